Context: an optimization exercise on an open-source flow, tuned for small area and a short achievable clock period. The choices shown serve that exercise and are no tape-out recipe. RTL that was checked went through simulation tests only; none was proved equivalent to the original. Runs are listed by start time; runs that overlapped did not see each other's results, and the first one shown may already differ from the original design. Not every run is shown, and edits may drop behaviour that the tests do not exercise. Function not checked in runs 2 to 4 and 7 to 10: the RTL went through the layout flow alone. No activity file was given, so power comes from the tool's default toggle rates.

==> design.v <==
module sign_extend( immed_in, ext_immed_out );
	input[15:0] immed_in;
	output[31:0] ext_immed_out;
	assign ext_immed_out = { {16{immed_in[15]}}, immed_in };
endmodule
module unsign_extend( immed_in, ext_immed_out );
	input[15:0] immed_in;
	output[31:0] ext_immed_out;
	assign ext_immed_out = { 16'd0, immed_in };
endmodule
module mux2( sel, a, b, y );
    parameter bitwidth=32;
    input sel;
    input  [bitwidth-1:0] a, b;
    output [bitwidth-1:0] y;
    assign y = sel ? b : a;
endmodule
module MUX3x1( output_data, signal, alu, hi, lo );
  input [1:0]signal;
  input [31:0]alu, hi, lo;
  output [31:0]output_data;
  assign output_data = ( signal == 2'b00 )?hi:( ( signal == 2'b01 )?lo:alu );
endmodule
module TwoToOneMux(out, sel, in1, in0);
output out;
input sel, in1, in0;
assign out = sel ? in1 : in0 ;
endmodule
module Shifter(out, B, A);
input [0:31]A, B;
output [0:31]out;
wire [0:31]w1, w2, w3, w4;
TwoToOneMux TTOM10(w1[0], B[31], A[1], A[0]);
TwoToOneMux TTOM11(w1[1], B[31], A[2], A[1]);
TwoToOneMux TTOM12(w1[2], B[31], A[3], A[2]);
TwoToOneMux TTOM13(w1[3], B[31], A[4], A[3]);
TwoToOneMux TTOM14(w1[4], B[31], A[5], A[4]);
TwoToOneMux TTOM15(w1[5], B[31], A[6], A[5]);
TwoToOneMux TTOM16(w1[6], B[31], A[7], A[6]);
TwoToOneMux TTOM17(w1[7], B[31], A[8], A[7]);
TwoToOneMux TTOM18(w1[8], B[31], A[9], A[8]);
TwoToOneMux TTOM19(w1[9], B[31], A[10], A[9]);
TwoToOneMux TTOM110(w1[10], B[31], A[11], A[10]);
TwoToOneMux TTOM111(w1[11], B[31], A[12], A[11]);
TwoToOneMux TTOM112(w1[12], B[31], A[13], A[12]);
TwoToOneMux TTOM113(w1[13], B[31], A[14], A[13]);
TwoToOneMux TTOM114(w1[14], B[31], A[15], A[14]);
TwoToOneMux TTOM115(w1[15], B[31], A[16], A[15]);
TwoToOneMux TTOM116(w1[16], B[31], A[17], A[16]);
TwoToOneMux TTOM117(w1[17], B[31], A[18], A[17]);
TwoToOneMux TTOM118(w1[18], B[31], A[19], A[18]);
TwoToOneMux TTOM119(w1[19], B[31], A[20], A[19]);
TwoToOneMux TTOM120(w1[20], B[31], A[21], A[20]);
TwoToOneMux TTOM121(w1[21], B[31], A[22], A[21]);
TwoToOneMux TTOM122(w1[22], B[31], A[23], A[22]);
TwoToOneMux TTOM123(w1[23], B[31], A[24], A[23]);
TwoToOneMux TTOM124(w1[24], B[31], A[25], A[24]);
TwoToOneMux TTOM125(w1[25], B[31], A[26], A[25]);
TwoToOneMux TTOM126(w1[26], B[31], A[27], A[26]);
TwoToOneMux TTOM127(w1[27], B[31], A[28], A[27]);
TwoToOneMux TTOM128(w1[28], B[31], A[29], A[28]);
TwoToOneMux TTOM129(w1[29], B[31], A[30], A[29]);
TwoToOneMux TTOM130(w1[30], B[31], A[31], A[30]);
TwoToOneMux TTOM131(w1[31], B[31], 1'b0, A[31]);
TwoToOneMux TTOM20(w2[0], B[30], w1[2], w1[0]);
TwoToOneMux TTOM21(w2[1], B[30], w1[3], w1[1]);
TwoToOneMux TTOM22(w2[2], B[30], w1[4], w1[2]);
TwoToOneMux TTOM23(w2[3], B[30], w1[5], w1[3]);
TwoToOneMux TTOM24(w2[4], B[30], w1[6], w1[4]);
TwoToOneMux TTOM25(w2[5], B[30], w1[7], w1[5]);
TwoToOneMux TTOM26(w2[6], B[30], w1[8], w1[6]);
TwoToOneMux TTOM27(w2[7], B[30], w1[9], w1[7]);
TwoToOneMux TTOM28(w2[8], B[30], w1[10], w1[8]);
TwoToOneMux TTOM29(w2[9], B[30], w1[11], w1[9]);
TwoToOneMux TTOM210(w2[10], B[30], w1[12], w1[10]);
TwoToOneMux TTOM211(w2[11], B[30], w1[13], w1[11]);
TwoToOneMux TTOM212(w2[12], B[30], w1[14], w1[12]);
TwoToOneMux TTOM213(w2[13], B[30], w1[15], w1[13]);
TwoToOneMux TTOM214(w2[14], B[30], w1[16], w1[14]);
TwoToOneMux TTOM215(w2[15], B[30], w1[17], w1[15]);
TwoToOneMux TTOM216(w2[16], B[30], w1[18], w1[16]);
TwoToOneMux TTOM217(w2[17], B[30], w1[19], w1[17]);
TwoToOneMux TTOM218(w2[18], B[30], w1[20], w1[18]);
TwoToOneMux TTOM219(w2[19], B[30], w1[21], w1[19]);
TwoToOneMux TTOM220(w2[20], B[30], w1[22], w1[20]);
TwoToOneMux TTOM221(w2[21], B[30], w1[23], w1[21]);
TwoToOneMux TTOM222(w2[22], B[30], w1[24], w1[22]);
TwoToOneMux TTOM223(w2[23], B[30], w1[25], w1[23]);
TwoToOneMux TTOM224(w2[24], B[30], w1[26], w1[24]);
TwoToOneMux TTOM225(w2[25], B[30], w1[27], w1[25]);
TwoToOneMux TTOM226(w2[26], B[30], w1[28], w1[26]);
TwoToOneMux TTOM227(w2[27], B[30], w1[29], w1[27]);
TwoToOneMux TTOM228(w2[28], B[30], w1[30], w1[28]);
TwoToOneMux TTOM229(w2[29], B[30], w1[31], w1[29]);
TwoToOneMux TTOM230(w2[30], B[30], 1'b0, w1[30]);
TwoToOneMux TTOM231(w2[31], B[30], 1'b0, w1[31]);
TwoToOneMux TTOM30(w3[0], B[29], w2[4], w2[0]);
TwoToOneMux TTOM31(w3[1], B[29], w2[5], w2[1]);
TwoToOneMux TTOM32(w3[2], B[29], w2[6], w2[2]);
TwoToOneMux TTOM33(w3[3], B[29], w2[7], w2[3]);
TwoToOneMux TTOM34(w3[4], B[29], w2[8], w2[4]);
TwoToOneMux TTOM35(w3[5], B[29], w2[9], w2[5]);
TwoToOneMux TTOM36(w3[6], B[29], w2[10], w2[6]);
TwoToOneMux TTOM37(w3[7], B[29], w2[11], w2[7]);
TwoToOneMux TTOM38(w3[8], B[29], w2[12], w2[8]);
TwoToOneMux TTOM39(w3[9], B[29], w2[13], w2[9]);
TwoToOneMux TTOM310(w3[10], B[29], w2[14], w2[10]);
TwoToOneMux TTOM311(w3[11], B[29], w2[15], w2[11]);
TwoToOneMux TTOM312(w3[12], B[29], w2[16], w2[12]);
TwoToOneMux TTOM313(w3[13], B[29], w2[17], w2[13]);
TwoToOneMux TTOM314(w3[14], B[29], w2[18], w2[14]);
TwoToOneMux TTOM315(w3[15], B[29], w2[19], w2[15]);
TwoToOneMux TTOM316(w3[16], B[29], w2[20], w2[16]);
TwoToOneMux TTOM317(w3[17], B[29], w2[21], w2[17]);
TwoToOneMux TTOM318(w3[18], B[29], w2[22], w2[18]);
TwoToOneMux TTOM319(w3[19], B[29], w2[23], w2[19]);
TwoToOneMux TTOM320(w3[20], B[29], w2[24], w2[20]);
TwoToOneMux TTOM321(w3[21], B[29], w2[25], w2[21]);
TwoToOneMux TTOM322(w3[22], B[29], w2[26], w2[22]);
TwoToOneMux TTOM323(w3[23], B[29], w2[27], w2[23]);
TwoToOneMux TTOM324(w3[24], B[29], w2[28], w2[24]);
TwoToOneMux TTOM325(w3[25], B[29], w2[29], w2[25]);
TwoToOneMux TTOM326(w3[26], B[29], w2[30], w2[26]);
TwoToOneMux TTOM327(w3[27], B[29], w2[31], w2[27]);
TwoToOneMux TTOM328(w3[28], B[29], 1'b0, w2[28]);
TwoToOneMux TTOM329(w3[29], B[29], 1'b0, w2[29]);
TwoToOneMux TTOM330(w3[30], B[29], 1'b0, w2[30]);
TwoToOneMux TTOM331(w3[31], B[29], 1'b0, w2[31]);
TwoToOneMux TTOM40(w4[0], B[28], w3[8], w3[0]);
TwoToOneMux TTOM41(w4[1], B[28], w3[9], w3[1]);
TwoToOneMux TTOM42(w4[2], B[28], w3[10], w3[2]);
TwoToOneMux TTOM43(w4[3], B[28], w3[11], w3[3]);
TwoToOneMux TTOM44(w4[4], B[28], w3[12], w3[4]);
TwoToOneMux TTOM45(w4[5], B[28], w3[13], w3[5]);
TwoToOneMux TTOM46(w4[6], B[28], w3[14], w3[6]);
TwoToOneMux TTOM47(w4[7], B[28], w3[15], w3[7]);
TwoToOneMux TTOM48(w4[8], B[28], w3[16], w3[8]);
TwoToOneMux TTOM49(w4[9], B[28], w3[17], w3[9]);
TwoToOneMux TTOM410(w4[10], B[28], w3[18], w3[10]);
TwoToOneMux TTOM411(w4[11], B[28], w3[19], w3[11]);
TwoToOneMux TTOM412(w4[12], B[28], w3[20], w3[12]);
TwoToOneMux TTOM413(w4[13], B[28], w3[21], w3[13]);
TwoToOneMux TTOM414(w4[14], B[28], w3[22], w3[14]);
TwoToOneMux TTOM415(w4[15], B[28], w3[23], w3[15]);
TwoToOneMux TTOM416(w4[16], B[28], w3[24], w3[16]);
TwoToOneMux TTOM417(w4[17], B[28], w3[25], w3[17]);
TwoToOneMux TTOM418(w4[18], B[28], w3[26], w3[18]);
TwoToOneMux TTOM419(w4[19], B[28], w3[27], w3[19]);
TwoToOneMux TTOM420(w4[20], B[28], w3[28], w3[20]);
TwoToOneMux TTOM421(w4[21], B[28], w3[29], w3[21]);
TwoToOneMux TTOM422(w4[22], B[28], w3[30], w3[22]);
TwoToOneMux TTOM423(w4[23], B[28], w3[31], w3[23]);
TwoToOneMux TTOM424(w4[24], B[28], 1'b0, w3[24]);
TwoToOneMux TTOM425(w4[25], B[28], 1'b0, w3[25]);
TwoToOneMux TTOM426(w4[26], B[28], 1'b0, w3[26]);
TwoToOneMux TTOM427(w4[27], B[28], 1'b0, w3[27]);
TwoToOneMux TTOM428(w4[28], B[28], 1'b0, w3[28]);
TwoToOneMux TTOM429(w4[29], B[28], 1'b0, w3[29]);
TwoToOneMux TTOM430(w4[30], B[28], 1'b0, w3[30]);
TwoToOneMux TTOM431(w4[31], B[28], 1'b0, w3[31]);
TwoToOneMux TTOM50(out[0], B[27], w4[16], w4[0]);
TwoToOneMux TTOM51(out[1], B[27], w4[17], w4[1]);
TwoToOneMux TTOM52(out[2], B[27], w4[18], w4[2]);
TwoToOneMux TTOM53(out[3], B[27], w4[19], w4[3]);
TwoToOneMux TTOM54(out[4], B[27], w4[20], w4[4]);
TwoToOneMux TTOM55(out[5], B[27], w4[21], w4[5]);
TwoToOneMux TTOM56(out[6], B[27], w4[22], w4[6]);
TwoToOneMux TTOM57(out[7], B[27], w4[23], w4[7]);
TwoToOneMux TTOM58(out[8], B[27], w4[24], w4[8]);
TwoToOneMux TTOM59(out[9], B[27], w4[25], w4[9]);
TwoToOneMux TTOM510(out[10], B[27], w4[26], w4[10]);
TwoToOneMux TTOM511(out[11], B[27], w4[27], w4[11]);
TwoToOneMux TTOM512(out[12], B[27], w4[28], w4[12]);
TwoToOneMux TTOM513(out[13], B[27], w4[29], w4[13]);
TwoToOneMux TTOM514(out[14], B[27], w4[30], w4[14]);
TwoToOneMux TTOM515(out[15], B[27], w4[31], w4[15]);
TwoToOneMux TTOM516(out[16], B[27], 1'b0, w4[16]);
TwoToOneMux TTOM517(out[17], B[27], 1'b0, w4[17]);
TwoToOneMux TTOM518(out[18], B[27], 1'b0, w4[18]);
TwoToOneMux TTOM519(out[19], B[27], 1'b0, w4[19]);
TwoToOneMux TTOM520(out[20], B[27], 1'b0, w4[20]);
TwoToOneMux TTOM521(out[21], B[27], 1'b0, w4[21]);
TwoToOneMux TTOM522(out[22], B[27], 1'b0, w4[22]);
TwoToOneMux TTOM523(out[23], B[27], 1'b0, w4[23]);
TwoToOneMux TTOM524(out[24], B[27], 1'b0, w4[24]);
TwoToOneMux TTOM525(out[25], B[27], 1'b0, w4[25]);
TwoToOneMux TTOM526(out[26], B[27], 1'b0, w4[26]);
TwoToOneMux TTOM527(out[27], B[27], 1'b0, w4[27]);
TwoToOneMux TTOM528(out[28], B[27], 1'b0, w4[28]);
TwoToOneMux TTOM529(out[29], B[27], 1'b0, w4[29]);
TwoToOneMux TTOM530(out[30], B[27], 1'b0, w4[30]);
TwoToOneMux TTOM531(out[31], B[27], 1'b0, w4[31]);
endmodule
module	bitFullAdder( Sum, Cout, A, B, Cin );
input A, B, Cin;
output Sum, Cout;
wire Sum, Cout, w1, w2, w3;
xor xor_ABCin( Sum, A, B, Cin );
or or_AB( w1, A, B );
and and_w1Cin( w2, w1, Cin );
and and_AB( w3, A, B );
or or_w2w3( Cout, w2, w3 );
endmodule
module bMUX4x1( output_data, sel, And, Or, Fa, Slt );
  input [2:0]sel;
  input And, Or, Fa, Slt;
  output output_data;
  assign output_data = sel[2]?Slt:( sel[1]?Fa:( sel[0]?Or:And ));
endmodule
module bALU( S, Cout, Set, A, B, Cin, Binv, ctrl, less, MSB );
  input A, B, Cin;
  input [2:0]ctrl;
  input Binv, less, MSB;
  output S, Cout, Set;
  wire Set, Cout, S;
  wire B2FA, andAB_output, orAB_output, FA_output;
  and and_AB( andAB_output, A, B );
  or or_AB( orAB_output, A, B ) ;
  xor xor_BinvB( B2FA, B, Binv );
  bitFullAdder bFA( FA_output, Cout, A, B2FA, Cin );
  and and_MSB( Set, FA_output, MSB );
  bMUX4x1 mux4x1( S, ctrl, andAB_output, orAB_output, FA_output, less );
endmodule
module ALU32( result, zero, dataA, dataB, signal );
	input [31:0]dataA;
	input [31:0]dataB;
	input [2:0]signal;
	output [31:0]result;
	output zero;
	wire Binv, set;
	wire [30:0]tmp;
	wire [31:0]cout;
	assign Binv = ( signal == 3'b011 )? 1'b1 :( signal == 3'b100 )? 1'b1 : 1'b0;
	assign zero = ( result == 32'd0 )? 1'b1 : 1'b0;
	bALU alu0( .S(result[0]), .Cout(cout[0]), .Set(tmp[0]), .A(dataA[0]), .B(dataB[0]), .Cin(Binv), .Binv(Binv), .ctrl(signal), .less(set), .MSB(1'b0));
	bALU alu1( .S(result[1]), .Cout(cout[1]), .Set(tmp[1]), .A(dataA[1]), .B(dataB[1]), .Cin(cout[0]), .Binv(Binv), .ctrl(signal), .less(1'b0), .MSB(1'b0));
	bALU alu2( .S(result[2]), .Cout(cout[2]), .Set(tmp[2]), .A(dataA[2]), .B(dataB[2]), .Cin(cout[1]), .Binv(Binv), .ctrl(signal), .less(1'b0), .MSB(1'b0));
	bALU alu3( .S(result[3]), .Cout(cout[3]), .Set(tmp[3]), .A(dataA[3]), .B(dataB[3]), .Cin(cout[2]), .Binv(Binv), .ctrl(signal), .less(1'b0), .MSB(1'b0));
	bALU alu4( .S(result[4]), .Cout(cout[4]), .Set(tmp[4]), .A(dataA[4]), .B(dataB[4]), .Cin(cout[3]), .Binv(Binv), .ctrl(signal), .less(1'b0), .MSB(1'b0));
	bALU alu5( .S(result[5]), .Cout(cout[5]), .Set(tmp[5]), .A(dataA[5]), .B(dataB[5]), .Cin(cout[4]), .Binv(Binv), .ctrl(signal), .less(1'b0), .MSB(1'b0));
	bALU alu6( .S(result[6]), .Cout(cout[6]), .Set(tmp[6]), .A(dataA[6]), .B(dataB[6]), .Cin(cout[5]), .Binv(Binv), .ctrl(signal), .less(1'b0), .MSB(1'b0));
	bALU alu7( .S(result[7]), .Cout(cout[7]), .Set(tmp[7]), .A(dataA[7]), .B(dataB[7]), .Cin(cout[6]), .Binv(Binv), .ctrl(signal), .less(1'b0), .MSB(1'b0));
	bALU alu8( .S(result[8]), .Cout(cout[8]), .Set(tmp[8]), .A(dataA[8]), .B(dataB[8]), .Cin(cout[7]), .Binv(Binv), .ctrl(signal), .less(1'b0), .MSB(1'b0));
	bALU alu9( .S(result[9]), .Cout(cout[9]), .Set(tmp[9]), .A(dataA[9]), .B(dataB[9]), .Cin(cout[8]), .Binv(Binv), .ctrl(signal), .less(1'b0), .MSB(1'b0));
	bALU alu10( .S(result[10]), .Cout(cout[10]), .Set(tmp[10]), .A(dataA[10]), .B(dataB[10]), .Cin(cout[9]), .Binv(Binv), .ctrl(signal), .less(1'b0), .MSB(1'b0));
	bALU alu11( .S(result[11]), .Cout(cout[11]), .Set(tmp[11]), .A(dataA[11]), .B(dataB[11]), .Cin(cout[10]), .Binv(Binv), .ctrl(signal), .less(1'b0), .MSB(1'b0));
	bALU alu12( .S(result[12]), .Cout(cout[12]), .Set(tmp[12]), .A(dataA[12]), .B(dataB[12]), .Cin(cout[11]), .Binv(Binv), .ctrl(signal), .less(1'b0), .MSB(1'b0));
	bALU alu13( .S(result[13]), .Cout(cout[13]), .Set(tmp[13]), .A(dataA[13]), .B(dataB[13]), .Cin(cout[12]), .Binv(Binv), .ctrl(signal), .less(1'b0), .MSB(1'b0));
	bALU alu14( .S(result[14]), .Cout(cout[14]), .Set(tmp[14]), .A(dataA[14]), .B(dataB[14]), .Cin(cout[13]), .Binv(Binv), .ctrl(signal), .less(1'b0), .MSB(1'b0));
	bALU alu15( .S(result[15]), .Cout(cout[15]), .Set(tmp[15]), .A(dataA[15]), .B(dataB[15]), .Cin(cout[14]), .Binv(Binv), .ctrl(signal), .less(1'b0), .MSB(1'b0));
	bALU alu16( .S(result[16]), .Cout(cout[16]), .Set(tmp[16]), .A(dataA[16]), .B(dataB[16]), .Cin(cout[15]), .Binv(Binv), .ctrl(signal), .less(1'b0), .MSB(1'b0));
	bALU alu17( .S(result[17]), .Cout(cout[17]), .Set(tmp[17]), .A(dataA[17]), .B(dataB[17]), .Cin(cout[16]), .Binv(Binv), .ctrl(signal), .less(1'b0), .MSB(1'b0));
	bALU alu18( .S(result[18]), .Cout(cout[18]), .Set(tmp[18]), .A(dataA[18]), .B(dataB[18]), .Cin(cout[17]), .Binv(Binv), .ctrl(signal), .less(1'b0), .MSB(1'b0));
	bALU alu19( .S(result[19]), .Cout(cout[19]), .Set(tmp[19]), .A(dataA[19]), .B(dataB[19]), .Cin(cout[18]), .Binv(Binv), .ctrl(signal), .less(1'b0), .MSB(1'b0));
	bALU alu20( .S(result[20]), .Cout(cout[20]), .Set(tmp[20]), .A(dataA[20]), .B(dataB[20]), .Cin(cout[19]), .Binv(Binv), .ctrl(signal), .less(1'b0), .MSB(1'b0));
	bALU alu21( .S(result[21]), .Cout(cout[21]), .Set(tmp[21]), .A(dataA[21]), .B(dataB[21]), .Cin(cout[20]), .Binv(Binv), .ctrl(signal), .less(1'b0), .MSB(1'b0));
	bALU alu22( .S(result[22]), .Cout(cout[22]), .Set(tmp[22]), .A(dataA[22]), .B(dataB[22]), .Cin(cout[21]), .Binv(Binv), .ctrl(signal), .less(1'b0), .MSB(1'b0));
	bALU alu23( .S(result[23]), .Cout(cout[23]), .Set(tmp[23]), .A(dataA[23]), .B(dataB[23]), .Cin(cout[22]), .Binv(Binv), .ctrl(signal), .less(1'b0), .MSB(1'b0));
	bALU alu24( .S(result[24]), .Cout(cout[24]), .Set(tmp[24]), .A(dataA[24]), .B(dataB[24]), .Cin(cout[23]), .Binv(Binv), .ctrl(signal), .less(1'b0), .MSB(1'b0));
	bALU alu25( .S(result[25]), .Cout(cout[25]), .Set(tmp[25]), .A(dataA[25]), .B(dataB[25]), .Cin(cout[24]), .Binv(Binv), .ctrl(signal), .less(1'b0), .MSB(1'b0));
	bALU alu26( .S(result[26]), .Cout(cout[26]), .Set(tmp[26]), .A(dataA[26]), .B(dataB[26]), .Cin(cout[25]), .Binv(Binv), .ctrl(signal), .less(1'b0), .MSB(1'b0));
	bALU alu27( .S(result[27]), .Cout(cout[27]), .Set(tmp[27]), .A(dataA[27]), .B(dataB[27]), .Cin(cout[26]), .Binv(Binv), .ctrl(signal), .less(1'b0), .MSB(1'b0));
	bALU alu28( .S(result[28]), .Cout(cout[28]), .Set(tmp[28]), .A(dataA[28]), .B(dataB[28]), .Cin(cout[27]), .Binv(Binv), .ctrl(signal), .less(1'b0), .MSB(1'b0));
	bALU alu29( .S(result[29]), .Cout(cout[29]), .Set(tmp[29]), .A(dataA[29]), .B(dataB[29]), .Cin(cout[28]), .Binv(Binv), .ctrl(signal), .less(1'b0), .MSB(1'b0));
	bALU alu30( .S(result[30]), .Cout(cout[30]), .Set(tmp[30]), .A(dataA[30]), .B(dataB[30]), .Cin(cout[29]), .Binv(Binv), .ctrl(signal), .less(1'b0), .MSB(1'b0));
	bALU alu31( .S(result[31]), .Cout(cout[31]), .Set(set), .A(dataA[31]), .B(dataB[31]), .Cin(cout[30]), .Binv(Binv), .ctrl(signal), .less(1'b0), .MSB(1'b1));
endmodule
module TotalALU( Output, dataA, dataB, signal, Zero, shamt );
	input [31:0] dataA ;
	input [31:0] dataB ;
	input [2:0] signal ;
	input [4:0] shamt ;
	output [31:0] Output ;
	output Zero;
	wire [31:0] ALUOut, ShifterOut, Ex_shamt ;
	assign Ex_shamt = { 27'd0, shamt };
	ALU32 ALU32( .result(ALUOut), .dataA(dataA), .dataB(dataB), .signal(signal), .zero(Zero) );
	Shifter Shifter( .out(ShifterOut), .B(Ex_shamt), .A(dataB) );
	assign Output = ( signal == 3'b101 )? ShifterOut : ALUOut;
endmodule
module add32(a, b, result);
  input [31:0] a, b;
  output [31:0] result;
  assign result = a + b;
endmodule
module reg32 ( clk, rst, en_reg, d_in, d_out );
    input clk, rst, en_reg;
    input[31:0]	d_in;
    output[31:0] d_out;
    reg [31:0] d_out;
    always @( posedge clk ) begin
        if ( rst )
			d_out <= 32'b0;
        else if ( en_reg && d_in != 32'd0 )
			d_out <= d_in;
    end
endmodule
module reg_file( clk, RegWrite, RN1, RN2, WN, WD, RD1, RD2 );
	input clk;
	input RegWrite;
	input[4:0] RN1, RN2, WN;
	input[31:0] WD;
	output[31:0] RD1, RD2;
	reg[31:0] file_array[31:1];
	assign RD1 = ( RN1 == 0 ) ? 32'd0 : file_array[RN1];
	assign RD2 = ( RN2 == 0 ) ? 32'd0 : file_array[RN2];
	always @( posedge clk ) begin
		if ( RegWrite && (WN != 0) )
			file_array[WN] <= WD;
	end
endmodule
module ifid( PCout, InstructionOut, clk, rst, PCin, InstructionIn );
	output reg [31:0] PCout, InstructionOut;
	input[31:0] PCin, InstructionIn;
	input clk, rst;
	always@(posedge clk) begin
		if ( rst ) begin
			PCout <= 32'd0;
			InstructionOut <= 32'd0;
		end
		else begin
			PCout <= PCin;
			InstructionOut <= InstructionIn;
		end
	end
endmodule
module idex(RegWriteO, MemtoRegO, MemReadO, MemWriteO, BranchO, ALUOpO, RegDstO, ALUSrcO, PCO, RD1O, RD2O, EXTNDEDImmO, rtO, rdO, functO, shamtO,
	    RegWriteI, MemtoRegI, MemReadI, MemWriteI, BranchI, ALUOpI, RegDstI, ALUSrcI, PCI, RD1I, RD2I, EXTNDEDImmI, rtI, rdI, functI, shamtI, clk, rst);
	output reg RegWriteO, MemtoRegO, MemReadO, MemWriteO, BranchO, RegDstO, ALUSrcO;
	input RegWriteI, MemtoRegI, MemReadI, MemWriteI, BranchI, RegDstI, ALUSrcI, clk, rst;
	output reg [1:0] ALUOpO;
	input [1:0] ALUOpI;
	output reg [31:0] PCO, RD1O, RD2O, EXTNDEDImmO;
	input [31:0] PCI, RD1I, RD2I, EXTNDEDImmI;
	output reg [4:0] rtO, rdO;
	input [4:0] rtI, rdI;
	output reg [5:0]functO;
	input [5:0]functI;
	output reg [4:0]shamtO;
	input [4:0]shamtI;
	always@(posedge clk) begin
		if ( rst ) begin
			RegWriteO <= 1'b0;
			MemtoRegO <= 1'b0;
			MemReadO <= 1'b0;
			MemWriteO <= 1'b0;
			BranchO <= 1'b0;
			RegDstO <= 1'b0;
			ALUSrcO <= 1'b0;
			ALUOpO <= 2'b0;
			PCO <= 32'd0;
			RD1O <= 32'd0;
			RD2O <= 32'd0;
			EXTNDEDImmO <= 32'd0;
			rtO <= 5'd0;
			rdO <= 5'd0;
			functO <= 6'd0;
			shamtO <= 5'd0;
		end
		else begin
			RegWriteO <= RegWriteI;
			MemtoRegO <= MemtoRegI;
			MemReadO <= MemReadI;
			MemWriteO <= MemWriteI;
			BranchO <= BranchI;
			RegDstO <= RegDstI;
			ALUSrcO <= ALUSrcI;
			ALUOpO <= ALUOpI;
			PCO <= PCI;
			RD1O <= RD1I;
			RD2O <= RD2I;
			EXTNDEDImmO <= EXTNDEDImmI;
			rtO <= rtI;
			rdO <= rdI;
			functO <= functI;
			shamtO <= shamtI;
		end
	end
endmodule
module exmem( RegWriteO, MemtoRegO, MemReadO, MemWriteO, BranchO, PCO, zeroO, ALUtoDataMemAddrO, RD2toDataMemWDO, WNO, jrO, 
	      RegWriteI, MemtoRegI, MemReadI, MemWriteI, BranchI, PCI, zeroI, ALUtoDataMemAddrI, RD2toDataMemWDI, WNI, jrI, clk, rst );
	output reg RegWriteO, MemtoRegO, MemReadO, MemWriteO, BranchO, zeroO;
	input RegWriteI, MemtoRegI, MemReadI, MemWriteI, BranchI, zeroI, clk, rst;
	output reg [31:0] PCO, ALUtoDataMemAddrO, RD2toDataMemWDO;
	input [31:0] PCI, ALUtoDataMemAddrI, RD2toDataMemWDI;
	output reg [4:0] WNO;
	input [4:0] WNI;
	output reg jrO;
	input jrI;
	always@( posedge clk ) begin
		if ( rst ) begin
			RegWriteO <= 1'b0;
			MemtoRegO <= 1'b0;
			MemReadO <= 1'b0;
			MemWriteO <= 1'b0;
			BranchO <= 1'b0;
			zeroO <= 1'b0;
			PCO <= 32'd0;
			ALUtoDataMemAddrO <= 32'd0;
			RD2toDataMemWDO <= 32'd0;
			WNO <= 5'd0;
			jrO <= 1'b0;
		end
		else begin
			RegWriteO <= RegWriteI;
			MemtoRegO <= MemtoRegI;
			MemReadO <= MemReadI;
			MemWriteO <= MemWriteI;
			BranchO <= BranchI;
			zeroO <= zeroI;
			PCO <= PCI;
			ALUtoDataMemAddrO <= ALUtoDataMemAddrI;
			RD2toDataMemWDO <= RD2toDataMemWDI;
			WNO <= WNI;
			jrO <= jrI;
		end
	end
endmodule
module memwb( RegWriteO, MemtoRegO, DataMemRDO, ALUResultO, WNO,
	      RegWriteI, MemtoRegI, DataMemRDI, ALUResultI, WNI, clk, rst );
	output reg RegWriteO, MemtoRegO;
	input RegWriteI, MemtoRegI, clk, rst;
	output reg [31:0] DataMemRDO, ALUResultO;
	input [31:0] DataMemRDI, ALUResultI;
	output reg [4:0] WNO;
	input [4:0] WNI;
	always@(posedge clk) begin
		if ( rst ) begin
			RegWriteO <= 1'b0;
			MemtoRegO <= 1'b0;
			DataMemRDO <= 32'd0;
			ALUResultO <= 32'd0;
			WNO <= 5'd0;
		end
		else begin
			RegWriteO <= RegWriteI;
			MemtoRegO <= MemtoRegI;
			DataMemRDO <= DataMemRDI;
			ALUResultO <= ALUResultI;
			WNO <= WNI;
		end
	end
endmodule
module control_single( RegDst, ALUOP, ALUSrc, Branch, MemRead, MemWrite, Regwrite, MemToReg, Jump, opcode, Sign ) ;
    input [5:0]opcode ;
    output reg RegDst, ALUSrc, Branch, MemRead, MemWrite, Regwrite, MemToReg, Jump, Sign ;
	output reg [1:0]ALUOP ;
    parameter R_FORMAT = 6'd0 ;
    parameter LW = 6'd35 ;
    parameter SW = 6'd43 ;
    parameter BEQ = 6'd4 ;
	parameter J = 6'd2 ;
	parameter ANDI = 6'd12;
    always @( opcode ) begin
        case ( opcode )
          R_FORMAT : 
          begin
              RegDst = 1'b1 ; ALUOP = 2'b10 ; ALUSrc = 1'b0; Branch = 1'b0 ; Sign = 1'b1;
              MemRead = 1'b0 ; MemWrite = 1'b0 ; Regwrite = 1'b1 ; MemToReg = 1'b0 ; Jump = 1'b0 ;
          end
          LW :
          begin
              RegDst = 1'b0 ; ALUOP = 2'b00 ; ALUSrc = 1'b1 ; Branch = 1'b0 ; Sign = 1'b1;
              MemRead = 1'b1 ; MemWrite = 1'b0 ; Regwrite = 1'b1 ; MemToReg = 1'b1 ; Jump = 1'b0 ;
          end
          SW :
          begin
              RegDst = 1'b0 ; ALUOP = 2'b00 ; ALUSrc = 1'b1 ; Branch = 1'b0 ; Sign = 1'b1;
              MemRead = 1'b0 ; MemWrite = 1'b1 ; Regwrite = 1'b0 ; MemToReg = 1'b0 ; Jump = 1'b0 ;
          end
          BEQ :
          begin
              RegDst = 1'b0 ; ALUOP = 2'b01 ; ALUSrc = 1'b0 ; Branch = 1'b1 ; Sign = 1'b1;
              MemRead = 1'b0 ; MemWrite = 1'b0 ; Regwrite = 1'b0 ; MemToReg = 1'b0 ; Jump = 1'b0 ;
          end
          J :
          begin
              RegDst = 1'b0 ; ALUOP = 2'b00 ; ALUSrc = 1'b0 ; Branch = 1'b0 ; Sign = 1'b1;
              MemRead = 1'b0 ; MemWrite = 1'b0 ; Regwrite = 1'b0 ; MemToReg = 1'b0 ; Jump = 1'b1 ;
          end
          ANDI :
          begin
              RegDst = 1'b0 ; ALUOP = 2'b11 ; ALUSrc = 1'b1 ; Branch = 1'b0 ; Sign = 1'b0;
              MemRead = 1'b0 ; MemWrite = 1'b0 ; Regwrite = 1'b1 ; MemToReg = 1'b0 ; Jump = 1'b0 ;
          end
          default
          begin
              RegDst = 1'b0 ; ALUOP = 2'b00 ; ALUSrc = 1'b0 ; Branch = 1'b0 ; Sign = 1'b1;
              MemRead = 1'b0 ; MemWrite = 1'b0 ; Regwrite = 1'b0 ; MemToReg = 1'b0 ; Jump = 1'b0 ;
          end
        endcase
    end
endmodule
module alu_ctl(ALUOp, Funct, ALUOperation, JumpReg, DIVOperation, HILOOperation);
    input [1:0] ALUOp;
    input [5:0] Funct;
    output [2:0] ALUOperation;
	output [1:0] HILOOperation;
	output DIVOperation;
	output JumpReg;
	reg		DIVOperation;
	reg	   [1:0]HILOOperation;
	reg		JumpReg;
    reg    [2:0] ALUOperation;
	parameter F_sll = 6'd0;
	parameter F_jr = 6'd8;
    parameter F_add = 6'd32;
    parameter F_sub = 6'd34;
    parameter F_and = 6'd36;
    parameter F_or  = 6'd37;
    parameter F_slt = 6'd42;
	parameter F_divu = 6'd27;
	parameter F_mfhi = 6'd16;
	parameter F_mflo = 6'd18;
    parameter ALU_and = 3'b000;
    parameter ALU_or  = 3'b001;
	parameter ALU_add = 3'b010;
    parameter ALU_sub = 3'b011;
    parameter ALU_slt = 3'b100;
	parameter ALU_sll = 3'b101;
    always @(ALUOp or Funct)
    begin
        case (ALUOp) 
            2'b00 : ALUOperation = ALU_add;
            2'b01 : ALUOperation = ALU_sub;
			2'b11 : ALUOperation = ALU_and;  
            2'b10 : case (Funct) 
                        F_add : ALUOperation = ALU_add;
                        F_sub : ALUOperation = ALU_sub;
                        F_and : ALUOperation = ALU_and;
                        F_or  : ALUOperation = ALU_or;
                        F_slt : ALUOperation = ALU_slt;
						F_sll : ALUOperation = ALU_sll;
						F_jr : ALUOperation = ALU_add;
                        default ALUOperation = ALU_and;
                    endcase
            default ALUOperation = ALU_and;
        endcase
		if( ALUOp == 2'b10 && Funct == F_divu )
			DIVOperation = 1'b1;
		else
			DIVOperation = 1'b0;
		if( ALUOp == 2'b10 && Funct == F_mfhi )
			HILOOperation = 2'b00;
		else if( ALUOp == 2'b10 && Funct == F_mflo )
			HILOOperation = 2'b01;
		else
			HILOOperation = 2'b10;
		if( ALUOp == 2'b10 && Funct == F_jr ) 
			JumpReg = 1'b1;
		else
			JumpReg = 1'b0;
    end
endmodule
module divider( Divout, Done, Diviend, Divsor, Signal, reset, clk ) ;
input [31:0]Diviend ;
input [31:0]Divsor ;
input Signal ;
input reset ;
input clk ;
output [63:0]Divout ;
output Done ;
reg [63:0]DIVR ;
reg [63:0]REM ;
reg [31:0]QUOT ;
reg [5:0]counter ;
reg busy ;
wire [63:0] divr_cur = Signal ? { Divsor, 32'b0 } : DIVR ;
wire [63:0] rem_cur  = Signal ? { 32'b0, Diviend } : REM ;
wire [31:0] quot_cur = Signal ? 32'b0 : QUOT ;
wire [5:0]  cnt_cur  = Signal ? 6'd0 : counter ;
wire [64:0] diff = { 1'b0, rem_cur } - { 1'b0, divr_cur } ;
wire ge = ~diff[64] ;
wire [63:0] rem_nxt = ge ? diff[63:0] : rem_cur ;
wire [31:0] quot_nxt = { quot_cur[30:0], ge } ;
wire active = Signal | busy ;
assign Done = active && ( cnt_cur == 6'd32 ) ;
assign Divout = { rem_nxt[31:0], quot_nxt } ;
always@( posedge clk )
 begin
  if ( reset )
  begin
    DIVR <= 64'b0 ;
    REM <= 64'b0 ;
    QUOT <= 32'b0 ;
	counter <= 6'b000000 ;
    busy <= 1'b0 ;
  end
  else if ( active )
  begin
    DIVR <= divr_cur >> 1 ;
    REM <= rem_nxt ;
    QUOT <= quot_nxt ;
    counter <= cnt_cur + 6'd1 ;
    busy <= ( cnt_cur != 6'd32 ) ;
  end
end
endmodule
module hilo( HI, LO, Divans, load, reset, clk ) ;
input [63:0]Divans ;
input load ;
input reset ;
input clk ;
reg [63:0]HILO ;
output [31:0]HI ;
output [31:0]LO ;
always@( posedge clk )
begin
  if ( reset )
    HILO <= 64'b0 ;
  else if ( load )
    HILO <= Divans ;
end
assign HI = HILO[63:32] ;
assign LO = HILO[31:0] ;
endmodule
module mips_pipeline( clk, rst, imem_addr, imem_rdata, dmem_addr, dmem_wdata, dmem_we, dmem_re, dmem_rdata, wb_we, wb_wn, wb_wd );
	input clk, rst;
	output [31:0] imem_addr;
	input  [31:0] imem_rdata;
	output [31:0] dmem_addr, dmem_wdata;
	output dmem_we, dmem_re;
	input  [31:0] dmem_rdata;
	output wb_we;
	output [4:0] wb_wn;
	output [31:0] wb_wd;
	wire[31:0] IF_instr, ID_instr;
	wire [5:0] ID_opcode, ID_funct, EX_funct;
    wire [4:0] ID_rs, ID_rt, ID_rd, ID_shamt, EX_shamt,  EX_rt, EX_rd;
    wire [15:0] ID_immed;
    wire [31:0] sign_ext_imm, unsign_ext_imm, ID_extend_immed, EX_extend_immed, b_offset;
    wire [25:0] jumpoffset;
    wire [4:0] EX_rfile_wn, MEM_rfile_wn, WB_rfile_wn;
    wire [31:0] ID_rfile_rd1, EX_rfile_rd1, ID_rfile_rd2, EX_rfile_rd2, MEM_rfile_rd2, WB_rfile_wd, EX_alu_b, EX_alu_out, MEM_alu_out, WB_alu_out, pc_next,
                pc, MEM_dmem_rdata, WB_dmem_rdata,  jump_addr, branch_addr;
	wire [31:0] IF_pc_incr, jr_pc_incr, ID_pc_incr, EX_pc_incr, EX_b_tgt, MEM_b_tgt;
	wire [31:0] HI_MUX, LO_MUX, ALU_MUX;
    wire ID_RegWrite, EX_RegWrite, MEM_RegWrite, WB_RegWrite, ID_Branch, EX_Branch, MEM_Branch,  PCSrc, ID_RegDst, EX_RegDst, ID_MemtoReg, EX_MemtoReg, MEM_MemtoReg, WB_MemtoReg;
	wire ID_MemRead, EX_MemRead, MEM_MemRead, ID_MemWrite, EX_MemWrite, MEM_MemWrite, ID_ALUSrc, EX_ALUSrc, EX_Zero, MEM_Zero, Jump, ID_sign, EX_jr, MEM_jr;
    wire [1:0] ID_ALUOp, EX_ALUOp;
    wire [2:0] Operation;
	wire DIVOp, DivDone;
	wire [1:0]HILOOp;
	wire [63:0] DivAns ;
    assign ID_opcode = ID_instr[31:26];
    assign ID_rs = ID_instr[25:21];
    assign ID_rt = ID_instr[20:16];
    assign ID_rd = ID_instr[15:11];
    assign ID_shamt = ID_instr[10:6];
    assign ID_funct = ID_instr[5:0];
    assign ID_immed = ID_instr[15:0];
    assign jumpoffset = ID_instr[25:0];
    assign b_offset = ( EX_extend_immed + 32'd3 ) << 2;
	assign jump_addr = { IF_pc_incr[31:28], jumpoffset << 2 };
	assign imem_addr = pc;
	assign IF_instr = imem_rdata;
	assign dmem_addr = MEM_alu_out;
	assign dmem_wdata = MEM_rfile_rd2;
	assign dmem_we = MEM_MemWrite;
	assign dmem_re = MEM_MemRead;
	assign MEM_dmem_rdata = dmem_rdata;
	assign wb_we = WB_RegWrite && ( WB_rfile_wn != 5'd0 );
	assign wb_wn = WB_rfile_wn;
	assign wb_wd = WB_rfile_wd;
	reg32 PC( .clk(clk), .rst(rst), .en_reg(1'b1), .d_in(pc_next), .d_out(pc) );
	ifid IFID( .PCout(ID_pc_incr), .InstructionOut(ID_instr), .clk(clk), .rst(rst), .PCin(IF_pc_incr), .InstructionIn(IF_instr) );
	idex IDEX( 	.RegWriteO(EX_RegWrite), .MemtoRegO(EX_MemtoReg), .MemReadO(EX_MemRead), .MemWriteO(EX_MemWrite), .BranchO(EX_Branch), .ALUOpO(EX_ALUOp), .RegDstO(EX_RegDst), .ALUSrcO(EX_ALUSrc),
				.PCO(EX_pc_incr), .RD1O(EX_rfile_rd1), .RD2O(EX_rfile_rd2), .EXTNDEDImmO(EX_extend_immed), .rtO(EX_rt), .rdO(EX_rd), .functO(EX_funct), .shamtO(EX_shamt), 
				.RegWriteI(ID_RegWrite), .MemtoRegI(ID_MemtoReg), .MemReadI(ID_MemRead), .MemWriteI(ID_MemWrite), .BranchI(ID_Branch), .ALUOpI(ID_ALUOp), .RegDstI(ID_RegDst), .ALUSrcI(ID_ALUSrc), 
				.PCI(ID_pc_incr), .RD1I(ID_rfile_rd1), .RD2I(ID_rfile_rd2), .EXTNDEDImmI(ID_extend_immed), .rtI(ID_rt), .rdI(ID_rd), .functI(ID_funct), .shamtI(ID_shamt), .clk(clk), .rst(rst) );
	exmem EXMEM( 	.RegWriteO(MEM_RegWrite), .MemtoRegO(MEM_MemtoReg), .MemReadO(MEM_MemRead), .MemWriteO(MEM_MemWrite), .BranchO(MEM_Branch), .PCO(MEM_b_tgt), .jrO(MEM_jr),  
					.zeroO(MEM_Zero), .ALUtoDataMemAddrO(MEM_alu_out), .RD2toDataMemWDO(MEM_rfile_rd2), .WNO(MEM_rfile_wn), 
					.RegWriteI(EX_RegWrite), .MemtoRegI(EX_MemtoReg), .MemReadI(EX_MemRead), .MemWriteI(EX_MemWrite), .BranchI(EX_Branch), .PCI(EX_b_tgt), .jrI(EX_jr), 
					.zeroI(EX_Zero), .ALUtoDataMemAddrI(EX_alu_out), .RD2toDataMemWDI(EX_rfile_rd2), .WNI(EX_rfile_wn), .clk(clk), .rst(rst) );
	memwb MEMWB( 	.RegWriteO(WB_RegWrite), .MemtoRegO(WB_MemtoReg), .DataMemRDO(WB_dmem_rdata), .ALUResultO(WB_alu_out), .WNO(WB_rfile_wn),
					.RegWriteI(MEM_RegWrite), .MemtoRegI(MEM_MemtoReg), .DataMemRDI(MEM_dmem_rdata), .ALUResultI(MEM_alu_out), .WNI(MEM_rfile_wn), .clk(clk), .rst(rst) );
	sign_extend SignExt( .immed_in(ID_immed), .ext_immed_out(sign_ext_imm) );
	unsign_extend UnSignExt( .immed_in(ID_immed), .ext_immed_out(unsign_ext_imm) );
	add32 PCADD( .a(pc), .b(32'd4), .result(IF_pc_incr) );
    add32 BRADD( .a(EX_pc_incr), .b(b_offset), .result(EX_b_tgt) );
    TotalALU ALU( .signal(Operation), .dataA(EX_rfile_rd1), .dataB(EX_alu_b), .Output(ALU_MUX), .Zero(EX_Zero), .shamt(EX_shamt) );
    divider DIVIDER( .Divout(DivAns), .Done(DivDone), .Diviend(EX_rfile_rd1), .Divsor(EX_alu_b), .Signal(DIVOp), .reset(rst), .clk(clk) );
    hilo HILO( .HI(HI_MUX), .LO(LO_MUX), .Divans(DivAns), .load(DivDone), .reset(rst), .clk(clk) );
	MUX3x1 ALU_HI_LO_MUX( .output_data(EX_alu_out), .signal(HILOOp), .alu(ALU_MUX), .hi(HI_MUX), .lo(LO_MUX) );
    and BR_AND(PCSrc, MEM_Branch, MEM_Zero);
    mux2 #(5) RFMUX( .sel(EX_RegDst), .a(EX_rt), .b(EX_rd), .y(EX_rfile_wn) );
	mux2 #(32) EXTMUX( .sel(ID_sign), .a(unsign_ext_imm), .b(sign_ext_imm), .y(ID_extend_immed) ) ;
    mux2 #(32) PCMUX( .sel(PCSrc), .a(jr_pc_incr), .b(MEM_b_tgt), .y(branch_addr) );
	mux2 #(32) JRMUX( .sel(MEM_jr), .a(IF_pc_incr), .b(MEM_alu_out), .y(jr_pc_incr) ); 
	mux2 #(32) JMUX( .sel(Jump), .a(branch_addr), .b(jump_addr), .y(pc_next) );
    mux2 #(32) ALUMUX( .sel(EX_ALUSrc), .a(EX_rfile_rd2), .b(EX_extend_immed), .y(EX_alu_b) );
    mux2 #(32) WRMUX( .sel(WB_MemtoReg), .a(WB_alu_out), .b(WB_dmem_rdata), .y(WB_rfile_wd) );
    control_single CTL(.opcode(ID_opcode), .RegDst(ID_RegDst), .ALUSrc(ID_ALUSrc), .MemToReg(ID_MemtoReg), 
                       .Regwrite(ID_RegWrite), .MemRead(ID_MemRead), .MemWrite(ID_MemWrite), .Branch(ID_Branch), 
                       .Jump(Jump), .ALUOP(ID_ALUOp), .Sign(ID_sign));
    alu_ctl ALUCTL( .ALUOp(EX_ALUOp), .Funct(EX_funct), .ALUOperation(Operation), .JumpReg(EX_jr), .DIVOperation(DIVOp), .HILOOperation(HILOOp) );
	reg_file RegFile( .clk(clk), .RegWrite(WB_RegWrite), .RN1(ID_rs), .RN2(ID_rt), .WN(WB_rfile_wn), 
					  .WD(WB_rfile_wd), .RD1(ID_rfile_rd1), .RD2(ID_rfile_rd2) );
endmodule
==> constraint.sdc <==
create_clock -name core_clock -period 14.5 [get_ports {clk}]
set_input_delay 2.9000 -clock core_clock [delete_from_list [all_inputs] [get_ports {clk}]]
set_output_delay 2.9000 -clock core_clock [all_outputs]
set_load 0.01 [all_outputs]
==> run.sh <==
#!/bin/bash
# synth_recipe.tcl (not shown) runs the flow's synth.tcl, then flattens the netlist and writes it again
# the make line also repeats each setting of config.mk as NAME=value (left out here)
make -C /OpenROAD-flow-scripts/flow DESIGN_CONFIG=/design/flow/config.mk WORK_HOME=/design/flow/orfs CLKGATE_MAP_FILE= SYNTH_SCRIPT=/design/flow/synth_recipe.tcl finish
==> config.mk <==
export PLATFORM = sky130hd
export DESIGN_NAME = mips_pipeline
export DESIGN_NICKNAME = mips_pipeline
export VERILOG_FILES = /design/flow/design.v
export SDC_FILE = /design/flow/constraint.sdc
export NUM_CORES = 4
export LEC_CHECK = 0
export CAP_MARGIN = 20
export CORE_MARGIN = 2
export CORE_UTILIZATION = 40
export SLEW_MARGIN = 20
==> reports/qor.yml, run 1 <==
status: "complete, no violations"
cts_num_sinks: 1621
critical_path_class: "reg -> reg"
synth-async-reset-ratio: 0
max-cap-violations: 0
dr_wl_met3_microns: 20800
post_drt_wl_per_cell_microns: 29.9
p_sw_frac: 0.257
leakage_nw: 30.3
slew_headroom: 0.243
h-tree-depth: 4
cts.clk_slew.worst_paths_ps: 60
period_needed_ps: 14060
dp_cells: 8620
cp-start-kind: "flip-flop"
synth_area_sq_um: 78100
cts_buffers: 175
highest_layer: "met5"
critPathArrivalTime_ps: 14750
max-clock-path-buffers: 3
synth.ff_latch_count: 1621
setup_ws_ps: 441
antenna_found_initial: 17
max_slew.worst_pin.slew_ps: 1120
die_h_microns: 446
powerDensity_nw_per_um2: 121
place_ws_ps: -371
max-vdd-ir-drop_mv: 0.146
r2r-end: "EXMEM.ALUtoDataMemAddrO[0]"
pwr-share-comb: 0.107
clock.fmax_ghz: 0.0711
synth_nets: 6369
routed-via-count: 54100
holdPathEnd: "IDEX.PCO[18]"
dieArea_sq_um: 199000
slew_violations: 0
synthCells: 6169
synth_edf_count: 992
post-route-period-util: 0.970
drtIter0Drc: 5651
grt_pass1_wl_microns: 382000
die_w_microns: 446
areaGrowthSynthToFinish_pct: 13.7
start_util: 0.402
clkPwrFrac: 0.414
postCtsHoldBufs: 0
dr_wl_met2_microns: 126000
port_buffers: 201
internal-power_mw: 7.99
io_pins: 202
drc: 0
core_sq_um: 194000
rows: 162
stdcell_count: 8948
grt_pass1_vias: 52800
p_sw_mw: 2.77
cts_root_buf: "clkbuf_16"
hp-start: "IFID.PCout[18]"
wl_met1_microns: 106000
ys_seq_area_frac: 0.543
synth_warnings: 10
critPathLaunch: "IDEX.functO[1]"
min_path_type: "reg -> reg"
via_per_inst: 6.05
fin_nets: 6456
p_seq_frac: 0.479
insertion_delay_ps: 840
grt_max_degree: 103
grt-ovfl-total: 0
cp_common_cell: "fa_2"
place_congestion: 0.944
cts_tree: "yes"
fin_area_sq_um: 88800
worst_setup_path_end_kind: "flip-flop"
hpwl_microns: 172000
hold_viol_final: 0
synth_ff_type: "edfxtp_1"
dpl_cell_area_sq_um: 83100
fin_worst_skew_ps: 43.7
wirelength_microns: 267000
cp.required_ps: 15190
dr.pass1.iters: 8
yosysUniqueCellTypes: 92
fin_util: 0.457
drive_gt1_frac: 0.168
setup_violations: 0
reg2reg_depth: 50
hold_depth: 1
grtUsageTotal: 0.266
rrSetupSlack_ps: 440
ant_nets: 0
synth.avg_cell_area_sq_um: 12.7
worst_path_largest_cell_delay_ps: 430
crit_fanout: 6
rr_startpoint: "IDEX.functO[1]"
cpMaxStageDelayCell: "fa_2"
worst max path at each step:
stage / end / slack (ps) / depth (start not counted)
after global routing: EXMEM.ALUtoDataMemAddrO[0] / -2 / 50
after CTS: EXMEM.ALUtoDataMemAddrO[0] / 2 / 50
after detailed placement: EXMEM.ALUtoDataMemAddrO[0] / -370 / 50
after floorplan: EXMEM.ALUtoDataMemAddrO[0] / 30 / 52
final: EXMEM.ALUtoDataMemAddrO[0] / 440 / 50
after global placement: EXMEM.ALUtoDataMemAddrO[0] / -330 / 50
timing repair:
| action | CTS | global route |
|---|---|---|
| gates resized for setup | 9 | 11 |
| pin swaps | 0 | 10 |
| setup buffers | 0 | 1 |
| endpoints found under the setup margin | 2 | 2 |
area by class of cell:
cell class,instances,area [sq um]
antenna,8,20.0
clock buffer,249,4910
clock inverter,70,767
fill,17300,106000
inverter,66,248
multi-input combinational,4028,34000
sequential,1621,42400
tap,2542,3180
timing repair buffer,364,3270
per-stage QoR:
step                setup TNS, ps  power, mW  hold WS (ps)
finish                          0       10.8           424
global route                -2.26       11.1           441
CTS                             0       10.8           429
detailed placement           -693       6.38           421
global placement             -649       6.37           418
floorplan                       0       5.82           410
power groups by stage:
stage,sequential [mW],combinational (mW),clock [mW]
finish,5.15,1.15,4.46
global route,5.16,1.21,4.69
CTS,5.15,1.14,4.52
detailed placement,5.25,1.13,0
global placement,5.25,1.12,0
floorplan,5.16,0.658,0
worst max-delay path, delay by kind of cell, from the launching register on:
kind	cells	cell delay (ps)
AND/OR/NAND/NOR	3	210
multiplexers	2	470
flip-flops	1	340
adder cells (fa/ha/maj)	31	11000
buffers and inverters	6	470
AO/OA/AOI/OAI	4	840
XOR/XNOR	4	570
synth_stat cells, drive strengths merged (19+ instances only):
cell type	n	area [sq um]
edfxtp	992	29800
dfxtp	629	12600
nor2	611	2300
mux4	463	10400
nand2	447	1680
mux2i	429	4290
a21oi	396	1990
clkbuf	318	1190
o21ai	231	1160
nor2b	203	1270
buf	136	648
nand3	109	546
o211ai	103	773
ha	102	1280
xnor2	94	823
and2	64	400
inv	64	240
mux2	63	717
a211oi	58	435
xor2	54	473
nor3	47	235
nand4	46	294
a221oi	43	377
a22oi	40	300
a21o	38	285
fa	32	641
o21a	30	225
o221ai	28	263
a2bb2oi	22	193
a31oi	19	119
registers in the layout, indices dropped and copies added (netlist names), 6 cells and up:
name and count:
RegFile.file_array 992, DIVIDER.REM 64, HILO.HILO 64, DIVIDER.DIVR 63
EXMEM.ALUtoDataMemAddrO 32, EXMEM.PCO 32, EXMEM.RD2toDataMemWDO 32, IDEX.PCO 32
IDEX.RD1O 32, IDEX.RD2O 32, IFID.InstructionOut 32, IFID.PCout 32
MEMWB.ALUResultO 32, MEMWB.DataMemRDO 32, PC.d_out 32, DIVIDER.QUOT 31
DIVIDER.counter 6
cell families after synthesis:
logic type | count (synthesis) | share of synthesized area
xor+xnor | 148 | 0.0166
mux | 955 | 0.198
compound gates | 1160 | 0.0956
simple gates | 1629 | 0.0956
buf+inv | 520 | 0.0268
flops | 1621 | 0.543
fa+ha+maj | 136 | 0.0248
routing by layer:
layer / track usage / vias up
met3: 0.0444 / 516
met5: 0 / -
met1: 0.350 / 27600
li1: - / 23600
met4: 0.135 / 4
met2: 0.424 / 2420
cells in the final DEF, fill, tap and decap left out, types with 29 or more instances in the layout:
cell and instances:
inv_1 59, mux4_2 463, nand4_1 45, and2_1 62
dfxtp_1 613, xnor2_1 94, xor2_1 54, buf_4 161
clkdlybuf4s50_1 200, mux2_2 61, o21ai_0 220, a21oi_1 394
a211oi_1 58, a221oi_1 42, clkbuf_16 179, a21o_1 38
mux2i_1 428, nor3_1 47, o211ai_1 103, clkbuf_1 53
nor2b_1 202, ha_1 100, nor2_4 33, nor2_1 576
nand3_1 108, a22oi_1 40, edfxtp_1 992, o21a_1 29
nand2_1 446
==> run 2, diff against run 1 <==
==> design.v (replaced) <==
module mips_pipeline( clk, rst, imem_addr, imem_rdata, dmem_addr, dmem_wdata, dmem_we, dmem_re, dmem_rdata, wb_we, wb_wn, wb_wd );
	input clk, rst;
	output [31:0] imem_addr;
	input  [31:0] imem_rdata;
	output [31:0] dmem_addr, dmem_wdata;
	output dmem_we, dmem_re;
	input  [31:0] dmem_rdata;
	output wb_we;
	output [4:0] wb_wn;
	output [31:0] wb_wd;
	reg [31:0] pc;
	reg [31:0] id_pc;
	reg [31:0] id_ir;
	reg [31:0] ex_a, ex_b, ex_x;
	reg [4:0]  ex_wn;
	reg        ex_we, ex_mrd, ex_mwr, ex_br, ex_jr, ex_div;
	reg        ex_sub, ex_sum, ex_and, ex_or, ex_slt, ex_sll, ex_hi, ex_lo, ex_tgt;
	reg [31:0] mem_out, mem_sd;
	reg [4:0]  mem_wn;
	reg        mem_we, mem_mrd, mem_mwr, mem_redir;
	reg [31:0] wb_d;
	reg [4:0]  wb_n;
	reg        wb_e;
	reg [31:0] rf [1:31];
	reg [31:0] dv_r, dv_q, dv_d;
	reg [4:0]  dv_cnt;
	reg        dv_busy;
	reg [31:0] hi, lo;
	assign imem_addr  = pc;
	assign dmem_addr  = mem_out;
	assign dmem_wdata = mem_sd;
	assign dmem_we    = mem_mwr;
	assign dmem_re    = mem_mrd;
	assign wb_we      = wb_e;
	assign wb_wn      = wb_n;
	assign wb_wd      = wb_d;
	wire [5:0]  op  = id_ir[31:26];
	wire [4:0]  rs  = id_ir[25:21];
	wire [4:0]  rt  = id_ir[20:16];
	wire [4:0]  rd  = id_ir[15:11];
	wire [5:0]  fn  = id_ir[5:0];
	wire [15:0] imm = id_ir[15:0];
	wire is_r    = ( op == 6'd0 );
	wire is_lw   = ( op == 6'd35 );
	wire is_sw   = ( op == 6'd43 );
	wire is_beq  = ( op == 6'd4 );
	wire is_j    = ( op == 6'd2 );
	wire is_andi = ( op == 6'd12 );
	wire f_add  = ( fn == 6'd32 ) | ( fn == 6'd8 );
	wire f_sub  = ( fn == 6'd34 );
	wire f_or   = ( fn == 6'd37 );
	wire f_slt  = ( fn == 6'd42 );
	wire f_sll  = ( fn == 6'd0 );
	wire f_hi   = ( fn == 6'd16 );
	wire f_lo   = ( fn == 6'd18 );
	wire f_and  = ~( f_add | f_sub | f_or | f_slt | f_sll | f_hi | f_lo );
	wire [4:0] id_wn = is_r ? rd : rt;
	wire id_we = ( is_r | is_lw | is_andi ) & ( id_wn != 5'd0 );
	wire [31:0] rs_v = ( rs == 5'd0 ) ? 32'd0 : rf[rs];
	wire [31:0] rt_v = ( rt == 5'd0 ) ? 32'd0 : rf[rt];
	wire use_imm = is_lw | is_sw | is_andi;
	wire [31:0] ext_imm = { {16{imm[15] & ~is_andi}}, imm };
	wire [31:0] id_tgt = id_pc + { {14{imm[15]}}, imm, 2'b00 } + 32'd16;
	wire [31:0] sum = ex_a + ( ex_b ^ {32{ex_sub}} ) + { 31'd0, ex_sub };
	wire [31:0] shl = ex_b << ex_x[4:0];
	wire        eq  = ( ex_a == ex_b );
	wire [31:0] ex_out = ( {32{ex_sum}} & sum )
	                   | ( {32{ex_and}} & ( ex_a & ex_b ) )
	                   | ( {32{ex_or}}  & ( ex_a | ex_b ) )
	                   | ( {32{ex_slt}} & { 31'd0, sum[31] } )
	                   | ( {32{ex_sll}} & shl )
	                   | ( {32{ex_hi}}  & hi )
	                   | ( {32{ex_lo}}  & lo )
	                   | ( {32{ex_tgt}} & ex_x );
	wire [32:0] dv_t  = { dv_r, dv_q[31] } - { 1'b0, dv_d };
	wire        dv_ge = ~dv_t[32];
	wire [31:0] dv_rn = dv_ge ? dv_t[31:0] : { dv_r[30:0], dv_q[31] };
	wire [31:0] dv_qn = { dv_q[30:0], dv_ge };
	wire        dv_last = dv_busy & ( dv_cnt == 5'd31 );
	wire [31:0] pc4   = pc + 32'd4;
	wire [31:0] jaddr = { 2'b00, pc4[31:28], id_ir[23:0], 2'b00 };
	wire [31:0] pc_nx = is_j ? jaddr : ( mem_redir ? mem_out : pc4 );
	always @( posedge clk ) begin
		if ( rst )
			pc <= 32'd0;
		else if ( pc_nx != 32'd0 )
			pc <= pc_nx;
	end
	always @( posedge clk ) begin
		id_pc <= pc;
		id_ir[25:0] <= imem_rdata[25:0];
		if ( rst )
			id_ir[31:26] <= 6'h3f;	 
		else
			id_ir[31:26] <= imem_rdata[31:26];
	end
	always @( posedge clk ) begin
		ex_a  <= rs_v;
		ex_b  <= use_imm ? ext_imm : rt_v;
		ex_x  <= is_sw ? rt_v : ( is_beq ? id_tgt : { 27'd0, id_ir[10:6] } );
		ex_wn <= id_wn;
		ex_sub <= is_r & ( f_sub | f_slt );
		ex_sum <= is_lw | is_sw | ( is_r & ( f_add | f_sub ) );
		ex_and <= is_andi | ( is_r & f_and );
		ex_or  <= is_r & f_or;
		ex_slt <= is_r & f_slt;
		ex_sll <= is_r & f_sll;
		ex_hi  <= is_r & f_hi;
		ex_lo  <= is_r & f_lo;
		ex_tgt <= is_beq;
		if ( rst ) begin
			ex_we  <= 1'b0;
			ex_mrd <= 1'b0;
			ex_mwr <= 1'b0;
			ex_br  <= 1'b0;
			ex_jr  <= 1'b0;
			ex_div <= 1'b0;
		end
		else begin
			ex_we  <= id_we;
			ex_mrd <= is_lw;
			ex_mwr <= is_sw;
			ex_br  <= is_beq;
			ex_jr  <= is_r & ( fn == 6'd8 );
			ex_div <= is_r & ( fn == 6'd27 );
		end
	end
	always @( posedge clk ) begin
		mem_out <= ex_out;
		mem_sd  <= ex_x;
		mem_wn  <= ex_wn;
		if ( rst ) begin
			mem_we    <= 1'b0;
			mem_mrd   <= 1'b0;
			mem_mwr   <= 1'b0;
			mem_redir <= 1'b0;
		end
		else begin
			mem_we    <= ex_we;
			mem_mrd   <= ex_mrd;
			mem_mwr   <= ex_mwr;
			mem_redir <= ( ex_br & eq ) | ex_jr;
		end
	end
	always @( posedge clk ) begin
		wb_d <= mem_mrd ? dmem_rdata : mem_out;
		wb_n <= mem_wn;
		if ( rst )
			wb_e <= 1'b0;
		else
			wb_e <= mem_we;
	end
	always @( posedge clk ) begin
		if ( wb_e )
			rf[wb_n] <= wb_d;
	end
	always @( posedge clk ) begin
		if ( rst )
			dv_busy <= 1'b0;
		else if ( ex_div )
			dv_busy <= 1'b1;
		else if ( dv_last )
			dv_busy <= 1'b0;
		if ( ex_div ) begin
			dv_r   <= 32'd0;
			dv_q   <= ex_a;
			dv_d   <= ex_b;
			dv_cnt <= 5'd0;
		end
		else if ( dv_busy ) begin
			dv_r   <= dv_rn;
			dv_q   <= dv_qn;
			dv_cnt <= dv_cnt + 5'd1;
		end
	end
	always @( posedge clk ) begin
		if ( rst ) begin
			hi <= 32'd0;
			lo <= 32'd0;
		end
		else if ( dv_last & ~ex_div ) begin
			hi <= dv_rn;
			lo <= dv_qn;
		end
	end
endmodule
==> run 2 against run 1 <==
Sequential cell count down 140. Clock power shrank 4%. Final cell count shrank 13%. Wire length down 7.6%. Clock skew decreased by 8.0 ps.
==> reports/qor.yml, run 2 <==
min_path_type: "reg -> reg"
max-clock-path-buffers: 3  # unchanged
synth.avg_cell_area_sq_um: 13.8  # +8.9%
synth_area_sq_um: 70600  # -9.5%
synth.ff_latch_count: 1481  # -8.6%
cts_tree: "yes"
highest_layer: "met5"
grt_max_degree: 106  # +2.9%
leakage_nw: 29.5  # -2.8%
cts_num_sinks: 1481  # -8.6%
max_slew.worst_pin.slew_ps: 1160  # +31.8 ps
synthMuxAreaShare: 0.190  # -0.00740
grt_pass1_wl_microns: 349000  # -8.6%
crit_path_cell_trace: "clkdlybuf4s50_1"
status: "complete, no violations"
slew_headroom: 0.229  # -0.0133
dp_cells: 7451  # -14%
port_buffers: 201  # unchanged
insertion_delay_ps: 830  # about the same
core_sq_um: 176000  # -9.6%
dr.pass1.iters: 6  # -2
cp.required_ps: 11600  # -3590 ps
max-vdd-ir-drop_mv: 0.136  # -6.5%
post-route-period-util: 0.384  # -0.586
synthCells: 5124  # -17%
crit_buf_inv: 1  # -5
cts.clk_slew.worst_paths_ps: 60  # about the same
grt-ovfl-total: 0  # unchanged
synth_edf_count: 1056  # +6.5%
io_pins: 202  # unchanged
synth.most_common_cell: "edfxtp_1"
final_cell_mix: "1056 x edfxtp_1, 408 x dfxtp_1, 398 x mux4_2"
place_congestion: 0.965  # +2.2%
setup_violations: 0  # unchanged
rsz0062_at_grt: "no"
routed-via-count: 48500  # -10%
via_per_inst: 6.25  # +3.5%
power_mw: 9.79  # -9.1%
slew_violations: 0  # unchanged
crit_fanout: 32  # +26
die_h_microns: 424  # -4.9%
antenna_found_initial: 11  # -6
synth_nets: 5386  # -15%
wl_met1_microns: 93900  # -11%
period_needed_ps: 5560  # -8490 ps
drc: 0  # unchanged
fin_worst_skew_ps: 35.7  # -7.98 ps
finalSetupTns_ps: 0  # unchanged
cts_root_buf: "clkbuf_16"
fin_nets: 5538  # -14%
synth_top_family_by_area: "multiplexers"
path_delay_family: "flip-flops"
critical_path_class: "reg -> out"
drtIter0Drc: 6150  # +8.8%
synth-async-reset-ratio: 0  # unchanged
ant_nets: 0  # unchanged
synth_ff_type: "edfxtp_1"
synth_compound_area_frac: 0.107  # +0.0119
ys_top_cells_by_area: "edfxtp_1 45%, mux4_2 13%, dfxtp_1 12%, mux2i_1 4.6%, ha_1 3.4%"
grt_pass1_vias: 47200  # -11%
wirelength_microns: 247000  # -7.6%
areaGrowthSynthToFinish_pct: 14.7
powerDensity_nw_per_um2: 121  # -0.32%
synth_xor_xnor_area_share: 0.0164  # -0.000214
dr_wl_met2_microns: 116000  # -8.1%
synth-adder-area-share: 0.0350  # +0.0102
layout_commonest_cell: "edfxtp_1"
synth_top_area_frac: 0.449  # +0.0675
yosysUniqueCellTypes: 90  # -2.2%
postCtsHoldBufs: 0  # unchanged
start_util: 0.402  # about the same
critPathArrivalTime_ps: 2660  # -12090 ps
post_drt_wl_per_cell_microns: 31.9  # +6.6%
cpMaxStageDelayCell: "dfxtp_1"
dr_wl_met3_microns: 20600  # -0.76%
largest_reg_flops: 992  # unchanged
stdcell_count: 7758  # -13%
hpwl_microns: 156000  # -9.2%
yosysTopAreaCell: "edfxtp_1"
rows: 154  # -4.9%
ys_seq_area_frac: 0.570  # +0.0267
clock.fmax_ghz: 0.180  # +150%
h-tree-depth: 4  # unchanged
cp-start-kind: "flip-flop"
die_w_microns: 424  # -4.9%
cts_setup_buffers: 0  # unchanged
drive_gt1_frac: 0.181  # +0.0125
hold_viol_final: 0  # unchanged
yosys.area_share.simple: 0.0547  # -0.0409
cts_buffers: 162  # -7.4%
synth_warnings: 1  # -9
dieArea_sq_um: 180000  # -9.5%
top_register: "rf"
worst_path_largest_cell_delay_ps: 980  # +550 ps
max-cap-violations: 0  # unchanged
ys_top_cells_by_count: "1056 x edfxtp_1, 425 x dfxtp_1, 398 x mux4_2"
postCtsResizedCells: 0  # -9
grtUsageTotal: 0.270  # +0.00444
worst_setup_path_end_kind: "output port"
## run 2: cell count changes after synthesis, moves of 69 or more
| cell | previous run | this run |
|---|---|---|
| a211oi_1 | 58 | 139 |
| o211ai_1 | 103 | 27 |
| clkbuf_1 | 317 | 239 |
| nor2b_1 | 203 | 21 |
| mux2i_1 | 429 | 327 |
| dfxtp_1 | 629 | 425 |
| nand2_1 | 447 | 231 |
| inv_1 | 62 | 131 |
| o22ai_1 | 12 | 94 |
| ha_1 | 102 | 193 |
| nor2_1 | 609 | 272 |
## run 2: final cells by class
cell class | count | area, sq um
fill | 15500 | 94700
sequential | 1481 | 40300
multi-input combinational | 3166 | 28800
clock buffer | 199 | 4380
timing repair buffer | 328 | 3020
tap | 2340 | 2930
clock inverter | 103 | 1100
inverter | 137 | 514
antenna | 4 | 10.0
## run 2: logic make-up (layout without fill, tap and decap cells)
| kind of cell | Yosys count | in the layout |
|---|---|---|
| DFF | 1481 | 1481 |
| AOI/OAI and AO/OA | 1184 | 1184 |
| muxes | 832 | 832 |
| and+or+nand+nor | 824 | 824 |
| buffers and inverters | 477 | 767 |
| adders and majority gates | 196 | 196 |
| xor gates and xnor gates | 130 | 130 |
| other | 0 | 4 |
## run 2: worst paths after layout
kind,startpoint,to,slack (ps),depth (start not counted)
max,wb_d[19],wb_wd[19],8940,1
min reg2reg,mem_wn[2],wb_n[2],330,0
max reg2reg,id_ir[16],ex_x[13],9440,7
min,mem_wn[2],wb_n[2],330,0
## run 2: report_power, final
part / internal (mW) / leakage [nW] / switching (mW) / total (mW)
Combinational: 0.348 / 12.9 / 0.497 / 0.845
Sequential: 4.54 / 13.9 / 0.128 / 4.67
Clock: 2.50 / 2.69 / 1.78 / 4.27
Total: 7.38 / 29.5 / 2.40 / 9.79
## run 2: per-layer routing
layer	up-vias	GRT usage
li1	20600	-
met1	24700	0.341
met2	2586	0.435
met3	622	0.0508
met4	10	0.160
met5	-	0
## run 2: through the flow
step	hold WS, ps	util	worst slack [ps]	cell area, sq um
after floorplan	310	-	10520	70600
after global placement	314	0.430	9440	75500
after detailed placement	317	0.430	9360	75500
after CTS	330	0.461	8870	81000
after global routing	333	0.461	8750	81000
final	328	0.461	8940	81000
==> run 3, diff against run 2 <==
--- a/design.v
+++ b/design.v
@@ -80,10 +80,12 @@
 	wire [31:0] pc4   = pc + 32'd4;
 	wire [31:0] jaddr = { 2'b00, pc4[31:28], id_ir[23:0], 2'b00 };
 	wire [31:0] pc_nx = is_j ? jaddr : ( mem_redir ? mem_out : pc4 );
+	wire pc_hold = is_j ? ( ( pc[31:28] == { 4{&pc[27:2]} } ) & ( id_ir[23:0] == 24'd0 ) )
+	                    : ( mem_redir ? ( mem_out == 32'd0 ) : ( pc == 32'hfffffffc ) );
 	always @( posedge clk ) begin
 		if ( rst )
 			pc <= 32'd0;
-		else if ( pc_nx != 32'd0 )
+		else if ( ~pc_hold )
 			pc <= pc_nx;
 	end
 	always @( posedge clk ) begin
@@ -161,17 +163,11 @@
 			dv_busy <= 1'b1;
 		else if ( dv_last )
 			dv_busy <= 1'b0;
-		if ( ex_div ) begin
-			dv_r   <= 32'd0;
-			dv_q   <= ex_a;
-			dv_d   <= ex_b;
-			dv_cnt <= 5'd0;
-		end
-		else if ( dv_busy ) begin
-			dv_r   <= dv_rn;
-			dv_q   <= dv_qn;
-			dv_cnt <= dv_cnt + 5'd1;
-		end
+		dv_r   <= ex_div ? 32'd0 : dv_rn;
+		dv_q   <= ex_div ? ex_a : dv_qn;
+		dv_cnt <= ex_div ? 5'd0 : dv_cnt + 5'd1;
+		if ( ex_div )
+			dv_d <= ex_b;
 	end
 	always @( posedge clk ) begin
 		if ( rst ) begin
==> flow/run.sh (new file) <==
#!/bin/bash
# Standard ORFS layout (standard.sh) with a setup margin for timing repair.
bash standard.sh SETUP_SLACK_MARGIN=10.5 finish > standard.log 2>&1
==> standard.sh (new file) <==
#!/bin/bash
# synth_recipe.tcl (not shown) runs the flow's synth.tcl, then flattens the netlist and writes it again
# the make line also repeats each setting of config.mk as NAME=value (left out here)
make -C /OpenROAD-flow-scripts/flow DESIGN_CONFIG=/design/flow/config.mk WORK_HOME=/design/flow/orfs CLKGATE_MAP_FILE= SYNTH_SCRIPT=/design/flow/synth_recipe.tcl "${@:-finish}"
removed: run.sh
==> run 3 against run 2 <==
Still clean on timing, DRC and antenna. Cell area rose by 3.0%. Largest cell class unchanged. Critical path depth grew 1. Critical endpoint is now wb_wd[2]. Via count increased by 0.70%. Setup slack better by 1200 ps. First-iteration DRC count increased by 4.4%. Clock skew is 16 ps higher. Synthesized area shrank 0.46%. Sequential cell count stayed put. Sequential share of layout area is 1.3 points lower.
==> reports/qor.yml, run 3 <==
fin_nets: 5651  # +2.0%
hold_viol_final: 0  # unchanged
place_ws_ps: 9730  # +367 ps
antenna_found_initial: 10  # -1
core_sq_um: 174000  # -0.87%
h-tree-depth: 4  # unchanged
synth_warnings: 1  # unchanged
wirelength_microns: 257000  # +3.9%
cts_tree: "yes"
stdcell_count: 7860  # +1.3%
synth.avg_cell_area_sq_um: 13.9  # +0.74%
insertion_delay_ps: 840  # about the same
slew_violations: 0  # unchanged
critPathLaunch: "wb_d[2]"
dr_wl_met2_microns: 119000  # +2.8%
grt_max_degree: 152  # +43%
port_buffers: 201  # unchanged
synth_top_area_frac: 0.437  # -0.0116
post_drt_wl_per_cell_microns: 32.7  # +2.5%
layout_commonest_cell: "edfxtp_1"
dieArea_sq_um: 179000  # -0.45%
yosysTopAreaCell: "edfxtp_1"
rr_startpoint: "id_ir[18]"
leakage_nw: 30.9  # +4.8%
rsz0062_at_grt: "yes"
rows: 153  # -0.65%
ys_top_cells_by_area: "edfxtp_1 44%, mux4_2 14%, dfxtp_1 13%, mux2i_1 4.5%, ha_1 3.4%"
ant_nets: 0  # unchanged
drc: 0  # unchanged
highest_layer: "met5"
fin_worst_skew_ps: 51.3  # +15.6 ps
grt_pass1_vias: 47700  # +0.96%
period_needed_ps: 4350  # -1220 ps
setup_violations: 0  # unchanged
synthCells: 5063  # -1.2%
drive_gt1_frac: 0.263  # +0.0822
synth_area_sq_um: 70300  # -0.46%
start_util: 0.404  # +0.00166
crit_fanout: 2  # -94%
cts.clk_slew.worst_paths_ps: 60  # about the same
place_congestion: 0.932  # -3.5%
via_per_inst: 6.22  # -0.60%
dr_wl_met3_microns: 25000  # +21%
die_h_microns: 423  # -0.23%
areaGrowthSynthToFinish_pct: 18.7
setup_ws_ps: 10150  # +1220 ps
clock.fmax_ghz: 0.230  # +28%
r2r-end: "ex_x[27]"
reg2reg_depth: 9  # +2
synth_edf_count: 1024  # -3.0%
worst_setup_path_end_kind: "output port"
routed-via-count: 48900  # +0.70%
min_path_type: "reg -> reg"
cts_buffers: 160  # -1.2%
synth-async-reset-ratio: 0  # unchanged
max_slew.worst_pin.slew_ps: 1130  # -24.8 ps
nFillCells: 15100  # -2.7%
cp-start-kind: "flip-flop"
hpwl_microns: 151000  # -3.4%
hp-start: "ex_wn[4]"
max-vdd-ir-drop_mv: 0.0978  # -28%
max-clock-path-buffers: 3  # unchanged
fin_util: 0.479  # +0.0179
slew_headroom: 0.239  # +0.00961
synth.ff_latch_count: 1481  # unchanged
grt_pass1_wl_microns: 359000  # +3.0%
cts_num_sinks: 1481  # unchanged
ys_seq_area_frac: 0.568  # -0.00193
final_cell_mix: "1024 x edfxtp_1, 435 x mux4_2, 319 x a21oi_1"
top_register: "rf"
critPathArrivalTime_ps: 1450  # -1210 ps
die_w_microns: 423  # -0.23%
cp.required_ps: 11600  # about the same
synth_ff_type: "edfxtp_1"
post-route-period-util: 0.300  # -0.0841
powerDensity_nw_per_um2: 129  # +6.4%
ys_top_cells_by_count: "1024 x edfxtp_1, 457 x dfxtp_1, 435 x mux4_2"
io_pins: 202  # unchanged
largest_reg_flops: 992  # unchanged
synth.most_common_cell: "edfxtp_1"
dr.pass1.iters: 6  # unchanged
grtUsageTotal: 0.281  # +0.0110
yosysUniqueCellTypes: 86  # -4.4%
critical_path_class: "reg -> out"
max-cap-violations: 0  # unchanged
drtIter0Drc: 6423  # +4.4%
dp_cells: 7381  # -0.94%
wl_met1_microns: 96600  # +2.9%
rrSetupSlack_ps: 10570  # +1130 ps
finalSetupTns_ps: 0  # unchanged
grt-ovfl-total: 0  # unchanged
cts_root_buf: "clkbuf_16"
cp-endpoint: "wb_wd[2]"
synth_nets: 5325  # -1.1%
status: "complete, no violations"
## run 3: power by group
group	internal (mW)	switching (mW)
registers	4.62	0.165
clock network	2.43	1.80
logic	0.737	0.973
## run 3: what timing repair did
item | CTS | global route
pin swaps | 1 | 0
endpoints found under the setup margin | 279 | 201
hold buffers | 0 | 0
buffers inserted | 144 | 10
gates resized for setup | 996 | 41
cloned | 17 | 0
## run 3: area by class of cell
cell class | instances | area [sq um] | area share
Inverter | 137 | 514 | 0.00616
Sequential cell | 1481 | 40300 | 0.483
Multi-Input combinational cell | 3110 | 28900 | 0.346
Timing Repair Buffer | 499 | 5300 | 0.0635
Clock inverter | 81 | 1010 | 0.0121
Clock buffer | 220 | 4450 | 0.0533
Antenna cell | 7 | 17.5 | 0.000210
Tap cell | 2325 | 2910 | 0.0349
## run 3: critical path, cell delays in order (launching register included)
cell and delay (ps):
dfxtp_4 360, buf_12 130, buf_8 120
## run 3: cells by family after synthesis
logic type	Yosys count	synth area share
DFF	1481	0.568
xor gates and xnor gates	134	0.0170
muxes	865	0.203
AOI/OAI and AO/OA	1063	0.0951
adders and majority gates	196	0.0352
and+or+nand+nor	852	0.0563
buffers and inverters	472	0.0263
## run 3: worst min path at each step
| stage | to | slack [ps] | cells past startpoint |
|---|---|---|---|
| 4_1_cts | mem_wn[4] | 310 | 0 |
| 5_1_grt | wb_n[1] | 330 | 0 |
| 2_1_floorplan | mem_wn[0] | 310 | 0 |
| 3_3_place_gp | wb_n[2] | 310 | 0 |
| 6_report | mem_wn[4] | 320 | 0 |
| 3_5_place_dp | wb_n[2] | 320 | 0 |
## run 3: per-layer routing
layer,up-vias,GRT usage
met5,-,0
li1,20600,-
met3,614,0.0612
met2,2822,0.446
met1,24900,0.361
met4,2,0.149
## run 3: through the flow
step,hold WS (ps),power [mW],cell area [sq um]
floorplan,310,6.01,70300
global route,328,11.1,83400
CTS,313,10.7,83200
finish,320,10.7,83400
global placement,312,6.50,75200
detailed placement,316,6.51,75300
==> run 4, diff against run 3 <==
==> flow/run.sh (replaced) <==
#!/bin/bash
# Standard ORFS layout (standard.sh), with plain buffers on the ports
# and a setup margin for timing repair.
export BUFFER_PORTS_ARGS="-buffer_cell sky130_fd_sc_hd__buf_4"
bash standard.sh SETUP_SLACK_MARGIN=10.5 finish > standard.log 2>&1
==> run 4 against run 3 <==
Synthesized area did not move. Via count grew 0.26%. Largest power group unchanged. Die area stayed put. Synthesized cell count is the same. Critical path depth unchanged. Cell area fell by 0.31%. Clock skew decreased by 7.6 ps. Utilization is 0.15 points lower. Clock power hardly changed. Clock-buffer cell count decreased by 1. Wire length rose by 0.77%. Still clean on timing, DRC and antenna.
==> reports/qor.yml, run 4 <==
drtIter0Drc: 6404  # -0.30%
antenna_found_initial: 15  # +5
worst_path_largest_cell_delay_ps: 350  # about the same
drc: 0  # unchanged
grt_pass1_wl_microns: 362000  # +0.70%
synth_area_sq_um: 70300  # unchanged
rows: 153  # unchanged
ys_seq_area_frac: 0.568  # unchanged
synth_top_area_frac: 0.437  # unchanged
post_drt_wl_per_cell_microns: 33.0  # +0.99%
ant_nets: 0  # unchanged
h-tree-depth: 4  # unchanged
layout_commonest_cell: "edfxtp_1"
fin_util: 0.477  # -0.00149
cp.required_ps: 11600  # about the same
grt_pass1_vias: 47900  # +0.56%
synth-async-reset-ratio: 0  # unchanged
final_cell_mix: "1024 x edfxtp_1, 435 x mux4_2, 318 x a21oi_1"
stdcell_count: 7843  # -0.22%
grt-ovfl-total: 0  # unchanged
cp-start-kind: "flip-flop"
max-clock-path-buffers: 3  # unchanged
top_register: "rf"
max-cap-violations: 0  # unchanged
wirelength_microns: 259000  # +0.77%
synth_nets: 5325  # unchanged
yosysUniqueCellTypes: 86  # unchanged
place_congestion: 0.917  # -1.6%
setup_violations: 0  # unchanged
synth.ff_latch_count: 1481  # unchanged
crit_fanout: 2  # unchanged
worst_setup_path_end_kind: "output port"
slew_headroom: 0.254  # +0.0153
ys_top_cells_by_count: "1024 x edfxtp_1, 457 x dfxtp_1, 435 x mux4_2"
slew_violations: 0  # unchanged
fin_worst_skew_ps: 43.8  # -7.55 ps
start_util: 0.404  # unchanged
die_h_microns: 423  # unchanged
yosysTopAreaCell: "edfxtp_1"
synth.most_common_cell: "edfxtp_1"
cts.clk_slew.worst_paths_ps: 60  # about the same
routed-via-count: 49000  # +0.26%
drive_gt1_frac: 0.275  # +0.0124
crit_buf_inv: 2  # unchanged
max_slew.worst_pin.slew_ps: 1120  # -12.5 ps
critical_path_class: "reg -> out"
synthCells: 5063  # unchanged
cts_buffers: 162  # +1.3%
largest_reg_flops: 992  # unchanged
hold_ws_ps: 331  # +10.9 ps
grt_max_degree: 138  # -9.2%
finalSetupTns_ps: 0  # unchanged
synth_edf_count: 1024  # unchanged
max-vdd-ir-drop_mv: 0.150  # +53%
critPathArrivalTime_ps: 1460  # about the same
cts_root_buf: "clkbuf_16"
min_path_type: "reg -> reg"
areaGrowthSynthToFinish_pct: 18.3
ys_top_cells_by_area: "edfxtp_1 44%, mux4_2 14%, dfxtp_1 13%, mux2i_1 4.5%, ha_1 3.4%"
insertion_delay_ps: 840  # about the same
cpMaxStageDelayCell: "dfxtp_4"
crit_path_cell_trace: "buf_12 > buf_6"
synth_warnings: 1  # unchanged
dieArea_sq_um: 179000  # unchanged
fin_nets: 5638  # -0.23%
rsz0062_at_grt: "yes"
die_w_microns: 423  # unchanged
cts_tree: "yes"
synth_ff_type: "edfxtp_1"
core_sq_um: 174000  # unchanged
postCtsHoldBufs: 0  # unchanged
hold_viol_final: 0  # unchanged
io_pins: 202  # unchanged
synth.avg_cell_area_sq_um: 13.9  # unchanged
place_ws_ps: 9570  # -166 ps
setup_ws_ps: 10140  # -15.6 ps
via_per_inst: 6.25  # +0.47%
dr.pass1.iters: 8  # +2
dp_cells: 7367  # -0.19%
status: "complete, no violations"
hpwl_microns: 152000  # +0.69%
clock.fmax_ghz: 0.229  # -0.36%
cts_num_sinks: 1481  # unchanged
leakage_nw: 30.8  # -0.24%
powerDensity_nw_per_um2: 129  # +0.36%
grtUsageTotal: 0.284  # +0.00282
path_delay_family: "flip-flops"
post-route-period-util: 0.301  # +0.00108
port_buffers: 201  # unchanged
period_needed_ps: 4360  # +15.6 ps
-- run 4: cell counts after synthesis --
No cell type changed its count.
-- run 4: final cells by class --
cell class                      instances  area (sq um)
Clock inverter                         81           945
Inverter                              137           514
Antenna cell                            6          15.0
Fill cell                           15200         91000
Multi-Input combinational cell       3111         28900
Timing Repair Buffer                  483          5000
Clock buffer                          219          4480
Sequential cell                      1481         40400
Tap cell                             2325          2910
-- run 4: stage by stage --
stage / power, mW / instance area, sq um
floorplan: 6.01 / 70300
global placement: 6.51 / 74600
detailed placement: 6.51 / 74600
CTS: 10.7 / 83000
global route: 11.1 / 83200
finish: 10.7 / 83200
-- run 4: timing repair --
action / 4_1_cts / 5_1_grt
gates cloned: 17 / 0
resized for setup: 445 / 27
setup buffers: 146 / 6
pin swaps: 0 / 0
setup endpoints to repair: 294 / 215
-- run 4: cells by family after synthesis --
logic type | share of synthesized area
mux | 0.203
xor+xnor | 0.0170
flops | 0.568
buf+inv | 0.0263
simple gates | 0.0563
fa+ha+maj | 0.0352
compound gates | 0.0951
-- run 4: final timing paths --
| path | start | endpoint | slack [ps] | cells after the start |
|---|---|---|---|---|
| worst max-delay path | wb_d[4] | wb_wd[4] | 10140 | 2 |
| worst min-delay path | ex_wn[0] | mem_wn[0] | 330 | 0 |
| worst max register to register | id_ir[19] | ex_b[0] | 10510 | 7 |
| worst min register to register | ex_wn[0] | mem_wn[0] | 330 | 0 |
-- run 4: layer usage --
| metal | vias up | part of all wire | global-route usage |
|---|---|---|---|
| met4 | 2 | 0.061 | 0.156 |
| met2 | 2855 | 0.46 | 0.445 |
| li1 | 20500 | - | - |
| met1 | 25000 | 0.38 | 0.372 |
| met3 | 616 | 0.095 | 0.0556 |
| met5 | - | 0.000042 | 0 |
-- run 4: power breakdown --
part           internal, mW  switching, mW  total (mW)  leakage, nW
combinational         0.733          0.970        1.70         14.2
clock                  2.41           1.81        4.22         2.63
sequential             4.62          0.188        4.81         14.0
==> run 5, diff against run 4 <==
--- a/design.v
+++ b/design.v
@@ -26,6 +26,7 @@
 	reg [4:0]  dv_cnt;
 	reg        dv_busy;
 	reg [31:0] hi, lo;
+	reg        dv_pend, hilo_z;	 
 	assign imem_addr  = pc;
 	assign dmem_addr  = mem_out;
 	assign dmem_wdata = mem_sd;
@@ -69,14 +70,19 @@
 	                   | ( {32{ex_or}}  & ( ex_a | ex_b ) )
 	                   | ( {32{ex_slt}} & { 31'd0, sum[31] } )
 	                   | ( {32{ex_sll}} & shl )
-	                   | ( {32{ex_hi}}  & hi )
-	                   | ( {32{ex_lo}}  & lo )
+	                   | ( {32{ex_hi}}  & hi_v )
+	                   | ( {32{ex_lo}}  & lo_v )
 	                   | ( {32{ex_tgt}} & ex_x );
 	wire [32:0] dv_t  = { dv_r, dv_q[31] } - { 1'b0, dv_d };
 	wire        dv_ge = ~dv_t[32];
 	wire [31:0] dv_rn = dv_ge ? dv_t[31:0] : { dv_r[30:0], dv_q[31] };
 	wire [31:0] dv_qn = { dv_q[30:0], dv_ge };
-	wire        dv_last = dv_busy & ( dv_cnt == 5'd31 );
+	wire        dv_b0 = ( ex_b[31:1] == 31'd0 );
+	wire        dv_ge1 = dv_b0 & ( ~ex_b[0] | ex_a[31] );	 
+	wire        dv_r1  = ex_a[31] & ~( dv_b0 & ex_b[0] );	 
+	wire        dv_end = dv_busy & ( dv_cnt == 5'd30 );
+	wire [31:0] hi_v = hilo_z ? 32'd0 : hi;
+	wire [31:0] lo_v = hilo_z ? 32'd0 : lo;
 	wire [31:0] pc4   = pc + 32'd4;
 	wire [31:0] jaddr = { 2'b00, pc4[31:28], id_ir[23:0], 2'b00 };
 	wire [31:0] pc_nx = is_j ? jaddr : ( mem_redir ? mem_out : pc4 );
@@ -157,26 +163,29 @@
 			rf[wb_n] <= wb_d;
 	end
 	always @( posedge clk ) begin
-		if ( rst )
+		if ( rst ) begin
 			dv_busy <= 1'b0;
-		else if ( ex_div )
-			dv_busy <= 1'b1;
-		else if ( dv_last )
-			dv_busy <= 1'b0;
-		dv_r   <= ex_div ? 32'd0 : dv_rn;
-		dv_q   <= ex_div ? ex_a : dv_qn;
+			dv_pend <= 1'b0;
+		end
+		else begin
+			dv_busy <= ex_div | ( dv_busy & ~dv_end );
+			dv_pend <= ~ex_div & dv_end;
+		end
+		dv_r   <= ex_div ? { 31'd0, dv_r1 } : dv_rn;
+		dv_q   <= ex_div ? { ex_a[30:0], dv_ge1 } : dv_qn;
 		dv_cnt <= ex_div ? 5'd0 : dv_cnt + 5'd1;
 		if ( ex_div )
 			dv_d <= ex_b;
 	end
+	wire hilo_ld = dv_pend & ~ex_div & ~rst;
 	always @( posedge clk ) begin
-		if ( rst ) begin
-			hi <= 32'd0;
-			lo <= 32'd0;
-		end
-		else if ( dv_last & ~ex_div ) begin
-			hi <= dv_rn;
-			lo <= dv_qn;
+		if ( rst )
+			hilo_z <= 1'b1;
+		else if ( hilo_ld )
+			hilo_z <= 1'b0;
+		if ( hilo_ld ) begin
+			hi <= dv_r;
+			lo <= dv_q;
 		end
 	end
 endmodule
==> flow/run.sh (replaced) <==
#!/bin/bash
# Standard ORFS layout (standard.sh) with a setup margin for timing repair.
bash standard.sh SETUP_SLACK_MARGIN=10.5 finish > standard.log 2>&1
--- a/config.mk
+++ b/config.mk
@@ -7,5 +7,7 @@
 export LEC_CHECK = 0
 export CAP_MARGIN = 20
 export CORE_MARGIN = 2
-export CORE_UTILIZATION = 40
+export CORE_UTILIZATION = 65
+export CTS_CLUSTER_DIAMETER = 60
+export CTS_CLUSTER_SIZE = 25
 export SLEW_MARGIN = 20
==> run 5 against run 4 <==
Still clean. Combinational power barely moved. First-iteration DRC count rose by 23%. Sequential share of layout area rose by 2.3 points.
==> reports/qor.yml, run 5 <==
worst_setup_path_end_kind: "output port"
grt-ovfl-total: 0  # unchanged
post-route-period-util: 0.296  # -0.00469
finalSetupTns_ps: 0  # unchanged
largest_reg_flops: 992  # unchanged
fin_nets: 5504  # -2.4%
ys_top_cells_by_area: "edfxtp_1 46%, mux4_2 13%, dfxtp_1 11%, mux2i_1 5.0%, ha_1 3.4%"
port_buffers: 201  # unchanged
die_w_microns: 333  # -21%
yosysTopAreaCell: "edfxtp_1"
layout_commonest_cell: "edfxtp_1"
path_delay_family: "flip-flops"
crit_buf_inv: 2  # unchanged
final_cell_mix: "1088 x edfxtp_1, 415 x mux4_2, 349 x mux2i_1"
insertion_delay_ps: 760  # -80 ps
cp-start-kind: "flip-flop"
rows: 120  # -22%
routed-via-count: 49900  # +1.9%
slew_headroom: 0.158  # -0.0957
hpwl_microns: 146000  # -4.1%
grtUsageTotal: 0.447  # +0.163
slew_violations: 0  # unchanged
critical_path_class: "reg -> out"
leakage_nw: 30.1  # -2.5%
max-vdd-ir-drop_mv: 0.138  # -7.8%
rsz0062_at_grt: "yes"
cpMaxStageDelayCell: "dfxtp_4"
fin_util: 0.753  # +0.275
hold_viol_final: 0  # unchanged
via_per_inst: 7.40  # +18%
grt_max_degree: 164  # +19%
place_congestion: 1.06  # +15%
dp_cells: 6357  # -14%
synth.most_common_cell: "edfxtp_1"
cp.required_ps: 11600  # about the same
cts.clk_slew.worst_paths_ps: 90  # +30 ps
hp-start: "mem_wn[1]"
powerDensity_nw_per_um2: 123  # -4.8%
rrSetupSlack_ps: 10410  # -100 ps
synth_ff_type: "edfxtp_1"
yosysUniqueCellTypes: 84  # -2.3%
die_h_microns: 333  # -21%
synth-async-reset-ratio: 0  # unchanged
fin_area_sq_um: 80700  # -3.0%
dieArea_sq_um: 111000  # -38%
min_path_type: "reg -> reg"
synth_warnings: 1  # unchanged
top_register: "rf"
dpl_cell_area_sq_um: 74000  # -0.76%
cts_root_buf: "clkbuf_16"
cts_buffers: 112  # -31%
areaGrowthSynthToFinish_pct: 14.8
place_ws_ps: 9740  # +171 ps
start_util: 0.656  # +0.253
setup_violations: 0  # unchanged
synth_nets: 5213  # -2.1%
grt_pass1_vias: 47700  # -0.39%
drc: 0  # unchanged
r2r-end: "ex_b[22]"
synthCells: 4951  # -2.2%
drive_gt1_frac: 0.258  # -0.0172
max-clock-path-buffers: 3  # unchanged
rr_startpoint: "id_ir[18]"
synth.avg_cell_area_sq_um: 14.2  # +2.3%
fin_worst_skew_ps: 53.8  # +10.1 ps
crit_path_cell_trace: "buf_12 > buf_6"
ys_top_cells_by_count: "1088 x edfxtp_1, 415 x mux4_2, 395 x dfxtp_1"
synth_top_area_frac: 0.465  # +0.0271
h-tree-depth: 3  # -1
ant_nets: 0  # unchanged
drtIter0Drc: 7874  # +23%
stdcell_count: 6751  # -14%
grt_pass1_wl_microns: 348000  # -3.7%
critPathArrivalTime_ps: 1390  # -70 ps
cts_num_sinks: 1483  # +0.14%
io_pins: 202  # unchanged
wirelength_microns: 250000  # -3.3%
clock.fmax_ghz: 0.233  # +1.6%
max_slew.worst_pin.slew_ps: 1250  # +130 ps
synth_edf_count: 1088  # +6.3%
holdPathEnd: "wb_n[1]"
synth.ff_latch_count: 1483  # +0.14%
setup_ws_ps: 10210  # +68.0 ps
crit_fanout: 2  # unchanged
worst_path_largest_cell_delay_ps: 370  # +20 ps
ys_seq_area_frac: 0.577  # +0.00941
antenna_found_initial: 17  # +2
cts_tree: "yes"
max-cap-violations: 0  # unchanged
reg2reg_depth: 9  # +2
nFillCells: 6561  # -57%
period_needed_ps: 4290  # -68.0 ps
hold_depth: 0  # unchanged
postCtsHoldBufs: 0  # unchanged
post_drt_wl_per_cell_microns: 37.1  # +12%
synth_area_sq_um: 70300  # about the same
core_sq_um: 107000  # -38%
dr.pass1.iters: 6  # -2
status: "complete, no violations"
run 5: cell count changes after synthesis, moves of 26 or more:
cell and delta:
o21ai_0 -33, buf_1 -28, a21oi_1 -45, nand2_1 -90, nor3b_1 -27, dfxtp_1 -62, mux2i_1 +30, nor3_1 +26
edfxtp_1 +64, clkbuf_1 -27
run 5: final cells by class:
cell class	count	area, sq um	share of cell area
timing repair buffer	488	5120	0.0634
clock buffer	125	2900	0.0359
tap	1403	1760	0.0217
sequential	1483	41000	0.508
inverter	134	503	0.00623
antenna	7	17.5	0.000217
multi-input combinational	3023	28300	0.350
clock inverter	88	1100	0.0137
run 5: cells by family after synthesis:
| logic type | synth area share |
|---|---|
| AOI/OAI and AO/OA | 0.0923 |
| DFF | 0.577 |
| adders and majority gates | 0.0352 |
| and+or+nand+nor | 0.0521 |
| xor gates and xnor gates | 0.0166 |
| buffers and inverters | 0.0259 |
| muxes | 0.201 |
run 5: stage by stage:
step	hold WS [ps]	total power [mW]
after global placement	313	6.53
after detailed placement	314	6.55
after global routing	337	10.2
after floorplan	310	6.04
final	332	9.91
after CTS	321	9.86
run 5: repair_timing:
item | in CTS | in global routing
gates resized for setup | 978 | 41
pin swaps | 1 | 1
cloned | 16 | 3
setup endpoints to repair | 235 | 189
setup buffers | 142 | 12
run 5: worst max path at each step:
stage | to | cells after the start | from
floorplan | hi[0] | 2 | rst
global placement | hi[10] | 4 | rst
detailed placement | lo[10] | 4 | rst
CTS | wb_wd[14] | 2 | wb_d[14]
global route | wb_wd[10] | 2 | wb_d[10]
finish | wb_wd[10] | 2 | wb_d[10]
run 5: metal layers:
metal	track usage	vias to the layer above	part of all wire
li1	-	20200	-
met1	0.573	24600	0.33
met3	0.130	926	0.14
met5	0	-	0.00044
met4	0.298	16	0.082
met2	0.665	4199	0.44
run 5: power by group:
| part | leakage, nW | internal, mW | total [mW] | switching (mW) |
|---|---|---|---|---|
| sequential | 14.1 | 4.67 | 4.88 | 0.206 |
| combinational | 14.1 | 0.725 | 1.69 | 0.961 |
| clock | 1.93 | 1.60 | 3.34 | 1.75 |
==> run 6, diff against run 5 <==
--- a/config.mk
+++ b/config.mk
@@ -8,6 +8,7 @@
 export CAP_MARGIN = 20
 export CORE_MARGIN = 2
 export CORE_UTILIZATION = 65
-export CTS_CLUSTER_DIAMETER = 60
-export CTS_CLUSTER_SIZE = 25
+export CTS_BUF_LIST = sky130_fd_sc_hd__clkbuf_16
+export CTS_CLUSTER_DIAMETER = 100
+export CTS_CLUSTER_SIZE = 30
 export SLEW_MARGIN = 20
==> run 6 against run 5 <==
Still clean. Clock skew down 20 ps. Register-to-register slack barely moved. Fmax about the same. Utilization fell by 2.3 points. Setup slack worse by 0.80 ps. Highest routed layer unchanged.
==> reports/qor.yml, run 6 <==
worst_setup_path_end_kind: "output port"
status: "complete, no violations"
drtIter0Drc: 8103  # +2.9%
critPathArrivalTime_ps: 1390  # about the same
max-vdd-ir-drop_mv: 0.137  # -0.97%
cts_buffers: 56  # -50%
critPathLaunch: "wb_d[25]"
synth.avg_cell_area_sq_um: 14.2  # unchanged
postCtsHoldBufs: 0  # unchanged
drive_gt1_frac: 0.236  # -0.0218
yosysUniqueCellTypes: 84  # unchanged
grt-ovfl-total: 0  # unchanged
fin_nets: 5439  # -1.2%
synth_top_area_frac: 0.465  # unchanged
rsz0062_at_grt: "yes"
internal-power_mw: 6.12  # -13%
powerDensity_nw_per_um2: 110  # -11%
setup_violations: 0  # unchanged
cts.clk_slew.worst_paths_ps: 120  # +30 ps
synth_ff_type: "edfxtp_1"
dr.pass1.iters: 6  # unchanged
dr_wl_met3_microns: 32900  # -6.0%
final_cell_mix: "1088 x edfxtp_1, 415 x mux4_2, 349 x mux2i_1"
via_per_inst: 7.42  # +0.28%
ant_nets: 0  # unchanged
dp_cells: 6357  # unchanged
core_sq_um: 107000  # unchanged
hold_viol_final: 0  # unchanged
rr_startpoint: "id_ir[18]"
nFillCells: 6866  # +4.6%
grt_max_degree: 164  # unchanged
leakage_nw: 29.0  # -3.4%
cp-endpoint: "wb_wd[25]"
yosysTopAreaCell: "edfxtp_1"
period_needed_ps: 4290  # +0.800 ps
rrSetupSlack_ps: 10410  # about the same
max-clock-path-buffers: 3  # unchanged
die_w_microns: 333  # unchanged
rows: 120  # unchanged
cts_num_sinks: 1483  # unchanged
port_buffers: 201  # unchanged
fin_util: 0.730  # -0.0227
largest_reg_flops: 992  # unchanged
top_register: "rf"
routed-via-count: 49200  # -1.6%
dr_wl_met2_microns: 111000  # +0.16%
io_pins: 202  # unchanged
synth_nets: 5213  # unchanged
r2r-end: "ex_b[1]"
ys_top_cells_by_count: "1088 x edfxtp_1, 415 x mux4_2, 395 x dfxtp_1"
synth-async-reset-ratio: 0  # unchanged
clkPwrFrac: 0.236  # -0.101
antenna_found_initial: 13  # -4
synth_warnings: 1  # unchanged
hold_ws_ps: 332  # +0.0660 ps
synth_area_sq_um: 70300  # unchanged
highest_layer: "met5"
synthCells: 4951  # unchanged
hpwl_microns: 146000  # unchanged
stdcell_count: 6627  # -1.8%
wirelength_microns: 247000  # -1.2%
die_h_microns: 333  # unchanged
layout_commonest_cell: "edfxtp_1"
grt_pass1_vias: 46900  # -1.8%
pwr-share-comb: 0.196  # +0.026
power_mw: 8.58  # -13%
critical_path_class: "reg -> out"
synth_edf_count: 1088  # unchanged
min_path_type: "reg -> reg"
cts_root_buf: "clkbuf_16"
h-tree-depth: 2  # -1
areaGrowthSynthToFinish_pct: 11.3
drc: 0  # unchanged
cp-start-kind: "flip-flop"
grtUsageTotal: 0.441  # -0.00610
start_util: 0.656  # unchanged
p_sw_mw: 2.46  # -16%
clock.fmax_ghz: 0.233  # about the same
dieArea_sq_um: 111000  # unchanged
synth.ff_latch_count: 1483  # unchanged
p_sw_frac: 0.287  # -0.00724
slew_violations: 0  # unchanged
finalSetupTns_ps: 0  # unchanged
fin_worst_skew_ps: 33.9  # -19.9 ps
p_seq_frac: 0.568  # +0.076
cts_tree: "yes"
ys_top_cells_by_area: "edfxtp_1 46%, mux4_2 13%, dfxtp_1 11%, mux2i_1 5.0%, ha_1 3.4%"
synth.most_common_cell: "edfxtp_1"
max-cap-violations: 0  # unchanged
wl_met1_microns: 83300  # -0.12%
ys_seq_area_frac: 0.577  # unchanged
place_congestion: 1.06  # unchanged
reg2reg_depth: 8  # -1
max_slew.worst_pin.slew_ps: 1180  # -71.5 ps
insertion_delay_ps: 750  # about the same
slew_headroom: 0.193  # +0.0340
cp.required_ps: 11600  # about the same
post-route-period-util: 0.296  # about the same
post_drt_wl_per_cell_microns: 37.3  # +0.64%
grt_pass1_wl_microns: 344000  # -1.4%
crit_fanout: 2  # unchanged
## run 6: cell counts after synthesis
No cell type changed its count.
## run 6: how the worst min path moves through the flow
stage,from,to,slack [ps],cells past startpoint
floorplan,ex_wn[0],mem_wn[0],310,0
global placement,ex_wn[2],mem_wn[2],310,0
detailed placement,mem_wn[4],wb_n[4],310,0
CTS,mem_wn[3],wb_n[3],330,0
global route,mem_wn[3],wb_n[3],330,0
finish,mem_wn[3],wb_n[3],330,0
## run 6: area by class of cell
cell class	instances	area, sq um	share of cell area
Sequential cell	1483	41000	0.524
Multi-Input combinational cell	3023	28300	0.362
Timing Repair Buffer	479	5050	0.0646
Tap cell	1403	1760	0.0224
Clock buffer	56	1400	0.0179
Inverter	134	503	0.00643
Clock inverter	46	228	0.00291
Antenna cell	3	7.51	0.0000959
## run 6: critical path, stage by stage (launching register included)
cell     delay [ps]
dfxtp_4         370
buf_12          140
buf_6           120
## run 6: metal layers
layer	vias up	GRT usage
met4	14	0.281
met3	868	0.117
met5	-	0
met2	3994	0.669
li1	19900	-
met1	24400	0.567
## run 6: cell families after synthesis
logic type,Yosys count,synth area share
mux,879,0.201
flops,1483,0.577
fa+ha+maj,196,0.0352
compound gates,1024,0.0923
xor+xnor,133,0.0166
buf+inv,446,0.0259
simple gates,790,0.0521
## run 6: metrics by stage
stage	setup slack (ps)	instance area [sq um]
after floorplan	9340	70300
after global placement	9770	74000
after detailed placement	9740	74000
after CTS	10200	78000
after global routing	10190	78300
final	10210	78300
## run 6: repair_timing
action / 4_1_cts / 5_1_grt
gates cloned: 17 / 2
gates resized for setup: 979 / 36
pin swaps: 1 / 1
setup endpoints to repair: 216 / 243
setup buffers: 141 / 5
## run 6: power groups by stage
| stage | Combinational, mW | Clock (mW) | Sequential (mW) |
|---|---|---|---|
| floorplan | 1.16 | 0 | 4.88 |
| global placement | 1.54 | 0 | 4.99 |
| detailed placement | 1.56 | 0 | 4.99 |
| CTS | 1.64 | 2.02 | 4.87 |
| global route | 1.81 | 2.15 | 4.89 |
| finish | 1.68 | 2.02 | 4.88 |
==> run 7, diff against run 6 <==
--- a/design.v
+++ b/design.v
@@ -18,7 +18,8 @@
 	reg [31:0] mem_out, mem_sd;
 	reg [4:0]  mem_wn;
 	reg        mem_we, mem_mrd, mem_mwr, mem_redir;
-	reg [31:0] wb_d;
+	reg [31:0] wb_d;	 
+	reg [31:0] wb_rd;	 
 	reg [4:0]  wb_n;
 	reg        wb_e;
 	reg [31:0] rf [1:31];
@@ -152,6 +153,8 @@
 	end
 	always @( posedge clk ) begin
 		wb_d <= mem_mrd ? dmem_rdata : mem_out;
+		if ( mem_we )
+			wb_rd <= mem_mrd ? dmem_rdata : mem_out;
 		wb_n <= mem_wn;
 		if ( rst )
 			wb_e <= 1'b0;
@@ -160,7 +163,7 @@
 	end
 	always @( posedge clk ) begin
 		if ( wb_e )
-			rf[wb_n] <= wb_d;
+			rf[wb_n] <= wb_rd;
 	end
 	always @( posedge clk ) begin
 		if ( rst ) begin
@@ -177,7 +180,7 @@
 		if ( ex_div )
 			dv_d <= ex_b;
 	end
-	wire hilo_ld = dv_pend & ~ex_div & ~rst;
+	wire hilo_ld = dv_pend & ~ex_div;
 	always @( posedge clk ) begin
 		if ( rst )
 			hilo_z <= 1'b1;
==> run 7 against run 6 <==
Combinational power down 9%. Critical path type unchanged. Clock-buffer cell count rose by 1. Cell area fell by 0.67%. Wire length decreased by 2.0%. Power hardly changed. Synthesized cell count rose by 5.4%. Fmax shrank 0.14%. Critical endpoint is now dmem_addr[26]. Clock power is 3% higher. Setup slack got worse by 6.0 ps.
==> reports/qor.yml, run 7 <==
status: "complete, no violations"
synth-async-reset-ratio: 0  # unchanged
slew_headroom: 0.113  # -0.0796
ant_nets: 0  # unchanged
synth_edf_count: 1120  # +2.9%
pwr-share-comb: 0.179  # -0.017
ys_top_cells_by_area: "edfxtp_1 47%, dfxtp_1 11%, mux4_2 9.9%, mux2i_1 5.9%, ha_1 3.4%"
max-cap-violations: 0  # unchanged
routed-via-count: 50100  # +1.8%
cts_root_buf: "clkbuf_16"
io_pins: 202  # unchanged
cts_tree: "yes"
finalSetupTns_ps: 0  # unchanged
fin_worst_skew_ps: 45.8  # +11.9 ps
cp.required_ps: 11600  # about the same
drc: 0  # unchanged
nFillCells: 7326  # +6.7%
antenna_found_initial: 16  # +3
die_h_microns: 335  # +0.67%
critPathArrivalTime_ps: 1400  # about the same
cts_num_sinks: 1515  # +2.2%
post_drt_wl_per_cell_microns: 35.7  # -4.4%
p_sw_mw: 2.40  # -2.3%
cpMaxStageDelayCell: "dfxtp_4"
drive_gt1_frac: 0.197  # -0.0396
p_seq_frac: 0.577  # +0.009
cts_buffers: 57  # +1.8%
core_sq_um: 109000  # +1.5%
drtIter0Drc: 7838  # -3.3%
post-route-period-util: 0.297  # +0.000414
power_mw: 8.58  # about the same
crit_path_cell_trace: "clkbuf_2"
rrSetupSlack_ps: 10400  # about the same
stdcell_count: 6791  # +2.5%
cp-start-kind: "flip-flop"
hpwl_microns: 145000  # -0.47%
period_needed_ps: 4300  # +6.00 ps
grt-ovfl-total: 0  # unchanged
clkPwrFrac: 0.244  # +0.008
fin_nets: 5583  # +2.6%
slew_violations: 0  # unchanged
place_ws_ps: 9670  # -65.8 ps
powerDensity_nw_per_um2: 110  # +0.70%
grtUsageTotal: 0.426  # -0.0148
clock.fmax_ghz: 0.233  # -0.14%
dp_cells: 6592  # +3.7%
min_path_type: "reg -> reg"
crit_buf_inv: 1  # -1
max-clock-path-buffers: 3  # unchanged
areaGrowthSynthToFinish_pct: 9.07
path_delay_family: "flip-flops"
ys_top_cells_by_count: "1120 x edfxtp_1, 420 x mux2i_1, 395 x dfxtp_1"
setup_ws_ps: 10200  # -6.00 ps
worst_setup_path_end_kind: "output port"
worst_path_largest_cell_delay_ps: 470  # +100 ps
max_slew.worst_pin.slew_ps: 1320  # +141 ps
synth_top_area_frac: 0.472  # +0.00725
ys_seq_area_frac: 0.583  # +0.00574
rsz0062_at_grt: "yes"
die_w_microns: 335  # +0.67%
rows: 121  # +0.83%
synth_warnings: 1  # unchanged
max-vdd-ir-drop_mv: 0.105  # -23%
hold_viol_final: 0  # unchanged
insertion_delay_ps: 770  # +20 ps
critical_path_class: "reg -> out"
synth.ff_latch_count: 1515  # +2.2%
largest_reg_flops: 992  # unchanged
grt_pass1_vias: 47300  # +0.87%
cts.clk_slew.worst_paths_ps: 120  # about the same
postCtsHoldBufs: 0  # unchanged
via_per_inst: 7.37  # -0.63%
internal-power_mw: 6.18  # +0.96%
place_congestion: 1.04  # -1.9%
synth_nets: 5479  # +5.1%
yosysUniqueCellTypes: 75  # -11%
layout_commonest_cell: "edfxtp_1"
grt_max_degree: 118  # -28%
wirelength_microns: 242000  # -2.0%
start_util: 0.655  # -0.00116
synth_ff_type: "edfxtp_1"
synth_area_sq_um: 71300  # +1.4%
synthCells: 5217  # +5.4%
h-tree-depth: 2  # unchanged
yosysTopAreaCell: "edfxtp_1"
setup_violations: 0  # unchanged
final_cell_mix: "1120 x edfxtp_1, 420 x mux2i_1, 388 x a21oi_1"
grt_pass1_wl_microns: 338000  # -1.5%
leakage_nw: 27.8  # -4.3%
crit_fanout: 2  # unchanged
top_register: "rf"
synth.avg_cell_area_sq_um: 13.7  # -3.8%
dieArea_sq_um: 112000  # +1.3%
p_sw_frac: 0.280  # -0.00662
dr.pass1.iters: 6  # unchanged
port_buffers: 201  # unchanged
synth.most_common_cell: "edfxtp_1"
==> run 7: changes by cell type after synthesis, moves of 21 or more <==
cell / previous run / this run
o22ai_1: 98 / 141
mux4_2: 415 / 314
mux2_2: 114 / 135
clkbuf_1: 194 / 228
edfxtp_1: 1088 / 1120
o21ai_0: 233 / 289
nor3b_1: 8 / 33
mux2i_1: 349 / 420
o221ai_1: 74 / 120
a21oi_1: 274 / 391
==> run 7: cell families (layout without fill, tap and decap cells) <==
family / Yosys count / count (layout) / share of synthesized area
flip-flops: 1515 / 1515 / 0.583
AO/OA/AOI/OAI: 1229 / 1229 / 0.107
multiplexers: 870 / 870 / 0.180
AND/OR/NAND/NOR: 792 / 794 / 0.0527
buffers and inverters: 480 / 629 / 0.0265
adder cells (fa/ha/maj): 196 / 196 / 0.0347
XOR/XNOR: 135 / 135 / 0.0166
other: 0 / 9 / 0
==> run 7: layout make-up <==
type	instances	area, sq um	area share
well taps	1414	1770	0.0228
inverters	139	522	0.00671
clock buffers	57	1430	0.0183
flip-flops and latches	1515	41900	0.539
repair buffers	384	3580	0.0461
diodes	9	22.5	0.000290
multi-input cells	3224	28300	0.363
clock inverters	49	270	0.00348
==> run 7: through the flow <==
stage	cell area [sq um]	hold WS, ps	util
floorplan	71300	310	-
global placement	74800	310	0.687
detailed placement	74800	313	0.687
CTS	77500	332	0.712
global route	77700	337	0.714
finish	77800	332	0.714
==> run 7: worst paths after layout <==
kind	startpoint	end	cells after the start
worst max register to register	id_ir[18]	ex_b[28]	10
worst min register to register	mem_wn[3]	wb_n[3]	0
worst max-delay path	mem_out[26]	dmem_addr[26]	1
worst min-delay path	mem_wn[3]	wb_n[3]	0
==> run 7: power by group through the flow <==
stage / registers [mW] / logic, mW / clock network, mW
global route: 4.97 / 1.65 / 2.23
global placement: 5.06 / 1.44 / 0
finish: 4.96 / 1.53 / 2.09
detailed placement: 5.06 / 1.46 / 0
floorplan: 4.95 / 1.13 / 0
CTS: 4.95 / 1.49 / 2.09
==> run 7: timing repair <==
action	in CTS	in global routing
cloned	3	1
buffers inserted	78	2
pin swaps	2	2
gates resized for setup	856	51
endpoints found under the setup margin	290	208
==> run 7: layer usage <==
layer / vias to the layer above / GRT usage / routed length [microns]
met2: 3755 / 0.627 / 106000
met5: - / 0 / 120
met4: 16 / 0.281 / 19400
met3: 881 / 0.113 / 32100
met1: 24800 / 0.562 / 84900
li1: 20600 / - / -
==> run 8, diff against run 7 <==
--- a/design.v
+++ b/design.v
@@ -58,8 +58,24 @@
 	wire f_and  = ~( f_add | f_sub | f_or | f_slt | f_sll | f_hi | f_lo );
 	wire [4:0] id_wn = is_r ? rd : rt;
 	wire id_we = ( is_r | is_lw | is_andi ) & ( id_wn != 5'd0 );
-	wire [31:0] rs_v = ( rs == 5'd0 ) ? 32'd0 : rf[rs];
-	wire [31:0] rt_v = ( rt == 5'd0 ) ? 32'd0 : rf[rt];
+	reg [31:0] rs_v, rt_v;
+	reg [31:0] rs_g, rt_g;
+	integer g, k;
+	always @* begin
+		rs_v = 32'd0;
+		rt_v = 32'd0;
+		for ( g = 0; g < 4; g = g + 1 ) begin
+			rs_g = 32'd0;
+			rt_g = 32'd0;
+			for ( k = 0; k < 8; k = k + 1 )
+				if ( g * 8 + k != 0 ) begin
+					rs_g = rs_g | ( {32{rs[2:0] == k}} & rf[g * 8 + k] );
+					rt_g = rt_g | ( {32{rt[2:0] == k}} & rf[g * 8 + k] );
+				end
+			rs_v = rs_v | ( {32{rs[4:3] == g}} & rs_g );
+			rt_v = rt_v | ( {32{rt[4:3] == g}} & rt_g );
+		end
+	end
 	wire use_imm = is_lw | is_sw | is_andi;
 	wire [31:0] ext_imm = { {16{imm[15] & ~is_andi}}, imm };
 	wire [31:0] id_tgt = id_pc + { {14{imm[15]}}, imm, 2'b00 } + 32'd16;
==> run 8 against run 7 <==
Fmax is 0.63% higher. Critical path depth is 1 higher. Non-clock buffer count increased by 29. Wire length increased by 10%. Utilization grew 0.64 points. Synthesized area decreased by 5.1%. Clock skew rose by 3.6 ps. Worst hold slack improved by 7.4 ps. Sequential share of layout area grew 2.3 points. Cell area fell by 4.2%.
==> reports/qor.yml, run 8 <==
max-clock-path-buffers: 3  # unchanged
finalSetupTns_ps: 0  # unchanged
critical_path_class: "reg -> out"
synth_warnings: 1  # unchanged
synth_top_area_frac: 0.497  # +0.0251
max-cap-violations: 0  # unchanged
cts.clk_slew.worst_paths_ps: 120  # about the same
drc: 0  # unchanged
start_util: 0.655  # about the same
post-route-period-util: 0.295  # -0.00187
grtUsageTotal: 0.486  # +0.0599
rr_startpoint: "id_ir[21]"
critPathArrivalTime_ps: 1370  # -30 ps
fin_nets: 5737  # +2.8%
fin_worst_skew_ps: 49.4  # +3.56 ps
period_needed_ps: 4270  # -27.1 ps
crit_buf_inv: 2  # +1
cp.required_ps: 11600  # about the same
wirelength_microns: 267000  # +10%
max_slew.worst_pin.slew_ps: 1240  # -77.1 ps
slew_violations: 0  # unchanged
hold_depth: 0  # unchanged
synth.ff_latch_count: 1515  # unchanged
yosysTopAreaCell: "edfxtp_1"
worst_setup_path_end_kind: "output port"
crit_path_cell_trace: "buf_8 > buf_6"
synth_edf_count: 1120  # unchanged
grt_max_degree: 85  # -28%
fin_util: 0.721  # +0.00638
critPathLaunch: "mem_out[2]"
dr.pass1.iters: 9  # +3
cts_buffers: 57  # unchanged
ant_nets: 0  # unchanged
die_h_microns: 327  # -2.5%
drtIter0Drc: 10200  # +31%
routed-via-count: 53900  # +7.6%
path_delay_family: "flip-flops"
setup_violations: 0  # unchanged
yosysUniqueCellTypes: 79  # +5.3%
cts_root_buf: "clkbuf_16"
grt_pass1_vias: 49900  # +5.6%
ys_top_cells_by_area: "edfxtp_1 50%, dfxtp_1 12%, a22oi_1 5.9%, ha_1 3.6%, a221oi_1 2.4%"
synth_nets: 5627  # +2.7%
via_per_inst: 7.79  # +5.7%
rsz0062_at_grt: "yes"
powerDensity_nw_per_um2: 116  # +4.9%
min_path_type: "reg -> reg"
grt_pass1_wl_microns: 366000  # +8.3%
worst_path_largest_cell_delay_ps: 360  # -110 ps
layout_commonest_cell: "edfxtp_1"
core_sq_um: 103000  # -5.1%
setup_ws_ps: 10230  # +27.1 ps
postCtsHoldBufs: 0  # unchanged
place_ws_ps: 9230  # -441 ps
hpwl_microns: 160000  # +10%
drive_gt1_frac: 0.146  # -0.0503
cts_num_sinks: 1515  # unchanged
leakage_nw: 25.8  # -7.0%
reg2reg_depth: 9  # -1
rows: 118  # -2.5%
rrSetupSlack_ps: 10330  # -70 ps
clock.fmax_ghz: 0.234  # +0.63%
die_w_microns: 327  # -2.5%
synth_area_sq_um: 67700  # -5.1%
ys_seq_area_frac: 0.614  # +0.0310
insertion_delay_ps: 780  # about the same
cts_tree: "yes"
fin_area_sq_um: 74500  # -4.2%
ys_top_cells_by_count: "1120 x edfxtp_1, 530 x a22oi_1, 395 x dfxtp_1"
io_pins: 202  # unchanged
synthCells: 5365  # +2.8%
synth_ff_type: "edfxtp_1"
dieArea_sq_um: 107000  # -5.0%
status: "complete, no violations"
port_buffers: 201  # unchanged
synth.avg_cell_area_sq_um: 12.6  # -7.7%
final_cell_mix: "1120 x edfxtp_1, 530 x a22oi_1, 330 x nand2_1"
place_congestion: 1.07  # +3.5%
h-tree-depth: 2  # unchanged
areaGrowthSynthToFinish_pct: 10.0
synth.most_common_cell: "edfxtp_1"
synth-async-reset-ratio: 0  # unchanged
hold_viol_final: 0  # unchanged
hp-start: "mem_wn[2]"
cp-start-kind: "flip-flop"
cpMaxStageDelayCell: "dfxtp_2"
largest_reg_flops: 992  # unchanged
max-vdd-ir-drop_mv: 0.142  # +35%
antenna_found_initial: 15  # -1
grt-ovfl-total: 0  # unchanged
top_register: "rf"
crit_fanout: 2  # unchanged
slew_headroom: 0.172  # +0.0595
post_drt_wl_per_cell_microns: 38.6  # +8.1%
dpl_cell_area_sq_um: 71300  # -4.7%
power_mw: 8.62  # +0.47%
path_depth: 2  # +1
==> run 8: metal layers <==
layer | track usage | share of wire | routed length, microns
met1 | 0.593 | 0.32 | 84500
met2 | 0.715 | 0.42 | 113000
met3 | 0.154 | 0.16 | 41400
met4 | 0.389 | 0.10 | 27800
met5 | 0 | 0.00020 | 54
==> run 8: repair_timing <==
action / 4_1_cts / 5_1_grt
cloned: 10 / 3
gates resized for setup: 852 / 51
setup buffers: 77 / 9
pin swaps: 6 / 6
endpoints found under the setup margin: 256 / 237
==> run 8: final cells by class <==
| type | count | area, sq um |
|---|---|---|
| Inverter | 146 | 549 |
| Antenna cell | 12 | 30.0 |
| Sequential cell | 1515 | 41900 |
| Multi-Input combinational cell | 3342 | 24800 |
| Clock buffer | 57 | 1430 |
| Tap cell | 1380 | 1730 |
| Clock inverter | 47 | 272 |
| Timing Repair Buffer | 413 | 3760 |
| Fill cell | 7104 | 28900 |
==> run 8: power by group <==
group	internal [mW]	switching, mW	leakage [nW]	total [mW]
Sequential	4.76	0.209	13.4	4.97
Clock	0.754	1.34	0.971	2.09
Combinational	0.619	0.939	11.5	1.56
Total	6.14	2.49	25.8	8.62
==> run 8: through the flow <==
step / hold slack (ps) / cells
after floorplan: 310 / 5365
after global placement: 315 / 6697
final: 339 / 6912
after detailed placement: 313 / 6697
after global routing: 347 / 6900
after CTS: 341 / 6888
==> run 8: path summary, 6_finish.rpt <==
kind                       end
hold / removal         wb_n[2]
hold reg to reg        wb_n[2]
setup reg to reg       ex_a[9]
setup / recovery  dmem_addr[2]
==> run 8: cell families after synthesis <==
kind of cell,after synthesis,share of synthesized area
buffers and inverters,520,0.0290
AOI/OAI and AO/OA,1712,0.181
xor gates and xnor gates,134,0.0176
and+or+nand+nor,1029,0.0733
adders and majority gates,196,0.0366
muxes,259,0.0491
DFF,1515,0.614
==> run 8: worst reg2reg max path: stages (launching register included) <==
cell	delay, ps
dfxtp_4	530
buf_4	460
and3_4	580
buf_6	590
buf_4	580
a22o_1	250
a221oi_1	40
nand4_1	160
o31ai_1	100
o21ai_0	670
==> run 9, diff against run 8 <==
--- a/design.v
+++ b/design.v
@@ -58,24 +58,8 @@
 	wire f_and  = ~( f_add | f_sub | f_or | f_slt | f_sll | f_hi | f_lo );
 	wire [4:0] id_wn = is_r ? rd : rt;
 	wire id_we = ( is_r | is_lw | is_andi ) & ( id_wn != 5'd0 );
-	reg [31:0] rs_v, rt_v;
-	reg [31:0] rs_g, rt_g;
-	integer g, k;
-	always @* begin
-		rs_v = 32'd0;
-		rt_v = 32'd0;
-		for ( g = 0; g < 4; g = g + 1 ) begin
-			rs_g = 32'd0;
-			rt_g = 32'd0;
-			for ( k = 0; k < 8; k = k + 1 )
-				if ( g * 8 + k != 0 ) begin
-					rs_g = rs_g | ( {32{rs[2:0] == k}} & rf[g * 8 + k] );
-					rt_g = rt_g | ( {32{rt[2:0] == k}} & rf[g * 8 + k] );
-				end
-			rs_v = rs_v | ( {32{rs[4:3] == g}} & rs_g );
-			rt_v = rt_v | ( {32{rt[4:3] == g}} & rt_g );
-		end
-	end
+	wire [31:0] rs_v = ( rs == 5'd0 ) ? 32'd0 : rf[rs];
+	wire [31:0] rt_v = ( rt == 5'd0 ) ? 32'd0 : rf[rt];
 	wire use_imm = is_lw | is_sw | is_andi;
 	wire [31:0] ext_imm = { {16{imm[15] & ~is_andi}}, imm };
 	wire [31:0] id_tgt = id_pc + { {14{imm[15]}}, imm, 2'b00 } + 32'd16;
==> flow/run.sh (replaced) <==
#!/bin/bash
# Standard ORFS layout (standard.sh), with small plain buffers on the
# ports and a setup margin for timing repair.
export BUFFER_PORTS_ARGS="-buffer_cell sky130_fd_sc_hd__buf_2"
bash standard.sh SETUP_SLACK_MARGIN=10.5 finish > standard.log 2>&1
--- a/config.mk
+++ b/config.mk
@@ -10,5 +10,5 @@
 export CORE_UTILIZATION = 65
 export CTS_BUF_LIST = sky130_fd_sc_hd__clkbuf_16
 export CTS_CLUSTER_DIAMETER = 100
-export CTS_CLUSTER_SIZE = 30
+export CTS_CLUSTER_SIZE = 24
 export SLEW_MARGIN = 20
==> run 9 against run 8 <==
Combinational power decreased by 3%. Non-clock buffer count decreased by 37. Clock power increased by 12%. Fmax increased by 1.4%. Die area increased by 5.3%. Via count decreased by 7.2%.
==> reports/qor.yml, run 9 <==
status: "complete, no violations"
cts_tree: "yes"
stdcell_count: 6808  # -1.5%
fin_worst_skew_ps: 27.7  # -21.7 ps
min_path_type: "reg -> reg"
port_buffers: 201  # unchanged
cp-start-kind: "flip-flop"
critical_path_class: "reg -> out"
drive_gt1_frac: 0.208  # +0.0617
synth.avg_cell_area_sq_um: 13.7  # +8.3%
crit_path_cell_trace: "buf_6"
post_drt_wl_per_cell_microns: 35.2  # -8.9%
start_util: 0.655  # about the same
rows: 121  # +2.5%
antenna_found_initial: 17  # +2
io_pins: 202  # unchanged
reg2reg_depth: 8  # -1
max-clock-path-buffers: 3  # unchanged
max_slew.worst_pin.slew_ps: 1180  # -57.9 ps
rrSetupSlack_ps: 10410  # +80 ps
rsz0062_at_grt: "yes"
fin_nets: 5590  # -2.6%
crit_fanout: 2  # unchanged
synth_top_area_frac: 0.472  # -0.0251
grt_pass1_wl_microns: 335000  # -8.6%
setup_ws_ps: 10280  # +57.0 ps
grt_pass1_vias: 47200  # -5.5%
insertion_delay_ps: 710  # -70 ps
max-cap-violations: 0  # unchanged
worst_path_largest_cell_delay_ps: 480  # +120 ps
ys_top_cells_by_count: "1120 x edfxtp_1, 420 x mux2i_1, 395 x dfxtp_1"
largest_reg_flops: 992  # unchanged
grt-ovfl-total: 0  # unchanged
synth_edf_count: 1120  # unchanged
r2r-end: "ex_x[31]"
critPathLaunch: "mem_out[23]"
via_per_inst: 7.34  # -5.8%
rr_startpoint: "id_ir[17]"
dpl_cell_area_sq_um: 73800  # +3.5%
power_mw: 8.84  # +2.5%
critPathArrivalTime_ps: 1320  # -50 ps
ys_top_cells_by_area: "edfxtp_1 47%, dfxtp_1 11%, mux4_2 9.9%, mux2i_1 5.9%, ha_1 3.4%"
cpMaxStageDelayCell: "dfxtp_4"
crit_buf_inv: 1  # -1
fin_util: 0.715  # -0.00539
synth_ff_type: "edfxtp_1"
hpwl_microns: 144000  # -10%
top_register: "rf"
leakage_nw: 28.0  # +8.4%
post-route-period-util: 0.291  # -0.00393
die_w_microns: 335  # +2.6%
yosysUniqueCellTypes: 75  # -5.1%
core_sq_um: 109000  # +5.3%
hold_depth: 0  # unchanged
drtIter0Drc: 8259  # -19%
ys_seq_area_frac: 0.583  # -0.0310
cts_root_buf: "clkbuf_16"
slew_headroom: 0.199  # +0.0261
grt_max_degree: 116  # +36%
h-tree-depth: 3  # +1
synth_nets: 5479  # -2.6%
slew_violations: 0  # unchanged
synth-async-reset-ratio: 0  # unchanged
cp-endpoint: "dmem_addr[23]"
dieArea_sq_um: 112000  # +5.3%
drc: 0  # unchanged
max-vdd-ir-drop_mv: 0.124  # -12%
path_depth: 1  # -1
setup_violations: 0  # unchanged
final_cell_mix: "1120 x edfxtp_1, 420 x mux2i_1, 389 x a21oi_1"
die_h_microns: 335  # +2.6%
routed-via-count: 50000  # -7.2%
synth_warnings: 1  # unchanged
synth_area_sq_um: 71300  # +5.3%
cts_buffers: 73  # +28%
synth.ff_latch_count: 1515  # unchanged
synth.most_common_cell: "edfxtp_1"
areaGrowthSynthToFinish_pct: 9.22
finalSetupTns_ps: 0  # unchanged
cts_num_sinks: 1515  # unchanged
synthCells: 5217  # -2.8%
powerDensity_nw_per_um2: 114  # -2.0%
hold_ws_ps: 330  # -9.38 ps
clock.fmax_ghz: 0.237  # +1.4%
period_needed_ps: 4220  # -57.0 ps
worst_setup_path_end_kind: "output port"
path_delay_family: "flip-flops"
ant_nets: 0  # unchanged
layout_commonest_cell: "edfxtp_1"
place_ws_ps: 9680  # +449 ps
grtUsageTotal: 0.422  # -0.0639
yosysTopAreaCell: "edfxtp_1"
cts.clk_slew.worst_paths_ps: 100  # -20 ps
wirelength_microns: 239000  # -10%
cp.required_ps: 11600  # about the same
dr.pass1.iters: 6  # -3
place_congestion: 1.00  # -6.6%
fin_area_sq_um: 77900  # +4.5%
dp_cells: 6586  # -1.7%
hold_viol_final: 0  # unchanged
-- run 9: per-layer routing --
layer  wire length [microns]  track usage
met5                      92            0
met3                   30900        0.110
met2                  105000        0.617
met4                   19200        0.282
met1                   84600        0.560
-- run 9: power by group --
group,internal [mW],leakage [nW],switching [mW],total (mW)
Combinational,0.657,13.4,0.867,1.52
Sequential,4.76,13.4,0.206,4.96
Clock,0.971,1.25,1.38,2.35
-- run 9: worst min-delay path by stage --
stage	start	end	slack [ps]
after global placement	mem_wn[0]	wb_n[0]	310
final	mem_wn[3]	wb_n[3]	330
after detailed placement	mem_wn[2]	wb_n[2]	310
after floorplan	ex_wn[0]	mem_wn[0]	310
after global routing	mem_wn[0]	wb_n[0]	330
after CTS	mem_wn[2]	wb_n[2]	330
-- run 9: area by class of cell --
cell class | count | area, sq um
Sequential cell | 1515 | 41900
Multi-Input combinational cell | 3223 | 28200
Timing Repair Buffer | 376 | 3230
Inverter | 139 | 522
Tap cell | 1414 | 1770
Fill cell | 7269 | 31000
Clock buffer | 76 | 1900
Clock inverter | 58 | 288
Antenna cell | 7 | 17.5
-- run 9: kinds of logic after synthesis --
group,count (synthesis),share of synthesized area
muxes,870,0.180
buffers and inverters,480,0.0265
and+or+nand+nor,792,0.0527
adders and majority gates,196,0.0347
DFF,1515,0.583
AOI/OAI and AO/OA,1229,0.107
xor gates and xnor gates,135,0.0166
-- run 9: timing repair --
action,CTS,global route
hold buffers,0,0
buffers inserted,76,2
cloned,3,0
endpoints found under the setup margin,268,201
endpoints found under the hold margin,0,0
resized for setup,295,58
pin swaps,1,0
==> run 10, diff against run 9 <==
--- a/design.v
+++ b/design.v
@@ -9,13 +9,15 @@
 	output [4:0] wb_wn;
 	output [31:0] wb_wd;
 	reg [31:0] pc;
-	reg [31:0] id_pc;
+	reg [31:0] id_pc16;	 
 	reg [31:0] id_ir;
 	reg [31:0] ex_a, ex_b, ex_x;
 	reg [4:0]  ex_wn;
 	reg        ex_we, ex_mrd, ex_mwr, ex_br, ex_jr, ex_div;
 	reg        ex_sub, ex_sum, ex_and, ex_or, ex_slt, ex_sll, ex_hi, ex_lo, ex_tgt;
 	reg [31:0] mem_out, mem_sd;
+	reg [31:0] mem_addr;	 
+	reg        mem_ld;	 
 	reg [4:0]  mem_wn;
 	reg        mem_we, mem_mrd, mem_mwr, mem_redir;
 	reg [31:0] wb_d;	 
@@ -29,7 +31,7 @@
 	reg [31:0] hi, lo;
 	reg        dv_pend, hilo_z;	 
 	assign imem_addr  = pc;
-	assign dmem_addr  = mem_out;
+	assign dmem_addr  = mem_addr;
 	assign dmem_wdata = mem_sd;
 	assign dmem_we    = mem_mwr;
 	assign dmem_re    = mem_mrd;
@@ -58,11 +60,27 @@
 	wire f_and  = ~( f_add | f_sub | f_or | f_slt | f_sll | f_hi | f_lo );
 	wire [4:0] id_wn = is_r ? rd : rt;
 	wire id_we = ( is_r | is_lw | is_andi ) & ( id_wn != 5'd0 );
-	wire [31:0] rs_v = ( rs == 5'd0 ) ? 32'd0 : rf[rs];
-	wire [31:0] rt_v = ( rt == 5'd0 ) ? 32'd0 : rf[rt];
+	reg [31:0] rs_v, rt_v;
+	reg [31:0] rs_g, rt_g;
+	integer g, k;
+	always @* begin
+		rs_v = 32'd0;
+		rt_v = 32'd0;
+		for ( g = 0; g < 4; g = g + 1 ) begin
+			rs_g = 32'd0;
+			rt_g = 32'd0;
+			for ( k = 0; k < 8; k = k + 1 )
+				if ( g * 8 + k != 0 ) begin
+					rs_g = rs_g | ( {32{rs[2:0] == k}} & rf[g * 8 + k] );
+					rt_g = rt_g | ( {32{rt[2:0] == k}} & rf[g * 8 + k] );
+				end
+			rs_v = rs_v | ( {32{rs[4:3] == g}} & rs_g );
+			rt_v = rt_v | ( {32{rt[4:3] == g}} & rt_g );
+		end
+	end
 	wire use_imm = is_lw | is_sw | is_andi;
 	wire [31:0] ext_imm = { {16{imm[15] & ~is_andi}}, imm };
-	wire [31:0] id_tgt = id_pc + { {14{imm[15]}}, imm, 2'b00 } + 32'd16;
+	wire [31:0] id_tgt = id_pc16 + { {14{imm[15]}}, imm, 2'b00 };
 	wire [31:0] sum = ex_a + ( ex_b ^ {32{ex_sub}} ) + { 31'd0, ex_sub };
 	wire [31:0] shl = ex_b << ex_x[4:0];
 	wire        eq  = ( ex_a == ex_b );
@@ -96,7 +114,7 @@
 			pc <= pc_nx;
 	end
 	always @( posedge clk ) begin
-		id_pc <= pc;
+		id_pc16 <= pc + 32'd16;
 		id_ir[25:0] <= imem_rdata[25:0];
 		if ( rst )
 			id_ir[31:26] <= 6'h3f;	 
@@ -136,6 +154,9 @@
 	end
 	always @( posedge clk ) begin
 		mem_out <= ex_out;
+		if ( ex_mrd | ex_mwr )
+			mem_addr <= ex_out;
+		mem_ld  <= ex_mrd;
 		mem_sd  <= ex_x;
 		mem_wn  <= ex_wn;
 		if ( rst ) begin
@@ -152,9 +173,9 @@
 		end
 	end
 	always @( posedge clk ) begin
-		wb_d <= mem_mrd ? dmem_rdata : mem_out;
+		wb_d <= mem_ld ? dmem_rdata : mem_out;
 		if ( mem_we )
-			wb_rd <= mem_mrd ? dmem_rdata : mem_out;
+			wb_rd <= mem_ld ? dmem_rdata : mem_out;
 		wb_n <= mem_wn;
 		if ( rst )
 			wb_e <= 1'b0;
--- a/config.mk
+++ b/config.mk
@@ -7,7 +7,7 @@
 export LEC_CHECK = 0
 export CAP_MARGIN = 20
 export CORE_MARGIN = 2
-export CORE_UTILIZATION = 65
+export CORE_UTILIZATION = 58
 export CTS_BUF_LIST = sky130_fd_sc_hd__clkbuf_16
 export CTS_CLUSTER_DIAMETER = 100
 export CTS_CLUSTER_SIZE = 24
==> run 10 against run 9 <==
Still clean. Clock power up 3%. Cell area fell by 2.8%. Worst hold slack improved by 1.6 ps. First-iteration DRC count up 17%. Critical path type unchanged.
==> reports/qor.yml, run 10 <==
status: "complete, no violations"
yosysTopAreaCell: "edfxtp_1"
max-cap-violations: 0  # unchanged
hpwl_microns: 169000  # +18%
grt_max_degree: 73  # -37%
core_sq_um: 118000  # +8.6%
power_mw: 9.00  # +1.9%
fin_nets: 5799  # +3.7%
drtIter0Drc: 9650  # +17%
synth_top_area_frac: 0.500  # +0.0279
grt-ovfl-total: 0  # unchanged
routed-via-count: 53400  # +6.7%
slew_violations: 0  # unchanged
cts_buffers: 75  # +2.7%
dr.pass1.iters: 6  # unchanged
cpMaxStageDelayCell: "edfxtp_1"
max-vdd-ir-drop_mv: 0.142  # +14%
crit_path_cell_trace: "buf_2"
hp-start: "mem_wn[4]"
insertion_delay_ps: 730  # +20 ps
cts_root_buf: "clkbuf_16"
synth_edf_count: 1152  # +2.9%
postCtsHoldBufs: 0  # unchanged
via_per_inst: 7.45  # +1.4%
h-tree-depth: 3  # unchanged
slew_headroom: 0.171  # -0.0274
ys_top_cells_by_area: "edfxtp_1 50%, dfxtp_1 11%, a22oi_1 6.1%, ha_1 3.0%, a221oi_1 2.4%"
crit_buf_inv: 1  # unchanged
hold_viol_final: 0  # unchanged
rr_startpoint: "id_ir[23]"
leakage_nw: 26.5  # -5.6%
synth.most_common_cell: "edfxtp_1"
holdPathEnd: "wb_n[4]"
synth_area_sq_um: 69200  # -2.9%
fin_worst_skew_ps: 46.9  # +19.2 ps
synth_warnings: 1  # unchanged
grt_pass1_wl_microns: 374000  # +12%
io_pins: 202  # unchanged
powerDensity_nw_per_um2: 119  # +4.8%
synthCells: 5500  # +5.4%
ys_seq_area_frac: 0.614  # +0.0315
dieArea_sq_um: 122000  # +8.7%
grtUsageTotal: 0.434  # +0.0118
synth.avg_cell_area_sq_um: 12.6  # -7.9%
min_path_type: "reg -> reg"
wirelength_microns: 271000  # +13%
synth-async-reset-ratio: 0  # unchanged
final_cell_mix: "1152 x edfxtp_1, 563 x a22oi_1, 312 x nand2_1"
dpl_cell_area_sq_um: 72000  # -2.5%
areaGrowthSynthToFinish_pct: 9.35
rrSetupSlack_ps: 10510  # +100 ps
grt_pass1_vias: 49400  # +4.7%
max-clock-path-buffers: 3  # unchanged
critPathArrivalTime_ps: 1420  # +100 ps
synth_nets: 5735  # +4.7%
setup_violations: 0  # unchanged
cts.clk_slew.worst_paths_ps: 100  # about the same
layout_commonest_cell: "edfxtp_1"
crit_fanout: 1  # -1
max_slew.worst_pin.slew_ps: 1230  # +46.7 ps
r2r-end: "ex_a[14]"
top_register: "rf"
worst_setup_path_end_kind: "output port"
ys_top_cells_by_count: "1152 x edfxtp_1, 563 x a22oi_1, 396 x dfxtp_1"
post_drt_wl_per_cell_microns: 37.8  # +7.4%
stdcell_count: 7166  # +5.3%
clock.fmax_ghz: 0.231  # -2.4%
place_congestion: 0.988  # -1.4%
largest_reg_flops: 992  # unchanged
rsz0062_at_grt: "yes"
nFillCells: 8996  # +24%
drc: 0  # unchanged
cts_num_sinks: 1548  # +2.2%
finalSetupTns_ps: 0  # unchanged
synth.ff_latch_count: 1548  # +2.2%
hold_depth: 0  # unchanged
fin_area_sq_um: 75700  # -2.8%
antenna_found_initial: 18  # +1
drive_gt1_frac: 0.148  # -0.0596
post-route-period-util: 0.298  # +0.00722
critical_path_class: "reg -> out"
cp.required_ps: 11600  # about the same
die_w_microns: 349  # +4.3%
rows: 126  # +4.1%
cts_tree: "yes"
cp-start-kind: "flip-flop"
start_util: 0.586  # -0.0693
period_needed_ps: 4320  # +105 ps
worst_path_largest_cell_delay_ps: 540  # +60 ps
reg2reg_depth: 8  # unchanged
synth_ff_type: "edfxtp_1"
yosysUniqueCellTypes: 84  # +12%
die_h_microns: 349  # +4.3%
dp_cells: 6963  # +5.7%
port_buffers: 201  # unchanged
path_delay_family: "flip-flops"
ant_nets: 0  # unchanged
run 10: changes by cell type after synthesis, sizes merged, moves of 45 or more:
| cell | before | now |
|---|---|---|
| a21oi | 392 | 247 |
| a221oi | 7 | 188 |
| a22o | 3 | 143 |
| a22oi | 37 | 563 |
| clkbuf | 228 | 296 |
| mux2i | 421 | 123 |
| mux4 | 314 | 36 |
| nand2 | 215 | 312 |
| nand4 | 23 | 159 |
| o211ai | 24 | 69 |
| o221ai | 120 | 1 |
| o22ai | 141 | 26 |
run 10: repair_timing:
action,in CTS,in global routing
resized for setup,239,58
setup endpoints to repair,266,201
gates cloned,3,0
setup buffers,42,7
pin swaps,4,2
run 10: layer usage:
metal | up-vias | global-route usage | part of all wire
met5 | - | 0 | 0.00033
met4 | 14 | 0.273 | 0.078
met3 | 1051 | 0.111 | 0.13
met2 | 4483 | 0.656 | 0.44
met1 | 26000 | 0.561 | 0.35
li1 | 21800 | - | -
run 10: kinds of logic after synthesis:
group	Yosys count	synth area share
AO/OA/AOI/OAI	1751	0.180
AND/OR/NAND/NOR	1040	0.0731
XOR/XNOR	149	0.0189
buffers and inverters	544	0.0302
flip-flops	1548	0.614
multiplexers	299	0.0523
adder cells (fa/ha/maj)	169	0.0309
run 10: per-stage QoR:
step / hold WS [ps] / worst slack (ps) / util
final: 331 / 10180 / 0.640
after global routing: 344 / 10160 / 0.640
after CTS: 330 / 10180 / 0.637
after detailed placement: 312 / 9350 / 0.609
after global placement: 310 / 9430 / 0.609
after floorplan: 310 / 10870 / -
run 10: worst max path at each step:
stage / start / endpoint / slack, ps / cells after the start
CTS: mem_addr[18] / dmem_addr[18] / 10180 / 1
detailed placement: id_ir[16] / ex_b[11] / 9350 / 11
finish: mem_addr[26] / dmem_addr[26] / 10180 / 1
global placement: id_ir[16] / ex_b[11] / 9430 / 11
floorplan: rst / id_ir[26] / 10870 / 3
global route: mem_addr[26] / dmem_addr[26] / 10160 / 1
run 10: final cells by class:
cell class                 count  area (sq um)  area share
timing repair buffer         381          3150      0.0416
tap                         1536          1920      0.0254
sequential                  1548         42800       0.565
clock buffer                  77          1930      0.0255
inverter                     147           552     0.00729
antenna                        5          12.5    0.000165
clock inverter                61           310     0.00410
multi-input combinational   3411         25100       0.331
run 10: where the power goes:
part / leakage, nW / internal (mW) / switching, mW
registers: 13.7 / 4.87 / 0.214
clock network: 1.28 / 0.986 / 1.42
logic: 11.5 / 0.623 / 0.887
total: 26.5 / 6.48 / 2.52
==> run 11, diff against run 10 <==
--- a/design.v
+++ b/design.v
@@ -61,21 +61,13 @@
 	wire [4:0] id_wn = is_r ? rd : rt;
 	wire id_we = ( is_r | is_lw | is_andi ) & ( id_wn != 5'd0 );
 	reg [31:0] rs_v, rt_v;
-	reg [31:0] rs_g, rt_g;
-	integer g, k;
+	integer k;
 	always @* begin
 		rs_v = 32'd0;
 		rt_v = 32'd0;
-		for ( g = 0; g < 4; g = g + 1 ) begin
-			rs_g = 32'd0;
-			rt_g = 32'd0;
-			for ( k = 0; k < 8; k = k + 1 )
-				if ( g * 8 + k != 0 ) begin
-					rs_g = rs_g | ( {32{rs[2:0] == k}} & rf[g * 8 + k] );
-					rt_g = rt_g | ( {32{rt[2:0] == k}} & rf[g * 8 + k] );
-				end
-			rs_v = rs_v | ( {32{rs[4:3] == g}} & rs_g );
-			rt_v = rt_v | ( {32{rt[4:3] == g}} & rt_g );
+		for ( k = 1; k < 32; k = k + 1 ) begin
+			rs_v = rs_v | ( {32{rs == k}} & rf[k] );
+			rt_v = rt_v | ( {32{rt == k}} & rf[k] );
 		end
 	end
 	wire use_imm = is_lw | is_sw | is_andi;
--- a/config.mk
+++ b/config.mk
@@ -7,7 +7,7 @@
 export LEC_CHECK = 0
 export CAP_MARGIN = 20
 export CORE_MARGIN = 2
-export CORE_UTILIZATION = 58
+export CORE_UTILIZATION = 50
 export CTS_BUF_LIST = sky130_fd_sc_hd__clkbuf_16
 export CTS_CLUSTER_DIAMETER = 100
 export CTS_CLUSTER_SIZE = 24
==> run 11 against run 10 <==
Still clean. Setup slack worse by 12 ps. Wire length up 13%. Register-to-register slack better by 20 ps. Utilization decreased by 8.5 points. Highest routed layer unchanged.
==> reports/qor.yml, run 11 <==
status: "complete, no violations"
h-tree-depth: 3  # unchanged
hold_viol_final: 0  # unchanged
cp.required_ps: 11600  # about the same
met2_usage: 0.639  # -0.0170
rrSetupSlack_ps: 10530  # +20 ps
port_buffers: 201  # unchanged
antenna_found_initial: 29  # +11
internal-power_mw: 6.44  # -0.66%
ys_top_cells_by_area: "edfxtp_1 52%, dfxtp_1 12%, a22oi_1 7.4%, ha_1 3.0%, a221oi_1 2.0%"
r2r-end: "ex_a[10]"
drive_gt1_frac: 0.148  # +0.000230
pwr-share-comb: 0.158  # -0.010
place_congestion: 1.00  # +1.2%
slew_headroom: 0.124  # -0.0476
cts_root_buf: "clkbuf_16"
largest_reg_flops: 992  # unchanged
hpwl_microns: 181000  # +7.1%
p_sw_mw: 2.53  # about the same
synthMuxAreaShare: 0.0317  # -0.0206
critPathArrivalTime_ps: 1430  # about the same
powerDensity_nw_per_um2: 121  # +2.0%
grt_pass1_vias: 49600  # +0.51%
fin_nets: 5512  # -4.9%
routed-via-count: 53800  # +0.80%
synth.most_common_cell: "edfxtp_1"
synth_nets: 5363  # -6.5%
critical_path_class: "reg -> out"
synth_edf_count: 1152  # unchanged
cp-start-kind: "flip-flop"
layout_commonest_cell: "edfxtp_1"
worst_path_largest_cell_delay_ps: 500  # -40 ps
cts_tree: "yes"
ys_top_cells_by_count: "1152 x edfxtp_1, 656 x a22oi_1, 396 x dfxtp_1"
cts_num_sinks: 1548  # unchanged
reg2reg_depth: 6  # -2
post-route-period-util: 0.299  # +0.000821
p_sw_frac: 0.282  # +0.00149
max-cap-violations: 0  # unchanged
use_met1: 0.536  # -0.0249
wirelength_microns: 305000  # +13%
synth-async-reset-ratio: 0  # unchanged
synth.avg_cell_area_sq_um: 13.0  # +3.3%
drtIter0Drc: 11800  # +23%
fin_worst_skew_ps: 57.5  # +10.6 ps
worst_setup_path_end_kind: "output port"
synthCells: 5135  # -6.6%
dieArea_sq_um: 137000  # +12%
synth_warnings: 1  # unchanged
max-clock-path-buffers: 3  # unchanged
ant_nets: 0  # unchanged
max-vdd-ir-drop_mv: 0.185  # +31%
crit_fanout: 1  # unchanged
cts_buffers: 76  # +1.3%
setup_violations: 0  # unchanged
period_needed_ps: 4330  # +11.9 ps
clock.fmax_ghz: 0.231  # -0.28%
max_slew.worst_pin.slew_ps: 1310  # +81.3 ps
critPathLaunch: "mem_addr[0]"
slew_violations: 0  # unchanged
start_util: 0.502  # -0.0832
cpMaxStageDelayCell: "edfxtp_1"
rows: 134  # +6.3%
grt.busiest_layer: "met2"
synth_area_sq_um: 66800  # -3.5%
dp_cells: 6925  # -0.55%
p_seq_frac: 0.567  # +0.002
hold_ws_ps: 332  # +0.743 ps
synth_ff_type: "edfxtp_1"
finalSetupTns_ps: 0  # unchanged
min_path_type: "reg -> reg"
final_cell_mix: "1152 x edfxtp_1, 656 x a22oi_1, 320 x dfxtp_1"
via_per_inst: 7.57  # +1.7%
crit_path_cell_trace: "buf_2"
synth_top_area_frac: 0.518  # +0.0183
stdcell_count: 7100  # -0.92%
grt-ovfl-total: 0  # unchanged
path_delay_family: "flip-flops"
fin_util: 0.556  # -0.0847
crit_buf_inv: 1  # unchanged
post_drt_wl_per_cell_microns: 42.9  # +14%
power_mw: 8.96  # -0.45%
cts.clk_slew.worst_paths_ps: 100  # about the same
cp-endpoint: "dmem_addr[0]"
yosysTopAreaCell: "edfxtp_1"
leakage_nw: 25.7  # -2.9%
yosysUniqueCellTypes: 86  # +2.4%
synth-adder-area-share: 0.0307  # -0.000180
core_sq_um: 133000  # +12%
rr_startpoint: "id_ir[22]"
clkPwrFrac: 0.275  # +0.007
synth_xor_xnor_area_share: 0.0201  # +0.00123
yosys.area_share.simple: 0.0816  # +0.00851
drc: 0  # unchanged
dr.pass1.iters: 13  # +7
rsz0062_at_grt: "yes"
areaGrowthSynthToFinish_pct: 10.6
top_register: "rf"
synth.ff_latch_count: 1548  # unchanged
grt_max_degree: 85  # +16%
grtUsageTotal: 0.435  # +0.00161
io_pins: 202  # unchanged
synth_compound_area_frac: 0.173  # -0.00736
grt_use_met3: 0.174  # +0.0627
path_depth: 1  # unchanged
ys_seq_area_frac: 0.637  # +0.0225
insertion_delay_ps: 760  # +30 ps
die_w_microns: 369  # +5.7%
nFillCells: 11000  # +22%
die_h_microns: 369  # +5.7%
grt_pass1_wl_microns: 408000  # +9.2%
synth_top_family_by_area: "compound AO/OA/AOI/OAI gates"
-- run 11: cell count changes after synthesis, sizes merged, moves of 35 or more --
cell    change
a21oi      -86
a221oi     -35
a222oi     +60
a22oi      +93
buf        -54
mux2       -51
mux2i      -46
nand2      -88
nand3     +114
nand4      -37
o211ai     -41
o21ai     -101
or4        +44
-- run 11: cells by family after synthesis --
logic type | after synthesis
mux | 181
compound gates | 1554
simple gates | 1093
fa+ha+maj | 162
buf+inv | 446
flops | 1548
xor+xnor | 151
-- run 11: how the worst min path moves through the flow --
stage	from	to	slack, ps	cells after the start
6_report	mem_wn[3]	wb_n[3]	330	0
5_1_grt	mem_wn[1]	wb_n[1]	340	0
4_1_cts	mem_wn[3]	wb_n[3]	330	0
3_5_place_dp	mem_wn[4]	wb_n[4]	310	0
3_3_place_gp	ex_wn[3]	mem_wn[3]	310	0
2_1_floorplan	ex_wn[0]	mem_wn[0]	310	0
-- run 11: power by group through the flow --
stage          Sequential, mW  Combinational (mW)  Clock (mW)
2_1_floorplan            5.07               0.987           0
3_3_place_gp             5.19                1.34           0
3_5_place_dp             5.19                1.35           0
4_1_cts                  5.08                1.37        2.46
5_1_grt                  5.09                1.53        2.60
6_report                 5.08                1.41        2.46
-- run 11: layout make-up --
| type | instances | area (sq um) | share of cell area |
|---|---|---|---|
| antenna | 12 | 30.0 | 0.000407 |
| clock buffer | 77 | 1930 | 0.0261 |
| clock inverter | 37 | 273 | 0.00369 |
| inverter | 131 | 492 | 0.00666 |
| multi-input combinational | 3141 | 23300 | 0.315 |
| sequential | 1548 | 42700 | 0.578 |
| tap | 1768 | 2210 | 0.0299 |
| timing repair buffer | 386 | 2960 | 0.0401 |
-- run 11: repair_timing --
action / CTS / global route
resized for setup: 169 / 30
gates cloned: 0 / 0
hold buffers: 0 / 0
pin swaps: 0 / 2
buffers inserted: 37 / 2
endpoints found under the setup margin: 138 / 158
-- run 11: worst register-to-register path, delay by kind of cell (launching register included) --
family / cells / cell delay [ps]
compound gates: 1 / 190
simple gates: 4 / 2440
buf+inv: 1 / 650
flops: 1 / 510
-- run 11: layer usage --
layer / part of all wire / up-vias
li1: - / 20700
met1: 0.33 / 26000
met2: 0.42 / 5435
met3: 0.16 / 1565
met4: 0.084 / 30
met5: 0.0013 / -
-- run 11: metrics by stage --
stage / area (sq um) / worst slack, ps
after CTS: 73500 / 10130
after global placement: 70500 / 10370
after global routing: 73800 / 10140
after detailed placement: 70500 / 10380
final: 73900 / 10170
after floorplan: 66800 / 10810
==> run 12, diff against run 11 <==
--- a/design.v
+++ b/design.v
@@ -9,7 +9,7 @@
 	output [4:0] wb_wn;
 	output [31:0] wb_wd;
 	reg [31:0] pc;
-	reg [31:0] id_pc16;	 
+	reg [31:0] id_pc;
 	reg [31:0] id_ir;
 	reg [31:0] ex_a, ex_b, ex_x;
 	reg [4:0]  ex_wn;
@@ -72,7 +72,7 @@
 	end
 	wire use_imm = is_lw | is_sw | is_andi;
 	wire [31:0] ext_imm = { {16{imm[15] & ~is_andi}}, imm };
-	wire [31:0] id_tgt = id_pc16 + { {14{imm[15]}}, imm, 2'b00 };
+	wire [31:0] id_tgt = id_pc + { {14{imm[15]}}, imm, 2'b00 } + 32'd16;
 	wire [31:0] sum = ex_a + ( ex_b ^ {32{ex_sub}} ) + { 31'd0, ex_sub };
 	wire [31:0] shl = ex_b << ex_x[4:0];
 	wire        eq  = ( ex_a == ex_b );
@@ -106,7 +106,7 @@
 			pc <= pc_nx;
 	end
 	always @( posedge clk ) begin
-		id_pc16 <= pc + 32'd16;
+		id_pc <= pc;
 		id_ir[25:0] <= imem_rdata[25:0];
 		if ( rst )
 			id_ir[31:26] <= 6'h3f;	 
@@ -146,8 +146,7 @@
 	end
 	always @( posedge clk ) begin
 		mem_out <= ex_out;
-		if ( ex_mrd | ex_mwr )
-			mem_addr <= ex_out;
+		mem_addr <= ex_out & {32{ex_mrd | ex_mwr}};
 		mem_ld  <= ex_mrd;
 		mem_sd  <= ex_x;
 		mem_wn  <= ex_wn;
--- a/config.mk
+++ b/config.mk
@@ -7,7 +7,7 @@
 export LEC_CHECK = 0
 export CAP_MARGIN = 20
 export CORE_MARGIN = 2
-export CORE_UTILIZATION = 50
+export CORE_UTILIZATION = 56
 export CTS_BUF_LIST = sky130_fd_sc_hd__clkbuf_16
 export CTS_CLUSTER_DIAMETER = 100
 export CTS_CLUSTER_SIZE = 24
==> run 12 against run 11 <==
Setup slack better by 200 ps. Worst hold slack worse by 31 ps. Utilization is 6.5 points higher. Critical path depth stayed put. First-iteration DRC count is 0.34% higher. Sequential cell count stayed put. Non-clock buffer count is 1 higher. Die area is 10% lower. Combinational power hardly changed.
==> reports/qor.yml, run 12 <==
cp-endpoint: "imem_addr[18]"
yosysUniqueCellTypes: 91  # +5.8%
cp-start-kind: "flip-flop"
via_per_inst: 7.67  # +1.3%
min_path_type: "reg -> reg"
synth_top_area_frac: 0.500  # -0.0178
finalSetupTns_ps: 0  # unchanged
max-vdd-ir-drop_mv: 0.110  # -40%
reg2reg_depth: 7  # +1
path_delay_family: "flip-flops"
crit_fanout: 3  # +2
rows: 127  # -5.2%
status: "complete, no violations"
synth-async-reset-ratio: 0  # unchanged
ys_top_cells_by_area: "edfxtp_1 50%, dfxtp_1 13%, a22oi_1 8.6%, ha_1 3.5%, nand2_1 1.9%"
ant_nets: 0  # unchanged
clock.fmax_ghz: 0.242  # +4.9%
leakage_nw: 26.2  # +2.0%
critPathArrivalTime_ps: 1230  # -200 ps
drtIter0Drc: 11900  # +0.34%
grtUsageTotal: 0.482  # +0.0472
grt_pass1_wl_microns: 406000  # -0.58%
rsz0062_at_grt: "yes"
max-cap-violations: 0  # unchanged
areaGrowthSynthToFinish_pct: 10.4
yosysTopAreaCell: "edfxtp_1"
powerDensity_nw_per_um2: 119  # -1.5%
routed-via-count: 54400  # +1.1%
antenna_found_initial: 25  # -14%
cpMaxStageDelayCell: "dfxtp_4"
worst_setup_path_end_kind: "output port"
setup_ws_ps: 10370  # +201 ps
cts_buffers: 75  # -1.3%
rrSetupSlack_ps: 10380  # -150 ps
max_slew.worst_pin.slew_ps: 1340  # +33.5 ps
critical_path_class: "reg -> out"
dieArea_sq_um: 123000  # -10%
ys_top_cells_by_count: "1120 x edfxtp_1, 771 x a22oi_1, 428 x dfxtp_1"
postCtsHoldBufs: 0  # unchanged
die_h_microns: 351  # -5.1%
rr_startpoint: "id_ir[22]"
path_depth: 1  # unchanged
slew_violations: 0  # unchanged
place_congestion: 0.994  # -0.58%
hpwl_microns: 181000  # +0.27%
critPathLaunch: "pc[18]"
crit_path_cell_trace: "buf_6"
fin_worst_skew_ps: 42.7  # -14.8 ps
cts_num_sinks: 1548  # unchanged
synthCells: 5279  # +2.8%
hold_viol_final: 0  # unchanged
worst_path_largest_cell_delay_ps: 420  # -80 ps
cts_tree: "yes"
synth_warnings: 1  # unchanged
io_pins: 202  # unchanged
crit_buf_inv: 1  # unchanged
synth.avg_cell_area_sq_um: 12.7  # -2.1%
r2r-end: "ex_a[5]"
place_ws_ps: 10370  # -5.10 ps
slew_headroom: 0.101  # -0.0224
wirelength_microns: 303000  # -0.77%
final_cell_mix: "1120 x edfxtp_1, 771 x a22oi_1, 344 x nand2_1"
fin_nets: 5683  # +3.1%
largest_reg_flops: 992  # unchanged
grt_max_degree: 90  # +5.9%
period_needed_ps: 4130  # -201 ps
post_drt_wl_per_cell_microns: 42.7  # -0.61%
post-route-period-util: 0.285  # -0.0139
synth_edf_count: 1120  # -2.8%
cp.required_ps: 11600  # about the same
max-clock-path-buffers: 3  # unchanged
synth.most_common_cell: "edfxtp_1"
synth_nets: 5534  # +3.2%
fin_util: 0.621  # +0.0655
hold_ws_ps: 301  # -30.6 ps
die_w_microns: 351  # -5.1%
setup_violations: 0  # unchanged
start_util: 0.563  # +0.0604
top_register: "rf"
layout_commonest_cell: "edfxtp_1"
synth_ff_type: "edfxtp_1"
drive_gt1_frac: 0.152  # +0.00304
port_buffers: 201  # unchanged
cts_root_buf: "clkbuf_16"
grt-ovfl-total: 0  # unchanged
dpl_cell_area_sq_um: 70800  # +0.41%
synth.ff_latch_count: 1548  # unchanged
dr.pass1.iters: 13  # unchanged
grt_pass1_vias: 50100  # +0.93%
cts.clk_slew.worst_paths_ps: 110  # about the same
ys_seq_area_frac: 0.628  # -0.00904
fin_area_sq_um: 74200  # +0.47%
h-tree-depth: 3  # unchanged
synth_area_sq_um: 67200  # +0.68%
insertion_delay_ps: 720  # -40 ps
core_sq_um: 119000  # -10%
drc: 0  # unchanged
-- run 12: changes by cell type in the layout (fill, tap and decap cells not counted), sizes merged, moves of 21 or more --
cell and change:
mux2i -27, nand2b -21, a22oi +115, dfxtp +32, edfxtp -32, nor2b +30
nand3 -49, nand2 +120, ha +27, a221oi -47, a22o -56
-- run 12: power by group --
part / leakage [nW] / switching, mW / total [mW] / internal [mW]
clock network: 1.13 / 1.42 / 2.39 / 0.972
logic: 11.5 / 0.835 / 1.40 / 0.567
registers: 13.6 / 0.207 / 5.07 / 4.86
total: 26.2 / 2.46 / 8.87 / 6.40
-- run 12: kinds of logic (layout without fill, tap and decap cells) --
logic type                 after synthesis  count (layout)  share of synthesized area
and+or+nand+nor                       1236            1236                     0.0917
DFF                                   1548            1548                      0.628
muxes                                  157             157                     0.0301
adders and majority gates              189             189                     0.0355
AOI/OAI and AO/OA                     1564            1564                      0.172
other                                    0              12                          0
xor gates and xnor gates               120             120                     0.0156
buffers and inverters                  465             650                     0.0276
-- run 12: layer usage --
layer  vias up  GRT usage  part of all wire
met5         -          0           0.00076
met4        22      0.358             0.097
met3      1643      0.190              0.16
met2      5403      0.699              0.42
met1     26100      0.583              0.33
li1      21200          -                 -
-- run 12: worst min-delay path by stage --
stage	startpoint	to	slack, ps	cells past startpoint
after floorplan	ex_wn[0]	mem_wn[0]	310	0
after global placement	ex_wn[3]	mem_wn[3]	320	0
after detailed placement	mem_wn[2]	wb_n[2]	310	0
after CTS	ex_wn[2]	mem_wn[2]	320	0
after global routing	ex_wn[2]	mem_wn[2]	320	0
final	ex_wn[2]	mem_wn[2]	300	0
-- run 12: layout make-up --
| type | count | area [sq um] |
|---|---|---|
| inverters | 150 | 563 |
| flip-flops and latches | 1548 | 42400 |
| fillers | 9374 | 45300 |
| clock buffers | 77 | 1930 |
| repair buffers | 387 | 3140 |
| diodes | 12 | 30.0 |
| well taps | 1612 | 2020 |
| clock inverters | 36 | 170 |
| multi-input cells | 3266 | 23900 |
-- run 12: repair_timing --
item / CTS / global route
setup endpoints to repair: 136 / 143
setup buffers: 38 / 0
resized for setup: 213 / 41
-- run 12: per-stage QoR --
stage          power (mW)  std cells
6_report             8.87       7088
3_5_place_dp         6.51       6921
2_1_floorplan        6.04       5279
4_1_cts              8.80       7072
3_3_place_gp         6.50       6919
5_1_grt              9.12       7079
==> run 13, diff against run 12 <==
--- a/config.mk
+++ b/config.mk
@@ -7,7 +7,7 @@
 export LEC_CHECK = 0
 export CAP_MARGIN = 20
 export CORE_MARGIN = 2
-export CORE_UTILIZATION = 56
+export CORE_UTILIZATION = 50
 export CTS_BUF_LIST = sky130_fd_sc_hd__clkbuf_16
 export CTS_CLUSTER_DIAMETER = 100
 export CTS_CLUSTER_SIZE = 24
==> run 13 against run 12 <==
Still clean. Fmax about the same. Via count is essentially flat. Sequential share of layout area shrank 0.23 points. Critical path type unchanged. Largest cell class unchanged. Largest power group unchanged.
==> reports/qor.yml, run 13 <==
dpl_cell_area_sq_um: 70900  # +0.12%
period_needed_ps: 4130  # -1.60 ps
die_w_microns: 371  # +5.8%
insertion_delay_ps: 750  # +30 ps
synthCells: 5279  # unchanged
fin_util: 0.558  # -0.0626
postCtsHoldBufs: 0  # unchanged
setup_ws_ps: 10370  # +1.60 ps
crit_buf_inv: 1  # unchanged
power_mw: 8.94  # +0.86%
start_util: 0.504  # -0.0589
layout_commonest_cell: "edfxtp_1"
post_drt_wl_per_cell_microns: 42.0  # -1.5%
dr.pass1.iters: 9  # -4
drive_gt1_frac: 0.152  # +0.000266
worst_path_largest_cell_delay_ps: 400  # -20 ps
hpwl_microns: 180000  # -0.94%
crit_path_cell_trace: "buf_6"
place_ws_ps: 10320  # -49.9 ps
leakage_nw: 26.2  # about the same
synth_area_sq_um: 67200  # unchanged
drc: 0  # unchanged
slew_headroom: 0.153  # +0.0521
areaGrowthSynthToFinish_pct: 10.9
crit_fanout: 1  # -2
grtUsageTotal: 0.431  # -0.0510
yosysTopAreaCell: "edfxtp_1"
cts_buffers: 75  # unchanged
slew_violations: 0  # unchanged
max-vdd-ir-drop_mv: 0.123  # +11%
synth.ff_latch_count: 1548  # unchanged
synth_edf_count: 1120  # unchanged
rows: 134  # +5.5%
hold_ws_ps: 334  # +32.9 ps
clock.fmax_ghz: 0.242  # about the same
grt_max_degree: 82  # -8.9%
grt.busiest_layer: "met2"
grt_use_met3: 0.170  # -0.0200
drtIter0Drc: 11700  # -1.5%
post-route-period-util: 0.285  # about the same
synth.avg_cell_area_sq_um: 12.7  # unchanged
io_pins: 202  # unchanged
ys_top_cells_by_count: "1120 x edfxtp_1, 771 x a22oi_1, 428 x dfxtp_1"
fin_worst_skew_ps: 39.6  # -3.16 ps
synth_ff_type: "edfxtp_1"
via_per_inst: 7.50  # -2.2%
hold_viol_final: 0  # unchanged
cts_tree: "yes"
grt-ovfl-total: 0  # unchanged
final_cell_mix: "1120 x edfxtp_1, 771 x a22oi_1, 344 x nand2_1"
ys_seq_area_frac: 0.628  # unchanged
place_congestion: 0.986  # -0.79%
finalSetupTns_ps: 0  # unchanged
cp-start-kind: "flip-flop"
synth_nets: 5534  # unchanged
h-tree-depth: 3  # unchanged
rsz0062_at_grt: "yes"
ant_nets: 0  # unchanged
top_register: "rf"
max_slew.worst_pin.slew_ps: 1270  # -75.0 ps
use_met1: 0.531  # -0.0515
synth.most_common_cell: "edfxtp_1"
yosysUniqueCellTypes: 91  # unchanged
grt_pass1_wl_microns: 407000  # +0.27%
min_path_type: "reg -> reg"
core_sq_um: 133000  # +12%
critical_path_class: "reg -> out"
max-cap-violations: 0  # unchanged
dieArea_sq_um: 137000  # +12%
wirelength_microns: 305000  # +0.66%
largest_reg_flops: 992  # unchanged
cpMaxStageDelayCell: "dfxtp_4"
fin_nets: 5681  # -0.035%
die_h_microns: 371  # +5.8%
setup_violations: 0  # unchanged
routed-via-count: 54400  # +0.0055%
synth-async-reset-ratio: 0  # unchanged
antenna_found_initial: 25  # unchanged
max-clock-path-buffers: 3  # unchanged
powerDensity_nw_per_um2: 120  # +0.43%
synth_top_area_frac: 0.500  # unchanged
met2_usage: 0.633  # -0.0663
cts_num_sinks: 1548  # unchanged
cp.required_ps: 11600  # about the same
status: "complete, no violations"
port_buffers: 201  # unchanged
cts.clk_slew.worst_paths_ps: 100  # about the same
stdcell_count: 7245  # +2.2%
worst_setup_path_end_kind: "output port"
path_delay_family: "flip-flops"
fin_area_sq_um: 74500  # +0.42%
synth_warnings: 1  # unchanged
dp_cells: 7066  # +2.1%
ys_top_cells_by_area: "edfxtp_1 50%, dfxtp_1 13%, a22oi_1 8.6%, ha_1 3.5%, nand2_1 1.9%"
cts_root_buf: "clkbuf_16"
grt_pass1_vias: 50000  # -0.23%
critPathArrivalTime_ps: 1230  # about the same
## run 13: cell counts after synthesis
Identical to the previous run, type by type.
## run 13: logic make-up (layout without fill, tap and decap cells)
| logic type | Yosys count | count (layout) | synth area share |
|---|---|---|---|
| other | 0 | 16 | 0 |
| XOR/XNOR | 120 | 120 | 0.0156 |
| adder cells (fa/ha/maj) | 189 | 189 | 0.0355 |
| AO/OA/AOI/OAI | 1564 | 1564 | 0.172 |
| flip-flops | 1548 | 1548 | 0.628 |
| AND/OR/NAND/NOR | 1236 | 1236 | 0.0917 |
| buffers and inverters | 465 | 647 | 0.0276 |
| multiplexers | 157 | 157 | 0.0301 |
## run 13: final timing paths
kind	startpoint	endpoint	slack, ps	cells past startpoint
setup / recovery	wb_d[6]	wb_wd[6]	10370	1
hold / removal	mem_wn[3]	wb_n[3]	330	0
setup reg to reg	id_ir[22]	ex_a[16]	10410	7
hold reg to reg	mem_wn[3]	wb_n[3]	330	0
## run 13: cell type report
type / count / area (sq um)
clock inverters: 33 / 220
well taps: 1768 / 2210
fillers: 11100 / 58900
repair buffers: 385 / 3140
flip-flops and latches: 1548 / 42500
diodes: 16 / 40.0
inverters: 150 / 563
clock buffers: 79 / 1980
multi-input cells: 3266 / 23900
## run 13: repair_timing
action / 4_1_cts / 5_1_grt
setup endpoints to repair: 136 / 173
gates resized for setup: 219 / 44
buffers inserted: 38 / 2
## run 13: metal layers
metal,part of all wire,routed length [microns]
met1,0.34,103000
met2,0.42,128000
met3,0.16,48000
met4,0.082,25000
met5,0.0010,304
## run 13: power breakdown
group | switching [mW] | internal, mW | total, mW
clock | 1.45 | 1.02 | 2.46
sequential | 0.221 | 4.86 | 5.09
combinational | 0.832 | 0.565 | 1.40
==> run 14, diff against run 13 <==
==> flow/run.sh (replaced) <==
#!/bin/bash
# Standard ORFS layout (standard.sh), with small plain buffers on the
# ports and a setup margin for timing repair.
export BUFFER_PORTS_ARGS="-buffer_cell sky130_fd_sc_hd__buf_2"
bash standard.sh SETUP_SLACK_MARGIN=10.4 finish > standard.log 2>&1
==> run 14 against run 13 <==
Still clean. Clock power barely moved. Utilization barely moved. Critical path depth did not move. Synthesized area did not move. Non-clock buffer count did not move. Worst hold slack improved by 0.85 ps. Power barely moved. First-iteration DRC count fell by 1.2%. Sequential cell count did not move. Clock skew rose by 3.3 ps. Cell area barely moved. Critical path type unchanged. Critical endpoint is now dmem_wdata[3]. Highest routed layer unchanged.
==> reports/qor.yml, run 14 <==
status: "complete, no violations"
hpwl_microns: 180000  # unchanged
fin_nets: 5681  # unchanged
slew_violations: 0  # unchanged
synth_nets: 5534  # unchanged
yosysUniqueCellTypes: 91  # unchanged
largest_reg_flops: 992  # unchanged
ant_nets: 0  # unchanged
drtIter0Drc: 11600  # -1.2%
reg2reg_depth: 7  # unchanged
synth.most_common_cell: "edfxtp_1"
cts_num_sinks: 1548  # unchanged
synth.avg_cell_area_sq_um: 12.7  # unchanged
synth_edf_count: 1120  # unchanged
hp-start: "mem_wn[3]"
die_h_microns: 371  # unchanged
max-vdd-ir-drop_mv: 0.123  # +0.69%
via_per_inst: 7.52  # +0.15%
grt_pass1_wl_microns: 407000  # about the same
min_path_type: "reg -> reg"
fin_worst_skew_ps: 42.9  # +3.29 ps
cp-start-kind: "flip-flop"
max-cap-violations: 0  # unchanged
drive_gt1_frac: 0.152  # -0.000183
post_drt_wl_per_cell_microns: 42.1  # +0.13%
critical_path_class: "reg -> out"
holdPathEnd: "wb_n[3]"
postCtsHoldBufs: 0  # unchanged
start_util: 0.504  # unchanged
cts_tree: "yes"
powerDensity_nw_per_um2: 120  # about the same
port_buffers: 201  # unchanged
place_congestion: 0.986  # unchanged
ys_top_cells_by_area: "edfxtp_1 50%, dfxtp_1 13%, a22oi_1 8.6%, ha_1 3.5%, nand2_1 1.9%"
slew_headroom: 0.125  # -0.0286
cp.required_ps: 11600  # about the same
synth_warnings: 1  # unchanged
synth.ff_latch_count: 1548  # unchanged
critPathArrivalTime_ps: 1230  # about the same
drc: 0  # unchanged
rr_startpoint: "id_ir[22]"
dieArea_sq_um: 137000  # unchanged
finalSetupTns_ps: 0  # unchanged
r2r-end: "ex_a[16]"
grt_max_degree: 82  # unchanged
insertion_delay_ps: 750  # about the same
fin_area_sq_um: 74500  # about the same
yosysTopAreaCell: "edfxtp_1"
ys_seq_area_frac: 0.628  # unchanged
dr.pass1.iters: 11  # +2
hold_viol_final: 0  # unchanged
post-route-period-util: 0.285  # about the same
synthCells: 5279  # unchanged
io_pins: 202  # unchanged
clock.fmax_ghz: 0.242  # about the same
grtUsageTotal: 0.431  # about the same
grt-ovfl-total: 0  # unchanged
grt_pass1_vias: 49900  # -0.054%
wirelength_microns: 305000  # about the same
rrSetupSlack_ps: 10390  # -20 ps
period_needed_ps: 4130  # -3.90 ps
layout_commonest_cell: "edfxtp_1"
max-clock-path-buffers: 3  # unchanged
core_sq_um: 133000  # unchanged
crit_path_cell_trace: "buf_6"
setup_violations: 0  # unchanged
synth_ff_type: "edfxtp_1"
die_w_microns: 371  # unchanged
rsz0062_at_grt: "yes"
hold_depth: 0  # unchanged
worst_path_largest_cell_delay_ps: 390  # about the same
top_register: "rf"
power_mw: 8.95  # about the same
worst_setup_path_end_kind: "output port"
rows: 134  # unchanged
synth_top_area_frac: 0.500  # unchanged
crit_fanout: 1  # unchanged
cts.clk_slew.worst_paths_ps: 110  # about the same
dpl_cell_area_sq_um: 70900  # unchanged
crit_buf_inv: 1  # unchanged
cts_root_buf: "clkbuf_16"
leakage_nw: 26.2  # about the same
cts_buffers: 75  # unchanged
routed-via-count: 54400  # +0.11%
antenna_found_initial: 25  # unchanged
h-tree-depth: 3  # unchanged
max_slew.worst_pin.slew_ps: 1310  # +43.0 ps
hold_ws_ps: 335  # +0.855 ps
cpMaxStageDelayCell: "dfxtp_2"
synth_area_sq_um: 67200  # unchanged
areaGrowthSynthToFinish_pct: 10.8  # about the same
ys_top_cells_by_count: "1120 x edfxtp_1, 771 x a22oi_1, 428 x dfxtp_1"
final_cell_mix: "1120 x edfxtp_1, 771 x a22oi_1, 344 x nand2_1"
path_delay_family: "flip-flops"
synth-async-reset-ratio: 0  # unchanged
## run 14: how the worst max path moves through the flow
stage	depth (start not counted)	end	slack, ps	from
2_1_floorplan	3	ex_jr	10760	rst
6_report	1	dmem_wdata[3]	10370	mem_sd[3]
4_1_cts	1	wb_wd[6]	10340	wb_d[6]
3_5_place_dp	4	ex_jr	10320	rst
3_3_place_gp	4	ex_jr	10370	rst
5_1_grt	1	wb_wd[25]	10330	wb_d[25]
## run 14: cell type report
type / instances / area (sq um)
Fill cell: 11100 / 59000
Sequential cell: 1548 / 42500
Antenna cell: 13 / 32.5
Multi-Input combinational cell: 3266 / 23900
Timing Repair Buffer: 385 / 3130
Inverter: 150 / 563
Tap cell: 1768 / 2210
Clock inverter: 33 / 220
Clock buffer: 79 / 1980
## run 14: stage by stage
step	util	setup slack [ps]	std cells
floorplan	-	10760	5279
global placement	0.531	10370	7066
detailed placement	0.531	10320	7066
CTS	0.555	10340	7216
global route	0.558	10330	7229
finish	0.558	10370	7242
## run 14: per-layer routing
layer | part of all wire | global-route usage | vias up
li1 | - | - | 21100
met1 | 0.34 | 0.531 | 26300
met2 | 0.42 | 0.633 | 5462
met3 | 0.16 | 0.170 | 1493
met4 | 0.081 | 0.273 | 20
met5 | 0.00054 | 0.00315 | -
## run 14: cell families after synthesis
logic type,count (synthesis),synth area share
xor gates and xnor gates,120,0.0156
adders and majority gates,189,0.0355
muxes,157,0.0301
and+or+nand+nor,1236,0.0917
AOI/OAI and AO/OA,1564,0.172
DFF,1548,0.628
buffers and inverters,465,0.0276
## run 14: repair_timing
item / in CTS / in global routing
endpoints found under the setup margin: 92 / 119
gates resized for setup: 199 / 58
buffers inserted: 38 / 2
gates cloned: 0 / 0
## run 14: power by group
part / leakage (nW) / total [mW] / switching (mW) / internal, mW
clock: 1.16 / 2.47 / 1.45 / 1.02
sequential: 13.6 / 5.09 / 0.221 / 4.86
combinational: 11.5 / 1.40 / 0.831 / 0.565
total: 26.2 / 8.95 / 2.50 / 6.45

-- what the ideal ports hide --
No port has a modelled driver above. Below, the same layouts with a new extraction and two added sets of constraints. Step 1 (the two cells are an assumption about what drives the block):
set clk [get_ports {clk}]
set_driving_cell -lib_cell sky130_fd_sc_hd__clkbuf_16 $clk
set_driving_cell -lib_cell sky130_fd_sc_hd__buf_2 [delete_from_list [all_inputs] $clk]
Step 2 times the ports against the registers' clock, not the clock port: input delays grow and output delays shrink by t, the midpoint of the rising clock arrivals with the driver on. a / b / c = ideal ports / drivers / drivers and shift; a / b = the first two.
| run | shift t [ns] | setup WS [ns] | slew at the worst register clock pin (ns) |
|---|---|---|---|
| run 1 | 0.909 | 0.441 / 0.441 / 0.441 | 0.07 / 0.07 |
| run 2 | 0.893 | 8.935 / 8.856 / 9.441 | 0.07 / 0.07 |
| run 3 | 0.889 | 10.155 / 10.075 / 9.889 | 0.07 / 0.07 |
| run 4 | 0.899 | 10.139 / 10.057 / 9.751 | 0.07 / 0.07 |
| run 5 | 0.810 | 10.207 / 10.130 / 9.860 | 0.09 / 0.09 |
| run 6 | 0.811 | 10.206 / 10.133 / 9.856 | 0.12 / 0.12 |
| run 7 | 0.833 | 10.200 / 10.116 / 10.224 | 0.12 / 0.12 |
| run 8 | 0.832 | 10.227 / 10.156 / 10.241 | 0.12 / 0.12 |
| run 9 | 0.768 | 10.284 / 10.209 / 10.294 | 0.11 / 0.11 |
| run 10 | 0.772 | 10.179 / 10.108 / 10.485 | 0.10 / 0.10 |
| run 11 | 0.806 | 10.168 / 10.091 / 10.335 | 0.11 / 0.11 |
| run 12 | 0.779 | 10.368 / 10.292 / 10.294 | 0.11 / 0.11 |
| run 13 | 0.809 | 10.370 / 10.292 / 10.256 | 0.11 / 0.11 |
| run 14 | 0.803 | 10.374 / 10.297 / 10.280 | 0.11 / 0.11 |
After both steps every run listed still meets setup and hold. The setup slack of run 4, which loses most, moves by -0.082 ns with the drivers and by -0.388 ns with both steps.
